What follows belongs to an exercise in optimizing a design on an open flow for small area and a short achievable clock period; a production flow would make more cautious choices. Function was checked by simulation only, so behaviour that the tests miss may differ from the original. The runs stand in the order in which they began. Some may have run side by side, so a run need not build on the results above it, and the first need not be the original design. The series may have gaps, and a smaller design here may also do less where the tests do not look. Power figures rest on the tool's default switching activity, not on a simulated workload.

[design/flow/run.sh]
#!/bin/bash
# synth_recipe.tcl (not shown) runs the flow's synth.tcl, then flattens the netlist and writes it again
# the make line also repeats each setting of config.mk as NAME=value (left out here)
make -C /OpenROAD-flow-scripts/flow DESIGN_CONFIG=/design/flow/config.mk WORK_HOME=/design/flow/orfs CLKGATE_MAP_FILE= SYNTH_SCRIPT=/design/flow/synth_recipe.tcl finish
[design/flow/config.mk]
export PLATFORM = sky130hd
export DESIGN_NAME = MIPS_16_bit_Processor
export DESIGN_NICKNAME = MIPS_16_bit_Processor
export VERILOG_FILES = /design/flow/design.v
export SDC_FILE = /design/flow/constraint.sdc
export NUM_CORES = 4
export LEC_CHECK = 0
export CAP_MARGIN = 35
export CORE_MARGIN = 2
export CORE_UTILIZATION = 40
export SLEW_MARGIN = 35
[design/flow/constraint.sdc]
create_clock -name core_clock -period 24.0 [get_ports {clk}]
set_input_delay 4.8000 -clock core_clock [delete_from_list [all_inputs] [get_ports {clk}]]
set_output_delay 4.8000 -clock core_clock [all_outputs]
set_load 0.01 [all_outputs]
[design/flow/design.v]
`timescale 1ns / 1ps
module booth_multiplication(Product,multiplicand,multiplier
    );
parameter multiplier_width=8;
parameter multiplicand_width=8;
reg [multiplicand_width-1 : 0] AC;
reg [multiplier_width-1 : 0] QR;
input [multiplicand_width-1 : 0] multiplicand;
input [multiplier_width-1 : 0] multiplier;
reg [multiplicand_width-1 : 0] BR;   
reg qnext;   
output [15:0] Product;
assign Product = (multiplicand==8'b10000000 && multiplier == 8'b10000000) ? 16'b0100000000000000 : {AC,QR};
integer i;
always@(multiplicand,multiplier) 
begin
BR=multiplicand;
QR=multiplier;
AC=0;
qnext=1'b0;
for(i=0; i<multiplier_width; i=i+1)
    begin
    case({QR[0],qnext})
    2'b01:  AC=AC+BR;
    2'b10:  AC=AC-BR;
    default: ;
    endcase
    qnext=QR[0];
    QR={AC[0],QR[multiplier_width-1 : 1]};
    AC={AC[multiplicand_width-1],AC[multiplicand_width-1 : 1]};
    end
end
endmodule
`timescale 1ns / 1ps
module ALU_16_bit(A,B,data_in,op_dec,clk,reset,ans_ex,DM_data,data_out,flag_ex);
input [15:0] A,B,data_in;
input [5:0] op_dec;
input reset,clk;
output reg [15:0] ans_ex,DM_data;
output reg [15:0] data_out;
output wire [1:0] flag_ex;
wire [15:0] data_out_buff,ans_tmp,arith_shift,temp,BB;
reg [1:0] flag_prv;
wire zero,overflow;
wire [15:0] mul_prod;
assign BB = ((op_dec == 6'b000001 || op_dec==6'b001001) ? ~B + 1'b1 : B);     
assign temp = A[14:0]+BB[14:0];       
assign overflow = temp[15]^A[15]^BB[15];    
arithshift rsa(A,B,arith_shift);     
booth_multiplication bm(mul_prod,A[7:0],B[7:0]);
assign ans_tmp = 		  
  (op_dec == 6'b000000 ) ?  A+B             
: (op_dec == 6'b000001) ? A-B				 
: (op_dec == 6'b000010 ) ? B					 
: (op_dec == 6'b000011 ) ? mul_prod			 
: (op_dec == 6'b000100 ) ? A&B				 
: (op_dec == 6'b000101 ) ? A|B				 
: (op_dec == 6'b000110 ) ? A^B				 
: (op_dec == 6'b000111 ) ? ~B				 
: (op_dec == 6'b001000 ) ? A+B				 
: (op_dec == 6'b001001 ) ? A-B				 
: (op_dec == 6'b001010 ) ? B					 
: (op_dec == 6'b001100 ) ? A&B				 
: (op_dec == 6'b001101 ) ? A|B   			 
: (op_dec == 6'b001110 ) ? A^B				 
: (op_dec == 6'b001111 ) ? ~B				 
: (op_dec == 6'b010000 ) ? ans_ex		 
: (op_dec == 6'b010001 ) ? ans_ex			 
: (op_dec == 6'b010100 ) ? A 				 
: (op_dec == 6'b010101 ) ? A					 
: (op_dec == 6'b010110 ) ? data_in			 
: (op_dec == 6'b010111 ) ? ans_ex			 
: (op_dec == 6'b011000 ) ? ans_ex			 
: (op_dec == 6'b011001 ) ? A<<B				 
: (op_dec == 6'b011010 ) ? A>>B 			 
: (op_dec == 6'b011011 ) ? arith_shift		 
: (op_dec == 6'b011100 ) ? ans_ex			 
: (op_dec == 6'b011101 ) ? ans_ex			 
: (op_dec == 6'b011110 ) ? ans_ex : ans_ex;	 
assign zero = (ans_tmp == 16'b0000000000000000) ? 1'b1 : 1'b0;   
assign flag_ex = 
(op_dec == 6'b000000) ? {zero,overflow} : 
(op_dec == 6'b000001) ? {zero,overflow} : 
(op_dec == 6'b000010) ? {zero,1'b0} :
(op_dec == 6'b000011) ? {zero,overflow} : 
(op_dec == 6'b000100) ? {zero,1'b0} : 
(op_dec == 6'b000101) ? {zero,1'b0} : 
(op_dec == 6'b000110) ? {zero,1'b0} : 
(op_dec == 6'b000111) ? {zero,1'b0} : 
(op_dec == 6'b001000) ? {zero,overflow} : 
(op_dec == 6'b001001) ? {zero,overflow} : 
(op_dec == 6'b001010) ? {zero,1'b0} : 
(op_dec == 6'b001100) ? {zero,1'b0} : 
(op_dec == 6'b001101) ? {zero,1'b0} : 
(op_dec == 6'b001110) ? {zero,1'b0} : 
(op_dec == 6'b001111) ? {zero,1'b0} : 
(op_dec == 6'b010000) ? 2'b00:
(op_dec == 6'b010001) ? 2'b00: 
(op_dec == 6'b010100) ? 2'b00: 
(op_dec == 6'b010101) ? 2'b00: 
(op_dec == 6'b010110) ? {zero,1'b0} : 
(op_dec == 6'b010111) ? 2'b00: 
(op_dec == 6'b011000) ? 2'b00: 
(op_dec == 6'b011001) ? {zero,1'b0} : 
(op_dec == 6'b011010) ? {zero,1'b0} : 
(op_dec == 6'b011011) ? {zero,1'b0} : 
(op_dec == 6'b011100) ? flag_prv : 
(op_dec == 6'b011101) ? flag_prv : 
(op_dec == 6'b011110) ? flag_prv : flag_prv;
assign data_out_buff = ((op_dec==6'b010111) ? A : data_out);    
always @ (posedge clk)    
begin
		ans_ex <= (reset==0) ? 16'b0000000000000000 : ans_tmp ;
		data_out <= (reset==0) ? 16'b0000000000000000 : data_out_buff ;
		DM_data <= (reset==0) ? 16'b0000000000000000 : B;
		flag_prv <= (reset==0) ? 2'b00 : flag_ex;
end
endmodule
module arithshift(A,B,Ans);
input signed [15:0] A,B;   
output [15:0] Ans;
assign Ans = A >>> B;
endmodule
`timescale 1ns / 1ps
module data_dependency(ins,clk,reset,imm,op_dec,RW_dm,mux_sel_A,mux_sel_B,imm_sel,mem_en_ex,mem_rw_ex,mem_mux_sel_dm);
input [31:0] ins;
input clk,reset;
output reg [15:0] imm;
output reg [5:0] op_dec;
output [4:0] RW_dm;
output [1:0]mux_sel_A, mux_sel_B;    
output imm_sel, mem_en_ex, mem_rw_ex, mem_mux_sel_dm;
wire [14:0] and1_out;
wire jmp;
wire Cond_J;
wire LD_fd;
wire Imm;
wire LD1;
wire ST;
wire nor1_out,d1_out,and2_out,d3_out,d4_out,d5_out,or1_out,and3_out,d7_out,and7_out,and6_out,and4_out,and5_out;
wire comp1,comp2,comp3,comp4,comp5,comp6;
wire [14:0] ext;
reg [4:0] reg2,reg3,reg4,reg5,reg6,reg7;
assign jmp = (~ins[26])&(~ins[27])&ins[28]&ins[29]&ins[30]&(~ins[31]);  
assign Cond_J = ins[28]&ins[29]&ins[30]&(~ins[31]);
assign LD_fb = (~ins[26])&(~ins[27])&ins[28]&(~ins[29])&ins[30]&(~ins[31])&(~d1_out);  
assign Imm = ins[29]&(~ins[30])&(~ins[31]);
assign LD1 = (~ins[26])&(~ins[27])&ins[28]&(~ins[29])&ins[30]&(~ins[31]);
assign ST = ins[26]&(~ins[27])&ins[28]&(~ins[29])&ins[30]&(~ins[31]);
assign nor1_out = ~(jmp|Cond_J|d1_out);   
assign ext[0]= nor1_out;
assign ext[14:1] = nor1_out ==1 ? 14'b11111111111111 : 14'b00000000000000;
assign and1_out = ext&ins[25:11];
assign and2_out = LD1&(~d4_out);
assign or1_out = d4_out|d5_out;
assign and3_out = (~d3_out)&or1_out;
assign RW_dm = reg5;
DFlipFlop d1(LD_fb,clk,d1_out,reset);
DFlipFlop d3(ins[26],clk,d3_out,reset);
DFlipFlop d4(and2_out,clk,d4_out,reset);
DFlipFlop d5(ST,clk,d5_out,reset);
DFlipFlop d2(Imm,clk,imm_sel,reset);
DFlipFlop d6(d3_out,clk,mem_rw_ex,reset);
DFlipFlop d7(and3_out,clk,d7_out,reset);
DFlipFlop d8(or1_out,clk,mem_en_ex,reset);
DFlipFlop d9(d7_out,clk,mem_mux_sel_dm,reset);
assign comp1 =  (reg4 == reg2) ? 1'b1 : 1'b0;
assign comp2 =  (reg5 == reg2) ? 1'b1 : 1'b0;
assign comp3 =  (reg6 == reg2) ? 1'b1 : 1'b0;
assign comp4 =  (reg4 == reg7) ? 1'b1 : 1'b0;
assign comp5 =  (reg7 == reg5) ? 1'b1 : 1'b0;
assign comp6 =  (reg7 == reg6) ? 1'b1 : 1'b0;
assign and7_out = comp2&(~comp1);
assign and6_out = (~comp1)&(~comp2)&comp3;
assign and5_out = (~comp4)&comp5;
assign and4_out = (~comp4)&(~comp5)&comp6;
priEnc p1(comp1,and7_out,and6_out,mux_sel_A);
priEnc p2(comp4,and5_out,and4_out,mux_sel_B);
always@(posedge clk) begin
    imm <= (reset==1'b1) ? ins[15:0] : 16'b0;
    op_dec <= (reset==1'b1) ? ins[31:26] : 6'b0;
    reg2 <= (reset==1'b1) ? and1_out[9:5] : 5'b0;  
    reg3 <= (reset==1'b1) ? and1_out[14:10] : 5'b0;
    reg4 <= (reset==1'b1) ? reg3 : 5'b0;
    reg5 <= (reset==1'b1) ? reg4 : 5'b0;
    reg6 <= (reset==1'b1) ? reg5 : 5'b0;
    reg7 <= (reset==1'b1) ? and1_out[4:0] : 5'b0;
end
endmodule
module DFlipFlop(D,clk,Q,reset);
input D;  
input clk;  
input reset;
output  Q;  
reg Q_temp;
assign Q = reset==1 ? Q_temp : 1'b0;
always @(posedge clk) begin
 Q_temp <= D; 
end 
endmodule  
module priEnc(B,C,D,out);
input B,C,D;
output [1:0]out;
assign out[0] = D|(~C&B);
assign out[1] = D|C;
endmodule
`timescale 1ns / 1ps
module reg_bank(ans_ex,ans_dm,ans_wb,imm,RA,RB,RW_dm,mux_sel_A,mux_sel_B,imm_sel,clk,A,B);
input [15:0] ans_ex,ans_dm,ans_wb,imm;
input [4:0] RA,RB,RW_dm;
input [1:0] mux_sel_A,mux_sel_B;
input clk,imm_sel;
output [15:0] A,B;
reg [15:0] AR,BR;   
wire [15:0] BI;
reg [15:0] reg_bank [31:0];
assign A = mux_sel_A[1] ? (mux_sel_A[0] ? ans_wb : ans_dm ) : (mux_sel_A[0] ? ans_ex : AR);   
assign BI = mux_sel_B[1] ? (mux_sel_B[0] ? ans_wb : ans_dm ) : (mux_sel_B[0] ? ans_ex : BR);
assign B = imm_sel ? imm : BI;
always@(posedge clk) begin                     
	AR <= reg_bank[RA]; 							 
	BR <= reg_bank[RB];							 
	reg_bank[RW_dm] <= ans_dm;			 
end
endmodule
`timescale 1ns / 1ps
module stall_control(op,clk,reset,stall,stall_pm);
input [5:0] op;
input clk, reset;
output stall, stall_pm;
wire HLT, L_D, JUMP, stall_temp, stall_pm_temp, Q1, Q2, Q4;
assign HLT = op[0] & (~op[1]) & (~op[2]) & (~op[3]) & op[4] & (~op[5]);
assign L_D = (~op[0]) & (~op[1]) & op[2] & (~op[3]) & op[4] & (~op[5]) & (~Q1);
assign JUMP = op[2] & op[3] & op[4] & (~op[5]) & (~Q4);
DFlipFlop d1(L_D,clk,Q1,reset);
DFlipFlop d2(JUMP,clk,Q2,reset);
DFlipFlop d3(stall_temp,clk,stall_pm_temp,reset);
DFlipFlop d4(Q2,clk,Q4,reset);
assign stall_temp = HLT | L_D | JUMP; 
assign stall = stall_temp;
assign stall_pm = stall_pm_temp;  
endmodule  
`timescale 1ns / 1ps
module WriteBack(ans_dm, clk, reset, ans_wb);
input [15:0] ans_dm;
input clk, reset;
output reg [15:0] ans_wb;
wire [15:0] ans_wb_temp;
assign ans_wb_temp = reset==1'b1 ? ans_dm : 16'b0;
always @(posedge clk) begin  
	ans_wb <= ans_wb_temp; 
end
endmodule
`timescale 1ns / 1ps
module jump_control(jmp_address_pm,current_address,op,flag_ex,interrupt,clk,reset,jmp_loc,pc_mux_sel);
input [15:0] jmp_address_pm,current_address;
input [5:0] op;
input [1:0] flag_ex;
input interrupt,clk,reset;
output [15:0] jmp_loc;
output pc_mux_sel;	 
wire wJV,wJNV,wJZ,wJNZ,RET,wInt,flag_mux_sel;
wire [15:0] next_add,interrupt_mux_out;
wire [15:0] sel_add_mux_out;
wire [1:0] flag_mux_out;
reg [15:0] hold_add;
reg [1:0] flag_reg;
wire [1:0] sel_jmp;
assign JV = (~op[0])&(~op[1])&(op[2])&(op[3])&(op[4])&(~op[5]);
assign JNV = (op[0])&(~op[1])&(op[2])&(op[3])&(op[4])&(~op[5]);
assign JZ = (~op[0])&(op[1])&(op[2])&(op[3])&(op[4])&(~op[5]);
assign JNZ = (op[0])&(op[1])&(op[2])&(op[3])&(op[4])&(~op[5]);
assign JMP = (~op[0])&(~op[1])&(~op[2])&(op[3])&(op[4])&(~op[5]);
assign wJV = sel_jmp[0] & JV;
assign wJNV = (~sel_jmp[0]) & JNV;
assign wJZ = sel_jmp[1] & JZ;
assign wJNZ = (~sel_jmp[1]) & JNZ;
assign RET = (~op[0])&(~op[1])&(~op[2])&(~op[3])&(op[4])&(~op[5]);
DFlipFlop d1(interrupt,clk,wInt,reset);
DFlipFlop d2(wInt,clk,flag_mux_sel,reset);
assign next_add = current_address + 16'b0000000000000001;
assign sel_add_mux_out = (interrupt == 1'b1) ? next_add : hold_add;
assign flag_mux_out = (flag_mux_sel == 1'b1) ? flag_ex : flag_reg;
assign sel_jmp = (RET == 1'b1 ) ? flag_reg : flag_ex ;
assign interrupt_mux_out  = (wInt == 1'b1 ) ? 16'b1111000000000000 : jmp_address_pm;
assign jmp_loc = (RET == 1'b1) ? hold_add : interrupt_mux_out;
assign pc_mux_sel = wJV|wJNV|wJZ|wJNZ|wInt|RET|JMP;
always@(posedge clk) begin
	hold_add <= (reset == 1'b1 ) ? sel_add_mux_out : 16'b0;
	flag_reg <= (reset == 1'b1 ) ? flag_mux_out : 2'b0;
end
endmodule
`timescale 1ns / 1ps
module branch_predictor(presentState,prediction,opcode,pc_mux_sel,clk,reset); 
input pc_mux_sel, clk, reset;
input [5:0] opcode;
output prediction;				 
output [1:0] presentState;		 
reg [1:0] present_state;		 
wire prediction_incorrect;
reg update;
assign prediction = present_state[1];
assign prediction_incorrect = (opcode[5:2] == 4'b0111) ? ((pc_mux_sel == prediction) ? (1'b0) : (1'b1)) : (1'b0) ;   
assign presentState = present_state;
always@(posedge clk) begin
	present_state <= (reset) ? present_state : 2'b00;
	if(opcode[5:2] == 4'b0111) begin 
		present_state <= (prediction_incorrect == 1'b1) ? ((present_state == 2'b00 | present_state == 2'b10) ? (2'b01) : (2'b10)) :	((present_state == 2'b10 | present_state == 2'b11) ? (2'b11) : (2'b00)) ;
	end
end
endmodule
`timescale 1ns / 1ps
module Program_memory(jmp_loc , pc_mux_sel , stall , stall_pm , reset , clk , PM_out , ins , current_address);
input [15:0] jmp_loc;
input pc_mux_sel , stall , stall_pm , reset , clk;
input [31:0] PM_out;    
output [31:0] ins;
output [15:0] current_address;
wire [31:0] ins_pm;
wire [15:0] CAJ,CAR,IA;
reg [15:0] hold_address,next_address;
reg [31:0] ins_prv;
assign CAJ = (stall == 1'b0 ) ? next_address : hold_address;     
assign CAR = (pc_mux_sel == 1'b0 ) ? CAJ : jmp_loc;    
assign current_address = (reset == 1'b0 ) ? 16'b0 : CAR;    
assign IA = current_address + 16'b0000000000000001;    
assign ins_pm = (stall_pm==1'b0) ? PM_out : ins_prv;    
assign ins = (reset==1'b1) ? ins_pm : 32'b0;    
always@(posedge clk) begin
	next_address <= (reset==1'b1) ? IA : 16'b0;   
	hold_address <= (reset==1'b1) ? current_address : 16'b0;   
	ins_prv <= (reset==1'b1) ? ins : 32'b0;    
end
endmodule
`timescale 1ns / 1ps
module dataMemoryBlock(ans_ex, DM_data, mem_rw_ex, mem_en_ex,mem_mux_sel_dm,reset,clk, DM_out, ans_dm);
input [15:0] ans_ex,DM_data;
input mem_rw_ex , mem_en_ex, mem_mux_sel_dm,reset,clk;
input [15:0] DM_out;    
output [15:0] ans_dm;
reg [15:0] Ex_out;
wire[15:0] temp;
assign ans_dm = (mem_mux_sel_dm == 1'b0)  ? Ex_out : DM_out;  
assign temp = (reset == 1'b1) ? ans_ex : 16'b0;
always @(posedge clk) begin
	Ex_out <= temp;
end
endmodule
`timescale 1ns / 1ps
module MIPS_16_bit_Processor(data_in,clk,interrupt,reset,data_out,imem_addr,imem_rdata,dmem_en,dmem_we,dmem_addr,dmem_wdata,dmem_rdata,prediction,present_state);
input [15:0] data_in;
input clk;
input interrupt;
input reset;
output [15:0] data_out;
output [15:0] imem_addr;
input [31:0] imem_rdata;
output dmem_en;
output dmem_we;
output [15:0] dmem_addr;
output [15:0] dmem_wdata;
input [15:0] dmem_rdata;
output [1:0] present_state;
output prediction;
wire [31:0] ins;
wire [15:0] A;
wire [15:0] B;
wire [15:0] Current_Address;
wire [15:0] ans_ex;
wire [15:0] ans_dm;
wire [15:0] ans_wb;
wire [1:0] mux_sel_A;
wire [1:0] mux_sel_B;
wire imm_sel;
wire [15:0] jmp_loc;
wire pc_mux_sel; 
wire stall , stall_pm;
wire [15:0] DM_data;
wire mem_rw_ex , mem_en_ex, mem_mux_sel_dm;
wire [15:0] imm;
wire [4:0] RA,RB,RW_dm;
wire [5:0] op_dec;
wire [15:0] jmp_address_pm,current_address;
wire [1:0] flag_ex;
Program_memory p1(jmp_loc , pc_mux_sel , stall , stall_pm , reset , clk , imem_rdata , ins , Current_Address);
assign imem_addr = Current_Address;
assign RA = ins[20:16];
assign RB = ins[15:11];
data_dependency p8(ins,clk,reset,imm,op_dec,RW_dm,mux_sel_A,mux_sel_B,imm_sel,mem_en_ex,mem_rw_ex,mem_mux_sel_dm);
ALU_16_bit p2(A,B,data_in,op_dec,clk,reset,ans_ex,DM_data,data_out,flag_ex);
dataMemoryBlock p3(ans_ex, DM_data, mem_rw_ex, mem_en_ex,mem_mux_sel_dm,reset,clk, dmem_rdata, ans_dm);
assign dmem_en = mem_en_ex;
assign dmem_we = mem_rw_ex;
assign dmem_addr = ans_ex;
assign dmem_wdata = DM_data;
reg_bank p4(ans_ex,ans_dm,ans_wb,imm,RA,RB,RW_dm,mux_sel_A,mux_sel_B,imm_sel,clk,A,B);
stall_control p5(ins[31:26],clk,reset,stall,stall_pm);
WriteBack p6(ans_dm, clk, reset, ans_wb);
jump_control p7(ins[15:0],Current_Address,ins[31:26],flag_ex,interrupt,clk,reset,jmp_loc,pc_mux_sel);
branch_predictor bp(present_state,prediction,ins[31:26],pc_mux_sel,clk,reset);
endmodule
==> results of run 1 <==
-- through the flow --
step	hold slack (ps)	setup TNS [ps]	worst slack [ps]	power (uW)
after CTS	437	0	82.2	9540
after global placement	415	0	227	8120
after global routing	446	-96.6	-59.2	10600
after floorplan	390	0	12.9	6350
final	433	0	649	9920
after detailed placement	422	-40.8	-38.2	8190
-- kinds of logic after synthesis --
family	Yosys count	share of synthesized area, %
AND/OR/NAND/NOR	1868	18.0
AO/OA/AOI/OAI	1142	16.3
flip-flops	754	42.8
buffers and inverters	475	3.93
multiplexers	360	11.7
XOR/XNOR	182	3.53
adder cells (fa/ha/maj)	135	3.72
-- metal layers --
metal	GRT usage, %	vias to the layer above
met2	45.7	2229
li1	-	18500
met5	0	-
met4	16.4	0
met1	37.4	20400
met3	5.33	537
-- critical path: cells and delay by family --
kind                       cells  cell delay [ps]
buffers and inverters          8             1440
muxes                          6             1830
xor gates and xnor gates       6              950
adders and majority gates      7             2160
and+or+nand+nor               15             2440
AOI/OAI and AO/OA             23             4870
-- cells in the mapped netlist (all sizes together), types with 25 or more instances --
cell type and n:
a211oi 108, nand2b 35, ha 126, edfxtp 514, a21oi 283, and2 80, o211ai 43, o221ai 30
nor2 395, a31oi 93, o21ai 216, nor4 25, o22ai 31, o31ai 38, mux2i 162, nand2 820
xor2 26, a21o 27, mux2 52, buf 79, a221oi 25, a311oi 67, mux4 146, inv 126
dfxtp 240, nor2b 29, nor3 101, nand3 171, and3 117, clkbuf 267, xnor2 154
-- layout by cell type, fill, tap and decap left out, drive strengths merged, types with 93 or more instances in the layout --
master         synthesis  layout
ha                   126     126
dfxtp                240     240
xnor2                154     154
nor3                 101     101
edfxtp               514     514
o21ai                216     216
nor2                 395     395
a211oi               108     108
mux2i                162     162
nand2                820     820
a31oi                 93      93
mux4                 146     146
clkbuf               267     113
and3                 117     117
inv                  126     130
clkdlybuf4s50          0     124
a21oi                283     283
buf                   79     227
nand3                171     171
-- power by group --
part | internal (uW) | switching, uW
clock network | 756 | 562
registers | 1480 | 48.5
logic | 2970 | 4100
total | 5210 | 4710
-- how the worst max path moves through the flow --
stage,slack (ps),from,end
floorplan,10,reset,imem_addr[12]
global route,-60,reset,imem_addr[6]
CTS,80,dmem_rdata[1],imem_addr[14]
detailed placement,-40,dmem_rdata[0],imem_addr[14]
global placement,230,dmem_rdata[1],imem_addr[14]
finish,650,reset,imem_addr[6]
-- what timing repair did --
| action | CTS | global route |
|---|---|---|
| endpoints found under the setup margin | 6 | 16 |
| gates resized for setup | 3 | 60 |
| gates cloned | 0 | 1 |
| pin swaps | 0 | 20 |
| hold buffers | 0 | 0 |
| setup buffers | 0 | 26 |
-- area by class of cell --
cell class | count | area [um^2] | area share (%)
Sequential cell | 754 | 20200 | 37.3
Antenna cell | 5 | 12.5 | 0.0230
Timing Repair Buffer | 361 | 3170 | 5.84
Clock buffer | 113 | 2270 | 4.17
Multi-Input combinational cell | 3688 | 25700 | 47.3
Tap cell | 1536 | 1920 | 3.54
Clock inverter | 42 | 502 | 0.924
Inverter | 129 | 499 | 0.919
==> run_summary.xml, run 1 <==
<?xml version="1.0" encoding="UTF-8"?>
<metrics>
  <group name="worst_hold_path">
    <metric name="hold_path.class" unit="">reg -&gt; reg</metric>
    <metric name="worst_min_delay_path_startpoint" unit="">p8.reg3[2]</metric>
    <metric name="timing.hold.worst_path_depth" unit="">1</metric>
    <metric name="timing.hold.worst_endpoint" unit="">p8.reg4[2]</metric>
  </group>
  <group name="cells_and_area">
    <metric name="fillers" unit="">11100</metric>
    <metric name="synthToLayoutAreaGrowth" unit="%">15.0</metric>
    <metric name="top_register" unit="">p4.reg_bank</metric>
    <metric name="post_layout_nonfiller_instances" unit="">6628</metric>
    <metric name="nNetsFinal" unit="">5220</metric>
    <metric name="largestRegisters" unit="">p4.reg_bank (512), p1.ins_prv (32)</metric>
    <metric name="largest_register_ffs" unit="">512</metric>
    <metric name="design_area" unit="mm^2">0.0543</metric>
    <metric name="final_layout_size_suffix_gt1_share" unit="%">14.0</metric>
    <metric name="post-route-util" unit="%">46.2</metric>
  </group>
  <group name="worst_setup_path">
    <metric name="crit_path_max_fanout" unit="">10</metric>
    <metric name="end_kind" unit="">output pin</metric>
    <metric name="critPathLaunchType" unit="">primary input</metric>
    <metric name="reg2reg_to" unit="">p7.hold_add[10]</metric>
    <metric name="critPathSlowestCell" unit="">sky130_fd_sc_hd__clkdlybuf4s50_1</metric>
    <metric name="reg2reg_slack" unit="ps">8140</metric>
    <metric name="critPathMaxStageDelay" unit="ps">510</metric>
    <metric name="timing.critical_path.mode_cell" unit="">sky130_fd_sc_hd__ha_1</metric>
    <metric name="worst-setup-path-type" unit="">in -&gt; out</metric>
    <metric name="arrival_time_reported_for_the_critical_path_endpoint" unit="ps">18550</metric>
    <metric name="worst-endpoint-required" unit="ps">19200</metric>
    <metric name="reg2regPathDepth" unit="">72</metric>
    <metric name="timing.rr.start" unit="">p8.reg5[4]</metric>
  </group>
  <group name="synth">
    <metric name="mappedNetlistNets" unit="">5118</metric>
    <metric name="syn-mean-instance-area" unit="um^2">9.61</metric>
    <metric name="cell_types_occupying_the_most_area_after_synthesis" unit="">sky130_fd_sc_hd__edfxtp_1, sky130_fd_sc_hd__dfxtp_1, sky130_fd_sc_hd__mux4_2</metric>
    <metric name="ys_async_sr_fraction" unit="%">0</metric>
    <metric name="synth_edf_count" unit="">514</metric>
    <metric name="synth_register_bits" unit="">754</metric>
    <metric name="yosys.area.top_type_share" unit="%">32.7</metric>
    <metric name="postSynth.topFlopCell" unit="">sky130_fd_sc_hd__edfxtp_1</metric>
    <metric name="netlist.top_cell.by_area" unit="">sky130_fd_sc_hd__edfxtp_1</metric>
    <metric name="yosysSeqAreaShare" unit="%">42.8</metric>
    <metric name="syn-cell-area" unit="mm^2">0.0473</metric>
    <metric name="syn_inst" unit="">4916</metric>
    <metric name="count_of_different_cell_masters_after_synthesis" unit="">125</metric>
    <metric name="yosysWarningCount" unit="">16</metric>
  </group>
  <group name="floorplan">
    <metric name="die_area" unit="mm^2">0.121</metric>
    <metric name="io_pins" unit="">136</metric>
    <metric name="placementRows" unit="">126</metric>
    <metric name="chipWidth" unit="um">348</metric>
    <metric name="die_height" unit="um">348</metric>
    <metric name="total_core_area" unit="mm^2">0.118</metric>
    <metric name="initial_utilization" unit="%">40.2</metric>
  </group>
  <group name="grt">
    <metric name="overflow" unit="">0</metric>
    <metric name="grt_max_degree" unit="">160</metric>
    <metric name="grt_first_pass_wirelength" unit="um">263000</metric>
    <metric name="gr-usage-all-layers" unit="%">29.0</metric>
    <metric name="first_global_vias" unit="">39300</metric>
    <metric name="antenna_violations_before_repair" unit="">10</metric>
  </group>
  <group name="route">
    <metric name="post_drt_wl_per_cell" unit="um">27.3</metric>
    <metric name="routedLengthMet1" unit="um">71000</metric>
    <metric name="met2WireLength" unit="um">82200</metric>
    <metric name="firstDrtPassIters" unit="">6</metric>
    <metric name="vias" unit="">41600</metric>
    <metric name="ant_nets" unit="">0</metric>
    <metric name="top_layer" unit="">met4</metric>
    <metric name="route.detailed.vias_per_inst" unit="">6.28</metric>
    <metric name="dr.first_iter.drc_count" unit="">4945</metric>
    <metric name="met3RoutedLength" unit="um">16100</metric>
    <metric name="routed_wl" unit="um">181000</metric>
    <metric name="drc_violation_count_after_routing" unit="">0</metric>
  </group>
  <group name="timing">
    <metric name="drv_slew" unit="">0</metric>
    <metric name="max_clock_freq" unit="MHz">42.8</metric>
    <metric name="fin_crit" unit="ps">23350</metric>
    <metric name="max-slew-margin-rel" unit="%">29.0</metric>
    <metric name="finalHoldViolations" unit="">0</metric>
    <metric name="fin_worst_skew" unit="ps">46.1</metric>
    <metric name="report.final.setup_viol" unit="">0</metric>
    <metric name="max_slew.worst_pin.slew" unit="ps">1050</metric>
    <metric name="finalCritPeriodShare" unit="%">97.3</metric>
  </group>
  <group name="outcome">
    <metric name="outcome" unit="">timing/DRC/antenna clean</metric>
  </group>
  <group name="placed_design">
    <metric name="hpwl" unit="um">123000</metric>
    <metric name="place.port_buffers" unit="">135</metric>
    <metric name="place_area" unit="mm^2">0.0510</metric>
    <metric name="place.detailed.instances" unit="">6440</metric>
    <metric name="place.gp.congestion" unit="">1.02</metric>
  </group>
  <group name="clock_network">
    <metric name="clkSlewWorstSetupHoldPaths" unit="ps">60</metric>
    <metric name="cts_root_buffer_type" unit="">sky130_fd_sc_hd__clkbuf_16</metric>
    <metric name="cts_htree_levels" unit="">3</metric>
    <metric name="clock-sinks" unit="">754</metric>
    <metric name="worst_skew_pair.late_latency" unit="ps">690</metric>
    <metric name="cts_tree" unit="">done</metric>
    <metric name="cts_buffers" unit="">84</metric>
    <metric name="cts_buffer_depth" unit="">3</metric>
  </group>
  <group name="flow_run">
    <metric name="max_cap_viol_count" unit="">0</metric>
  </group>
  <group name="power_and_ir_drop">
    <metric name="static-leakage-power" unit="uW">0.0199</metric>
    <metric name="maximum_vdd_drop" unit="mV">0.335</metric>
    <metric name="p_per_area" unit="mW/mm^2">183</metric>
  </group>
</metrics>
==> inputs of run 2 (changes only) <==
==> design/flow/design.v (replaced) <==
`timescale 1ns / 1ps
module MIPS_16_bit_Processor(data_in,clk,interrupt,reset,data_out,imem_addr,imem_rdata,dmem_en,dmem_we,dmem_addr,dmem_wdata,dmem_rdata,prediction,present_state);
input [15:0] data_in;
input clk;
input interrupt;
input reset;
output [15:0] data_out;
output [15:0] imem_addr;
input [31:0] imem_rdata;
output dmem_en;
output dmem_we;
output [15:0] dmem_addr;
output [15:0] dmem_wdata;
input [15:0] dmem_rdata;
output [1:0] present_state;
output prediction;
reg [31:0] ins_prv;             
reg [15:0] next_address, hold_address;
reg q1_t, q2_t, q3_t, q4_t;     
reg d3_t, d5_t, d6_t, d7_t, d8_t, d9_t;
reg g_t;                        
reg [4:0] reg4, reg5;
reg [4:0] wb_idx;
reg [15:0] wb_data;
reg rst_q;
reg [15:0] ans_ex, DM_data, data_out_r, Ex_out;
reg [1:0] flag_prv;
reg wi_t, fm_t;
reg [15:0] hold_add;
reg [1:0] flag_reg;
reg [1:0] ps;
reg [15:0] rf [0:31];
wire stall_pm = reset & q3_t;
wire [31:0] ins = reset ? (stall_pm ? ins_prv : imem_rdata) : 32'b0;
wire [5:0] op = ins[31:26];
wire Q1 = reset & q1_t;
wire Q2 = reset & q2_t;
wire Q4 = reset & q4_t;
wire is_LD  = (op == 6'o24);
wire is_ST  = (op == 6'o25);
wire HLT    = (op == 6'o21);
wire Cond_J = (op[5:2] == 4'b0111);
wire L_D    = is_LD & ~Q1;
wire JUMP   = Cond_J & ~Q4;
wire stall  = HLT | L_D | JUMP;
wire nor1_out = ~(Cond_J | Q1);
wire d3_out = reset & d3_t;
wire d5_out = reset & d5_t;
wire d7_out = reset & d7_t;
wire or1_out = Q1 | d5_out;
wire and3_out = ~d3_out & or1_out;
wire mem_rw_ex = reset & d6_t;
wire mem_en_ex = reset & d8_t;
wire mem_mux_sel_dm = reset & d9_t;
always @(posedge clk) begin
    ins_prv <= ins;
    q1_t <= L_D;
    q2_t <= JUMP;
    q3_t <= stall;
    q4_t <= Q2;
    d3_t <= ins[26];
    d5_t <= is_ST;
    d6_t <= d3_out;
    d7_t <= and3_out;
    d8_t <= or1_out;
    d9_t <= d7_out;
    g_t <= nor1_out;
end
wire [5:0] op_dec = ins_prv[31:26];
wire [15:0] imm = ins_prv[15:0];
wire imm_sel = (op_dec[5:3] == 3'b001);
wire [4:0] reg2 = g_t ? ins_prv[20:16] : 5'b0;
wire [4:0] reg3 = g_t ? ins_prv[25:21] : 5'b0;
wire [4:0] reg7 = g_t ? ins_prv[15:11] : 5'b0;
wire [4:0] reg6 = rst_q ? wb_idx : 5'b0;
wire [15:0] ans_wb = rst_q ? wb_data : 16'b0;
wire [15:0] ans_dm = mem_mux_sel_dm ? dmem_rdata : Ex_out;
wire comp1 = (reg4 == reg2);
wire comp2 = (reg5 == reg2);
wire comp3 = (reg6 == reg2);
wire comp4 = (reg4 == reg7);
wire comp5 = (reg7 == reg5);
wire comp6 = (reg7 == reg6);
wire [15:0] AR = rf[ins_prv[20:16]];
wire [15:0] BR = rf[ins_prv[15:11]];
wire [15:0] A  = comp1 ? ans_ex : comp2 ? ans_dm : comp3 ? ans_wb : AR;
wire [15:0] BI = comp4 ? ans_ex : comp5 ? ans_dm : comp6 ? ans_wb : BR;
wire [15:0] B  = imm_sel ? imm : BI;
wire is_sub = (op_dec[4] == 1'b0) & (op_dec[2:0] == 3'b001);
wire [15:0] BB = is_sub ? ~B : B;
wire [15:0] sum = A + BB + {15'b0, is_sub};
wire ovf = sum[15];
wire a80 = (A[7:0] == 8'h80);
wire b80 = (B[7:0] == 8'h80);
wire signed [8:0] ma = {A[7] & ~(a80 & ~b80), A[7:0]};
wire signed [7:0] mb = B[7:0];
wire signed [16:0] mp = ma * mb;
wire [15:0] mul_prod = mp[15:0];
wire sh_big = |B[15:4];
wire [3:0] sh = B[3:0];
wire [15:0] sh_l = sh_big ? 16'b0 : (A << sh);
wire [15:0] sh_r = sh_big ? 16'b0 : (A >> sh);
wire signed [15:0] A_s = A;
wire [15:0] sh_ra0 = A_s >>> sh;
wire [15:0] sh_ra = sh_big ? {16{A[15]}} : sh_ra0;
reg [15:0] ans_tmp;
always @(*) begin
    ans_tmp = ans_ex;
    if (op_dec[4] == 1'b0) begin
        case (op_dec[2:0])
            3'd0: ans_tmp = sum;
            3'd1: ans_tmp = sum;
            3'd2: ans_tmp = B;
            3'd3: ans_tmp = mul_prod;
            3'd4: ans_tmp = A & B;
            3'd5: ans_tmp = A | B;
            3'd6: ans_tmp = A ^ B;
            default: ans_tmp = ~B;
        endcase
    end else begin
        case (op_dec[3:0])
            4'd4: ans_tmp = A;
            4'd5: ans_tmp = A;
            4'd6: ans_tmp = data_in;
            4'd9: ans_tmp = sh_l;
            4'd10: ans_tmp = sh_r;
            4'd11: ans_tmp = sh_ra;
            default: ans_tmp = ans_ex;
        endcase
    end
end
wire z_add = ~|((A ^ B) ^ {(A[14:0] | B[14:0]), 1'b0});
wire z_eq  = (A == B);
wire z_B   = ~|B;
wire z_nB  = &B;
wire z_mul = ~|A[7:0] | ~|B[7:0];
wire z_and = ~|(A & B);
wire z_or  = ~|(A | B);
wire z_in  = ~|data_in;
wire z_ls  = sh_big | ~|(A & (16'hFFFF >> sh));
wire z_rs  = sh_big | ~|(A & (16'hFFFF << sh));
wire z_rsa = ~A[15] & z_rs;
reg [1:0] flag_ex;
always @(*) begin
    flag_ex = flag_prv;
    if (op_dec[4] == 1'b0) begin
        case (op_dec[2:0])
            3'd0: flag_ex = {z_add, ovf};
            3'd1: flag_ex = {z_eq, ovf};
            3'd2: flag_ex = {z_B, 1'b0};
            3'd3: flag_ex = {z_mul, ovf};
            3'd4: flag_ex = {z_and, 1'b0};
            3'd5: flag_ex = {z_or, 1'b0};
            3'd6: flag_ex = {z_eq, 1'b0};
            default: flag_ex = {z_nB, 1'b0};
        endcase
    end else begin
        case (op_dec[3:0])
            4'd6: flag_ex = {z_in, 1'b0};
            4'd9: flag_ex = {z_ls, 1'b0};
            4'd10: flag_ex = {z_rs, 1'b0};
            4'd11: flag_ex = {z_rsa, 1'b0};
            4'd12, 4'd13, 4'd14, 4'd15: flag_ex = flag_prv;
            default: flag_ex = 2'b00;
        endcase
    end
end
wire is_OUT = (op_dec == 6'o27);
always @(posedge clk) begin
    ans_ex <= reset ? ans_tmp : 16'b0;
    data_out_r <= reset ? (is_OUT ? A : data_out_r) : 16'b0;
    DM_data <= reset ? B : 16'b0;
    flag_prv <= reset ? flag_ex : 2'b00;
    Ex_out <= reset ? ans_ex : 16'b0;
    reg4 <= reset ? reg3 : 5'b0;
    reg5 <= reset ? reg4 : 5'b0;
    wb_idx <= reg5;
    wb_data <= ans_dm;
    rst_q <= reset;
    rf[wb_idx] <= wb_data;
end
wire wInt = reset & wi_t;
wire flag_mux_sel = reset & fm_t;
wire RET = (op == 6'o20);
wire JMP = (op == 6'o30);
wire JV  = (op == 6'o34);
wire JNV = (op == 6'o35);
wire JZ  = (op == 6'o36);
wire JNZ = (op == 6'o37);
wire pc_mux_sel = (JV & flag_ex[0]) | (JNV & ~flag_ex[0]) | (JZ & flag_ex[1]) | (JNZ & ~flag_ex[1])
                | wInt | RET | JMP;
wire [15:0] jmp_loc = RET ? hold_add : (wInt ? 16'hF000 : ins[15:0]);
wire [15:0] CAJ = stall ? hold_address : next_address;
wire [15:0] CAR = pc_mux_sel ? jmp_loc : CAJ;
wire [15:0] current_address = reset ? CAR : 16'b0;
wire [15:0] IA = current_address + 16'd1;
always @(posedge clk) begin
    next_address <= reset ? IA : 16'b0;
    hold_address <= current_address;
    wi_t <= interrupt;
    fm_t <= wInt;
    hold_add <= reset ? (interrupt ? IA : hold_add) : 16'b0;
    flag_reg <= reset ? (flag_mux_sel ? flag_ex : flag_reg) : 2'b00;
end
wire pred = ps[1];
wire incorrect = (pc_mux_sel != pred);
always @(posedge clk) begin
    if (Cond_J)
        ps <= incorrect ? (ps[0] ? 2'b10 : 2'b01) : (ps[1] ? 2'b11 : 2'b00);
    else if (!reset)
        ps <= 2'b00;
end
assign imem_addr = current_address;
assign dmem_en = mem_en_ex;
assign dmem_we = mem_rw_ex;
assign dmem_addr = ans_ex;
assign dmem_wdata = DM_data;
assign data_out = data_out_r;
assign prediction = pred;
assign present_state = ps;
endmodule
==> run_summary.xml, run 2 <==
<?xml version="1.0" encoding="UTF-8"?>
<metrics>
  <group name="outcome">
    <metric name="outcome" unit="">timing/DRC/antenna clean</metric>
  </group>
  <group name="synth">
    <metric name="syn_inst" unit="">3518</metric>
    <metric name="synth_edf_count" unit="">514</metric>
    <metric name="count_of_different_cell_masters_after_synthesis" unit="">118</metric>
    <metric name="synth_register_bits" unit="">708</metric>
    <metric name="syn-mean-instance-area" unit="um^2">11.7</metric>
    <metric name="yosysSeqAreaShare" unit="%">46.9</metric>
    <metric name="ys_async_sr_fraction" unit="%">0</metric>
    <metric name="top_cells_by_instance_count_after_synthesis" unit="">sky130_fd_sc_hd__edfxtp_1, sky130_fd_sc_hd__mux2i_1, sky130_fd_sc_hd__nor2_1</metric>
    <metric name="yosysWarningCount" unit="">1</metric>
    <metric name="mappedNetlistNets" unit="">3723</metric>
    <metric name="syn-cell-area" unit="mm^2">0.0412</metric>
    <metric name="postSynth.topFlopCell" unit="">sky130_fd_sc_hd__edfxtp_1</metric>
    <metric name="yosys.area.top_type_share" unit="%">37.5</metric>
    <metric name="cell_types_occupying_the_most_area_after_synthesis" unit="">sky130_fd_sc_hd__edfxtp_1, sky130_fd_sc_hd__dfxtp_1, sky130_fd_sc_hd__mux4_2</metric>
    <metric name="synth_most_common_cell" unit="">sky130_fd_sc_hd__edfxtp_1</metric>
    <metric name="netlist.top_cell.by_area" unit="">sky130_fd_sc_hd__edfxtp_1</metric>
  </group>
  <group name="grt">
    <metric name="grt_max_degree" unit="">95</metric>
    <metric name="overflow" unit="">0</metric>
    <metric name="use_met1" unit="%">36.2</metric>
    <metric name="grt_util_met2" unit="%">46.6</metric>
    <metric name="antenna_violations_before_repair" unit="">2</metric>
    <metric name="grt_util_met3" unit="%">6.19</metric>
    <metric name="first_global_vias" unit="">31200</metric>
    <metric name="grt.busiest_layer" unit="">met2</metric>
    <metric name="gr-usage-all-layers" unit="%">28.6</metric>
    <metric name="grt_first_pass_wirelength" unit="um">221000</metric>
  </group>
  <group name="route">
    <metric name="routed_wl" unit="um">155000</metric>
    <metric name="drc_violation_count_after_routing" unit="">0</metric>
    <metric name="ant_nets" unit="">0</metric>
    <metric name="vias" unit="">31900</metric>
    <metric name="post_drt_wl_per_cell" unit="um">30.8</metric>
    <metric name="firstDrtPassIters" unit="">6</metric>
    <metric name="route.detailed.vias_per_inst" unit="">6.35</metric>
    <metric name="dr.first_iter.drc_count" unit="">4597</metric>
  </group>
  <group name="cells_and_area">
    <metric name="final_layout_size_suffix_gt1_share" unit="%">15.4</metric>
    <metric name="top_register" unit="">rf</metric>
    <metric name="post-route-util" unit="%">46.3</metric>
    <metric name="nNetsFinal" unit="">3799</metric>
    <metric name="largest_register_ffs" unit="">512</metric>
    <metric name="layout.cells.most_common_list" unit="">sky130_fd_sc_hd__edfxtp_1, sky130_fd_sc_hd__mux2i_1, sky130_fd_sc_hd__nor2_1, sky130_fd_sc_hd__nand2_1, sky130_fd_sc_hd__dfxtp_1</metric>
    <metric name="synthToLayoutAreaGrowth" unit="%">14.7</metric>
    <metric name="largestRegisters" unit="">rf (512), ins_prv (32)</metric>
    <metric name="most_frequent_standard_cell_in_the_layout_excluding_fill_and_tap_cells" unit="">sky130_fd_sc_hd__edfxtp_1</metric>
    <metric name="post_layout_nonfiller_instances" unit="">5027</metric>
  </group>
  <group name="clock_network">
    <metric name="cts_buffer_depth" unit="">3</metric>
    <metric name="cts.repair.resized" unit="">0</metric>
    <metric name="cts_buffers" unit="">81</metric>
    <metric name="clkSlewWorstSetupHoldPaths" unit="ps">60</metric>
    <metric name="buffers_inserted_by_post_cts_timing_repair" unit="">0</metric>
    <metric name="cts.hold.buffers_added" unit="">0</metric>
    <metric name="worst_skew_pair.late_latency" unit="ps">680</metric>
    <metric name="cts_root_buffer_type" unit="">sky130_fd_sc_hd__clkbuf_16</metric>
    <metric name="clock-sinks" unit="">708</metric>
    <metric name="cts_tree" unit="">done</metric>
    <metric name="cts_htree_levels" unit="">3</metric>
  </group>
  <group name="worst_setup_path">
    <metric name="worst-setup-path-type" unit="">in -&gt; out</metric>
    <metric name="critPathLaunchType" unit="">primary input</metric>
    <metric name="crit_path_max_fanout" unit="">39</metric>
    <metric name="worst-endpoint-required" unit="ps">19200</metric>
    <metric name="end_kind" unit="">output pin</metric>
    <metric name="arrival_time_reported_for_the_critical_path_endpoint" unit="ps">12010</metric>
  </group>
  <group name="floorplan">
    <metric name="die_height" unit="um">325</metric>
    <metric name="chipWidth" unit="um">325</metric>
    <metric name="placementRows" unit="">117</metric>
    <metric name="io_pins" unit="">136</metric>
    <metric name="initial_utilization" unit="%">40.4</metric>
    <metric name="die_area" unit="mm^2">0.106</metric>
    <metric name="total_core_area" unit="mm^2">0.102</metric>
  </group>
  <group name="power_and_ir_drop">
    <metric name="power.share.switching" unit="%">39.1</metric>
    <metric name="design_power_total" unit="uW">4660</metric>
    <metric name="power.share.combinational" unit="%">41.2</metric>
    <metric name="static-leakage-power" unit="uW">0.0166</metric>
    <metric name="power_switching" unit="uW">1820</metric>
    <metric name="power.share.clock" unit="%">27.3</metric>
    <metric name="p_per_area" unit="mW/mm^2">98.5</metric>
    <metric name="power.internal" unit="uW">2840</metric>
    <metric name="maximum_vdd_drop" unit="mV">0.197</metric>
    <metric name="power_frac_seq" unit="%">31.5</metric>
  </group>
  <group name="timing">
    <metric name="fin_crit" unit="ps">16810</metric>
    <metric name="fin_worst_skew" unit="ps">39.2</metric>
    <metric name="max-slew-margin-rel" unit="%">32.4</metric>
    <metric name="drv_slew" unit="">0</metric>
    <metric name="unrepaired_setup_endpoints_after_global_routing" unit="">false</metric>
    <metric name="finalCritPeriodShare" unit="%">70.0</metric>
    <metric name="report.final.setup_viol" unit="">0</metric>
    <metric name="final_worst_path_setup_slack" unit="ps">7190</metric>
    <metric name="max_clock_freq" unit="MHz">59.5</metric>
    <metric name="max_slew.worst_pin.slew" unit="ps">1010</metric>
    <metric name="finalHoldViolations" unit="">0</metric>
    <metric name="totalNegativeSetupSlack" unit="ps">0</metric>
  </group>
  <group name="placed_design">
    <metric name="place.port_buffers" unit="">135</metric>
    <metric name="worst_slack_at_placement" unit="ps">7330</metric>
    <metric name="place.gp.congestion" unit="">0.989</metric>
    <metric name="place.detailed.instances" unit="">4879</metric>
    <metric name="hpwl" unit="um">107000</metric>
  </group>
  <group name="worst_hold_path">
    <metric name="hold_path.class" unit="">reg -&gt; reg</metric>
  </group>
  <group name="flow_run">
    <metric name="max_cap_viol_count" unit="">0</metric>
  </group>
</metrics>
## run 2: cell types whose count changed after synthesis, sizes merged, moves of 60 or more
cell    delta
nand2    -595
mux2i    +166
clkbuf   -155
a21oi    -143
and3     -103
xnor2    -102
a22oi     +96
o21ai     -92
nor2      -88
nand3     -85
a31oi     -68
a311oi    -60
nor3      -60
## run 2: metrics by stage
stage	cell area, um^2	hold slack (ps)
2_1_floorplan	41200	380
3_3_place_gp	43900	408
3_5_place_dp	44600	410
4_1_cts	47300	406
5_1_grt	47300	417
6_report	47300	408
## run 2: area by class of cell
type / count / area [um^2]
clock inverters: 43 / 504
inverters: 156 / 588
flip-flops and latches: 708 / 19400
repair buffers: 243 / 2610
fillers: 9309 / 54800
well taps: 1368 / 1710
diodes: 1 / 2.50
clock buffers: 104 / 2200
multi-input cells: 2404 / 20300
## run 2: routing by layer
layer	wire length (um)	vias up
li1	-	13600
met3	15900	368
met1	58700	16100
met2	72100	1885
met4	8140	2
met5	13	-
## run 2: path summary, 6_finish.rpt
check,start,end,slack [ps],cells after the start
min,reg5[4],wb_idx[4],410,0
min reg2reg,reg5[4],wb_idx[4],410,0
max,reset,imem_addr[0],7190,27
max reg2reg,ins_prv[11],ans_ex[15],13580,30
## run 2: worst max-delay path, cell delays in order
cell and delay [ps]:
sky130_fd_sc_hd__buf_2 80, sky130_fd_sc_hd__buf_4 380, sky130_fd_sc_hd__nand2_1 510, sky130_fd_sc_hd__buf_6 320, sky130_fd_sc_hd__mux2_2 300, sky130_fd_sc_hd__or4_1 510
sky130_fd_sc_hd__a22oi_1 200, sky130_fd_sc_hd__or2_1 720, sky130_fd_sc_hd__xnor2_1 180, sky130_fd_sc_hd__ha_1 250, sky130_fd_sc_hd__a21oi_1 160, sky130_fd_sc_hd__o21ai_0 90
sky130_fd_sc_hd__a21oi_1 130, sky130_fd_sc_hd__o21ai_0 90, sky130_fd_sc_hd__a31oi_1 340, sky130_fd_sc_hd__o21ai_0 150, sky130_fd_sc_hd__mux2i_1 200, sky130_fd_sc_hd__mux2i_1 120
sky130_fd_sc_hd__o21a_1 250, sky130_fd_sc_hd__a2111oi_2 450, sky130_fd_sc_hd__o32ai_2 160, sky130_fd_sc_hd__nor3b_4 170, sky130_fd_sc_hd__buf_4 290, sky130_fd_sc_hd__a211oi_1 260
sky130_fd_sc_hd__a21oi_1 100, sky130_fd_sc_hd__and2_1 230, sky130_fd_sc_hd__clkdlybuf4s50_1 490
## run 2: power groups by stage
stage	Combinational (uW)	Clock, uW	Sequential [uW]
final	1920	1270	1470
after global routing	2070	1330	1470
after CTS	1890	1290	1460
after detailed placement	1880	0	1490
after global placement	1860	0	1490
after floorplan	1260	0	1460
## run 2: kinds of logic (layout without fill, tap and decap cells)
| logic type | after synthesis | count (layout) | synth area share, % |
|---|---|---|---|
| flip-flops | 708 | 708 | 46.9 |
| AND/OR/NAND/NOR | 941 | 941 | 11.1 |
| multiplexers | 533 | 533 | 18.2 |
| AO/OA/AOI/OAI | 699 | 699 | 11.9 |
| adder cells (fa/ha/maj) | 140 | 140 | 5.28 |
| XOR/XNOR | 91 | 91 | 1.97 |
| buffers and inverters | 406 | 546 | 4.61 |
| other | 0 | 1 | 0 |
==> inputs of run 3 (changes only) <==
--- a/design/flow/design.v
+++ b/design/flow/design.v
@@ -26,22 +26,21 @@
 reg [15:0] ans_ex, DM_data, data_out_r, Ex_out;
 reg [1:0] flag_prv;
-reg wi_t, fm_t;
+reg wi_t;
 reg [15:0] hold_add;
-reg [1:0] flag_reg;
 reg [1:0] ps;
 reg [15:0] rf [0:31];
-wire stall_pm = reset & q3_t;
-wire [31:0] ins = reset ? (stall_pm ? ins_prv : imem_rdata) : 32'b0;
+integer i, j;
+wire [31:0] insU = q3_t ? ins_prv : imem_rdata;
+wire [31:0] ins = reset ? insU : 32'b0;
 wire [5:0] op = ins[31:26];
+wire [5:0] opU = insU[31:26];
 wire Q1 = reset & q1_t;
 wire Q2 = reset & q2_t;
-wire Q4 = reset & q4_t;
 wire is_LD  = (op == 6'o24);
 wire is_ST  = (op == 6'o25);
-wire HLT    = (op == 6'o21);
 wire Cond_J = (op[5:2] == 4'b0111);
 wire L_D    = is_LD & ~Q1;
-wire JUMP   = Cond_J & ~Q4;
-wire stall  = HLT | L_D | JUMP;
+wire JUMP   = Cond_J & ~(reset & q4_t);
+wire stall  = (op == 6'o21) | L_D | JUMP;
 wire nor1_out = ~(Cond_J | Q1);
 wire d3_out = reset & d3_t;
@@ -84,24 +83,46 @@
 wire [15:0] AR = rf[ins_prv[20:16]];
 wire [15:0] BR = rf[ins_prv[15:11]];
-wire [15:0] A  = comp1 ? ans_ex : comp2 ? ans_dm : comp3 ? ans_wb : AR;
-wire [15:0] BI = comp4 ? ans_ex : comp5 ? ans_dm : comp6 ? ans_wb : BR;
-wire [15:0] B  = imm_sel ? imm : BI;
+wire selA_dm = ~comp1 & comp2 & d9_t;
+wire selB_dm = ~imm_sel & ~comp4 & comp5 & d9_t;
+wire [15:0] A_early = comp1 ? ans_ex : comp2 ? Ex_out : comp3 ? ans_wb : AR;
+wire [15:0] B_early = imm_sel ? imm : comp4 ? ans_ex : comp5 ? Ex_out : comp6 ? ans_wb : BR;
+wire [15:0] A = selA_dm ? dmem_rdata : A_early;
+wire [15:0] B = selB_dm ? dmem_rdata : B_early;
 wire is_sub = (op_dec[4] == 1'b0) & (op_dec[2:0] == 3'b001);
 wire [15:0] BB = is_sub ? ~B : B;
 wire [15:0] sum = A + BB + {15'b0, is_sub};
 wire ovf = sum[15];
-wire a80 = (A[7:0] == 8'h80);
-wire b80 = (B[7:0] == 8'h80);
-wire signed [8:0] ma = {A[7] & ~(a80 & ~b80), A[7:0]};
-wire signed [7:0] mb = B[7:0];
-wire signed [16:0] mp = ma * mb;
-wire [15:0] mul_prod = mp[15:0];
+reg [15:0] row [0:7];
+reg [15:0] cs_s, cs_c, cs_t;
+always @(*) begin
+    for (i = 0; i < 8; i = i + 1) begin
+        row[i] = 16'b0;
+        for (j = 0; j < 8; j = j + 1)
+            row[i][i+j] = ((i == 7) ^ (j == 7)) ? ~(A[j] & B[i]) : (A[j] & B[i]);
+    end
+    cs_s = row[0] ^ row[1] ^ 16'h8100;
+    cs_c = ((row[0] & row[1]) | (row[0] & 16'h8100) | (row[1] & 16'h8100)) << 1;
+    for (i = 2; i < 8; i = i + 1) begin
+        cs_t = cs_s ^ cs_c ^ row[i];
+        cs_c = ((cs_s & cs_c) | (cs_s & row[i]) | (cs_c & row[i])) << 1;
+        cs_s = cs_t;
+    end
+end
+wire mul_fix = (A[7:0] == 8'h80) & (B[7:0] != 8'h80);
+wire [15:0] mul_pp = cs_s + cs_c;
+wire [15:0] mul_prod = mul_fix ? {B[7], B[7:0], 7'b0} : mul_pp;
 wire sh_big = |B[15:4];
 wire [3:0] sh = B[3:0];
-wire [15:0] sh_l = sh_big ? 16'b0 : (A << sh);
-wire [15:0] sh_r = sh_big ? 16'b0 : (A >> sh);
-wire signed [15:0] A_s = A;
-wire [15:0] sh_ra0 = A_s >>> sh;
-wire [15:0] sh_ra = sh_big ? {16{A[15]}} : sh_ra0;
+wire sh_fill = (op_dec[1:0] == 2'b11) & A[15];    
+reg [15:0] sh_in, sh_out;
+always @(*)
+    for (i = 0; i < 16; i = i + 1)
+        sh_in[i] = (op_dec[1:0] == 2'b01) ? A[15-i] : A[i];
+wire [31:0] sh_ext = {{16{sh_fill}}, sh_in};
+wire [31:0] sh_t = sh_ext >> sh;
+wire [15:0] sh_r = sh_big ? {16{sh_fill}} : sh_t[15:0];
+always @(*)
+    for (i = 0; i < 16; i = i + 1)
+        sh_out[i] = (op_dec[1:0] == 2'b01) ? sh_r[15-i] : sh_r[i];
 reg [15:0] ans_tmp;
 always @(*) begin
@@ -123,7 +144,7 @@
             4'd5: ans_tmp = A;
             4'd6: ans_tmp = data_in;
-            4'd9: ans_tmp = sh_l;
-            4'd10: ans_tmp = sh_r;
-            4'd11: ans_tmp = sh_ra;
+            4'd9: ans_tmp = sh_out;
+            4'd10: ans_tmp = sh_out;
+            4'd11: ans_tmp = sh_out;
             default: ans_tmp = ans_ex;
         endcase
@@ -180,36 +201,31 @@
     rf[wb_idx] <= wb_data;
 end
-wire wInt = reset & wi_t;
-wire flag_mux_sel = reset & fm_t;
-wire RET = (op == 6'o20);
-wire JMP = (op == 6'o30);
-wire JV  = (op == 6'o34);
-wire JNV = (op == 6'o35);
-wire JZ  = (op == 6'o36);
-wire JNZ = (op == 6'o37);
-wire pc_mux_sel = (JV & flag_ex[0]) | (JNV & ~flag_ex[0]) | (JZ & flag_ex[1]) | (JNZ & ~flag_ex[1])
-                | wInt | RET | JMP;
-wire [15:0] jmp_loc = RET ? hold_add : (wInt ? 16'hF000 : ins[15:0]);
-wire [15:0] CAJ = stall ? hold_address : next_address;
-wire [15:0] CAR = pc_mux_sel ? jmp_loc : CAJ;
-wire [15:0] current_address = reset ? CAR : 16'b0;
-wire [15:0] IA = current_address + 16'd1;
+wire RET = (opU == 6'o20);
+wire JMP = (opU == 6'o30);
+wire CJ  = (opU[5:2] == 4'b0111);
+wire stallU = (opU == 6'o21) | ((opU == 6'o24) & ~q1_t) | (CJ & ~q4_t);
+wire X = wi_t | RET | JMP;
+wire [15:0] jmp_loc = RET ? hold_add : (wi_t ? 16'hF000 : insU[15:0]);
+wire [15:0] CAJ = stallU ? hold_address : next_address;
+wire [15:0] t0 = X ? jmp_loc : CAJ;           
+wire [15:0] t1 = (X | CJ) ? jmp_loc : CAJ;    
+wire cond = (opU[1] ? flag_ex[1] : flag_ex[0]) ^ opU[0];
+wire [15:0] CAR = cond ? t1 : t0;
+wire pc_mux_sel = X | (CJ & cond);
+wire [15:0] IA = CAR + 16'd1;
 always @(posedge clk) begin
     next_address <= reset ? IA : 16'b0;
-    hold_address <= current_address;
+    hold_address <= reset ? CAR : 16'b0;
     wi_t <= interrupt;
-    fm_t <= wInt;
     hold_add <= reset ? (interrupt ? IA : hold_add) : 16'b0;
-    flag_reg <= reset ? (flag_mux_sel ? flag_ex : flag_reg) : 2'b00;
-end
-wire pred = ps[1];
-wire incorrect = (pc_mux_sel != pred);
-always @(posedge clk) begin
-    if (Cond_J)
+end
+wire incorrect = (pc_mux_sel != ps[1]);
+always @(posedge clk) begin
+    if (!reset)
+        ps <= 2'b00;
+    else if (CJ)
         ps <= incorrect ? (ps[0] ? 2'b10 : 2'b01) : (ps[1] ? 2'b11 : 2'b00);
-    else if (!reset)
-        ps <= 2'b00;
-end
-assign imem_addr = current_address;
+end
+assign imem_addr = reset ? CAR : 16'b0;
 assign dmem_en = mem_en_ex;
 assign dmem_we = mem_rw_ex;
@@ -217,5 +233,5 @@
 assign dmem_wdata = DM_data;
 assign data_out = data_out_r;
-assign prediction = pred;
+assign prediction = ps[1];
 assign present_state = ps;
 endmodule
==> run_summary.xml, run 3 <==
<?xml version="1.0" encoding="UTF-8"?>
<metrics>
  <group name="synth">
    <metric name="yosysWarningCount" unit="">2</metric>
    <metric name="synth_register_bits" unit="">708</metric>
    <metric name="synth_most_common_cell" unit="">sky130_fd_sc_hd__edfxtp_1</metric>
    <metric name="mappedNetlistNets" unit="">3570</metric>
    <metric name="syn-cell-area" unit="mm^2">0.0404</metric>
    <metric name="count_of_different_cell_masters_after_synthesis" unit="">107</metric>
    <metric name="top_cells_by_instance_count_after_synthesis" unit="">sky130_fd_sc_hd__edfxtp_1, sky130_fd_sc_hd__mux2i_1, sky130_fd_sc_hd__nor2_1</metric>
    <metric name="yosysSeqAreaShare" unit="%">47.8</metric>
    <metric name="ys_async_sr_fraction" unit="%">0</metric>
    <metric name="synth_edf_count" unit="">512</metric>
    <metric name="netlist.top_cell.by_area" unit="">sky130_fd_sc_hd__edfxtp_1</metric>
    <metric name="postSynth.topFlopCell" unit="">sky130_fd_sc_hd__edfxtp_1</metric>
    <metric name="syn-mean-instance-area" unit="um^2">11.9</metric>
    <metric name="cell_types_occupying_the_most_area_after_synthesis" unit="">sky130_fd_sc_hd__edfxtp_1, sky130_fd_sc_hd__dfxtp_1, sky130_fd_sc_hd__mux4_2</metric>
    <metric name="syn_inst" unit="">3394</metric>
    <metric name="yosys.area.top_type_share" unit="%">38.1</metric>
  </group>
  <group name="power_and_ir_drop">
    <metric name="maximum_vdd_drop" unit="mV">0.0907</metric>
    <metric name="static-leakage-power" unit="uW">0.0157</metric>
    <metric name="p_per_area" unit="mW/mm^2">93.5</metric>
  </group>
  <group name="worst_setup_path">
    <metric name="reg2regPathDepth" unit="">33</metric>
    <metric name="crit_path_max_fanout" unit="">13</metric>
    <metric name="worst_path_dominant_cell_family" unit="">simple AND/OR/NAND/NOR gates</metric>
    <metric name="end_kind" unit="">output pin</metric>
    <metric name="reg2reg_to" unit="">ans_ex[15]</metric>
    <metric name="worst-endpoint-required" unit="ps">19200</metric>
    <metric name="worst-setup-path-type" unit="">in -&gt; out</metric>
    <metric name="worstPathCellList" unit="">clkdlybuf4s50_1 &gt; nor2_1 &gt; a21oi_1 &gt; a22oi_1 &gt; o21ai_0 &gt; nand2_1 &gt; nand2_1 &gt; inv_1 &gt; ha_1 &gt; xnor2_1 &gt; nor4_1 &gt; nand4_1 &gt; nor3_1 &gt; a211oi_1 &gt; o21ai_0 &gt; o22a_1 &gt; or2_2 &gt; o21ai_2 &gt; mux2_4 &gt; a22oi_1 &gt; and2_1 &gt; clkdlybuf4s50_1</metric>
    <metric name="critPathLaunchType" unit="">primary input</metric>
    <metric name="arrival_time_reported_for_the_critical_path_endpoint" unit="ps">10520</metric>
    <metric name="timing.critical_path.buf_inv" unit="">3</metric>
    <metric name="reg2reg_slack" unit="ps">13290</metric>
    <metric name="timing.rr.start" unit="">ins_prv[13]</metric>
    <metric name="critPathMaxStageDelay" unit="ps">660</metric>
    <metric name="worstSetupStartpoint" unit="">dmem_rdata[6]</metric>
    <metric name="critPathSlowestCell" unit="">sky130_fd_sc_hd__clkdlybuf4s50_1</metric>
  </group>
  <group name="worst_hold_path">
    <metric name="timing.hold.worst_path_depth" unit="">0</metric>
    <metric name="worst_min_delay_path_startpoint" unit="">reg5[0]</metric>
    <metric name="timing.hold.worst_endpoint" unit="">wb_idx[0]</metric>
    <metric name="hold_path.class" unit="">reg -&gt; reg</metric>
  </group>
  <group name="timing">
    <metric name="max_slew.worst_pin.slew" unit="ps">1030</metric>
    <metric name="drv_slew" unit="">0</metric>
    <metric name="max_clock_freq" unit="MHz">65.3</metric>
    <metric name="report.final.setup_viol" unit="">0</metric>
    <metric name="fin_worst_skew" unit="ps">43.7</metric>
    <metric name="totalNegativeSetupSlack" unit="ps">0</metric>
    <metric name="finalCritPeriodShare" unit="%">63.8</metric>
    <metric name="max-slew-margin-rel" unit="%">31.0</metric>
    <metric name="fin_crit" unit="ps">15320</metric>
    <metric name="unrepaired_setup_endpoints_after_global_routing" unit="">false</metric>
    <metric name="finalHoldViolations" unit="">0</metric>
  </group>
  <group name="grt">
    <metric name="antenna_violations_before_repair" unit="">9</metric>
    <metric name="grt_max_degree" unit="">132</metric>
    <metric name="gr-usage-all-layers" unit="%">28.2</metric>
    <metric name="grt_first_pass_wirelength" unit="um">212000</metric>
    <metric name="overflow" unit="">0</metric>
    <metric name="first_global_vias" unit="">29700</metric>
  </group>
  <group name="clock_network">
    <metric name="clock-sinks" unit="">708</metric>
    <metric name="worst_skew_pair.late_latency" unit="ps">680</metric>
    <metric name="cts_buffer_depth" unit="">3</metric>
    <metric name="cts_root_buffer_type" unit="">sky130_fd_sc_hd__clkbuf_16</metric>
    <metric name="clkSlewWorstSetupHoldPaths" unit="ps">70</metric>
    <metric name="buffers_inserted_by_post_cts_timing_repair" unit="">0</metric>
    <metric name="cts.hold.buffers_added" unit="">0</metric>
    <metric name="cts_tree" unit="">done</metric>
    <metric name="cts_htree_levels" unit="">3</metric>
    <metric name="cts.repair.resized" unit="">0</metric>
    <metric name="cts_buffers" unit="">80</metric>
  </group>
  <group name="route">
    <metric name="vias" unit="">30700</metric>
    <metric name="drc_violation_count_after_routing" unit="">0</metric>
    <metric name="dr.first_iter.drc_count" unit="">4138</metric>
    <metric name="routed_wl" unit="um">148000</metric>
    <metric name="ant_nets" unit="">0</metric>
    <metric name="post_drt_wl_per_cell" unit="um">30.7</metric>
    <metric name="firstDrtPassIters" unit="">6</metric>
    <metric name="route.detailed.vias_per_inst" unit="">6.36</metric>
  </group>
  <group name="floorplan">
    <metric name="die_area" unit="mm^2">0.103</metric>
    <metric name="initial_utilization" unit="%">40.4</metric>
    <metric name="total_core_area" unit="mm^2">0.100</metric>
    <metric name="io_pins" unit="">136</metric>
    <metric name="placementRows" unit="">116</metric>
    <metric name="die_height" unit="um">322</metric>
    <metric name="chipWidth" unit="um">322</metric>
  </group>
  <group name="cells_and_area">
    <metric name="synthToLayoutAreaGrowth" unit="%">13.7</metric>
    <metric name="nNetsFinal" unit="">3640</metric>
    <metric name="top_register" unit="">rf</metric>
    <metric name="layout.cells.most_common_list" unit="">sky130_fd_sc_hd__edfxtp_1, sky130_fd_sc_hd__mux2i_1, sky130_fd_sc_hd__nor2_1, sky130_fd_sc_hd__nand2_1, sky130_fd_sc_hd__dfxtp_1</metric>
    <metric name="register_area" unit="mm^2">0.0193</metric>
    <metric name="multiInputGateArea" unit="mm^2">0.0197</metric>
    <metric name="largest_register_ffs" unit="">512</metric>
    <metric name="final_layout_size_suffix_gt1_share" unit="%">16.3</metric>
    <metric name="fillers" unit="">8995</metric>
    <metric name="most_frequent_standard_cell_in_the_layout_excluding_fill_and_tap_cells" unit="">sky130_fd_sc_hd__edfxtp_1</metric>
    <metric name="largestRegisters" unit="">rf (512), ins_prv (32)</metric>
    <metric name="post_layout_nonfiller_instances" unit="">4828</metric>
  </group>
  <group name="placed_design">
    <metric name="place.port_buffers" unit="">135</metric>
    <metric name="hpwl" unit="um">100000</metric>
    <metric name="place.gp.congestion" unit="">1.02</metric>
    <metric name="place.detailed.instances" unit="">4679</metric>
  </group>
  <group name="flow_run">
    <metric name="max_cap_viol_count" unit="">0</metric>
  </group>
  <group name="outcome">
    <metric name="outcome" unit="">timing/DRC/antenna clean</metric>
  </group>
</metrics>
run 3: cell families after synthesis:
group           share of synthesized area [%]
buf+inv                                  3.79
mux                                      19.4
simple gates                             10.7
flops                                    47.8
compound gates                           12.3
fa+ha+maj                                4.20
xor+xnor                                 1.86
run 3: layer usage:
| layer | track usage [%] | routed length (um) | up-vias |
|---|---|---|---|
| met5 | 0 | 39 | - |
| met4 | 13.0 | 7500 | 6 |
| met3 | 5.87 | 14300 | 387 |
| met2 | 44.8 | 68300 | 1710 |
| met1 | 36.9 | 58100 | 15400 |
| li1 | - | - | 13200 |
run 3: how the worst max path moves through the flow:
stage,to,slack [ps],cells after the start
finish,imem_addr[8],8680,22
global placement,imem_addr[8],8860,20
global route,imem_addr[8],8540,22
detailed placement,imem_addr[8],8800,20
floorplan,imem_addr[8],10420,20
CTS,imem_addr[8],8780,20
run 3: final cells by class:
cell class	instances	area share, %
Antenna cell	3	0.0164
Clock buffer	101	4.68
Clock inverter	44	1.14
Inverter	93	0.766
Multi-Input combinational cell	2344	43.0
Sequential cell	708	42.1
Tap cell	1298	3.54
Timing Repair Buffer	237	4.72
run 3: power breakdown:
part | internal, uW | total (uW) | leakage, uW | switching (uW)
combinational | 589 | 1550 | 0.00810 | 966
sequential | 1400 | 1490 | 0.00637 | 90.2
clock | 708 | 1250 | 0.00127 | 542
run 3: stage by stage:
stage	setup WS, ps	area, um^2	power [uW]	util, %	hold slack (ps)
after floorplan	10420	40400	2460	-	329
after global placement	8860	43100	3030	43.1	415
after detailed placement	8800	43200	3040	43.2	417
after CTS	8780	45900	4280	45.9	424
after global routing	8540	45900	4470	45.9	430
final	8680	45900	4290	45.9	426
==> inputs of run 4 (changes only) <==
==> design/flow/flow/run.sh (new file) <==
#!/bin/bash
set -euo pipefail
export SETUP_SLACK_MARGIN=10
bash standard.sh > standard_flow.log 2>&1
==> design/flow/standard.sh (new file) <==
#!/bin/bash
# synth_recipe.tcl (not shown) runs the flow's synth.tcl, then flattens the netlist and writes it again
# the make line also repeats each setting of config.mk as NAME=value (left out here)
make -C /OpenROAD-flow-scripts/flow DESIGN_CONFIG=/design/flow/config.mk WORK_HOME=/design/flow/orfs CLKGATE_MAP_FILE= SYNTH_SCRIPT=/design/flow/synth_recipe.tcl "${@:-finish}"
removed: design/flow/run.sh
==> run_summary.xml, run 4 <==
<?xml version="1.0" encoding="UTF-8"?>
<metrics>
  <group name="synth">
    <metric name="synth-simple-area-share" unit="%">10.7</metric>
    <metric name="yosys.area.top_type_share" unit="%">38.1</metric>
    <metric name="synth_register_bits" unit="">708</metric>
    <metric name="ys_async_sr_fraction" unit="%">0</metric>
    <metric name="syn-mean-instance-area" unit="um^2">11.9</metric>
    <metric name="syn_inst" unit="">3394</metric>
    <metric name="postSynth.topFlopCell" unit="">sky130_fd_sc_hd__edfxtp_1</metric>
    <metric name="dominant_combinational_cell_family_by_area_after_synthesis" unit="">multiplexers</metric>
    <metric name="netlist.top_cell.by_area" unit="">sky130_fd_sc_hd__edfxtp_1</metric>
    <metric name="yosysSeqAreaShare" unit="%">47.8</metric>
    <metric name="top_cells_by_instance_count_after_synthesis" unit="">sky130_fd_sc_hd__edfxtp_1, sky130_fd_sc_hd__mux2i_1, sky130_fd_sc_hd__nor2_1</metric>
    <metric name="post_synth_fa_ha_maj_area_fraction" unit="%">4.20</metric>
    <metric name="synth_most_common_cell" unit="">sky130_fd_sc_hd__edfxtp_1</metric>
    <metric name="synth_edf_count" unit="">512</metric>
    <metric name="count_of_different_cell_masters_after_synthesis" unit="">107</metric>
    <metric name="parity_gate_share_of_the_synthesized_area_counting_xor_and_xnor_cells" unit="%">1.86</metric>
    <metric name="synth_compound_gate_area_share" unit="%">12.3</metric>
    <metric name="yosysWarningCount" unit="">2</metric>
    <metric name="cell_types_occupying_the_most_area_after_synthesis" unit="">sky130_fd_sc_hd__edfxtp_1, sky130_fd_sc_hd__dfxtp_1, sky130_fd_sc_hd__mux4_2</metric>
    <metric name="synth.mux.area_fraction" unit="%">19.4</metric>
    <metric name="mappedNetlistNets" unit="">3570</metric>
    <metric name="syn-cell-area" unit="mm^2">0.0404</metric>
  </group>
  <group name="worst_setup_path">
    <metric name="reg2reg_slack" unit="ps">13680</metric>
    <metric name="reg2reg_to" unit="">ans_ex[15]</metric>
    <metric name="arrival_time_reported_for_the_critical_path_endpoint" unit="ps">9170</metric>
    <metric name="worst-setup-path-type" unit="">in -&gt; out</metric>
    <metric name="critPathLaunchType" unit="">primary input</metric>
    <metric name="crit_path_max_fanout" unit="">9</metric>
    <metric name="worst-endpoint-required" unit="ps">19200</metric>
    <metric name="reg2regPathDepth" unit="">32</metric>
    <metric name="end_kind" unit="">output pin</metric>
  </group>
  <group name="route">
    <metric name="vias" unit="">31300</metric>
    <metric name="ant_nets" unit="">0</metric>
    <metric name="drc_violation_count_after_routing" unit="">0</metric>
    <metric name="route.detailed.vias_per_inst" unit="">6.40</metric>
    <metric name="dr.first_iter.drc_count" unit="">4421</metric>
    <metric name="firstDrtPassIters" unit="">6</metric>
    <metric name="routed_wl" unit="um">151000</metric>
    <metric name="post_drt_wl_per_cell" unit="um">30.8</metric>
  </group>
  <group name="worst_hold_path">
    <metric name="hold_path.class" unit="">reg -&gt; reg</metric>
    <metric name="timing.hold.worst_path_depth" unit="">0</metric>
    <metric name="timing.hold.worst_endpoint" unit="">wb_idx[0]</metric>
    <metric name="worst_min_delay_path_startpoint" unit="">reg5[0]</metric>
  </group>
  <group name="grt">
    <metric name="grt_first_pass_wirelength" unit="um">215000</metric>
    <metric name="gr-usage-all-layers" unit="%">28.6</metric>
    <metric name="use_met1" unit="%">37.2</metric>
    <metric name="overflow" unit="">0</metric>
    <metric name="grt_max_degree" unit="">132</metric>
    <metric name="antenna_violations_before_repair" unit="">8</metric>
    <metric name="grt_util_met3" unit="%">5.90</metric>
    <metric name="grt_util_met2" unit="%">45.3</metric>
    <metric name="first_global_vias" unit="">30100</metric>
    <metric name="grt.busiest_layer" unit="">met2</metric>
  </group>
  <group name="timing">
    <metric name="final_worst_path_setup_slack" unit="ps">10030</metric>
    <metric name="totalNegativeSetupSlack" unit="ps">0</metric>
    <metric name="drv_slew" unit="">0</metric>
    <metric name="max-slew-margin-rel" unit="%">32.1</metric>
    <metric name="fin_crit" unit="ps">13970</metric>
    <metric name="max_slew.worst_pin.slew" unit="ps">1010</metric>
    <metric name="fin_worst_skew" unit="ps">40.1</metric>
    <metric name="finalCritPeriodShare" unit="%">58.2</metric>
    <metric name="finalHoldViolations" unit="">0</metric>
    <metric name="report.final.setup_viol" unit="">0</metric>
    <metric name="max_clock_freq" unit="MHz">71.6</metric>
    <metric name="unrepaired_setup_endpoints_after_global_routing" unit="">true</metric>
  </group>
  <group name="floorplan">
    <metric name="total_core_area" unit="mm^2">0.100</metric>
    <metric name="io_pins" unit="">136</metric>
    <metric name="die_height" unit="um">322</metric>
    <metric name="die_area" unit="mm^2">0.103</metric>
    <metric name="placementRows" unit="">116</metric>
    <metric name="chipWidth" unit="um">322</metric>
    <metric name="initial_utilization" unit="%">40.4</metric>
  </group>
  <group name="placed_design">
    <metric name="place_area" unit="mm^2">0.0432</metric>
    <metric name="worst_slack_at_placement" unit="ps">8800</metric>
    <metric name="place.gp.congestion" unit="">1.02</metric>
    <metric name="hpwl" unit="um">100000</metric>
    <metric name="place.port_buffers" unit="">135</metric>
  </group>
  <group name="clock_network">
    <metric name="cts_tree" unit="">done</metric>
    <metric name="cts_buffers" unit="">80</metric>
    <metric name="clock-sinks" unit="">708</metric>
    <metric name="cts_buffer_depth" unit="">3</metric>
    <metric name="cts.hold.buffers_added" unit="">0</metric>
    <metric name="clkSlewWorstSetupHoldPaths" unit="ps">70</metric>
    <metric name="cts_root_buffer_type" unit="">sky130_fd_sc_hd__clkbuf_16</metric>
    <metric name="cts_htree_levels" unit="">3</metric>
    <metric name="worst_skew_pair.late_latency" unit="ps">680</metric>
  </group>
  <group name="cells_and_area">
    <metric name="nNetsFinal" unit="">3703</metric>
    <metric name="most_frequent_standard_cell_in_the_layout_excluding_fill_and_tap_cells" unit="">sky130_fd_sc_hd__edfxtp_1</metric>
    <metric name="final_layout_size_suffix_gt1_share" unit="%">19.6</metric>
    <metric name="largestRegisters" unit="">rf (512), ins_prv (32)</metric>
    <metric name="largest_register_ffs" unit="">512</metric>
    <metric name="synthToLayoutAreaGrowth" unit="%">16.3</metric>
    <metric name="top_register" unit="">rf</metric>
    <metric name="layout.cells.most_common_list" unit="">sky130_fd_sc_hd__edfxtp_1, sky130_fd_sc_hd__mux2i_1, sky130_fd_sc_hd__nor2_1, sky130_fd_sc_hd__nand2_1, sky130_fd_sc_hd__dfxtp_1</metric>
    <metric name="design_area" unit="mm^2">0.0469</metric>
  </group>
  <group name="power_and_ir_drop">
    <metric name="maximum_vdd_drop" unit="mV">0.0907</metric>
    <metric name="design_power_total" unit="uW">4420</metric>
    <metric name="static-leakage-power" unit="uW">0.0162</metric>
    <metric name="p_per_area" unit="mW/mm^2">94.1</metric>
  </group>
  <group name="outcome">
    <metric name="outcome" unit="">timing/DRC/antenna clean</metric>
  </group>
  <group name="flow_run">
    <metric name="max_cap_viol_count" unit="">0</metric>
  </group>
</metrics>
[run 4: worst max path at each step]
stage	startpoint	cells past startpoint	end
global route	dmem_rdata[8]	19	imem_addr[5]
global placement	dmem_rdata[3]	20	imem_addr[8]
finish	dmem_rdata[13]	21	imem_addr[5]
floorplan	dmem_rdata[1]	20	imem_addr[8]
CTS	dmem_rdata[3]	20	imem_addr[10]
detailed placement	dmem_rdata[3]	20	imem_addr[8]
[run 4: area by class of cell]
| class | instances | area, um^2 |
|---|---|---|
| sequential | 708 | 19300 |
| fill | 8921 | 53100 |
| clock buffer | 101 | 2150 |
| inverter | 93 | 390 |
| timing repair buffer | 296 | 2730 |
| antenna | 4 | 10.0 |
| tap | 1298 | 1620 |
| timing repair inverter | 2 | 13.8 |
| multi-input combinational | 2346 | 20200 |
| clock inverter | 44 | 523 |
[run 4: critical path, stage by stage]
cell and delay [ps]:
sky130_fd_sc_hd__dlygate4sd2_1 350, sky130_fd_sc_hd__a21oi_1 210, sky130_fd_sc_hd__a21oi_1 90, sky130_fd_sc_hd__a32oi_2 260, sky130_fd_sc_hd__buf_6 200, sky130_fd_sc_hd__inv_1 190, sky130_fd_sc_hd__ha_4 340, sky130_fd_sc_hd__nor4_1 40
sky130_fd_sc_hd__nand4_1 120, sky130_fd_sc_hd__o22ai_1 100, sky130_fd_sc_hd__a211oi_1 220, sky130_fd_sc_hd__o21ai_1 180, sky130_fd_sc_hd__o22a_2 330, sky130_fd_sc_hd__or2_4 270, sky130_fd_sc_hd__o21ai_4 220, sky130_fd_sc_hd__buf_4 160
sky130_fd_sc_hd__mux2i_4 220, sky130_fd_sc_hd__buf_4 150, sky130_fd_sc_hd__mux2i_2 240, sky130_fd_sc_hd__and2_4 180, sky130_fd_sc_hd__dlygate4sd2_1 270
[run 4: through the flow]
step                      cells  hold WS, ps  util (%)
final                      4892          421      46.9
after global routing       4889          428      46.9
after CTS                  4861          424      46.5
after detailed placement   4679          417      43.2
after global placement     4678          415      43.1
after floorplan            3394          329         -
[run 4: metal layers]
metal / up-vias / share of wire (%)
li1: 13400 / -
met1: 15700 / 39
met2: 1825 / 46
met3: 464 / 9.6
met4: 2 / 5.9
met5: - / 0.0080
[run 4: power breakdown]
group / internal, uW / switching, uW
Combinational: 662 / 1020
Sequential: 1400 / 90.7
Clock: 708 / 543
[run 4: timing repair]
action	in CTS	in global routing
setup endpoints to repair	16	15
cloned	5	1
pin swaps	20	16
gates resized for setup	100	49
setup buffers	32	24
[run 4: logic make-up (layout without fill, tap and decap cells)]
family,after synthesis,count (layout)
other cells,0,4
flops,708,708
mux,560,561
xor+xnor,84,84
buf+inv,342,536
compound gates,705,705
simple gates,886,887
fa+ha+maj,109,109
==> inputs of run 5 (changes only) <==
--- a/design/flow/design.v
+++ b/design/flow/design.v
@@ -16,5 +16,5 @@
 output prediction;
 reg [31:0] ins_prv;             
-reg [15:0] next_address, hold_address;
+reg [15:0] hold_address;           
 reg q1_t, q2_t, q3_t, q4_t;     
 reg d3_t, d5_t, d6_t, d7_t, d8_t, d9_t;
@@ -27,5 +27,5 @@
 reg [1:0] flag_prv;
 reg wi_t;
-reg [15:0] hold_add;
+reg [15:0] hold_ret;               
 reg [1:0] ps;
 reg [15:0] rf [0:31];
@@ -81,6 +81,15 @@
 wire comp5 = (reg7 == reg5);
 wire comp6 = (reg7 == reg6);
-wire [15:0] AR = rf[ins_prv[20:16]];
-wire [15:0] BR = rf[ins_prv[15:11]];
+wire [31:0] selA = 32'b1 << ins_prv[20:16];
+wire [31:0] selB = 32'b1 << ins_prv[15:11];
+reg [15:0] AR, BR;
+always @(*) begin
+    AR = 16'b0;
+    BR = 16'b0;
+    for (i = 0; i < 32; i = i + 1) begin
+        AR = AR | ({16{selA[i]}} & rf[i]);
+        BR = BR | ({16{selB[i]}} & rf[i]);
+    end
+end
 wire selA_dm = ~comp1 & comp2 & d9_t;
 wire selB_dm = ~imm_sel & ~comp4 & comp5 & d9_t;
@@ -91,5 +100,6 @@
 wire is_sub = (op_dec[4] == 1'b0) & (op_dec[2:0] == 3'b001);
 wire [15:0] BB = is_sub ? ~B : B;
-wire [15:0] sum = A + BB + {15'b0, is_sub};
+wire [16:0] sum17 = {A, 1'b1} + {BB, is_sub};
+wire [15:0] sum = sum17[16:1];
 wire ovf = sum[15];
 reg [15:0] row [0:7];
@@ -206,4 +216,6 @@
 wire stallU = (opU == 6'o21) | ((opU == 6'o24) & ~q1_t) | (CJ & ~q4_t);
 wire X = wi_t | RET | JMP;
+wire [15:0] next_address = rst_q ? hold_address + 16'd1 : 16'b0;
+wire [15:0] hold_add = hold_ret + 16'd1;
 wire [15:0] jmp_loc = RET ? hold_add : (wi_t ? 16'hF000 : insU[15:0]);
 wire [15:0] CAJ = stallU ? hold_address : next_address;
@@ -213,10 +225,8 @@
 wire [15:0] CAR = cond ? t1 : t0;
 wire pc_mux_sel = X | (CJ & cond);
-wire [15:0] IA = CAR + 16'd1;
-always @(posedge clk) begin
-    next_address <= reset ? IA : 16'b0;
+always @(posedge clk) begin
     hold_address <= reset ? CAR : 16'b0;
     wi_t <= interrupt;
-    hold_add <= reset ? (interrupt ? IA : hold_add) : 16'b0;
+    hold_ret <= reset ? (interrupt ? CAR : hold_ret) : 16'hFFFF;
 end
 wire incorrect = (pc_mux_sel != ps[1]);
==> design/flow/flow/run.sh (replaced) <==
#!/bin/bash
set -euo pipefail
export SETUP_SLACK_MARGIN=12
export BUFFER_PORTS_ARGS="-buffer_cell sky130_fd_sc_hd__buf_2"
bash standard.sh > standard_flow.log 2>&1
==> run_summary.xml, run 5 <==
<?xml version="1.0" encoding="UTF-8"?>
<metrics>
  <group name="cells_and_area">
    <metric name="fillers" unit="">9075</metric>
    <metric name="nNetsFinal" unit="">4096</metric>
    <metric name="register_area" unit="mm^2">0.0189</metric>
    <metric name="most_frequent_standard_cell_in_the_layout_excluding_fill_and_tap_cells" unit="">sky130_fd_sc_hd__edfxtp_1</metric>
    <metric name="final_layout_size_suffix_gt1_share" unit="%">18.5</metric>
    <metric name="top_register" unit="">rf</metric>
    <metric name="layout.cells.most_common_list" unit="">sky130_fd_sc_hd__edfxtp_1, sky130_fd_sc_hd__nand3_1, sky130_fd_sc_hd__and3_1, sky130_fd_sc_hd__nor2_1, sky130_fd_sc_hd__buf_4</metric>
    <metric name="largestRegisters" unit="">rf (512), ins_prv (32)</metric>
    <metric name="multiInputGateArea" unit="mm^2">0.0193</metric>
    <metric name="largest_register_ffs" unit="">512</metric>
    <metric name="synthToLayoutAreaGrowth" unit="%">16.4</metric>
  </group>
  <group name="route">
    <metric name="vias" unit="">38200</metric>
    <metric name="routedLengthMet1" unit="um">77400</metric>
    <metric name="drc_violation_count_after_routing" unit="">0</metric>
    <metric name="firstDrtPassIters" unit="">9</metric>
    <metric name="dr.first_iter.drc_count" unit="">8156</metric>
    <metric name="met3RoutedLength" unit="um">34700</metric>
    <metric name="ant_nets" unit="">0</metric>
    <metric name="post_drt_wl_per_cell" unit="um">39.2</metric>
    <metric name="top_layer" unit="">met5</metric>
    <metric name="met2WireLength" unit="um">80000</metric>
    <metric name="routed_wl" unit="um">207000</metric>
    <metric name="route.detailed.vias_per_inst" unit="">7.25</metric>
  </group>
  <group name="synth">
    <metric name="syn-mean-instance-area" unit="um^2">10.3</metric>
    <metric name="syn-cell-area" unit="mm^2">0.0391</metric>
    <metric name="syn_inst" unit="">3796</metric>
    <metric name="yosysSeqAreaShare" unit="%">48.3</metric>
    <metric name="synth_edf_count" unit="">512</metric>
    <metric name="post_synth_fa_ha_maj_area_fraction" unit="%">4.41</metric>
    <metric name="postSynth.topFlopCell" unit="">sky130_fd_sc_hd__edfxtp_1</metric>
    <metric name="yosys.area.top_type_share" unit="%">39.4</metric>
    <metric name="count_of_different_cell_masters_after_synthesis" unit="">98</metric>
    <metric name="synth_most_common_cell" unit="">sky130_fd_sc_hd__edfxtp_1</metric>
    <metric name="synth_register_bits" unit="">687</metric>
    <metric name="yosysWarningCount" unit="">2</metric>
    <metric name="synth.mux.area_fraction" unit="%">4.59</metric>
    <metric name="synth-simple-area-share" unit="%">21.3</metric>
    <metric name="mappedNetlistNets" unit="">3975</metric>
    <metric name="parity_gate_share_of_the_synthesized_area_counting_xor_and_xnor_cells" unit="%">2.17</metric>
    <metric name="cell_types_occupying_the_most_area_after_synthesis" unit="">sky130_fd_sc_hd__edfxtp_1, sky130_fd_sc_hd__dfxtp_1, sky130_fd_sc_hd__and3_1</metric>
    <metric name="netlist.top_cell.by_area" unit="">sky130_fd_sc_hd__edfxtp_1</metric>
    <metric name="top_cells_by_instance_count_after_synthesis" unit="">sky130_fd_sc_hd__edfxtp_1, sky130_fd_sc_hd__nand3_1, sky130_fd_sc_hd__and3_1</metric>
    <metric name="synth_compound_gate_area_share" unit="%">14.8</metric>
    <metric name="ys_async_sr_fraction" unit="%">0</metric>
    <metric name="dominant_combinational_cell_family_by_area_after_synthesis" unit="">simple AND/OR/NAND/NOR gates</metric>
  </group>
  <group name="floorplan">
    <metric name="initial_utilization" unit="%">40.4</metric>
    <metric name="placementRows" unit="">114</metric>
    <metric name="io_pins" unit="">136</metric>
    <metric name="die_height" unit="um">317</metric>
    <metric name="total_core_area" unit="mm^2">0.0967</metric>
    <metric name="chipWidth" unit="um">317</metric>
    <metric name="die_area" unit="mm^2">0.100</metric>
  </group>
  <group name="timing">
    <metric name="fin_crit" unit="ps">14340</metric>
    <metric name="drv_slew" unit="">0</metric>
    <metric name="finalHoldViolations" unit="">0</metric>
    <metric name="unrepaired_setup_endpoints_after_global_routing" unit="">true</metric>
    <metric name="totalNegativeSetupSlack" unit="ps">0</metric>
    <metric name="finalCritPeriodShare" unit="%">59.8</metric>
    <metric name="final_worst_path_setup_slack" unit="ps">9660</metric>
    <metric name="report.final.setup_viol" unit="">0</metric>
    <metric name="max_slew.worst_pin.slew" unit="ps">1100</metric>
    <metric name="max_clock_freq" unit="MHz">69.7</metric>
    <metric name="fin_worst_skew" unit="ps">58.8</metric>
    <metric name="max-slew-margin-rel" unit="%">26.4</metric>
  </group>
  <group name="worst_setup_path">
    <metric name="worst_path_dominant_cell_family" unit="">simple AND/OR/NAND/NOR gates</metric>
    <metric name="end_kind" unit="">output pin</metric>
    <metric name="reg2reg_slack" unit="ps">12900</metric>
    <metric name="arrival_time_reported_for_the_critical_path_endpoint" unit="ps">9540</metric>
    <metric name="worst-setup-path-type" unit="">in -&gt; out</metric>
    <metric name="worstPathCellList" unit="">buf_2 &gt; mux2i_1 &gt; nor2_1 &gt; a21oi_1 &gt; a21oi_1 &gt; xnor2_1 &gt; ha_1 &gt; and4_1 &gt; nand4_1 &gt; nor3_2 &gt; o2111ai_1 &gt; o211ai_1 &gt; buf_4 &gt; mux2_4 &gt; and3_4 &gt; nand4_1 &gt; o311ai_4 &gt; nor3_4 &gt; buf_6 &gt; buf_16 &gt; mux2i_1 &gt; nor2_2 &gt; buf_2</metric>
    <metric name="timing.rr.start" unit="">ins_prv[11]</metric>
    <metric name="timing.critical_path.buf_inv" unit="">5</metric>
    <metric name="reg2reg_to" unit="">ans_ex[15]</metric>
    <metric name="worst-endpoint-required" unit="ps">19200</metric>
    <metric name="critPathSlowestCell" unit="">sky130_fd_sc_hd__a21oi_1</metric>
    <metric name="crit_path_max_fanout" unit="">6</metric>
    <metric name="reg2regPathDepth" unit="">35</metric>
    <metric name="critPathMaxStageDelay" unit="ps">610</metric>
    <metric name="critPathLaunchType" unit="">primary input</metric>
  </group>
  <group name="grt">
    <metric name="gr-usage-all-layers" unit="%">40.1</metric>
    <metric name="grt_max_degree" unit="">65</metric>
    <metric name="antenna_violations_before_repair" unit="">22</metric>
    <metric name="grt_first_pass_wirelength" unit="um">282000</metric>
    <metric name="first_global_vias" unit="">35100</metric>
    <metric name="overflow" unit="">0</metric>
  </group>
  <group name="worst_hold_path">
    <metric name="hold_path.class" unit="">reg -&gt; reg</metric>
    <metric name="worst_min_delay_path_startpoint" unit="">d7_t</metric>
    <metric name="timing.hold.worst_path_depth" unit="">1</metric>
    <metric name="timing.hold.worst_endpoint" unit="">d9_t</metric>
  </group>
  <group name="placed_design">
    <metric name="place.gp.congestion" unit="">1.03</metric>
    <metric name="hpwl" unit="um">134000</metric>
    <metric name="place.port_buffers" unit="">135</metric>
    <metric name="worst_slack_at_placement" unit="ps">8790</metric>
  </group>
  <group name="clock_network">
    <metric name="cts_htree_levels" unit="">3</metric>
    <metric name="worst_skew_pair.late_latency" unit="ps">700</metric>
    <metric name="cts_buffer_depth" unit="">3</metric>
    <metric name="cts_buffers" unit="">80</metric>
    <metric name="clock-sinks" unit="">687</metric>
    <metric name="cts_root_buffer_type" unit="">sky130_fd_sc_hd__clkbuf_16</metric>
    <metric name="clkSlewWorstSetupHoldPaths" unit="ps">60</metric>
    <metric name="cts.hold.buffers_added" unit="">0</metric>
    <metric name="cts_tree" unit="">done</metric>
  </group>
  <group name="outcome">
    <metric name="outcome" unit="">timing/DRC/antenna clean</metric>
  </group>
  <group name="flow_run">
    <metric name="max_cap_viol_count" unit="">0</metric>
  </group>
  <group name="power_and_ir_drop">
    <metric name="static-leakage-power" unit="uW">0.0170</metric>
    <metric name="maximum_vdd_drop" unit="mV">0.0783</metric>
    <metric name="p_per_area" unit="mW/mm^2">101</metric>
  </group>
</metrics>
==> run 5: cell types whose count changed after synthesis, moves of 21 or more <==
cell / delta
sky130_fd_sc_hd__nand2_1: -24
sky130_fd_sc_hd__mux4_2: -170
sky130_fd_sc_hd__a2111oi_0: +79
sky130_fd_sc_hd__nand4_1: +101
sky130_fd_sc_hd__and3_1: +284
sky130_fd_sc_hd__mux2i_1: -194
sky130_fd_sc_hd__o22ai_1: -23
sky130_fd_sc_hd__nand3_1: +222
sky130_fd_sc_hd__a32oi_1: +52
sky130_fd_sc_hd__dfxtp_1: -21
sky130_fd_sc_hd__o21ai_0: -67
sky130_fd_sc_hd__clkbuf_1: +74
sky130_fd_sc_hd__nand2b_1: -22
==> run 5: logic make-up (layout without fill, tap and decap cells) <==
group,Yosys count,count (layout)
buffers and inverters,417,602
other,0,14
multiplexers,174,174
XOR/XNOR,97,97
AND/OR/NAND/NOR,1545,1545
AO/OA/AOI/OAI,764,765
flip-flops,687,687
adder cells (fa/ha/maj),112,112
==> run 5: timing repair <==
item / CTS / global route
gates cloned: 3 / 1
pin swaps: 9 / 13
setup endpoints to repair: 17 / 17
setup buffers: 36 / 13
hold endpoints to repair: 0 / 0
gates resized for setup: 56 / 21
==> run 5: how the worst max path moves through the flow <==
stage	startpoint	slack [ps]	to	cells after the start
after floorplan	dmem_rdata[2]	10500	imem_addr[6]	24
after global placement	dmem_rdata[4]	8920	imem_addr[2]	22
after detailed placement	dmem_rdata[4]	8790	imem_addr[0]	22
after CTS	dmem_rdata[4]	9800	imem_addr[6]	27
after global routing	dmem_rdata[3]	9510	imem_addr[6]	26
final	dmem_rdata[13]	9660	imem_addr[6]	23
==> run 5: layer usage <==
| layer | global-route usage [%] | vias up |
|---|---|---|
| li1 | - | 14900 |
| met1 | 54.0 | 18600 |
| met2 | 53.5 | 3834 |
| met3 | 17.1 | 878 |
| met4 | 22.4 | 22 |
| met5 | 0 | - |
==> run 5: final cells by class <==
| class | count | area share [%] |
|---|---|---|
| diodes | 14 | 0.0771 |
| flip-flops and latches | 687 | 41.6 |
| repair buffers | 353 | 5.41 |
| clock buffers | 102 | 4.90 |
| clock inverters | 45 | 1.10 |
| multi-input cells | 2693 | 42.5 |
| inverters | 102 | 0.949 |
| well taps | 1276 | 3.51 |
==> run 5: where the power goes <==
group | switching (uW) | internal (uW)
registers | 83.6 | 1360
clock network | 550 | 747
logic | 1230 | 609
==> run 5: through the flow <==
step                area, um^2  power [uW]  hold slack [ps]  utilization, %  std cells
floorplan                39300        2430              388               -       3796
global placement         41700        3140              415            43.1       5058
detailed placement       41800        3130              420            43.2       5058
CTS                      45100        4470              436            46.7       5244
global route             45400        4700              465            47.0       5262
finish                   45500        4580              435            47.0       5272
==> inputs of run 6 (changes only) <==
--- a/design/flow/design.v
+++ b/design/flow/design.v
@@ -21,6 +21,7 @@
 reg g_t;                        
 reg [4:0] reg4, reg5;
-reg [4:0] wb_idx;
-reg [15:0] wb_data;
+reg [4:0] reg6;
+reg [15:0] ans_wb;
+reg [15:0] AR, BR;                
 reg rst_q;
 reg [15:0] ans_ex, DM_data, data_out_r, Ex_out;
@@ -72,6 +73,4 @@
 wire [4:0] reg3 = g_t ? ins_prv[25:21] : 5'b0;
 wire [4:0] reg7 = g_t ? ins_prv[15:11] : 5'b0;
-wire [4:0] reg6 = rst_q ? wb_idx : 5'b0;
-wire [15:0] ans_wb = rst_q ? wb_data : 16'b0;
 wire [15:0] ans_dm = mem_mux_sel_dm ? dmem_rdata : Ex_out;
 wire comp1 = (reg4 == reg2);
@@ -81,13 +80,13 @@
 wire comp5 = (reg7 == reg5);
 wire comp6 = (reg7 == reg6);
-wire [31:0] selA = 32'b1 << ins_prv[20:16];
-wire [31:0] selB = 32'b1 << ins_prv[15:11];
-reg [15:0] AR, BR;
+wire [31:0] selA = 32'b1 << ins[20:16];
+wire [31:0] selB = 32'b1 << ins[15:11];
+reg [15:0] rdA, rdB;
 always @(*) begin
-    AR = 16'b0;
-    BR = 16'b0;
+    rdA = 16'b0;
+    rdB = 16'b0;
     for (i = 0; i < 32; i = i + 1) begin
-        AR = AR | ({16{selA[i]}} & rf[i]);
-        BR = BR | ({16{selB[i]}} & rf[i]);
+        rdA = rdA | ({16{selA[i]}} & rf[i]);
+        rdB = rdB | ({16{selB[i]}} & rf[i]);
     end
 end
@@ -161,40 +160,36 @@
     end
 end
-wire z_add = ~|((A ^ B) ^ {(A[14:0] | B[14:0]), 1'b0});
-wire z_eq  = (A == B);
-wire z_B   = ~|B;
-wire z_nB  = &B;
-wire z_mul = ~|A[7:0] | ~|B[7:0];
-wire z_and = ~|(A & B);
-wire z_or  = ~|(A | B);
-wire z_in  = ~|data_in;
-wire z_ls  = sh_big | ~|(A & (16'hFFFF >> sh));
-wire z_rs  = sh_big | ~|(A & (16'hFFFF << sh));
-wire z_rsa = ~A[15] & z_rs;
-reg [1:0] flag_ex;
-always @(*) begin
-    flag_ex = flag_prv;
-    if (op_dec[4] == 1'b0) begin
-        case (op_dec[2:0])
-            3'd0: flag_ex = {z_add, ovf};
-            3'd1: flag_ex = {z_eq, ovf};
-            3'd2: flag_ex = {z_B, 1'b0};
-            3'd3: flag_ex = {z_mul, ovf};
-            3'd4: flag_ex = {z_and, 1'b0};
-            3'd5: flag_ex = {z_or, 1'b0};
-            3'd6: flag_ex = {z_eq, 1'b0};
-            default: flag_ex = {z_nB, 1'b0};
-        endcase
-    end else begin
-        case (op_dec[3:0])
-            4'd6: flag_ex = {z_in, 1'b0};
-            4'd9: flag_ex = {z_ls, 1'b0};
-            4'd10: flag_ex = {z_rs, 1'b0};
-            4'd11: flag_ex = {z_rsa, 1'b0};
-            4'd12, 4'd13, 4'd14, 4'd15: flag_ex = flag_prv;
-            default: flag_ex = 2'b00;
-        endcase
-    end
-end
+wire c_lo   = (op_dec[4] == 1'b0);                       
+wire c_add  = c_lo & (op_dec[2:0] == 3'd0);
+wire c_eqx  = c_lo & ((op_dec[2:0] == 3'd1) | (op_dec[2:0] == 3'd6));    
+wire c_movB = c_lo & (op_dec[2:0] == 3'd2);
+wire c_mul  = c_lo & (op_dec[2:0] == 3'd3);
+wire c_and  = c_lo & (op_dec[2:0] == 3'd4);
+wire c_or   = c_lo & (op_dec[2:0] == 3'd5);
+wire c_not  = c_lo & (op_dec[2:0] == 3'd7);
+wire c_hi   = op_dec[4];                                 
+wire c_in   = c_hi & (op_dec[3:0] == 4'd6);
+wire c_ls   = c_hi & (op_dec[3:0] == 4'd9);
+wire c_rs   = c_hi & (op_dec[3:1] == 3'd5);              
+wire c_rsa  = c_hi & (op_dec[3:0] == 4'd11);
+wire c_j    = c_hi & (op_dec[3:2] == 2'd3);              
+wire c_zf   = c_lo | c_in | c_ls | c_rs;                 
+wire c_ovf  = c_lo & ~op_dec[2] & ~(op_dec[1] & ~op_dec[0]);   
+wire [15:0] mask_l = 16'hFFFF >> B[3:0];
+wire [15:0] mask_r = 16'hFFFF << B[3:0];
+wire [15:0] t_add = (A ^ B) ^ {(A[14:0] | B[14:0]), 1'b0};
+wire [15:0] nz = ({16{c_add}} & t_add)
+               | ({16{c_eqx}} & (A ^ B))
+               | ({16{c_movB}} & B)
+               | ({16{c_not}} & ~B)
+               | ({16{c_and}} & (A & B))
+               | ({16{c_or}} & (A | B))
+               | ({16{c_in}} & data_in)
+               | ({16{c_ls & ~sh_big}} & A & mask_l)
+               | ({16{c_rs & ~sh_big}} & A & mask_r)
+               | {c_rsa & A[15], 14'b0, c_mul & (|A[7:0]) & (|B[7:0])};
+wire zf = (c_zf & ~|nz) | (c_j & flag_prv[1]);
+wire of = (c_ovf & ovf) | (c_j & flag_prv[0]);
+wire [1:0] flag_ex = {zf, of};
 wire is_OUT = (op_dec == 6'o27);
 always @(posedge clk) begin
@@ -206,8 +201,10 @@
     reg4 <= reset ? reg3 : 5'b0;
     reg5 <= reset ? reg4 : 5'b0;
-    wb_idx <= reg5;
-    wb_data <= ans_dm;
+    reg6 <= reset ? reg5 : 5'b0;
+    ans_wb <= reset ? ans_dm : 16'b0;
     rst_q <= reset;
-    rf[wb_idx] <= wb_data;
+    AR <= rdA;
+    BR <= rdB;
+    rf[reg5] <= ans_dm;
 end
 wire RET = (opU == 6'o20);
==> run_summary.xml, run 6 <==
<?xml version="1.0" encoding="UTF-8"?>
<metrics>
  <group name="worst_hold_path">
    <metric name="hold_path.class" unit="">reg -&gt; reg</metric>
  </group>
  <group name="grt">
    <metric name="grt_max_degree" unit="">62</metric>
    <metric name="first_global_vias" unit="">31900</metric>
    <metric name="grt_first_pass_wirelength" unit="um">246000</metric>
    <metric name="gr-usage-all-layers" unit="%">36.5</metric>
    <metric name="overflow" unit="">0</metric>
    <metric name="antenna_violations_before_repair" unit="">7</metric>
  </group>
  <group name="synth">
    <metric name="synth_register_bits" unit="">719</metric>
    <metric name="top_cells_by_instance_count_after_synthesis" unit="">sky130_fd_sc_hd__edfxtp_1, sky130_fd_sc_hd__a22oi_1, sky130_fd_sc_hd__nor2_1</metric>
    <metric name="count_of_different_cell_masters_after_synthesis" unit="">107</metric>
    <metric name="syn_inst" unit="">3379</metric>
    <metric name="yosys.area.top_type_share" unit="%">41.1</metric>
    <metric name="ys_async_sr_fraction" unit="%">0</metric>
    <metric name="syn-mean-instance-area" unit="um^2">11.1</metric>
    <metric name="yosysWarningCount" unit="">2</metric>
    <metric name="synth_edf_count" unit="">512</metric>
    <metric name="cell_types_occupying_the_most_area_after_synthesis" unit="">sky130_fd_sc_hd__edfxtp_1, sky130_fd_sc_hd__dfxtp_1, sky130_fd_sc_hd__a22oi_1</metric>
    <metric name="syn-cell-area" unit="mm^2">0.0374</metric>
    <metric name="yosysSeqAreaShare" unit="%">52.2</metric>
    <metric name="synth_most_common_cell" unit="">sky130_fd_sc_hd__edfxtp_1</metric>
    <metric name="mappedNetlistNets" unit="">3552</metric>
    <metric name="netlist.top_cell.by_area" unit="">sky130_fd_sc_hd__edfxtp_1</metric>
    <metric name="postSynth.topFlopCell" unit="">sky130_fd_sc_hd__edfxtp_1</metric>
  </group>
  <group name="placed_design">
    <metric name="worst_slack_at_placement" unit="ps">9390</metric>
    <metric name="hpwl" unit="um">110000</metric>
    <metric name="place.port_buffers" unit="">135</metric>
    <metric name="place.gp.congestion" unit="">0.991</metric>
  </group>
  <group name="clock_network">
    <metric name="clock-sinks" unit="">719</metric>
    <metric name="worst_skew_pair.late_latency" unit="ps">670</metric>
    <metric name="cts_buffer_depth" unit="">3</metric>
    <metric name="cts_tree" unit="">done</metric>
    <metric name="cts_htree_levels" unit="">3</metric>
    <metric name="clkSlewWorstSetupHoldPaths" unit="ps">50</metric>
    <metric name="cts_root_buffer_type" unit="">sky130_fd_sc_hd__clkbuf_16</metric>
    <metric name="cts_buffers" unit="">78</metric>
  </group>
  <group name="cells_and_area">
    <metric name="largestRegisters" unit="">rf (512), ins_prv (32)</metric>
    <metric name="layout.cells.most_common_list" unit="">sky130_fd_sc_hd__edfxtp_1, sky130_fd_sc_hd__a22oi_1, sky130_fd_sc_hd__dfxtp_1, sky130_fd_sc_hd__nor2_1, sky130_fd_sc_hd__nand2_1</metric>
    <metric name="top_register" unit="">rf</metric>
    <metric name="synthToLayoutAreaGrowth" unit="%">18.7</metric>
    <metric name="largest_register_ffs" unit="">512</metric>
    <metric name="final_layout_size_suffix_gt1_share" unit="%">20.0</metric>
    <metric name="most_frequent_standard_cell_in_the_layout_excluding_fill_and_tap_cells" unit="">sky130_fd_sc_hd__edfxtp_1</metric>
    <metric name="post-route-util" unit="%">47.7</metric>
    <metric name="nNetsFinal" unit="">3740</metric>
  </group>
  <group name="floorplan">
    <metric name="chipWidth" unit="um">310</metric>
    <metric name="placementRows" unit="">112</metric>
    <metric name="die_height" unit="um">310</metric>
    <metric name="initial_utilization" unit="%">40.2</metric>
    <metric name="io_pins" unit="">136</metric>
    <metric name="total_core_area" unit="mm^2">0.0930</metric>
    <metric name="die_area" unit="mm^2">0.0960</metric>
  </group>
  <group name="timing">
    <metric name="timing.hold.ws" unit="ps">440</metric>
    <metric name="fin_crit" unit="ps">14040</metric>
    <metric name="unrepaired_setup_endpoints_after_global_routing" unit="">true</metric>
    <metric name="final_worst_path_setup_slack" unit="ps">9960</metric>
    <metric name="finalHoldViolations" unit="">0</metric>
    <metric name="max_clock_freq" unit="MHz">71.2</metric>
    <metric name="max_slew.worst_pin.slew" unit="ps">1100</metric>
    <metric name="fin_worst_skew" unit="ps">43.3</metric>
    <metric name="drv_slew" unit="">0</metric>
    <metric name="totalNegativeSetupSlack" unit="ps">0</metric>
    <metric name="max-slew-margin-rel" unit="%">26.5</metric>
    <metric name="finalCritPeriodShare" unit="%">58.5</metric>
    <metric name="report.final.setup_viol" unit="">0</metric>
  </group>
  <group name="worst_setup_path">
    <metric name="end_kind" unit="">output pin</metric>
    <metric name="crit_path_max_fanout" unit="">5</metric>
    <metric name="critPathLaunchType" unit="">primary input</metric>
    <metric name="worst-setup-path-type" unit="">in -&gt; out</metric>
    <metric name="worst_path_dominant_cell_family" unit="">simple AND/OR/NAND/NOR gates</metric>
    <metric name="critPathMaxStageDelay" unit="ps">360</metric>
    <metric name="timing.critical_path.buf_inv" unit="">6</metric>
    <metric name="arrival_time_reported_for_the_critical_path_endpoint" unit="ps">9240</metric>
    <metric name="reg2reg_slack" unit="ps">14540</metric>
    <metric name="worstPathCellList" unit="">buf_12 &gt; a2111oi_4 &gt; a311oi_2 &gt; or2_4 &gt; clkinvlp_4 &gt; ha_4 &gt; nor4_4 &gt; nand4_1 &gt; buf_4 &gt; nor2_1 &gt; or4_1 &gt; nor4bb_2 &gt; o32ai_2 &gt; o21a_1 &gt; or3_4 &gt; o21a_1 &gt; a221oi_4 &gt; buf_12 &gt; buf_8 &gt; nand3_4 &gt; a32oi_2 &gt; nor2_1 &gt; buf_2</metric>
    <metric name="critPathSlowestCell" unit="">sky130_fd_sc_hd__a2111oi_4</metric>
    <metric name="worst-endpoint-required" unit="ps">19200</metric>
  </group>
  <group name="power_and_ir_drop">
    <metric name="maximum_vdd_drop" unit="mV">0.116</metric>
    <metric name="design_power_total" unit="uW">4590</metric>
    <metric name="static-leakage-power" unit="uW">0.0156</metric>
    <metric name="p_per_area" unit="mW/mm^2">103</metric>
  </group>
  <group name="route">
    <metric name="drc_violation_count_after_routing" unit="">0</metric>
    <metric name="dr.first_iter.drc_count" unit="">6838</metric>
    <metric name="routed_wl" unit="um">180000</metric>
    <metric name="firstDrtPassIters" unit="">8</metric>
    <metric name="met3RoutedLength" unit="um">27400</metric>
    <metric name="met2WireLength" unit="um">74600</metric>
    <metric name="ant_nets" unit="">0</metric>
    <metric name="vias" unit="">34300</metric>
    <metric name="route.detailed.vias_per_inst" unit="">7.02</metric>
    <metric name="post_drt_wl_per_cell" unit="um">36.8</metric>
    <metric name="routedLengthMet1" unit="um">63900</metric>
    <metric name="top_layer" unit="">met5</metric>
  </group>
  <group name="flow_run">
    <metric name="max_cap_viol_count" unit="">0</metric>
  </group>
  <group name="outcome">
    <metric name="outcome" unit="">timing/DRC/antenna clean</metric>
  </group>
</metrics>
run 6: cell count changes after synthesis, sizes merged, moves of 41 or more:
cell	before	now
and3	307	25
a22oi	96	312
nand3	309	121
a221oi	30	128
a22o	21	108
a2111oi	86	7
clkbuf	217	157
nand4	128	76
a32oi	61	12
buf	98	53
mux2i	133	92
run 6: stage by stage:
stage               cell area (um^2)  cells
detailed placement             40200   4669
floorplan                      37500   3379
global placement               40200   4667
CTS                            43800   4854
global route                   44400   4882
finish                         44400   4886
run 6: timing repair:
item | CTS | global route
setup buffers | 39 | 17
hold endpoints to repair | 0 | 0
cloned | 5 | 1
resized for setup | 102 | 23
pin swaps | 31 | 20
hold buffers | 0 | 0
endpoints found under the setup margin | 16 | 16
run 6: worst register-to-register path: cells and delay by family, from the launching register on:
| family | cells | cell delay [ps] |
|---|---|---|
| compound gates | 13 | 3620 |
| xor+xnor | 1 | 80 |
| fa+ha+maj | 8 | 3410 |
| buf+inv | 8 | 1070 |
| flops | 1 | 300 |
| simple gates | 4 | 920 |
run 6: cells by family (layout without fill, tap and decap cells):
| kind of cell | after synthesis | count (layout) | synth area share (%) |
|---|---|---|---|
| simple gates | 970 | 974 | 12.8 |
| buf+inv | 300 | 545 | 3.21 |
| xor+xnor | 98 | 98 | 2.33 |
| compound gates | 1044 | 1044 | 21.0 |
| other cells | 0 | 4 | 0 |
| fa+ha+maj | 109 | 109 | 4.49 |
| flops | 719 | 719 | 52.2 |
| mux | 139 | 139 | 3.90 |
run 6: cell type report:
type | instances | area (um^2)
Fill cell | 8528 | 48700
Sequential cell | 719 | 19500
Multi-Input combinational cell | 2364 | 17700
Timing Repair Buffer | 314 | 2400
Clock buffer | 96 | 2100
Tap cell | 1254 | 1570
Clock inverter | 45 | 629
Inverter | 90 | 413
Antenna cell | 4 | 10.0
run 6: where the power goes:
group	switching [uW]	leakage, uW	internal (uW)
clock network	534	0.00133	758
registers	57.7	0.00647	1420
logic	1140	0.00775	681
run 6: path summary, 6_finish.rpt:
path                                      end  cells past startpoint     startpoint
worst max-delay path            imem_addr[15]                     23  dmem_rdata[4]
worst min-delay path                     d9_t                      1           d7_t
worst max register to register     ans_ex[15]                     34            g_t
worst min register to register           d9_t                      1           d7_t
run 6: metal layers:
layer / up-vias / GRT usage, %
li1: 13700 / -
met1: 16500 / 45.7
met2: 3207 / 53.2
met3: 871 / 14.4
met4: 8 / 21.8
met5: - / 0.455
==> inputs of run 7 (changes only) <==
--- a/design/flow/design.v
+++ b/design/flow/design.v
@@ -95,11 +95,7 @@
 wire [15:0] A_early = comp1 ? ans_ex : comp2 ? Ex_out : comp3 ? ans_wb : AR;
 wire [15:0] B_early = imm_sel ? imm : comp4 ? ans_ex : comp5 ? Ex_out : comp6 ? ans_wb : BR;
-wire [15:0] A = selA_dm ? dmem_rdata : A_early;
-wire [15:0] B = selB_dm ? dmem_rdata : B_early;
-wire is_sub = (op_dec[4] == 1'b0) & (op_dec[2:0] == 3'b001);
-wire [15:0] BB = is_sub ? ~B : B;
-wire [16:0] sum17 = {A, 1'b1} + {BB, is_sub};
-wire [15:0] sum = sum17[16:1];
-wire ovf = sum[15];
+wire [15:0] A, B, sum;
+wire [1:0] flag_ex;
+wire cond;
 reg [15:0] row [0:7];
 reg [15:0] cs_s, cs_c, cs_t;
@@ -160,4 +156,81 @@
     end
 end
+wire is_OUT = (op_dec == 6'o27);
+always @(posedge clk) begin
+    ans_ex <= reset ? ans_tmp : 16'b0;
+    data_out_r <= reset ? (is_OUT ? A : data_out_r) : 16'b0;
+    DM_data <= reset ? B : 16'b0;
+    flag_prv <= reset ? flag_ex : 2'b00;
+    Ex_out <= reset ? ans_ex : 16'b0;
+    reg4 <= reset ? reg3 : 5'b0;
+    reg5 <= reset ? reg4 : 5'b0;
+    reg6 <= reset ? reg5 : 5'b0;
+    ans_wb <= reset ? ans_dm : 16'b0;
+    rst_q <= reset;
+    AR <= rdA;
+    BR <= rdB;
+    rf[reg5] <= ans_dm;
+end
+wire RET = (opU == 6'o20);
+wire JMP = (opU == 6'o30);
+wire CJ  = (opU[5:2] == 4'b0111);
+wire stallU = (opU == 6'o21) | ((opU == 6'o24) & ~q1_t) | (CJ & ~q4_t);
+wire X = wi_t | RET | JMP;
+wire [15:0] next_address = rst_q ? hold_address + 16'd1 : 16'b0;
+wire [15:0] hold_add = hold_ret + 16'd1;
+wire [15:0] jmp_loc = RET ? hold_add : (wi_t ? 16'hF000 : insU[15:0]);
+wire [15:0] CAJ = stallU ? hold_address : next_address;
+wire [15:0] t0 = X ? jmp_loc : CAJ;           
+wire [15:0] t1 = (X | CJ) ? jmp_loc : CAJ;    
+wire [15:0] CAR = cond ? t1 : t0;
+jump_unit ju(
+    .A_early(A_early), .B_early(B_early), .dm(dmem_rdata),
+    .selA_dm(selA_dm), .selB_dm(selB_dm),
+    .op_dec(op_dec), .data_in(data_in), .flag_prv(flag_prv),
+    .jop(opU[1:0]), .reset(reset), .t0(t0), .t1(t1),
+    .A(A), .B(B), .sum(sum), .flag_ex(flag_ex), .cond(cond), .imem_addr(imem_addr));
+wire pc_mux_sel = X | (CJ & cond);
+always @(posedge clk) begin
+    hold_address <= reset ? CAR : 16'b0;
+    wi_t <= interrupt;
+    hold_ret <= reset ? (interrupt ? CAR : hold_ret) : 16'hFFFF;
+end
+wire incorrect = (pc_mux_sel != ps[1]);
+always @(posedge clk) begin
+    if (!reset)
+        ps <= 2'b00;
+    else if (CJ)
+        ps <= incorrect ? (ps[0] ? 2'b10 : 2'b01) : (ps[1] ? 2'b11 : 2'b00);
+end
+assign dmem_en = mem_en_ex;
+assign dmem_we = mem_rw_ex;
+assign dmem_addr = ans_ex;
+assign dmem_wdata = DM_data;
+assign data_out = data_out_r;
+assign prediction = ps[1];
+assign present_state = ps;
+endmodule
+module jump_unit(A_early, B_early, dm, selA_dm, selB_dm, op_dec, data_in, flag_prv,
+                 jop, reset, t0, t1, A, B, sum, flag_ex, cond, imem_addr);
+input [15:0] A_early, B_early, dm;
+input selA_dm, selB_dm;
+input [5:0] op_dec;
+input [15:0] data_in;
+input [1:0] flag_prv;
+input [1:0] jop;             
+input reset;
+input [15:0] t0, t1;         
+output [15:0] A, B, sum;
+output [1:0] flag_ex;
+output cond;
+output [15:0] imem_addr;
+assign A = selA_dm ? dm : A_early;
+assign B = selB_dm ? dm : B_early;
+wire is_sub = (op_dec[4] == 1'b0) & (op_dec[2:0] == 3'b001);
+wire [15:0] BB = is_sub ? ~B : B;
+wire [16:0] sum17 = {A, 1'b1} + {BB, is_sub};
+assign sum = sum17[16:1];
+wire ovf = sum[15];
+wire sh_big = |B[15:4];
 wire c_lo   = (op_dec[4] == 1'b0);                       
 wire c_add  = c_lo & (op_dec[2:0] == 3'd0);
@@ -191,54 +264,6 @@
 wire zf = (c_zf & ~|nz) | (c_j & flag_prv[1]);
 wire of = (c_ovf & ovf) | (c_j & flag_prv[0]);
-wire [1:0] flag_ex = {zf, of};
-wire is_OUT = (op_dec == 6'o27);
-always @(posedge clk) begin
-    ans_ex <= reset ? ans_tmp : 16'b0;
-    data_out_r <= reset ? (is_OUT ? A : data_out_r) : 16'b0;
-    DM_data <= reset ? B : 16'b0;
-    flag_prv <= reset ? flag_ex : 2'b00;
-    Ex_out <= reset ? ans_ex : 16'b0;
-    reg4 <= reset ? reg3 : 5'b0;
-    reg5 <= reset ? reg4 : 5'b0;
-    reg6 <= reset ? reg5 : 5'b0;
-    ans_wb <= reset ? ans_dm : 16'b0;
-    rst_q <= reset;
-    AR <= rdA;
-    BR <= rdB;
-    rf[reg5] <= ans_dm;
-end
-wire RET = (opU == 6'o20);
-wire JMP = (opU == 6'o30);
-wire CJ  = (opU[5:2] == 4'b0111);
-wire stallU = (opU == 6'o21) | ((opU == 6'o24) & ~q1_t) | (CJ & ~q4_t);
-wire X = wi_t | RET | JMP;
-wire [15:0] next_address = rst_q ? hold_address + 16'd1 : 16'b0;
-wire [15:0] hold_add = hold_ret + 16'd1;
-wire [15:0] jmp_loc = RET ? hold_add : (wi_t ? 16'hF000 : insU[15:0]);
-wire [15:0] CAJ = stallU ? hold_address : next_address;
-wire [15:0] t0 = X ? jmp_loc : CAJ;           
-wire [15:0] t1 = (X | CJ) ? jmp_loc : CAJ;    
-wire cond = (opU[1] ? flag_ex[1] : flag_ex[0]) ^ opU[0];
-wire [15:0] CAR = cond ? t1 : t0;
-wire pc_mux_sel = X | (CJ & cond);
-always @(posedge clk) begin
-    hold_address <= reset ? CAR : 16'b0;
-    wi_t <= interrupt;
-    hold_ret <= reset ? (interrupt ? CAR : hold_ret) : 16'hFFFF;
-end
-wire incorrect = (pc_mux_sel != ps[1]);
-always @(posedge clk) begin
-    if (!reset)
-        ps <= 2'b00;
-    else if (CJ)
-        ps <= incorrect ? (ps[0] ? 2'b10 : 2'b01) : (ps[1] ? 2'b11 : 2'b00);
-end
-assign imem_addr = reset ? CAR : 16'b0;
-assign dmem_en = mem_en_ex;
-assign dmem_we = mem_rw_ex;
-assign dmem_addr = ans_ex;
-assign dmem_wdata = DM_data;
-assign data_out = data_out_r;
-assign prediction = ps[1];
-assign present_state = ps;
+assign flag_ex = {zf, of};
+assign cond = (jop[1] ? flag_ex[1] : flag_ex[0]) ^ jop[0];
+assign imem_addr = cond ? (reset ? t1 : 16'b0) : (reset ? t0 : 16'b0);
 endmodule
--- a/design/flow/config.mk
+++ b/design/flow/config.mk
@@ -9,3 +9,4 @@
 export CORE_MARGIN = 2
 export CORE_UTILIZATION = 40
+export CTS_BUF_LIST = sky130_fd_sc_hd__clkbuf_4
 export SLEW_MARGIN = 35
==> run_summary.xml, run 7 <==
<?xml version="1.0" encoding="UTF-8"?>
<metrics>
  <group name="floorplan">
    <metric name="die_height" unit="um">311</metric>
    <metric name="initial_utilization" unit="%">40.4</metric>
    <metric name="die_area" unit="mm^2">0.0969</metric>
    <metric name="placementRows" unit="">112</metric>
    <metric name="io_pins" unit="">136</metric>
    <metric name="chipWidth" unit="um">311</metric>
    <metric name="total_core_area" unit="mm^2">0.0935</metric>
  </group>
  <group name="clock_network">
    <metric name="worst_skew_pair.late_latency" unit="ps">1180</metric>
    <metric name="clock-sinks" unit="">719</metric>
    <metric name="clkSlewWorstSetupHoldPaths" unit="ps">70</metric>
    <metric name="cts_tree" unit="">done</metric>
    <metric name="cts_buffer_depth" unit="">3</metric>
    <metric name="cts_htree_levels" unit="">4</metric>
    <metric name="cts_root_buffer_type" unit="">sky130_fd_sc_hd__clkbuf_4</metric>
    <metric name="cts_buffers" unit="">187</metric>
  </group>
  <group name="synth">
    <metric name="netlist.top_cell.by_area" unit="">sky130_fd_sc_hd__edfxtp_1</metric>
    <metric name="yosys.area.top_type_share" unit="%">40.7</metric>
    <metric name="synth_register_bits" unit="">719</metric>
    <metric name="parity_gate_share_of_the_synthesized_area_counting_xor_and_xnor_cells" unit="%">2.30</metric>
    <metric name="yosysSeqAreaShare" unit="%">51.7</metric>
    <metric name="dominant_combinational_cell_family_by_area_after_synthesis" unit="">compound AO/OA/AOI/OAI gates</metric>
    <metric name="synth_compound_gate_area_share" unit="%">21.6</metric>
    <metric name="yosysWarningCount" unit="">2</metric>
    <metric name="synth_most_common_cell" unit="">sky130_fd_sc_hd__edfxtp_1</metric>
    <metric name="ys_async_sr_fraction" unit="%">0</metric>
    <metric name="syn_inst" unit="">3447</metric>
    <metric name="post_synth_fa_ha_maj_area_fraction" unit="%">4.49</metric>
    <metric name="synth-simple-area-share" unit="%">13.0</metric>
    <metric name="syn-mean-instance-area" unit="um^2">11.0</metric>
    <metric name="synth_edf_count" unit="">512</metric>
    <metric name="mappedNetlistNets" unit="">3623</metric>
    <metric name="top_cells_by_instance_count_after_synthesis" unit="">sky130_fd_sc_hd__edfxtp_1, sky130_fd_sc_hd__a22oi_1, sky130_fd_sc_hd__nor2_1</metric>
    <metric name="count_of_different_cell_masters_after_synthesis" unit="">104</metric>
    <metric name="syn-cell-area" unit="mm^2">0.0378</metric>
    <metric name="cell_types_occupying_the_most_area_after_synthesis" unit="">sky130_fd_sc_hd__edfxtp_1, sky130_fd_sc_hd__dfxtp_1, sky130_fd_sc_hd__a22oi_1</metric>
    <metric name="synth.mux.area_fraction" unit="%">3.41</metric>
    <metric name="postSynth.topFlopCell" unit="">sky130_fd_sc_hd__edfxtp_1</metric>
  </group>
  <group name="route">
    <metric name="drc_violation_count_after_routing" unit="">0</metric>
    <metric name="vias" unit="">36000</metric>
    <metric name="route.detailed.vias_per_inst" unit="">6.98</metric>
    <metric name="dr.first_iter.drc_count" unit="">7193</metric>
    <metric name="ant_nets" unit="">0</metric>
    <metric name="routed_wl" unit="um">183000</metric>
    <metric name="firstDrtPassIters" unit="">8</metric>
    <metric name="post_drt_wl_per_cell" unit="um">35.5</metric>
  </group>
  <group name="grt">
    <metric name="grt_first_pass_wirelength" unit="um">253000</metric>
    <metric name="gr-usage-all-layers" unit="%">36.6</metric>
    <metric name="grt_max_degree" unit="">67</metric>
    <metric name="first_global_vias" unit="">33500</metric>
    <metric name="antenna_violations_before_repair" unit="">15</metric>
    <metric name="overflow" unit="">0</metric>
  </group>
  <group name="worst_setup_path">
    <metric name="reg2regPathDepth" unit="">30</metric>
    <metric name="critPathLaunchType" unit="">primary input</metric>
    <metric name="end_kind" unit="">output pin</metric>
    <metric name="timing.rr.start" unit="">ins_prv[13]</metric>
    <metric name="timing.critical_path.to" unit="">imem_addr[5]</metric>
    <metric name="reg2reg_to" unit="">ans_ex[12]</metric>
    <metric name="arrival_time_reported_for_the_critical_path_endpoint" unit="ps">9120</metric>
    <metric name="worstSetupStartpoint" unit="">dmem_rdata[14]</metric>
    <metric name="worst-setup-path-type" unit="">in -&gt; out</metric>
    <metric name="worst-endpoint-required" unit="ps">19200</metric>
    <metric name="crit_path_max_fanout" unit="">7</metric>
    <metric name="reg2reg_slack" unit="ps">14540</metric>
  </group>
  <group name="cells_and_area">
    <metric name="top_register" unit="">rf</metric>
    <metric name="nNetsFinal" unit="">3920</metric>
    <metric name="largest_register_ffs" unit="">512</metric>
    <metric name="layout.cells.most_common_list" unit="">sky130_fd_sc_hd__edfxtp_1, sky130_fd_sc_hd__a22oi_1, sky130_fd_sc_hd__clkbuf_4, sky130_fd_sc_hd__dfxtp_1, sky130_fd_sc_hd__nor2_1</metric>
    <metric name="most_frequent_standard_cell_in_the_layout_excluding_fill_and_tap_cells" unit="">sky130_fd_sc_hd__edfxtp_1</metric>
    <metric name="post_layout_nonfiller_instances" unit="">5151</metric>
    <metric name="fillers" unit="">8632</metric>
    <metric name="final_layout_size_suffix_gt1_share" unit="%">23.3</metric>
    <metric name="largestRegisters" unit="">rf (512), ins_prv (32)</metric>
    <metric name="synthToLayoutAreaGrowth" unit="%">17.8</metric>
  </group>
  <group name="timing">
    <metric name="max-slew-margin-rel" unit="%">23.8</metric>
    <metric name="totalNegativeSetupSlack" unit="ps">0</metric>
    <metric name="finalCritPeriodShare" unit="%">58.0</metric>
    <metric name="drv_slew" unit="">0</metric>
    <metric name="finalHoldViolations" unit="">0</metric>
    <metric name="report.final.setup_viol" unit="">0</metric>
    <metric name="fin_worst_skew" unit="ps">119</metric>
    <metric name="unrepaired_setup_endpoints_after_global_routing" unit="">true</metric>
    <metric name="max_slew.worst_pin.slew" unit="ps">1140</metric>
    <metric name="max_clock_freq" unit="MHz">71.8</metric>
    <metric name="fin_crit" unit="ps">13920</metric>
  </group>
  <group name="power_and_ir_drop">
    <metric name="static-leakage-power" unit="uW">0.0159</metric>
    <metric name="power_frac_seq" unit="%">34.8</metric>
    <metric name="p_per_area" unit="mW/mm^2">96.0</metric>
    <metric name="maximum_vdd_drop" unit="mV">0.0927</metric>
    <metric name="power.internal" unit="uW">2590</metric>
    <metric name="power_switching" unit="uW">1680</metric>
    <metric name="power.share.combinational" unit="%">39.2</metric>
    <metric name="power.share.clock" unit="%">26.0</metric>
    <metric name="power.share.switching" unit="%">39.4</metric>
    <metric name="design_power_total" unit="uW">4270</metric>
  </group>
  <group name="placed_design">
    <metric name="place.detailed.instances" unit="">4723</metric>
    <metric name="place.port_buffers" unit="">135</metric>
    <metric name="hpwl" unit="um">114000</metric>
    <metric name="place.gp.congestion" unit="">1.00</metric>
  </group>
  <group name="outcome">
    <metric name="outcome" unit="">timing/DRC/antenna clean</metric>
  </group>
  <group name="flow_run">
    <metric name="max_cap_viol_count" unit="">0</metric>
  </group>
  <group name="worst_hold_path">
    <metric name="hold_path.class" unit="">reg -&gt; reg</metric>
  </group>
</metrics>
-- run 7: worst min path at each step --
stage               startpoint   end  slack (ps)  depth (start not counted)
finish                    q2_t  q4_t         450                          1
detailed placement        d7_t  d9_t         420                          1
CTS                       q2_t  q4_t         440                          1
floorplan                 d7_t  d9_t         410                          1
global route              q2_t  q4_t         470                          1
global placement          q2_t  q4_t         420                          1
-- run 7: logic make-up after synthesis --
kind of cell               Yosys count
muxes                              123
xor gates and xnor gates            97
adders and majority gates          110
buffers and inverters              326
and+or+nand+nor                    985
DFF                                719
AOI/OAI and AO/OA                 1087
-- run 7: power groups by stage --
| stage | combinational (uW) | clock, uW | sequential [uW] |
|---|---|---|---|
| 6_report | 1670 | 1110 | 1490 |
| 5_1_grt | 1790 | 1180 | 1490 |
| 4_1_cts | 1620 | 1120 | 1480 |
| 3_5_place_dp | 1540 | 0 | 1510 |
| 3_3_place_gp | 1530 | 0 | 1510 |
| 2_1_floorplan | 998 | 0 | 1480 |
-- run 7: per-layer routing --
layer	track usage, %	vias to the layer above	share of wire [%]
met5	0.692	-	0.19
met2	52.2	3524	41
met4	21.2	18	7.2
met1	46.3	17200	36
met3	15.1	897	16
li1	-	14300	-
-- run 7: cell type report --
cell class / count / area (um^2) / share of cell area, %
clock inverters: 71 / 494 / 1.11
repair buffers: 334 / 2520 / 5.66
inverters: 100 / 425 / 0.956
clock buffers: 258 / 1940 / 4.35
diodes: 13 / 32.5 / 0.0731
multi-input cells: 2402 / 18000 / 40.4
well taps: 1254 / 1570 / 3.53
flip-flops and latches: 719 / 19500 / 43.9
-- run 7: timing repair --
item | CTS | global route
pin swaps | 27 | 18
resized for setup | 83 | 10
hold buffers | 0 | 0
setup endpoints to repair | 16 | 16
setup buffers | 59 | 16
-- run 7: per-stage QoR --
step                utilization, %  setup slack (ps)  instance area [um^2]  hold slack [ps]
finish                        47.6             10080                 44500              449
global route                  47.6             10010                 44500              468
floorplan                        -             10810                 38000              412
detailed placement            43.5              9150                 40700              423
CTS                           47.1             10210                 44000              444
global placement              43.4              9220                 40500              417
-- run 7: worst max-delay path, cell delays in order --
cell and delay (ps):
sky130_fd_sc_hd__buf_6 100, sky130_fd_sc_hd__and2_4 130, sky130_fd_sc_hd__a2111oi_4 210, sky130_fd_sc_hd__a311oi_2 90, sky130_fd_sc_hd__a21oi_1 190, sky130_fd_sc_hd__buf_4 170
sky130_fd_sc_hd__buf_4 180, sky130_fd_sc_hd__ha_1 290, sky130_fd_sc_hd__nor4_2 280, sky130_fd_sc_hd__nand4_1 130, sky130_fd_sc_hd__nand3_1 140, sky130_fd_sc_hd__o221ai_1 120
sky130_fd_sc_hd__or3_1 440, sky130_fd_sc_hd__a21oi_2 120, sky130_fd_sc_hd__nand4bb_1 210, sky130_fd_sc_hd__a221oi_4 290, sky130_fd_sc_hd__buf_12 160, sky130_fd_sc_hd__a21boi_4 60
sky130_fd_sc_hd__a211o_4 400, sky130_fd_sc_hd__buf_6 160, sky130_fd_sc_hd__o21ai_4 170, sky130_fd_sc_hd__a21oi_2 70, sky130_fd_sc_hd__buf_2 180
==> inputs of run 8 (changes only) <==
--- a/design/flow/config.mk
+++ b/design/flow/config.mk
@@ -11,2 +11,3 @@
 export CTS_BUF_LIST = sky130_fd_sc_hd__clkbuf_4
 export SLEW_MARGIN = 35
+export SYNTH_HIERARCHICAL = 1
==> run_summary.xml, run 8 <==
<?xml version="1.0" encoding="UTF-8"?>
<metrics>
  <group name="worst_hold_path">
    <metric name="worst_min_delay_path_startpoint" unit="">q2_t</metric>
    <metric name="hold_path.class" unit="">reg -&gt; reg</metric>
    <metric name="timing.hold.worst_endpoint" unit="">q4_t</metric>
    <metric name="timing.hold.worst_path_depth" unit="">1</metric>
  </group>
  <group name="worst_setup_path">
    <metric name="critPathSlowestCell" unit="">sky130_fd_sc_hd__a311oi_1</metric>
    <metric name="timing.rr.start" unit="">reg5[4]</metric>
    <metric name="end_kind" unit="">output pin</metric>
    <metric name="critPathLaunchType" unit="">primary input</metric>
    <metric name="worst-setup-path-type" unit="">in -&gt; out</metric>
    <metric name="worst-endpoint-required" unit="ps">19200</metric>
    <metric name="reg2regPathDepth" unit="">32</metric>
    <metric name="worstPathCellList" unit="">clkbuf_4 &gt; mux2i_4 &gt; buf_4 &gt; inv_8 &gt; ha_1 &gt; nor3_1 &gt; nand3_1 &gt; a311oi_1 &gt; nand4_1 &gt; nor4b_4 &gt; a21boi_2 &gt; a2bb2oi_4 &gt; buf_12 &gt; clkbuf_16 &gt; a21oi_2 &gt; a311o_1 &gt; buf_2</metric>
    <metric name="reg2reg_to" unit="">ans_ex[14]</metric>
    <metric name="crit_path_max_fanout" unit="">18</metric>
    <metric name="reg2reg_slack" unit="ps">13850</metric>
    <metric name="critPathMaxStageDelay" unit="ps">350</metric>
    <metric name="arrival_time_reported_for_the_critical_path_endpoint" unit="ps">8030</metric>
  </group>
  <group name="grt">
    <metric name="first_global_vias" unit="">34900</metric>
    <metric name="gr-usage-all-layers" unit="%">35.6</metric>
    <metric name="grt_max_degree" unit="">80</metric>
    <metric name="antenna_violations_before_repair" unit="">16</metric>
    <metric name="overflow" unit="">0</metric>
    <metric name="grt_first_pass_wirelength" unit="um">261000</metric>
  </group>
  <group name="cells_and_area">
    <metric name="synthToLayoutAreaGrowth" unit="%">15.9</metric>
    <metric name="multiInputGateArea" unit="mm^2">0.0200</metric>
    <metric name="top_register" unit="">rf</metric>
    <metric name="final_layout_size_suffix_gt1_share" unit="%">22.1</metric>
    <metric name="post-route-util" unit="%">46.6</metric>
    <metric name="most_frequent_standard_cell_in_the_layout_excluding_fill_and_tap_cells" unit="">sky130_fd_sc_hd__edfxtp_1</metric>
    <metric name="register_area" unit="mm^2">0.0195</metric>
    <metric name="layout.cells.most_common_list" unit="">sky130_fd_sc_hd__edfxtp_1, sky130_fd_sc_hd__a22oi_1, sky130_fd_sc_hd__nand2_1, sky130_fd_sc_hd__nor2_1, sky130_fd_sc_hd__clkbuf_4</metric>
    <metric name="fillers" unit="">9346</metric>
    <metric name="largestRegisters" unit="">rf (512), ins_prv (32)</metric>
    <metric name="nNetsFinal" unit="">4295</metric>
    <metric name="design_area" unit="mm^2">0.0465</metric>
    <metric name="largest_register_ffs" unit="">512</metric>
  </group>
  <group name="timing">
    <metric name="fin_crit" unit="ps">12830</metric>
    <metric name="fin_worst_skew" unit="ps">117</metric>
    <metric name="max_clock_freq" unit="MHz">78.0</metric>
    <metric name="totalNegativeSetupSlack" unit="ps">0</metric>
    <metric name="finalCritPeriodShare" unit="%">53.4</metric>
    <metric name="unrepaired_setup_endpoints_after_global_routing" unit="">true</metric>
    <metric name="drv_slew" unit="">0</metric>
    <metric name="timing.hold.ws" unit="ps">434</metric>
    <metric name="finalHoldViolations" unit="">0</metric>
    <metric name="max_slew.worst_pin.slew" unit="ps">1120</metric>
    <metric name="max-slew-margin-rel" unit="%">25.4</metric>
    <metric name="report.final.setup_viol" unit="">0</metric>
  </group>
  <group name="synth">
    <metric name="netlist.top_cell.by_area" unit="">sky130_fd_sc_hd__edfxtp_1</metric>
    <metric name="synth_most_common_cell" unit="">sky130_fd_sc_hd__edfxtp_1</metric>
    <metric name="yosysWarningCount" unit="">8</metric>
    <metric name="top_cells_by_instance_count_after_synthesis" unit="">sky130_fd_sc_hd__edfxtp_1, sky130_fd_sc_hd__a22oi_1, sky130_fd_sc_hd__nor2_1</metric>
    <metric name="count_of_different_cell_masters_after_synthesis" unit="">102</metric>
    <metric name="cell_types_occupying_the_most_area_after_synthesis" unit="">sky130_fd_sc_hd__edfxtp_1, sky130_fd_sc_hd__dfxtp_1, sky130_fd_sc_hd__a22oi_1</metric>
    <metric name="postSynth.topFlopCell" unit="">sky130_fd_sc_hd__edfxtp_1</metric>
    <metric name="syn_inst" unit="">3816</metric>
    <metric name="ys_async_sr_fraction" unit="%">0</metric>
    <metric name="syn-cell-area" unit="mm^2">0.0402</metric>
    <metric name="yosys.area.top_type_share" unit="%">38.3</metric>
    <metric name="yosysSeqAreaShare" unit="%">48.6</metric>
    <metric name="syn-mean-instance-area" unit="um^2">10.5</metric>
    <metric name="mappedNetlistNets" unit="">4027</metric>
    <metric name="synth_register_bits" unit="">719</metric>
    <metric name="synth_edf_count" unit="">512</metric>
  </group>
  <group name="floorplan">
    <metric name="initial_utilization" unit="%">40.2</metric>
    <metric name="die_area" unit="mm^2">0.103</metric>
    <metric name="chipWidth" unit="um">321</metric>
    <metric name="placementRows" unit="">116</metric>
    <metric name="io_pins" unit="">136</metric>
    <metric name="total_core_area" unit="mm^2">0.0999</metric>
    <metric name="die_height" unit="um">321</metric>
  </group>
  <group name="clock_network">
    <metric name="cts_buffer_depth" unit="">3</metric>
    <metric name="cts_buffers" unit="">185</metric>
    <metric name="cts_root_buffer_type" unit="">sky130_fd_sc_hd__clkbuf_4</metric>
    <metric name="clkSlewWorstSetupHoldPaths" unit="ps">70</metric>
    <metric name="cts_htree_levels" unit="">4</metric>
    <metric name="clock-sinks" unit="">719</metric>
    <metric name="cts_tree" unit="">done</metric>
    <metric name="worst_skew_pair.late_latency" unit="ps">1160</metric>
  </group>
  <group name="route">
    <metric name="firstDrtPassIters" unit="">10</metric>
    <metric name="post_drt_wl_per_cell" unit="um">34.1</metric>
    <metric name="vias" unit="">37600</metric>
    <metric name="route.detailed.vias_per_inst" unit="">6.80</metric>
    <metric name="dr.first_iter.drc_count" unit="">6767</metric>
    <metric name="routed_wl" unit="um">189000</metric>
    <metric name="ant_nets" unit="">0</metric>
    <metric name="drc_violation_count_after_routing" unit="">0</metric>
  </group>
  <group name="power_and_ir_drop">
    <metric name="power.share.combinational" unit="%">37.0</metric>
    <metric name="design_power_total" unit="uW">4070</metric>
    <metric name="power.share.clock" unit="%">27.0</metric>
    <metric name="maximum_vdd_drop" unit="mV">0.106</metric>
    <metric name="p_per_area" unit="mW/mm^2">87.5</metric>
    <metric name="power.share.switching" unit="%">38.1</metric>
    <metric name="static-leakage-power" unit="uW">0.0170</metric>
    <metric name="power_frac_seq" unit="%">35.9</metric>
    <metric name="power_switching" unit="uW">1550</metric>
    <metric name="power.internal" unit="uW">2520</metric>
  </group>
  <group name="placed_design">
    <metric name="place_area" unit="mm^2">0.0428</metric>
    <metric name="place.port_buffers" unit="">135</metric>
    <metric name="hpwl" unit="um">121000</metric>
    <metric name="place.gp.congestion" unit="">1.06</metric>
  </group>
  <group name="flow_run">
    <metric name="max_cap_viol_count" unit="">0</metric>
  </group>
  <group name="outcome">
    <metric name="outcome" unit="">timing/DRC/antenna clean</metric>
  </group>
</metrics>
## run 8: cell count changes after synthesis, moves of 37 or more
cell                       before  now
sky130_fd_sc_hd__nor2_1       276  333
sky130_fd_sc_hd__a221oi_1     127   46
sky130_fd_sc_hd__nand2_1      190  328
sky130_fd_sc_hd__buf_2         24   61
sky130_fd_sc_hd__a22oi_1      312  461
sky130_fd_sc_hd__mux2_2        30   69
sky130_fd_sc_hd__a22o_1       114   32
sky130_fd_sc_hd__nand3_1      120   60
## run 8: repair_timing
action | in CTS | in global routing
endpoints found under the setup margin | 16 | 16
cloned | 3 | 1
resized for setup | 96 | 19
hold buffers | 0 | 0
buffers inserted | 52 | 12
pin swaps | 30 | 11
## run 8: area by class of cell
class | instances | share of cell area (%)
antenna | 10 | 0.0538
clock buffer | 263 | 4.24
clock inverter | 66 | 0.920
inverter | 132 | 1.13
multi-input combinational | 2718 | 43.0
sequential | 719 | 42.0
tap | 1298 | 3.49
timing repair buffer | 327 | 5.19
timing repair inverter | 1 | 0.0134
## run 8: cell families (layout without fill, tap and decap cells)
kind of cell	Yosys count	in the layout	share of synthesized area (%)
DFF	719	719	48.6
buffers and inverters	379	789	4.00
adders and majority gates	145	145	5.32
and+or+nand+nor	1216	1216	14.9
xor gates and xnor gates	82	82	1.79
muxes	207	207	6.01
AOI/OAI and AO/OA	1068	1068	19.3
other	0	10	0
## run 8: critical path, delay by kind of cell
kind / cells / cell delay (ps)
mux: 1 / 220
fa+ha+maj: 1 / 190
buf+inv: 6 / 920
simple gates: 4 / 870
compound gates: 5 / 980
## run 8: worst max-delay path by stage
stage	from	endpoint	slack, ps	depth (start not counted)
3_5_place_dp	dmem_rdata[1]	imem_addr[11]	10720	16
5_1_grt	dmem_rdata[4]	imem_addr[2]	11100	16
3_3_place_gp	dmem_rdata[3]	imem_addr[7]	10280	15
4_1_cts	dmem_rdata[6]	imem_addr[7]	11230	16
2_1_floorplan	dmem_rdata[3]	imem_addr[10]	11890	14
6_report	dmem_rdata[1]	imem_addr[15]	11170	17
## run 8: per-module statistics from Yosys (local to each module, per instance)
module,cells inside,flip-flops and latches,times used
MIPS_16_bit_Processor,3320,719,1
jump_unit,496,0,1
## run 8: power by group through the flow
stage               logic [uW]  clock network [uW]  registers [uW]
finish                    1510                1100            1460
global route              1600                1170            1460
floorplan                  870                   0            1460
global placement          1330                   0            1490
CTS                       1430                1110            1460
detailed placement        1340                   0            1490
## run 8: per-layer routing
metal | wire (um) | global-route usage (%) | vias up
met4 | 16100 | 24.2 | 14
met2 | 80400 | 53.7 | 3318
li1 | - | - | 15400
met3 | 25700 | 11.8 | 897
met5 | 219 | 0.662 | -
met1 | 66100 | 43.1 | 18000
## run 8: metrics by stage
stage	cells	setup slack (ps)
global placement	5119	10280
CTS	5506	11230
finish	5534	11170
floorplan	3816	11890
global route	5528	11100
detailed placement	5122	10720
==> inputs of run 9 (changes only) <==
--- a/design/flow/design.v
+++ b/design/flow/design.v
@@ -183,5 +183,4 @@
 wire [15:0] t0 = X ? jmp_loc : CAJ;           
 wire [15:0] t1 = (X | CJ) ? jmp_loc : CAJ;    
-wire [15:0] CAR = cond ? t1 : t0;
 jump_unit ju(
     .A_early(A_early), .B_early(B_early), .dm(dmem_rdata),
@@ -192,7 +191,7 @@
 wire pc_mux_sel = X | (CJ & cond);
 always @(posedge clk) begin
-    hold_address <= reset ? CAR : 16'b0;
+    hold_address <= imem_addr;           
     wi_t <= interrupt;
-    hold_ret <= reset ? (interrupt ? CAR : hold_ret) : 16'hFFFF;
+    hold_ret <= reset ? (interrupt ? imem_addr : hold_ret) : 16'hFFFF;
 end
 wire incorrect = (pc_mux_sel != ps[1]);
--- a/design/flow/config.mk
+++ b/design/flow/config.mk
@@ -6,8 +6,8 @@
 export NUM_CORES = 4
 export LEC_CHECK = 0
-export CAP_MARGIN = 35
+export CAP_MARGIN = 15
 export CORE_MARGIN = 2
 export CORE_UTILIZATION = 40
-export CTS_BUF_LIST = sky130_fd_sc_hd__clkbuf_4
-export SLEW_MARGIN = 35
+export GPL_TIMING_DRIVEN = 1
+export SLEW_MARGIN = 15
 export SYNTH_HIERARCHICAL = 1
==> run_summary.xml, run 9 <==
<?xml version="1.0" encoding="UTF-8"?>
<metrics>
  <group name="outcome">
    <metric name="outcome" unit="">timing/DRC/antenna clean</metric>
  </group>
  <group name="timing">
    <metric name="finalHoldViolations" unit="">0</metric>
    <metric name="report.final.setup_viol" unit="">0</metric>
    <metric name="fin_worst_skew" unit="ps">56.3</metric>
    <metric name="timing.hold.ws" unit="ps">437</metric>
    <metric name="unrepaired_setup_endpoints_after_global_routing" unit="">true</metric>
    <metric name="max-slew-margin-rel" unit="%">15.2</metric>
    <metric name="max_slew.worst_pin.slew" unit="ps">1270</metric>
    <metric name="drv_slew" unit="">0</metric>
    <metric name="finalCritPeriodShare" unit="%">53.6</metric>
    <metric name="fin_crit" unit="ps">12870</metric>
    <metric name="final_worst_path_setup_slack" unit="ps">11130</metric>
    <metric name="totalNegativeSetupSlack" unit="ps">0</metric>
    <metric name="max_clock_freq" unit="MHz">77.7</metric>
  </group>
  <group name="synth">
    <metric name="yosysSeqAreaShare" unit="%">50.2</metric>
    <metric name="cell_types_occupying_the_most_area_after_synthesis" unit="">sky130_fd_sc_hd__edfxtp_1, sky130_fd_sc_hd__dfxtp_1, sky130_fd_sc_hd__a22oi_1</metric>
    <metric name="synth_register_bits" unit="">719</metric>
    <metric name="ys_async_sr_fraction" unit="%">0</metric>
    <metric name="count_of_different_cell_masters_after_synthesis" unit="">88</metric>
    <metric name="syn_inst" unit="">3593</metric>
    <metric name="top_cells_by_instance_count_after_synthesis" unit="">sky130_fd_sc_hd__edfxtp_1, sky130_fd_sc_hd__a22oi_1, sky130_fd_sc_hd__nor2_1</metric>
    <metric name="postSynth.topFlopCell" unit="">sky130_fd_sc_hd__edfxtp_1</metric>
    <metric name="syn-cell-area" unit="mm^2">0.0389</metric>
    <metric name="yosysWarningCount" unit="">8</metric>
    <metric name="synth_most_common_cell" unit="">sky130_fd_sc_hd__edfxtp_1</metric>
    <metric name="netlist.top_cell.by_area" unit="">sky130_fd_sc_hd__edfxtp_1</metric>
    <metric name="yosys.area.top_type_share" unit="%">39.6</metric>
    <metric name="mappedNetlistNets" unit="">3804</metric>
    <metric name="syn-mean-instance-area" unit="um^2">10.8</metric>
    <metric name="synth_edf_count" unit="">512</metric>
  </group>
  <group name="worst_setup_path">
    <metric name="worstPathCellList" unit="">buf_6 &gt; mux2i_4 &gt; xnor2_1 &gt; ha_1 &gt; a21oi_1 &gt; o21a_1 &gt; o21ai_2 &gt; o211ai_1 &gt; o21a_1 &gt; o21ai_4 &gt; mux2i_4 &gt; buf_12 &gt; buf_12 &gt; a2bb2oi_4 &gt; buf_12 &gt; and3_1 &gt; a311o_1 &gt; buf_2</metric>
    <metric name="critPathLaunchType" unit="">primary input</metric>
    <metric name="worst-setup-path-type" unit="">in -&gt; out</metric>
    <metric name="crit_path_max_fanout" unit="">12</metric>
    <metric name="worst-endpoint-required" unit="ps">19200</metric>
    <metric name="end_kind" unit="">output pin</metric>
    <metric name="critPathMaxStageDelay" unit="ps">360</metric>
    <metric name="arrival_time_reported_for_the_critical_path_endpoint" unit="ps">8070</metric>
    <metric name="timing.critical_path.mode_cell" unit="">sky130_fd_sc_hd__buf_12</metric>
    <metric name="critPathSlowestCell" unit="">sky130_fd_sc_hd__ha_1</metric>
  </group>
  <group name="power_and_ir_drop">
    <metric name="p_per_area" unit="mW/mm^2">96.0</metric>
    <metric name="maximum_vdd_drop" unit="mV">0.0872</metric>
    <metric name="static-leakage-power" unit="uW">0.0162</metric>
  </group>
  <group name="route">
    <metric name="firstDrtPassIters" unit="">9</metric>
    <metric name="vias" unit="">36000</metric>
    <metric name="drc_violation_count_after_routing" unit="">0</metric>
    <metric name="route.detailed.vias_per_inst" unit="">7.03</metric>
    <metric name="ant_nets" unit="">0</metric>
    <metric name="routed_wl" unit="um">175000</metric>
    <metric name="dr.first_iter.drc_count" unit="">7791</metric>
    <metric name="post_drt_wl_per_cell" unit="um">34.2</metric>
  </group>
  <group name="floorplan">
    <metric name="chipWidth" unit="um">316</metric>
    <metric name="placementRows" unit="">114</metric>
    <metric name="die_height" unit="um">316</metric>
    <metric name="total_core_area" unit="mm^2">0.0964</metric>
    <metric name="die_area" unit="mm^2">0.0997</metric>
    <metric name="io_pins" unit="">136</metric>
    <metric name="initial_utilization" unit="%">40.3</metric>
  </group>
  <group name="grt">
    <metric name="overflow" unit="">0</metric>
    <metric name="grt_max_degree" unit="">73</metric>
    <metric name="antenna_violations_before_repair" unit="">15</metric>
    <metric name="use_met1" unit="%">42.1</metric>
    <metric name="grt.busiest_layer" unit="">met2</metric>
    <metric name="grt_util_met2" unit="%">49.3</metric>
    <metric name="gr-usage-all-layers" unit="%">34.0</metric>
    <metric name="first_global_vias" unit="">33400</metric>
    <metric name="grt_util_met3" unit="%">14.5</metric>
    <metric name="grt_first_pass_wirelength" unit="um">242000</metric>
  </group>
  <group name="cells_and_area">
    <metric name="most_frequent_standard_cell_in_the_layout_excluding_fill_and_tap_cells" unit="">sky130_fd_sc_hd__edfxtp_1</metric>
    <metric name="largest_register_ffs" unit="">512</metric>
    <metric name="nNetsFinal" unit="">3973</metric>
    <metric name="layout.cells.most_common_list" unit="">sky130_fd_sc_hd__edfxtp_1, sky130_fd_sc_hd__a22oi_1, sky130_fd_sc_hd__nand2_1, sky130_fd_sc_hd__dfxtp_1, sky130_fd_sc_hd__nor2_1</metric>
    <metric name="largestRegisters" unit="">rf (512), ins_prv (32)</metric>
    <metric name="top_register" unit="">rf</metric>
    <metric name="synthToLayoutAreaGrowth" unit="%">17.3</metric>
    <metric name="fillers" unit="">8821</metric>
    <metric name="final_layout_size_suffix_gt1_share" unit="%">18.4</metric>
  </group>
  <group name="clock_network">
    <metric name="cts_htree_levels" unit="">3</metric>
    <metric name="cts_buffers" unit="">78</metric>
    <metric name="cts.hold.buffers_added" unit="">0</metric>
    <metric name="worst_skew_pair.late_latency" unit="ps">670</metric>
    <metric name="cts_root_buffer_type" unit="">sky130_fd_sc_hd__clkbuf_16</metric>
    <metric name="clock-sinks" unit="">719</metric>
    <metric name="cts_tree" unit="">done</metric>
    <metric name="cts_buffer_depth" unit="">3</metric>
    <metric name="clkSlewWorstSetupHoldPaths" unit="ps">60</metric>
  </group>
  <group name="placed_design">
    <metric name="place.port_buffers" unit="">135</metric>
    <metric name="hpwl" unit="um">105000</metric>
    <metric name="worst_slack_at_placement" unit="ps">10010</metric>
    <metric name="place.gp.congestion" unit="">1.01</metric>
  </group>
  <group name="worst_hold_path">
    <metric name="hold_path.class" unit="">reg -&gt; reg</metric>
  </group>
  <group name="flow_run">
    <metric name="max_cap_viol_count" unit="">0</metric>
  </group>
</metrics>
[run 9: cell count changes after synthesis, sizes merged, moves of 24 or more]
cell / change
a22oi: -140
a221oi: +83
a22o: +81
nand2: -71
nor3: -47
nor2: -45
nand3: +39
mux2: -30
a211oi: +26
a211o: -24
buf: -24
[run 9: timing repair]
item / CTS / global route
pin swaps: 29 / 20
setup endpoints to repair: 16 / 16
gates cloned: 7 / 0
resized for setup: 82 / 27
setup buffers: 72 / 8
[run 9: metal layers]
metal  vias to the layer above  wire length (um)
met2                      3433             72200
met1                     17300             62200
met5                         -               160
met4                        11             13000
met3                       887             27400
li1                      14300                 -
[run 9: path summary, 6_finish.rpt]
kind / from / endpoint / slack (ps) / cells past startpoint
worst min-delay path: q2_t / q4_t / 440 / 1
worst max-delay path: dmem_rdata[4] / imem_addr[10] / 11130 / 18
worst max register to register: g_t / ans_ex[15] / 14210 / 32
worst min register to register: q2_t / q4_t / 440 / 1
[run 9: where the power goes]
group	leakage, uW	internal (uW)	switching (uW)	total (uW)
combinational	0.00847	637	991	1630
sequential	0.00644	1420	65.6	1480
clock	0.00127	723	538	1260
[run 9: modules after synthesis (local to each module, per instance)]
module                 area [um^2]  cells inside
MIPS_16_bit_Processor        35300          3097
jump_unit                     3510           496
[run 9: per-stage QoR]
| step | cells | util [%] | area, um^2 | power [uW] |
|---|---|---|---|---|
| 6_report | 5113 | 47.3 | 45600 | 4370 |
| 5_1_grt | 5101 | 47.2 | 45500 | 4530 |
| 4_1_cts | 5092 | 47.0 | 45300 | 4300 |
| 3_5_place_dp | 4871 | 43.0 | 41500 | 2920 |
| 3_3_place_gp | 4871 | 43.0 | 41500 | 2910 |
| 2_1_floorplan | 3593 | - | 39000 | 2430 |
[run 9: layout make-up]
cell class / count / area [um^2] / area share (%)
Antenna cell: 13 / 32.5 / 0.0714
Sequential cell: 719 / 19500 / 42.8
Clock buffer: 94 / 2080 / 4.57
Inverter: 127 / 494 / 1.08
Timing Repair Buffer: 315 / 2290 / 5.02
Clock inverter: 48 / 561 / 1.23
Tap cell: 1276 / 1600 / 3.50
Multi-Input combinational cell: 2521 / 19000 / 41.7
[run 9: logic make-up after synthesis]
group                    synth area share, %
AND/OR/NAND/NOR                         13.3
AO/OA/AOI/OAI                           19.9
adder cells (fa/ha/maj)                 5.49
buffers and inverters                   3.76
flip-flops                              50.2
XOR/XNOR                                2.01
multiplexers                            5.28
[run 9: critical path, delay by kind of cell]
family | cells | cell delay (ps)
compound gates | 8 | 1440
buf+inv | 5 | 710
mux | 2 | 450
fa+ha+maj | 1 | 360
simple gates | 1 | 160
xor+xnor | 1 | 130
==> inputs of run 10 (changes only) <==
--- a/design/flow/design.v
+++ b/design/flow/design.v
@@ -16,5 +16,5 @@
 output prediction;
 reg [31:0] ins_prv;             
-reg [15:0] hold_address;           
+reg [15:0] hold_address;        
 reg q1_t, q2_t, q3_t, q4_t;     
 reg d3_t, d5_t, d6_t, d7_t, d8_t, d9_t;
@@ -23,17 +23,16 @@
 reg [4:0] reg6;
 reg [15:0] ans_wb;
-reg [15:0] AR, BR;                
+reg [15:0] AR, BR;              
 reg rst_q;
 reg [15:0] ans_ex, DM_data, data_out_r, Ex_out;
 reg [1:0] flag_prv;
 reg wi_t;
-reg [15:0] hold_ret;               
+reg [15:0] hold_ret;            
 reg [1:0] ps;
 reg [15:0] rf [0:31];
 integer i, j;
-wire [31:0] insU = q3_t ? ins_prv : imem_rdata;
+wire [31:0] insU;               
 wire [31:0] ins = reset ? insU : 32'b0;
 wire [5:0] op = ins[31:26];
-wire [5:0] opU = insU[31:26];
 wire Q1 = reset & q1_t;
 wire Q2 = reset & q2_t;
@@ -97,5 +96,4 @@
 wire [15:0] A, B, sum;
 wire [1:0] flag_ex;
-wire cond;
 reg [15:0] row [0:7];
 reg [15:0] cs_s, cs_c, cs_t;
@@ -172,22 +170,15 @@
     rf[reg5] <= ans_dm;
 end
-wire RET = (opU == 6'o20);
-wire JMP = (opU == 6'o30);
-wire CJ  = (opU[5:2] == 4'b0111);
-wire stallU = (opU == 6'o21) | ((opU == 6'o24) & ~q1_t) | (CJ & ~q4_t);
-wire X = wi_t | RET | JMP;
 wire [15:0] next_address = rst_q ? hold_address + 16'd1 : 16'b0;
 wire [15:0] hold_add = hold_ret + 16'd1;
-wire [15:0] jmp_loc = RET ? hold_add : (wi_t ? 16'hF000 : insU[15:0]);
-wire [15:0] CAJ = stallU ? hold_address : next_address;
-wire [15:0] t0 = X ? jmp_loc : CAJ;           
-wire [15:0] t1 = (X | CJ) ? jmp_loc : CAJ;    
+wire CJ, pc_mux_sel;
 jump_unit ju(
+    .imem_rdata(imem_rdata), .ins_prv(ins_prv), .q3_t(q3_t), .q1_t(q1_t), .q4_t(q4_t),
+    .wi_t(wi_t), .hold_address(hold_address), .next_address(next_address), .hold_add(hold_add),
     .A_early(A_early), .B_early(B_early), .dm(dmem_rdata),
     .selA_dm(selA_dm), .selB_dm(selB_dm),
-    .op_dec(op_dec), .data_in(data_in), .flag_prv(flag_prv),
-    .jop(opU[1:0]), .reset(reset), .t0(t0), .t1(t1),
-    .A(A), .B(B), .sum(sum), .flag_ex(flag_ex), .cond(cond), .imem_addr(imem_addr));
-wire pc_mux_sel = X | (CJ & cond);
+    .op_dec(op_dec), .data_in(data_in), .flag_prv(flag_prv), .reset(reset),
+    .insU(insU), .A(A), .B(B), .sum(sum), .flag_ex(flag_ex),
+    .CJ(CJ), .pc_mux_sel(pc_mux_sel), .imem_addr(imem_addr));
 always @(posedge clk) begin
     hold_address <= imem_addr;           
@@ -210,6 +201,10 @@
 assign present_state = ps;
 endmodule
-module jump_unit(A_early, B_early, dm, selA_dm, selB_dm, op_dec, data_in, flag_prv,
-                 jop, reset, t0, t1, A, B, sum, flag_ex, cond, imem_addr);
+module jump_unit(imem_rdata, ins_prv, q3_t, q1_t, q4_t, wi_t, hold_address, next_address, hold_add,
+                 A_early, B_early, dm, selA_dm, selB_dm, op_dec, data_in, flag_prv, reset,
+                 insU, A, B, sum, flag_ex, CJ, pc_mux_sel, imem_addr);
+input [31:0] imem_rdata, ins_prv;
+input q3_t, q1_t, q4_t, wi_t;
+input [15:0] hold_address, next_address, hold_add;
 input [15:0] A_early, B_early, dm;
 input selA_dm, selB_dm;
@@ -217,11 +212,23 @@
 input [15:0] data_in;
 input [1:0] flag_prv;
-input [1:0] jop;             
 input reset;
-input [15:0] t0, t1;         
+output [31:0] insU;
 output [15:0] A, B, sum;
 output [1:0] flag_ex;
-output cond;
+output CJ, pc_mux_sel;
 output [15:0] imem_addr;
+assign insU = q3_t ? ins_prv : imem_rdata;
+wire [5:0] opU = insU[31:26];
+wire RET = (opU == 6'o20);
+wire JMP = (opU == 6'o30);
+assign CJ = (opU[5:2] == 4'b0111);
+wire stallU = (opU == 6'o21) | ((opU == 6'o24) & ~q1_t) | (CJ & ~q4_t);
+wire X = wi_t | RET | JMP;
+wire [15:0] jmp_loc = RET ? hold_add : (wi_t ? 16'hF000 : insU[15:0]);
+wire [15:0] CAJ = stallU ? hold_address : next_address;
+wire [15:0] t0 = X ? jmp_loc : CAJ;           
+wire [15:0] t1 = (X | CJ) ? jmp_loc : CAJ;    
+wire [1:0] jop = opU[1:0];                    
+wire cond;
 assign A = selA_dm ? dm : A_early;
 assign B = selB_dm ? dm : B_early;
@@ -266,3 +273,4 @@
 assign cond = (jop[1] ? flag_ex[1] : flag_ex[0]) ^ jop[0];
 assign imem_addr = cond ? (reset ? t1 : 16'b0) : (reset ? t0 : 16'b0);
+assign pc_mux_sel = X | (CJ & cond);
 endmodule
--- a/design/flow/config.mk
+++ b/design/flow/config.mk
@@ -6,8 +6,9 @@
 export NUM_CORES = 4
 export LEC_CHECK = 0
-export CAP_MARGIN = 15
+export CAP_MARGIN = 35
 export CORE_MARGIN = 2
 export CORE_UTILIZATION = 40
-export GPL_TIMING_DRIVEN = 1
-export SLEW_MARGIN = 15
+export CTS_CLUSTER_DIAMETER = 60
+export CTS_CLUSTER_SIZE = 24
+export SLEW_MARGIN = 35
 export SYNTH_HIERARCHICAL = 1
==> run_summary.xml, run 10 <==
<?xml version="1.0" encoding="UTF-8"?>
<metrics>
  <group name="outcome">
    <metric name="outcome" unit="">timing/DRC/antenna clean</metric>
  </group>
  <group name="synth">
    <metric name="synth_register_bits" unit="">719</metric>
    <metric name="synth_edf_count" unit="">512</metric>
    <metric name="syn-mean-instance-area" unit="um^2">10.7</metric>
    <metric name="syn-cell-area" unit="mm^2">0.0389</metric>
    <metric name="mappedNetlistNets" unit="">3851</metric>
    <metric name="yosys.area.top_type_share" unit="%">39.5</metric>
    <metric name="postSynth.topFlopCell" unit="">sky130_fd_sc_hd__edfxtp_1</metric>
    <metric name="yosysWarningCount" unit="">8</metric>
    <metric name="yosysSeqAreaShare" unit="%">50.2</metric>
    <metric name="syn_inst" unit="">3640</metric>
    <metric name="netlist.top_cell.by_area" unit="">sky130_fd_sc_hd__edfxtp_1</metric>
    <metric name="cell_types_occupying_the_most_area_after_synthesis" unit="">sky130_fd_sc_hd__edfxtp_1, sky130_fd_sc_hd__dfxtp_1, sky130_fd_sc_hd__a22oi_1</metric>
    <metric name="count_of_different_cell_masters_after_synthesis" unit="">93</metric>
    <metric name="top_cells_by_instance_count_after_synthesis" unit="">sky130_fd_sc_hd__edfxtp_1, sky130_fd_sc_hd__nand2_1, sky130_fd_sc_hd__nor2_1</metric>
    <metric name="synth_most_common_cell" unit="">sky130_fd_sc_hd__edfxtp_1</metric>
    <metric name="ys_async_sr_fraction" unit="%">0</metric>
  </group>
  <group name="clock_network">
    <metric name="cts_buffers" unit="">69</metric>
    <metric name="cts_tree" unit="">done</metric>
    <metric name="cts_root_buffer_type" unit="">sky130_fd_sc_hd__clkbuf_16</metric>
    <metric name="cts.hold.buffers_added" unit="">0</metric>
    <metric name="clock-sinks" unit="">719</metric>
    <metric name="cts_buffer_depth" unit="">3</metric>
    <metric name="worst_skew_pair.late_latency" unit="ps">680</metric>
    <metric name="clkSlewWorstSetupHoldPaths" unit="ps">60</metric>
    <metric name="cts_htree_levels" unit="">3</metric>
  </group>
  <group name="floorplan">
    <metric name="placementRows" unit="">114</metric>
    <metric name="chipWidth" unit="um">316</metric>
    <metric name="initial_utilization" unit="%">40.3</metric>
    <metric name="io_pins" unit="">136</metric>
    <metric name="die_area" unit="mm^2">0.0998</metric>
    <metric name="total_core_area" unit="mm^2">0.0966</metric>
    <metric name="die_height" unit="um">316</metric>
  </group>
  <group name="flow_run">
    <metric name="max_cap_viol_count" unit="">0</metric>
  </group>
  <group name="timing">
    <metric name="fin_crit" unit="ps">13070</metric>
    <metric name="finalCritPeriodShare" unit="%">54.5</metric>
    <metric name="drv_slew" unit="">0</metric>
    <metric name="timing.hold.ws" unit="ps">437</metric>
    <metric name="finalHoldViolations" unit="">0</metric>
    <metric name="max-slew-margin-rel" unit="%">24.7</metric>
    <metric name="max_slew.worst_pin.slew" unit="ps">1130</metric>
    <metric name="fin_worst_skew" unit="ps">45.5</metric>
    <metric name="unrepaired_setup_endpoints_after_global_routing" unit="">true</metric>
    <metric name="report.final.setup_viol" unit="">0</metric>
    <metric name="max_clock_freq" unit="MHz">76.5</metric>
    <metric name="totalNegativeSetupSlack" unit="ps">0</metric>
  </group>
  <group name="route">
    <metric name="route.detailed.vias_per_inst" unit="">6.86</metric>
    <metric name="firstDrtPassIters" unit="">10</metric>
    <metric name="post_drt_wl_per_cell" unit="um">35.2</metric>
    <metric name="dr.first_iter.drc_count" unit="">7123</metric>
    <metric name="ant_nets" unit="">0</metric>
    <metric name="routed_wl" unit="um">181000</metric>
    <metric name="vias" unit="">35300</metric>
    <metric name="drc_violation_count_after_routing" unit="">0</metric>
  </group>
  <group name="cells_and_area">
    <metric name="largest_register_ffs" unit="">512</metric>
    <metric name="synthToLayoutAreaGrowth" unit="%">17.7</metric>
    <metric name="post_layout_nonfiller_instances" unit="">5139</metric>
    <metric name="largestRegisters" unit="">rf (512), ins_prv (32)</metric>
    <metric name="final_layout_size_suffix_gt1_share" unit="%">19.8</metric>
    <metric name="nNetsFinal" unit="">4014</metric>
    <metric name="layout.cells.most_common_list" unit="">sky130_fd_sc_hd__edfxtp_1, sky130_fd_sc_hd__nand2_1, sky130_fd_sc_hd__a22oi_1, sky130_fd_sc_hd__nor2_1, sky130_fd_sc_hd__dfxtp_1</metric>
    <metric name="top_register" unit="">rf</metric>
    <metric name="most_frequent_standard_cell_in_the_layout_excluding_fill_and_tap_cells" unit="">sky130_fd_sc_hd__edfxtp_1</metric>
  </group>
  <group name="power_and_ir_drop">
    <metric name="power_switching" unit="uW">1550</metric>
    <metric name="p_per_area" unit="mW/mm^2">88.8</metric>
    <metric name="power.share.clock" unit="%">28.7</metric>
    <metric name="power.share.switching" unit="%">38.1</metric>
    <metric name="power.share.combinational" unit="%">35.3</metric>
    <metric name="power.internal" unit="uW">2520</metric>
    <metric name="maximum_vdd_drop" unit="mV">0.0587</metric>
    <metric name="power_frac_seq" unit="%">36.0</metric>
    <metric name="static-leakage-power" unit="uW">0.0162</metric>
  </group>
  <group name="grt">
    <metric name="gr-usage-all-layers" unit="%">35.1</metric>
    <metric name="antenna_violations_before_repair" unit="">17</metric>
    <metric name="grt_max_degree" unit="">61</metric>
    <metric name="overflow" unit="">0</metric>
    <metric name="grt_first_pass_wirelength" unit="um">248000</metric>
    <metric name="first_global_vias" unit="">32700</metric>
  </group>
  <group name="placed_design">
    <metric name="place.port_buffers" unit="">135</metric>
    <metric name="place.gp.congestion" unit="">1.00</metric>
    <metric name="hpwl" unit="um">115000</metric>
    <metric name="place.detailed.instances" unit="">4929</metric>
  </group>
  <group name="worst_setup_path">
    <metric name="crit_path_max_fanout" unit="">5</metric>
    <metric name="worst-endpoint-required" unit="ps">19200</metric>
    <metric name="end_kind" unit="">output pin</metric>
    <metric name="critPathLaunchType" unit="">primary input</metric>
    <metric name="worst-setup-path-type" unit="">in -&gt; out</metric>
    <metric name="arrival_time_reported_for_the_critical_path_endpoint" unit="ps">8270</metric>
  </group>
  <group name="worst_hold_path">
    <metric name="hold_path.class" unit="">reg -&gt; reg</metric>
  </group>
</metrics>
run 10: cell count changes after synthesis, moves of 29 or more:
cell | previous run | this run
sky130_fd_sc_hd__a221oi_1 | 129 | 70
sky130_fd_sc_hd__a222oi_1 | 0 | 51
sky130_fd_sc_hd__a22o_1 | 113 | 42
sky130_fd_sc_hd__a22oi_1 | 321 | 278
sky130_fd_sc_hd__inv_1 | 121 | 150
sky130_fd_sc_hd__mux2_2 | 40 | 81
sky130_fd_sc_hd__nand2_1 | 259 | 371
sky130_fd_sc_hd__o21ai_0 | 89 | 129
sky130_fd_sc_hd__o221ai_1 | 5 | 39
run 10: metrics by stage:
| step | util (%) | setup slack [ps] | total power (uW) | area [um^2] |
|---|---|---|---|---|
| detailed placement | 43.1 | 9770 | 2730 | 41600 |
| global placement | 43.0 | 9880 | 2730 | 41500 |
| CTS | 47.0 | 10940 | 4000 | 45400 |
| floorplan | - | 11350 | 2250 | 39100 |
| global route | 47.4 | 10860 | 4190 | 45800 |
| finish | 47.4 | 10930 | 4070 | 45800 |
run 10: path summary, 6_finish.rpt:
path | slack [ps] | from | depth (start not counted) | end
worst min register to register | 440 | d7_t | 1 | d9_t
worst min-delay path | 440 | d7_t | 1 | d9_t
worst max-delay path | 10930 | dmem_rdata[9] | 19 | imem_addr[10]
worst max register to register | 14300 | ins_prv[15] | 31 | ans_ex[14]
run 10: critical path: stages:
cell and delay, ps:
sky130_fd_sc_hd__buf_6 120, sky130_fd_sc_hd__mux2i_4 270, sky130_fd_sc_hd__clkinvlp_4 180, sky130_fd_sc_hd__buf_6 150, sky130_fd_sc_hd__ha_4 150, sky130_fd_sc_hd__nor4_4 390
sky130_fd_sc_hd__nor3b_2 90, sky130_fd_sc_hd__o21ai_1 130, sky130_fd_sc_hd__a31oi_1 100, sky130_fd_sc_hd__nor4_2 270, sky130_fd_sc_hd__buf_4 170, sky130_fd_sc_hd__a21oi_2 50
sky130_fd_sc_hd__a211o_1 260, sky130_fd_sc_hd__xnor2_1 130, sky130_fd_sc_hd__a211o_2 340, sky130_fd_sc_hd__buf_4 150, sky130_fd_sc_hd__buf_12 140, sky130_fd_sc_hd__mux2i_4 190
sky130_fd_sc_hd__buf_6 150
run 10: layer usage:
layer	global-route usage [%]	wire length [um]	share of wire [%]
met5	0.237	198	0.11
met4	20.5	13300	7.3
met3	13.2	26700	15
met2	51.9	76200	42
met1	43.6	64600	36
run 10: cell families (layout without fill, tap and decap cells):
family / Yosys count / in the layout / synth area share [%]
AOI/OAI and AO/OA: 929 / 929 / 17.3
xor gates and xnor gates: 91 / 91 / 2.05
adders and majority gates: 144 / 144 / 5.46
buffers and inverters: 380 / 596 / 4.03
DFF: 719 / 719 / 50.2
muxes: 229 / 229 / 6.74
other: 0 / 7 / 0
and+or+nand+nor: 1148 / 1148 / 14.3
run 10: area by class of cell:
| cell class | instances | area [um^2] |
|---|---|---|
| timing repair buffer | 318 | 2490 |
| tap | 1276 | 1600 |
| sequential | 719 | 19500 |
| clock buffer | 70 | 1730 |
| inverter | 154 | 637 |
| antenna | 7 | 17.5 |
| fill | 8847 | 50800 |
| clock inverter | 54 | 659 |
| multi-input combinational | 2541 | 19100 |
run 10: per-module statistics from Yosys, one instance, submodules excluded:
module                 area [um^2]  times used  flip-flops and latches
MIPS_16_bit_Processor        34700           1                     719
jump_unit                     4230           1                       0
run 10: power by group through the flow:
stage | sequential [uW] | clock (uW) | combinational (uW)
detailed placement | 1490 | 0 | 1240
global route | 1470 | 1220 | 1510
finish | 1460 | 1170 | 1430
CTS | 1460 | 1170 | 1370
floorplan | 1460 | 0 | 792
global placement | 1490 | 0 | 1240
run 10: timing repair:
action                     CTS  global route
gates resized for setup    191            26
setup endpoints to repair   16            16
cloned                       2             0
hold endpoints to repair     0             0
buffers inserted            62            10
pin swaps                   15            15
==> inputs of run 11 (changes only) <==
--- a/design/flow/config.mk
+++ b/design/flow/config.mk
@@ -6,9 +6,8 @@
 export NUM_CORES = 4
 export LEC_CHECK = 0
-export CAP_MARGIN = 35
+export CAP_MARGIN = 15
 export CORE_MARGIN = 2
 export CORE_UTILIZATION = 40
-export CTS_CLUSTER_DIAMETER = 60
-export CTS_CLUSTER_SIZE = 24
-export SLEW_MARGIN = 35
+export GPL_TIMING_DRIVEN = 1
+export SLEW_MARGIN = 15
 export SYNTH_HIERARCHICAL = 1
==> run_summary.xml, run 11 <==
<?xml version="1.0" encoding="UTF-8"?>
<metrics>
  <group name="timing">
    <metric name="drv_slew" unit="">0</metric>
    <metric name="report.final.setup_viol" unit="">0</metric>
    <metric name="max_clock_freq" unit="MHz">76.8</metric>
    <metric name="fin_crit" unit="ps">13030</metric>
    <metric name="max_slew.worst_pin.slew" unit="ps">1270</metric>
    <metric name="finalCritPeriodShare" unit="%">54.3</metric>
    <metric name="unrepaired_setup_endpoints_after_global_routing" unit="">true</metric>
    <metric name="totalNegativeSetupSlack" unit="ps">0</metric>
    <metric name="max-slew-margin-rel" unit="%">15.0</metric>
    <metric name="fin_worst_skew" unit="ps">47.4</metric>
    <metric name="timing.hold.ws" unit="ps">430</metric>
    <metric name="finalHoldViolations" unit="">0</metric>
  </group>
  <group name="clock_network">
    <metric name="cts_tree" unit="">done</metric>
    <metric name="cts_root_buffer_type" unit="">sky130_fd_sc_hd__clkbuf_16</metric>
    <metric name="cts_buffers" unit="">80</metric>
    <metric name="worst_skew_pair.late_latency" unit="ps">690</metric>
    <metric name="clkSlewWorstSetupHoldPaths" unit="ps">60</metric>
    <metric name="cts_htree_levels" unit="">3</metric>
    <metric name="cts.hold.buffers_added" unit="">0</metric>
    <metric name="clock-sinks" unit="">719</metric>
    <metric name="cts_buffer_depth" unit="">3</metric>
  </group>
  <group name="worst_setup_path">
    <metric name="arrival_time_reported_for_the_critical_path_endpoint" unit="ps">8230</metric>
    <metric name="reg2regPathDepth" unit="">29</metric>
    <metric name="critPathLaunchType" unit="">primary input</metric>
    <metric name="worst-setup-path-type" unit="">in -&gt; out</metric>
    <metric name="worst-endpoint-required" unit="ps">19200</metric>
    <metric name="reg2reg_to" unit="">ans_ex[14]</metric>
    <metric name="end_kind" unit="">output pin</metric>
    <metric name="crit_path_max_fanout" unit="">5</metric>
    <metric name="reg2reg_slack" unit="ps">14120</metric>
    <metric name="timing.rr.start" unit="">g_t</metric>
  </group>
  <group name="synth">
    <metric name="synth_compound_gate_area_share" unit="%">17.3</metric>
    <metric name="post_synth_fa_ha_maj_area_fraction" unit="%">5.46</metric>
    <metric name="synth.mux.area_fraction" unit="%">6.74</metric>
    <metric name="syn-mean-instance-area" unit="um^2">10.7</metric>
    <metric name="yosysWarningCount" unit="">8</metric>
    <metric name="netlist.top_cell.by_area" unit="">sky130_fd_sc_hd__edfxtp_1</metric>
    <metric name="syn-cell-area" unit="mm^2">0.0389</metric>
    <metric name="syn_inst" unit="">3640</metric>
    <metric name="ys_async_sr_fraction" unit="%">0</metric>
    <metric name="synth_most_common_cell" unit="">sky130_fd_sc_hd__edfxtp_1</metric>
    <metric name="top_cells_by_instance_count_after_synthesis" unit="">sky130_fd_sc_hd__edfxtp_1, sky130_fd_sc_hd__nand2_1, sky130_fd_sc_hd__nor2_1</metric>
    <metric name="synth-simple-area-share" unit="%">14.3</metric>
    <metric name="parity_gate_share_of_the_synthesized_area_counting_xor_and_xnor_cells" unit="%">2.05</metric>
    <metric name="mappedNetlistNets" unit="">3851</metric>
    <metric name="yosys.area.top_type_share" unit="%">39.5</metric>
    <metric name="synth_register_bits" unit="">719</metric>
    <metric name="dominant_combinational_cell_family_by_area_after_synthesis" unit="">compound AO/OA/AOI/OAI gates</metric>
    <metric name="count_of_different_cell_masters_after_synthesis" unit="">93</metric>
    <metric name="yosysSeqAreaShare" unit="%">50.2</metric>
    <metric name="postSynth.topFlopCell" unit="">sky130_fd_sc_hd__edfxtp_1</metric>
    <metric name="synth_edf_count" unit="">512</metric>
    <metric name="cell_types_occupying_the_most_area_after_synthesis" unit="">sky130_fd_sc_hd__edfxtp_1, sky130_fd_sc_hd__dfxtp_1, sky130_fd_sc_hd__a22oi_1</metric>
  </group>
  <group name="floorplan">
    <metric name="die_area" unit="mm^2">0.0998</metric>
    <metric name="chipWidth" unit="um">316</metric>
    <metric name="total_core_area" unit="mm^2">0.0966</metric>
    <metric name="io_pins" unit="">136</metric>
    <metric name="placementRows" unit="">114</metric>
    <metric name="die_height" unit="um">316</metric>
    <metric name="initial_utilization" unit="%">40.3</metric>
  </group>
  <group name="placed_design">
    <metric name="place.gp.congestion" unit="">1.00</metric>
    <metric name="hpwl" unit="um">114000</metric>
    <metric name="place.port_buffers" unit="">135</metric>
  </group>
  <group name="grt">
    <metric name="grt_max_degree" unit="">61</metric>
    <metric name="first_global_vias" unit="">32900</metric>
    <metric name="antenna_violations_before_repair" unit="">16</metric>
    <metric name="grt_first_pass_wirelength" unit="um">249000</metric>
    <metric name="overflow" unit="">0</metric>
    <metric name="gr-usage-all-layers" unit="%">35.3</metric>
  </group>
  <group name="cells_and_area">
    <metric name="post-route-util" unit="%">47.7</metric>
    <metric name="largest_register_ffs" unit="">512</metric>
    <metric name="most_frequent_standard_cell_in_the_layout_excluding_fill_and_tap_cells" unit="">sky130_fd_sc_hd__edfxtp_1</metric>
    <metric name="fillers" unit="">8816</metric>
    <metric name="layout.cells.most_common_list" unit="">sky130_fd_sc_hd__edfxtp_1, sky130_fd_sc_hd__nand2_1, sky130_fd_sc_hd__a22oi_1, sky130_fd_sc_hd__nor2_1, sky130_fd_sc_hd__dfxtp_1</metric>
    <metric name="largestRegisters" unit="">rf (512), ins_prv (32)</metric>
    <metric name="top_register" unit="">rf</metric>
    <metric name="final_layout_size_suffix_gt1_share" unit="%">20.0</metric>
    <metric name="synthToLayoutAreaGrowth" unit="%">18.3</metric>
    <metric name="nNetsFinal" unit="">4039</metric>
  </group>
  <group name="route">
    <metric name="drc_violation_count_after_routing" unit="">0</metric>
    <metric name="dr.first_iter.drc_count" unit="">7242</metric>
    <metric name="route.detailed.vias_per_inst" unit="">6.85</metric>
    <metric name="post_drt_wl_per_cell" unit="um">35.2</metric>
    <metric name="ant_nets" unit="">0</metric>
    <metric name="vias" unit="">35400</metric>
    <metric name="routed_wl" unit="um">182000</metric>
    <metric name="firstDrtPassIters" unit="">11</metric>
  </group>
  <group name="power_and_ir_drop">
    <metric name="maximum_vdd_drop" unit="mV">0.0585</metric>
    <metric name="static-leakage-power" unit="uW">0.0164</metric>
    <metric name="p_per_area" unit="mW/mm^2">90.3</metric>
  </group>
  <group name="worst_hold_path">
    <metric name="worst_min_delay_path_startpoint" unit="">q2_t</metric>
    <metric name="timing.hold.worst_path_depth" unit="">1</metric>
    <metric name="timing.hold.worst_endpoint" unit="">q4_t</metric>
    <metric name="hold_path.class" unit="">reg -&gt; reg</metric>
  </group>
  <group name="outcome">
    <metric name="outcome" unit="">timing/DRC/antenna clean</metric>
  </group>
  <group name="flow_run">
    <metric name="max_cap_viol_count" unit="">0</metric>
  </group>
</metrics>
[run 11: cell counts after synthesis]
Identical to the previous run, type by type.
[run 11: layout make-up]
| type | count | area [um^2] | area share (%) |
|---|---|---|---|
| sequential | 719 | 19500 | 42.4 |
| tap | 1276 | 1600 | 3.47 |
| timing repair inverter | 1 | 5.00 | 0.0109 |
| clock inverter | 46 | 427 | 0.927 |
| antenna | 5 | 12.5 | 0.0272 |
| timing repair buffer | 331 | 2460 | 5.34 |
| inverter | 154 | 639 | 1.39 |
| clock buffer | 97 | 2130 | 4.62 |
| multi-input combinational | 2541 | 19200 | 41.8 |
[run 11: power breakdown]
group          switching [uW]  internal [uW]  leakage [uW]
Combinational             924            548       0.00866
Sequential               56.2           1410       0.00646
Clock                     540            680       0.00125
Total                    1520           2640        0.0164
[run 11: kinds of logic (layout without fill, tap and decap cells)]
logic type / count (synthesis) / count (layout)
other: 0 / 5
AO/OA/AOI/OAI: 929 / 929
multiplexers: 229 / 229
adder cells (fa/ha/maj): 144 / 144
buffers and inverters: 380 / 629
XOR/XNOR: 91 / 91
AND/OR/NAND/NOR: 1148 / 1148
flip-flops: 719 / 719
[run 11: worst max-delay path: stages]
cell	delay, ps
sky130_fd_sc_hd__buf_12	120
sky130_fd_sc_hd__mux2i_4	230
sky130_fd_sc_hd__buf_6	150
sky130_fd_sc_hd__clkinvlp_4	110
sky130_fd_sc_hd__ha_4	190
sky130_fd_sc_hd__nor4_4	360
sky130_fd_sc_hd__nand3_2	140
sky130_fd_sc_hd__nand3_2	100
sky130_fd_sc_hd__o211ai_1	160
sky130_fd_sc_hd__nor4_4	290
sky130_fd_sc_hd__buf_4	170
sky130_fd_sc_hd__a21oi_2	50
sky130_fd_sc_hd__a211o_1	250
sky130_fd_sc_hd__xnor2_1	140
sky130_fd_sc_hd__a211o_2	390
sky130_fd_sc_hd__clkbuf_16	210
sky130_fd_sc_hd__mux2i_4	200
sky130_fd_sc_hd__buf_6	150
[run 11: modules after synthesis (local to each module, per instance)]
module                 flops+latches  cell area, um^2  times used
MIPS_16_bit_Processor            719            34700           1
jump_unit                          0             4230           1
[run 11: how the worst max path moves through the flow]
| stage | startpoint | end | slack (ps) | cells after the start |
|---|---|---|---|---|
| after global placement | dmem_rdata[9] | imem_addr[1] | 9880 | 16 |
| final | dmem_rdata[12] | imem_addr[15] | 10970 | 18 |
| after detailed placement | dmem_rdata[9] | imem_addr[15] | 9800 | 16 |
| after CTS | dmem_rdata[7] | imem_addr[12] | 11030 | 18 |
| after floorplan | dmem_rdata[2] | imem_addr[6] | 11350 | 15 |
| after global routing | dmem_rdata[12] | imem_addr[15] | 10910 | 18 |
[run 11: timing repair]
action,in CTS,in global routing
buffers inserted,81,12
hold endpoints to repair,0,0
pin swaps,42,19
resized for setup,186,52
gates cloned,3,0
setup endpoints to repair,16,16
[run 11: routing by layer]
layer  wire length, um  up-vias  track usage (%)
li1                  -    14300                -
met1             65400    17200             44.2
met2             76900     3091             52.4
met3             26200      838             13.3
met4             13200       10             19.6
met5               216        -            0.947
[run 11: through the flow]
stage          instance area [um^2]  total power (uW)  instances  setup slack [ps]
6_report                      46000              4160       5170             10970
3_5_place_dp                  41500              2730       4926              9800
5_1_grt                       46000              4280       5167             10910
2_1_floorplan                 39100              2250       3640             11350
4_1_cts                       45600              4060       5153             11030
3_3_place_gp                  41500              2730       4926              9880
==> inputs of run 12 (changes only) <==
==> design/flow/design.v: back to that of run 9 <==
--- a/design/flow/config.mk
+++ b/design/flow/config.mk
@@ -9,4 +9,6 @@
 export CORE_MARGIN = 2
 export CORE_UTILIZATION = 40
+export CTS_CLUSTER_DIAMETER = 80
+export CTS_CLUSTER_SIZE = 24
 export GPL_TIMING_DRIVEN = 1
 export SLEW_MARGIN = 15
==> run_summary.xml, run 12 <==
<?xml version="1.0" encoding="UTF-8"?>
<metrics>
  <group name="route">
    <metric name="vias" unit="">35500</metric>
    <metric name="post_drt_wl_per_cell" unit="um">34.5</metric>
    <metric name="route.detailed.vias_per_inst" unit="">7.02</metric>
    <metric name="routed_wl" unit="um">174000</metric>
    <metric name="firstDrtPassIters" unit="">8</metric>
    <metric name="dr.first_iter.drc_count" unit="">7631</metric>
    <metric name="drc_violation_count_after_routing" unit="">0</metric>
    <metric name="ant_nets" unit="">0</metric>
  </group>
  <group name="cells_and_area">
    <metric name="top_register" unit="">rf</metric>
    <metric name="layout.cells.most_common_list" unit="">sky130_fd_sc_hd__edfxtp_1, sky130_fd_sc_hd__a22oi_1, sky130_fd_sc_hd__nand2_1, sky130_fd_sc_hd__dfxtp_1, sky130_fd_sc_hd__nor2_1</metric>
    <metric name="synthToLayoutAreaGrowth" unit="%">14.7</metric>
    <metric name="nNetsFinal" unit="">3957</metric>
    <metric name="largestRegisters" unit="">rf (512), ins_prv (32)</metric>
    <metric name="largest_register_ffs" unit="">512</metric>
    <metric name="final_layout_size_suffix_gt1_share" unit="%">17.9</metric>
    <metric name="design_area" unit="mm^2">0.0446</metric>
    <metric name="most_frequent_standard_cell_in_the_layout_excluding_fill_and_tap_cells" unit="">sky130_fd_sc_hd__edfxtp_1</metric>
  </group>
  <group name="synth">
    <metric name="top_cells_by_instance_count_after_synthesis" unit="">sky130_fd_sc_hd__edfxtp_1, sky130_fd_sc_hd__a22oi_1, sky130_fd_sc_hd__nor2_1</metric>
    <metric name="syn_inst" unit="">3593</metric>
    <metric name="synth_register_bits" unit="">719</metric>
    <metric name="syn-mean-instance-area" unit="um^2">10.8</metric>
    <metric name="yosysWarningCount" unit="">8</metric>
    <metric name="syn-cell-area" unit="mm^2">0.0389</metric>
    <metric name="synth_most_common_cell" unit="">sky130_fd_sc_hd__edfxtp_1</metric>
    <metric name="yosysSeqAreaShare" unit="%">50.2</metric>
    <metric name="synth_edf_count" unit="">512</metric>
    <metric name="mappedNetlistNets" unit="">3804</metric>
    <metric name="ys_async_sr_fraction" unit="%">0</metric>
    <metric name="cell_types_occupying_the_most_area_after_synthesis" unit="">sky130_fd_sc_hd__edfxtp_1, sky130_fd_sc_hd__dfxtp_1, sky130_fd_sc_hd__a22oi_1</metric>
    <metric name="yosys.area.top_type_share" unit="%">39.6</metric>
    <metric name="count_of_different_cell_masters_after_synthesis" unit="">88</metric>
    <metric name="postSynth.topFlopCell" unit="">sky130_fd_sc_hd__edfxtp_1</metric>
    <metric name="netlist.top_cell.by_area" unit="">sky130_fd_sc_hd__edfxtp_1</metric>
  </group>
  <group name="floorplan">
    <metric name="total_core_area" unit="mm^2">0.0964</metric>
    <metric name="io_pins" unit="">136</metric>
    <metric name="initial_utilization" unit="%">40.3</metric>
    <metric name="chipWidth" unit="um">316</metric>
    <metric name="die_area" unit="mm^2">0.0997</metric>
    <metric name="die_height" unit="um">316</metric>
    <metric name="placementRows" unit="">114</metric>
  </group>
  <group name="placed_design">
    <metric name="place.port_buffers" unit="">135</metric>
    <metric name="place.gp.congestion" unit="">1.01</metric>
    <metric name="place_area" unit="mm^2">0.0415</metric>
    <metric name="hpwl" unit="um">105000</metric>
  </group>
  <group name="worst_setup_path">
    <metric name="worst-setup-path-type" unit="">in -&gt; out</metric>
    <metric name="crit_path_max_fanout" unit="">6</metric>
    <metric name="arrival_time_reported_for_the_critical_path_endpoint" unit="ps">8110</metric>
    <metric name="end_kind" unit="">output pin</metric>
    <metric name="critPathSlowestCell" unit="">sky130_fd_sc_hd__ha_1</metric>
    <metric name="worst-endpoint-required" unit="ps">19200</metric>
    <metric name="critPathLaunchType" unit="">primary input</metric>
    <metric name="critPathMaxStageDelay" unit="ps">350</metric>
    <metric name="timing.critical_path.mode_cell" unit="">sky130_fd_sc_hd__buf_12</metric>
    <metric name="worstPathCellList" unit="">buf_12 &gt; mux2i_4 &gt; buf_6 &gt; xnor2_2 &gt; ha_1 &gt; nand2_1 &gt; nor3_2 &gt; o211ai_1 &gt; o21a_1 &gt; o21ai_4 &gt; mux2i_4 &gt; buf_12 &gt; a2bb2oi_4 &gt; buf_12 &gt; buf_16 &gt; and3_4 &gt; a311o_1 &gt; buf_2</metric>
  </group>
  <group name="clock_network">
    <metric name="cts_buffers" unit="">41</metric>
    <metric name="cts_tree" unit="">done</metric>
    <metric name="clock-sinks" unit="">719</metric>
    <metric name="worst_skew_pair.late_latency" unit="ps">690</metric>
    <metric name="cts.hold.buffers_added" unit="">0</metric>
    <metric name="cts_buffer_depth" unit="">3</metric>
    <metric name="cts_htree_levels" unit="">2</metric>
    <metric name="cts_root_buffer_type" unit="">sky130_fd_sc_hd__clkbuf_16</metric>
    <metric name="clkSlewWorstSetupHoldPaths" unit="ps">110</metric>
  </group>
  <group name="flow_run">
    <metric name="max_cap_viol_count" unit="">0</metric>
  </group>
  <group name="timing">
    <metric name="fin_worst_skew" unit="ps">70.6</metric>
    <metric name="report.final.setup_viol" unit="">0</metric>
    <metric name="finalCritPeriodShare" unit="%">53.8</metric>
    <metric name="max_clock_freq" unit="MHz">77.5</metric>
    <metric name="finalHoldViolations" unit="">0</metric>
    <metric name="max-slew-margin-rel" unit="%">16.3</metric>
    <metric name="unrepaired_setup_endpoints_after_global_routing" unit="">true</metric>
    <metric name="drv_slew" unit="">0</metric>
    <metric name="totalNegativeSetupSlack" unit="ps">0</metric>
    <metric name="fin_crit" unit="ps">12910</metric>
    <metric name="max_slew.worst_pin.slew" unit="ps">1250</metric>
  </group>
  <group name="grt">
    <metric name="gr-usage-all-layers" unit="%">33.6</metric>
    <metric name="first_global_vias" unit="">32700</metric>
    <metric name="antenna_violations_before_repair" unit="">13</metric>
    <metric name="overflow" unit="">0</metric>
    <metric name="grt_max_degree" unit="">73</metric>
    <metric name="grt_first_pass_wirelength" unit="um">240000</metric>
  </group>
  <group name="power_and_ir_drop">
    <metric name="maximum_vdd_drop" unit="mV">0.0865</metric>
    <metric name="static-leakage-power" unit="uW">0.0157</metric>
    <metric name="p_per_area" unit="mW/mm^2">88.4</metric>
  </group>
  <group name="worst_hold_path">
    <metric name="hold_path.class" unit="">reg -&gt; reg</metric>
  </group>
  <group name="outcome">
    <metric name="outcome" unit="">timing/DRC/antenna clean</metric>
  </group>
</metrics>
run 12: changes by cell type in the layout (fill, tap and decap cells not counted), moves of 27 or more:
cell and change:
sky130_fd_sc_hd__nand2_1 -112, sky130_fd_sc_hd__a22o_1 +71, sky130_fd_sc_hd__a221oi_1 +60, sky130_fd_sc_hd__a222oi_1 -51, sky130_fd_sc_hd__mux2_2 -49, sky130_fd_sc_hd__a22oi_1 +43, sky130_fd_sc_hd__o21ai_0 -41, sky130_fd_sc_hd__clkbuf_16 -40
sky130_fd_sc_hd__o221ai_1 -34, sky130_fd_sc_hd__a211oi_1 +27, sky130_fd_sc_hd__mux2i_4 -27
run 12: logic make-up after synthesis:
group,synth area share (%)
AO/OA/AOI/OAI,19.9
XOR/XNOR,2.01
adder cells (fa/ha/maj),5.49
buffers and inverters,3.76
flip-flops,50.2
multiplexers,5.28
AND/OR/NAND/NOR,13.3
run 12: routing by layer:
| metal | routed length (um) | up-vias | part of all wire, % | global-route usage (%) |
|---|---|---|---|---|
| met4 | 13200 | 15 | 7.6 | 18.4 |
| met5 | 227 | - | 0.13 | 0.758 |
| met3 | 27200 | 863 | 16 | 14.4 |
| li1 | - | 14300 | - | - |
| met2 | 71700 | 3251 | 41 | 49.1 |
| met1 | 61900 | 17100 | 36 | 41.9 |
run 12: area by class of cell:
type	count	area (um^2)
clock inverter	20	264
antenna	12	30.0
clock buffer	46	1040
fill	8912	51800
multi-input combinational	2521	19100
tap	1276	1600
inverter	127	512
sequential	719	19500
timing repair buffer	336	2510
run 12: worst max-delay path, delay by kind of cell:
family / cells / cell delay [ps]
adder cells (fa/ha/maj): 1 / 350
buffers and inverters: 6 / 840
AND/OR/NAND/NOR: 3 / 480
multiplexers: 2 / 570
XOR/XNOR: 1 / 60
AO/OA/AOI/OAI: 5 / 980
run 12: final timing paths:
check                                    from      endpoint  slack [ps]  depth (start not counted)
worst max-delay path            dmem_rdata[1]  imem_addr[2]       11090                         18
worst min-delay path                     q2_t          q4_t         450                          1
worst max register to register            g_t    ans_ex[15]       14300                         31
worst min register to register           q2_t          q4_t         450                          1
run 12: metrics by stage:
step / cells / utilization, % / worst slack, ps / hold slack [ps] / power, uW
3_5_place_dp: 4871 / 43.0 / 10010 / 421 / 2920
3_3_place_gp: 4871 / 43.0 / 10140 / 415 / 2910
2_1_floorplan: 3593 / - / 11870 / 412 / 2430
5_1_grt: 5046 / 46.2 / 10970 / 469 / 4090
6_report: 5057 / 46.2 / 11090 / 449 / 3940
4_1_cts: 5007 / 45.5 / 11090 / 445 / 3810
run 12: repair_timing:
action	in CTS	in global routing
pin swaps	28	44
gates cloned	7	2
endpoints found under the setup margin	16	16
resized for setup	72	81
buffers inserted	63	36
run 12: per-module statistics from Yosys, one instance, submodules excluded:
module	area (um^2)	cells inside	copies in the design	flops+latches
MIPS_16_bit_Processor	35300	3097	1	719
jump_unit	3510	496	1	0
run 12: power breakdown:
part	leakage [uW]	switching, uW	internal, uW
logic	0.00864	1000	659
clock network	0.000625	461	333
registers	0.00644	65.6	1420
total	0.0157	1530	2410
==> inputs of run 13 (changes only) <==
--- a/design/flow/config.mk
+++ b/design/flow/config.mk
@@ -8,5 +8,5 @@
 export CAP_MARGIN = 15
 export CORE_MARGIN = 2
-export CORE_UTILIZATION = 40
+export CORE_UTILIZATION = 50
 export CTS_CLUSTER_DIAMETER = 80
 export CTS_CLUSTER_SIZE = 24
==> run_summary.xml, run 13 <==
<?xml version="1.0" encoding="UTF-8"?>
<metrics>
  <group name="synth">
    <metric name="syn-cell-area" unit="mm^2">0.0389</metric>
    <metric name="mappedNetlistNets" unit="">3804</metric>
    <metric name="syn_inst" unit="">3593</metric>
    <metric name="dominant_combinational_cell_family_by_area_after_synthesis" unit="">compound AO/OA/AOI/OAI gates</metric>
    <metric name="count_of_different_cell_masters_after_synthesis" unit="">88</metric>
    <metric name="yosysSeqAreaShare" unit="%">50.2</metric>
    <metric name="synth_edf_count" unit="">512</metric>
    <metric name="ys_async_sr_fraction" unit="%">0</metric>
    <metric name="synth.mux.area_fraction" unit="%">5.28</metric>
    <metric name="cell_types_occupying_the_most_area_after_synthesis" unit="">sky130_fd_sc_hd__edfxtp_1, sky130_fd_sc_hd__dfxtp_1, sky130_fd_sc_hd__a22oi_1</metric>
    <metric name="synth_most_common_cell" unit="">sky130_fd_sc_hd__edfxtp_1</metric>
    <metric name="synth_register_bits" unit="">719</metric>
    <metric name="synth-simple-area-share" unit="%">13.3</metric>
    <metric name="synth_compound_gate_area_share" unit="%">19.9</metric>
    <metric name="yosys.area.top_type_share" unit="%">39.6</metric>
    <metric name="postSynth.topFlopCell" unit="">sky130_fd_sc_hd__edfxtp_1</metric>
    <metric name="post_synth_fa_ha_maj_area_fraction" unit="%">5.49</metric>
    <metric name="syn-mean-instance-area" unit="um^2">10.8</metric>
    <metric name="netlist.top_cell.by_area" unit="">sky130_fd_sc_hd__edfxtp_1</metric>
    <metric name="parity_gate_share_of_the_synthesized_area_counting_xor_and_xnor_cells" unit="%">2.01</metric>
    <metric name="yosysWarningCount" unit="">8</metric>
    <metric name="top_cells_by_instance_count_after_synthesis" unit="">sky130_fd_sc_hd__edfxtp_1, sky130_fd_sc_hd__a22oi_1, sky130_fd_sc_hd__nor2_1</metric>
  </group>
  <group name="cells_and_area">
    <metric name="layout.cells.most_common_list" unit="">sky130_fd_sc_hd__edfxtp_1, sky130_fd_sc_hd__a22oi_1, sky130_fd_sc_hd__nand2_1, sky130_fd_sc_hd__nor2_1, sky130_fd_sc_hd__dfxtp_1</metric>
    <metric name="most_frequent_standard_cell_in_the_layout_excluding_fill_and_tap_cells" unit="">sky130_fd_sc_hd__edfxtp_1</metric>
    <metric name="largestRegisters" unit="">rf (512), ins_prv (32)</metric>
    <metric name="largest_register_ffs" unit="">512</metric>
    <metric name="final_layout_size_suffix_gt1_share" unit="%">17.6</metric>
    <metric name="fillers" unit="">6503</metric>
    <metric name="top_register" unit="">rf</metric>
    <metric name="nNetsFinal" unit="">3948</metric>
    <metric name="post_layout_nonfiller_instances" unit="">4819</metric>
    <metric name="synthToLayoutAreaGrowth" unit="%">14.0</metric>
  </group>
  <group name="clock_network">
    <metric name="cts_buffer_depth" unit="">3</metric>
    <metric name="cts_root_buffer_type" unit="">sky130_fd_sc_hd__clkbuf_16</metric>
    <metric name="cts.hold.buffers_added" unit="">0</metric>
    <metric name="clkSlewWorstSetupHoldPaths" unit="ps">80</metric>
    <metric name="cts_buffers" unit="">44</metric>
    <metric name="cts_tree" unit="">done</metric>
    <metric name="worst_skew_pair.late_latency" unit="ps">670</metric>
    <metric name="clock-sinks" unit="">719</metric>
    <metric name="cts_htree_levels" unit="">2</metric>
  </group>
  <group name="grt">
    <metric name="grt_max_degree" unit="">69</metric>
    <metric name="gr-usage-all-layers" unit="%">44.0</metric>
    <metric name="first_global_vias" unit="">33300</metric>
    <metric name="grt_first_pass_wirelength" unit="um">248000</metric>
    <metric name="antenna_violations_before_repair" unit="">11</metric>
    <metric name="overflow" unit="">0</metric>
  </group>
  <group name="worst_setup_path">
    <metric name="critPathSlowestCell" unit="">sky130_fd_sc_hd__ha_1</metric>
    <metric name="end_kind" unit="">output pin</metric>
    <metric name="critPathLaunchType" unit="">primary input</metric>
    <metric name="reg2regPathDepth" unit="">29</metric>
    <metric name="arrival_time_reported_for_the_critical_path_endpoint" unit="ps">8030</metric>
    <metric name="timing.rr.start" unit="">g_t</metric>
    <metric name="crit_path_max_fanout" unit="">5</metric>
    <metric name="timing.critical_path.to" unit="">imem_addr[13]</metric>
    <metric name="reg2reg_slack" unit="ps">13790</metric>
    <metric name="worstPathCellList" unit="">buf_12 &gt; mux2i_4 &gt; xnor2_1 &gt; ha_1 &gt; nand4_1 &gt; nor3_2 &gt; o211ai_1 &gt; o21a_1 &gt; o21ai_4 &gt; mux2i_4 &gt; buf_12 &gt; a2bb2oi_4 &gt; buf_6 &gt; a21oi_1 &gt; a311o_1 &gt; buf_2</metric>
    <metric name="worst-endpoint-required" unit="ps">19200</metric>
    <metric name="reg2reg_to" unit="">ans_ex[12]</metric>
    <metric name="worstSetupStartpoint" unit="">dmem_rdata[4]</metric>
    <metric name="worst-setup-path-type" unit="">in -&gt; out</metric>
    <metric name="critPathMaxStageDelay" unit="ps">370</metric>
  </group>
  <group name="timing">
    <metric name="finalHoldViolations" unit="">0</metric>
    <metric name="finalCritPeriodShare" unit="%">53.4</metric>
    <metric name="max-slew-margin-rel" unit="%">13.8</metric>
    <metric name="fin_crit" unit="ps">12830</metric>
    <metric name="max_clock_freq" unit="MHz">78.0</metric>
    <metric name="fin_worst_skew" unit="ps">59.8</metric>
    <metric name="drv_slew" unit="">0</metric>
    <metric name="unrepaired_setup_endpoints_after_global_routing" unit="">true</metric>
    <metric name="report.final.setup_viol" unit="">0</metric>
    <metric name="totalNegativeSetupSlack" unit="ps">0</metric>
    <metric name="max_slew.worst_pin.slew" unit="ps">1290</metric>
  </group>
  <group name="floorplan">
    <metric name="die_height" unit="um">283</metric>
    <metric name="io_pins" unit="">136</metric>
    <metric name="die_area" unit="mm^2">0.0800</metric>
    <metric name="total_core_area" unit="mm^2">0.0772</metric>
    <metric name="initial_utilization" unit="%">50.3</metric>
    <metric name="placementRows" unit="">102</metric>
    <metric name="chipWidth" unit="um">283</metric>
  </group>
  <group name="worst_hold_path">
    <metric name="hold_path.class" unit="">reg -&gt; reg</metric>
  </group>
  <group name="placed_design">
    <metric name="place.port_buffers" unit="">135</metric>
    <metric name="place.detailed.instances" unit="">4622</metric>
    <metric name="place.gp.congestion" unit="">0.991</metric>
    <metric name="hpwl" unit="um">109000</metric>
  </group>
  <group name="flow_run">
    <metric name="max_cap_viol_count" unit="">0</metric>
  </group>
  <group name="route">
    <metric name="ant_nets" unit="">0</metric>
    <metric name="firstDrtPassIters" unit="">10</metric>
    <metric name="vias" unit="">35700</metric>
    <metric name="dr.first_iter.drc_count" unit="">6060</metric>
    <metric name="routed_wl" unit="um">179000</metric>
    <metric name="drc_violation_count_after_routing" unit="">0</metric>
    <metric name="route.detailed.vias_per_inst" unit="">7.41</metric>
    <metric name="post_drt_wl_per_cell" unit="um">37.2</metric>
  </group>
  <group name="power_and_ir_drop">
    <metric name="static-leakage-power" unit="uW">0.0156</metric>
    <metric name="maximum_vdd_drop" unit="mV">0.109</metric>
    <metric name="p_per_area" unit="mW/mm^2">90.8</metric>
  </group>
  <group name="outcome">
    <metric name="outcome" unit="">timing/DRC/antenna clean</metric>
  </group>
</metrics>
## run 13: report_power, final
group          switching (uW)  total [uW]  internal (uW)
Clock                     483         873            390
Sequential               66.5        1480           1420
Combinational            1020        1670            647
Total                    1570        4020           2450
## run 13: layout make-up
cell class,instances,area (um^2),area share [%]
Antenna cell,13,32.5,0.0734
Clock buffer,56,1200,2.70
Clock inverter,19,303,0.683
Inverter,127,512,1.15
Multi-Input combinational cell,2522,19200,43.3
Sequential cell,719,19500,44.1
Tap cell,1040,1300,2.94
Timing Repair Buffer,322,2250,5.09
Timing Repair inverter,1,5.00,0.0113
## run 13: worst max-delay path: cells and delay by family
| kind | cells | cell delay [ps] |
|---|---|---|
| compound gates | 6 | 1220 |
| xor+xnor | 1 | 120 |
| mux | 2 | 550 |
| simple gates | 2 | 370 |
| buf+inv | 4 | 570 |
| fa+ha+maj | 1 | 370 |
## run 13: stage by stage
stage / total power, uW / util, % / area [um^2] / hold WS, ps / setup slack (ps)
after floorplan: 2430 / - / 39000 / 412 / 11870
after global routing: 4180 / 57.4 / 44300 / 462 / 11040
after global placement: 2920 / 53.3 / 41100 / 418 / 10210
after detailed placement: 2930 / 53.3 / 41100 / 428 / 10070
final: 4020 / 57.4 / 44300 / 446 / 11170
after CTS: 3920 / 56.8 / 43900 / 447 / 11190
## run 13: cell families (layout without fill, tap and decap cells)
family,after synthesis,after routing
simple gates,1053,1053
compound gates,1049,1052
flops,719,719
buf+inv,358,525
mux,180,183
fa+ha+maj,145,145
xor+xnor,89,89
other cells,0,13
## run 13: metal layers
layer  GRT usage (%)  part of all wire (%)
met5           0.611                 0.042
met3            15.6                    14
met4            28.2                   8.4
met2            65.5                    43
met1            54.3                    35
## run 13: how the worst min path moves through the flow
stage          from   end  depth (start not counted)  slack (ps)
2_1_floorplan  d7_t  d9_t                          1         410
3_3_place_gp   q2_t  q4_t                          1         420
3_5_place_dp   q2_t  q4_t                          1         430
4_1_cts        q2_t  q4_t                          1         450
5_1_grt        q2_t  q4_t                          1         460
6_report       q2_t  q4_t                          1         450
## run 13: per-module statistics from Yosys (local to each module, per instance)
module,cell area [um^2],flip-flops and latches
MIPS_16_bit_Processor,35300,719
jump_unit,3510,0
## run 13: what timing repair did
| action | 4_1_cts | 5_1_grt |
|---|---|---|
| setup buffers | 79 | 22 |
| gates cloned | 7 | 0 |
| endpoints found under the setup margin | 16 | 16 |
| pin swaps | 26 | 28 |
| hold endpoints to repair | 0 | 0 |
| resized for setup | 90 | 47 |
==> inputs of run 14 (changes only) <==
==> design/flow/flow/run.sh (replaced) <==
#!/bin/bash
set -euo pipefail
export SETUP_SLACK_MARGIN=12
export BUFFER_PORTS_ARGS="-buffer_cell sky130_fd_sc_hd__buf_2"
export CTS_ARGS="-sink_clustering_enable -repair_clock_nets -sink_clustering_size 24 -sink_clustering_max_diameter 80 -dont_use_dummy_load"
bash standard.sh > standard_flow.log 2>&1
--- a/design/flow/config.mk
+++ b/design/flow/config.mk
@@ -8,5 +8,5 @@
 export CAP_MARGIN = 15
 export CORE_MARGIN = 2
-export CORE_UTILIZATION = 50
+export CORE_UTILIZATION = 40
 export CTS_CLUSTER_DIAMETER = 80
 export CTS_CLUSTER_SIZE = 24
==> run_summary.xml, run 14 <==
<?xml version="1.0" encoding="UTF-8"?>
<metrics>
  <group name="grt">
    <metric name="use_met1" unit="%">42.1</metric>
    <metric name="grt_first_pass_wirelength" unit="um">240000</metric>
    <metric name="grt_max_degree" unit="">73</metric>
    <metric name="grt.busiest_layer" unit="">met2</metric>
    <metric name="antenna_violations_before_repair" unit="">18</metric>
    <metric name="grt_util_met3" unit="%">13.8</metric>
    <metric name="overflow" unit="">0</metric>
    <metric name="first_global_vias" unit="">32600</metric>
    <metric name="grt_util_met2" unit="%">49.2</metric>
    <metric name="gr-usage-all-layers" unit="%">33.6</metric>
  </group>
  <group name="power_and_ir_drop">
    <metric name="static-leakage-power" unit="uW">0.0155</metric>
    <metric name="p_per_area" unit="mW/mm^2">87.0</metric>
    <metric name="maximum_vdd_drop" unit="mV">0.0876</metric>
  </group>
  <group name="cells_and_area">
    <metric name="largestRegisters" unit="">rf (512), ins_prv (32)</metric>
    <metric name="final_layout_size_suffix_gt1_share" unit="%">17.1</metric>
    <metric name="layout.cells.most_common_list" unit="">sky130_fd_sc_hd__edfxtp_1, sky130_fd_sc_hd__a22oi_1, sky130_fd_sc_hd__nand2_1, sky130_fd_sc_hd__dfxtp_1, sky130_fd_sc_hd__nor2_1</metric>
    <metric name="synthToLayoutAreaGrowth" unit="%">13.5</metric>
    <metric name="post_layout_nonfiller_instances" unit="">5018</metric>
    <metric name="most_frequent_standard_cell_in_the_layout_excluding_fill_and_tap_cells" unit="">sky130_fd_sc_hd__edfxtp_1</metric>
    <metric name="design_area" unit="mm^2">0.0441</metric>
    <metric name="post-route-util" unit="%">45.7</metric>
    <metric name="top_register" unit="">rf</metric>
    <metric name="largest_register_ffs" unit="">512</metric>
    <metric name="nNetsFinal" unit="">3942</metric>
  </group>
  <group name="timing">
    <metric name="report.final.setup_viol" unit="">0</metric>
    <metric name="timing.hold.ws" unit="ps">446</metric>
    <metric name="finalCritPeriodShare" unit="%">53.8</metric>
    <metric name="totalNegativeSetupSlack" unit="ps">0</metric>
    <metric name="finalHoldViolations" unit="">0</metric>
    <metric name="fin_crit" unit="ps">12910</metric>
    <metric name="max_clock_freq" unit="MHz">77.4</metric>
    <metric name="drv_slew" unit="">0</metric>
    <metric name="fin_worst_skew" unit="ps">110</metric>
    <metric name="unrepaired_setup_endpoints_after_global_routing" unit="">true</metric>
    <metric name="max-slew-margin-rel" unit="%">16.1</metric>
    <metric name="max_slew.worst_pin.slew" unit="ps">1260</metric>
  </group>
  <group name="clock_network">
    <metric name="cts_buffers" unit="">41</metric>
    <metric name="cts_root_buffer_type" unit="">sky130_fd_sc_hd__clkbuf_16</metric>
    <metric name="worst_skew_pair.late_latency" unit="ps">690</metric>
    <metric name="cts_htree_levels" unit="">2</metric>
    <metric name="clock-sinks" unit="">719</metric>
    <metric name="cts.hold.buffers_added" unit="">0</metric>
    <metric name="cts_tree" unit="">done</metric>
    <metric name="cts_buffer_depth" unit="">3</metric>
    <metric name="clkSlewWorstSetupHoldPaths" unit="ps">100</metric>
  </group>
  <group name="flow_run">
    <metric name="max_cap_viol_count" unit="">0</metric>
  </group>
  <group name="outcome">
    <metric name="outcome" unit="">timing/DRC/antenna clean</metric>
  </group>
  <group name="synth">
    <metric name="yosys.area.top_type_share" unit="%">39.6</metric>
    <metric name="mappedNetlistNets" unit="">3804</metric>
    <metric name="yosysWarningCount" unit="">8</metric>
    <metric name="top_cells_by_instance_count_after_synthesis" unit="">sky130_fd_sc_hd__edfxtp_1, sky130_fd_sc_hd__a22oi_1, sky130_fd_sc_hd__nor2_1</metric>
    <metric name="synth_register_bits" unit="">719</metric>
    <metric name="cell_types_occupying_the_most_area_after_synthesis" unit="">sky130_fd_sc_hd__edfxtp_1, sky130_fd_sc_hd__dfxtp_1, sky130_fd_sc_hd__a22oi_1</metric>
    <metric name="syn_inst" unit="">3593</metric>
    <metric name="synth_edf_count" unit="">512</metric>
    <metric name="syn-cell-area" unit="mm^2">0.0389</metric>
    <metric name="yosysSeqAreaShare" unit="%">50.2</metric>
    <metric name="ys_async_sr_fraction" unit="%">0</metric>
    <metric name="netlist.top_cell.by_area" unit="">sky130_fd_sc_hd__edfxtp_1</metric>
    <metric name="synth_most_common_cell" unit="">sky130_fd_sc_hd__edfxtp_1</metric>
    <metric name="postSynth.topFlopCell" unit="">sky130_fd_sc_hd__edfxtp_1</metric>
    <metric name="count_of_different_cell_masters_after_synthesis" unit="">88</metric>
    <metric name="syn-mean-instance-area" unit="um^2">10.8</metric>
  </group>
  <group name="placed_design">
    <metric name="place_area" unit="mm^2">0.0415</metric>
    <metric name="place.detailed.instances" unit="">4871</metric>
    <metric name="place.gp.congestion" unit="">1.01</metric>
    <metric name="place.port_buffers" unit="">135</metric>
    <metric name="hpwl" unit="um">105000</metric>
  </group>
  <group name="floorplan">
    <metric name="initial_utilization" unit="%">40.3</metric>
    <metric name="io_pins" unit="">136</metric>
    <metric name="placementRows" unit="">114</metric>
    <metric name="die_area" unit="mm^2">0.0997</metric>
    <metric name="chipWidth" unit="um">316</metric>
    <metric name="total_core_area" unit="mm^2">0.0964</metric>
    <metric name="die_height" unit="um">316</metric>
  </group>
  <group name="worst_setup_path">
    <metric name="arrival_time_reported_for_the_critical_path_endpoint" unit="ps">8110</metric>
    <metric name="worst-setup-path-type" unit="">in -&gt; out</metric>
    <metric name="worstSetupStartpoint" unit="">dmem_rdata[3]</metric>
    <metric name="critPathLaunchType" unit="">primary input</metric>
    <metric name="worst-endpoint-required" unit="ps">19200</metric>
    <metric name="reg2reg_slack" unit="ps">14280</metric>
    <metric name="crit_path_max_fanout" unit="">6</metric>
    <metric name="end_kind" unit="">output pin</metric>
    <metric name="timing.rr.start" unit="">g_t</metric>
  </group>
  <group name="route">
    <metric name="drc_violation_count_after_routing" unit="">0</metric>
    <metric name="route.detailed.vias_per_inst" unit="">7.06</metric>
    <metric name="ant_nets" unit="">0</metric>
    <metric name="vias" unit="">35400</metric>
    <metric name="routed_wl" unit="um">173000</metric>
    <metric name="firstDrtPassIters" unit="">11</metric>
    <metric name="dr.first_iter.drc_count" unit="">7742</metric>
    <metric name="post_drt_wl_per_cell" unit="um">34.6</metric>
  </group>
  <group name="worst_hold_path">
    <metric name="worst_min_delay_path_startpoint" unit="">q2_t</metric>
    <metric name="hold_path.class" unit="">reg -&gt; reg</metric>
  </group>
</metrics>
[run 14: cell counts after synthesis]
No cell type changed its count.
[run 14: cell families (layout without fill, tap and decap cells)]
group	count (synthesis)	in the layout	synth area share, %
muxes	180	182	5.28
buffers and inverters	358	489	3.76
AOI/OAI and AO/OA	1049	1052	19.9
DFF	719	719	50.2
other	0	13	0
adders and majority gates	145	145	5.49
and+or+nand+nor	1053	1053	13.3
xor gates and xnor gates	89	89	2.01
[run 14: path summary, 6_finish.rpt]
kind,end,depth (start not counted)
max reg2reg,ans_ex[15],29
min reg2reg,q4_t,1
min,q4_t,1
max,imem_addr[2],18
[run 14: critical path: stages]
cell and delay [ps]:
sky130_fd_sc_hd__buf_12 110, sky130_fd_sc_hd__mux2i_4 260, sky130_fd_sc_hd__buf_12 160, sky130_fd_sc_hd__xnor2_4 70, sky130_fd_sc_hd__ha_4 290, sky130_fd_sc_hd__nand4_1 180, sky130_fd_sc_hd__nor3_2 210, sky130_fd_sc_hd__o211ai_1 170
sky130_fd_sc_hd__o21a_1 250, sky130_fd_sc_hd__o21ai_4 230, sky130_fd_sc_hd__mux2i_4 310, sky130_fd_sc_hd__buf_12 160, sky130_fd_sc_hd__a2bb2oi_4 210, sky130_fd_sc_hd__buf_12 140, sky130_fd_sc_hd__buf_16 110, sky130_fd_sc_hd__and3_4 170
sky130_fd_sc_hd__a311o_1 150, sky130_fd_sc_hd__buf_2 150
[run 14: metal layers]
layer	vias to the layer above	share of wire (%)
li1	14200	-
met1	17000	36
met2	3313	41
met3	878	15
met4	16	7.5
met5	-	0.15
[run 14: repair_timing]
action / 4_1_cts / 5_1_grt
resized for setup: 72 / 59
hold endpoints to repair: 0 / 0
setup buffers: 63 / 23
endpoints found under the setup margin: 16 / 16
cloned: 7 / 0
pin swaps: 28 / 23
[run 14: power breakdown]
group	internal, uW	leakage [uW]	switching [uW]
clock network	304	0.000505	408
logic	645	0.00852	999
registers	1420	0.00644	65.1
[run 14: through the flow]
step	power, uW	setup slack [ps]
final	3840	11090
after global routing	3980	10980
after CTS	3730	11090
after detailed placement	2920	10010
after global placement	2910	10140
after floorplan	2430	11870
[run 14: Yosys stat by module, one instance, submodules excluded]
| module | flip-flops and latches | cell area, um^2 |
|---|---|---|
| jump_unit | 0 | 3510 |
| MIPS_16_bit_Processor | 719 | 35300 |
[run 14: final cells by class]
cell class	instances	area (um^2)
inverters	127	502
diodes	13	32.5
fillers	8939	52300
multi-input cells	2521	19100
flip-flops and latches	719	19500
clock buffers	41	1030
repair buffers	321	2330
well taps	1276	1600
==> inputs of run 15 (changes only) <==
--- a/design/flow/config.mk
+++ b/design/flow/config.mk
@@ -8,5 +8,5 @@
 export CAP_MARGIN = 15
 export CORE_MARGIN = 2
-export CORE_UTILIZATION = 40
+export CORE_UTILIZATION = 50
 export CTS_CLUSTER_DIAMETER = 80
 export CTS_CLUSTER_SIZE = 24
==> run_summary.xml, run 15 <==
<?xml version="1.0" encoding="UTF-8"?>
<metrics>
  <group name="outcome">
    <metric name="outcome" unit="">timing/DRC/antenna clean</metric>
  </group>
  <group name="synth">
    <metric name="postSynth.topFlopCell" unit="">sky130_fd_sc_hd__edfxtp_1</metric>
    <metric name="yosys.area.top_type_share" unit="%">39.6</metric>
    <metric name="synth_most_common_cell" unit="">sky130_fd_sc_hd__edfxtp_1</metric>
    <metric name="top_cells_by_instance_count_after_synthesis" unit="">sky130_fd_sc_hd__edfxtp_1, sky130_fd_sc_hd__a22oi_1, sky130_fd_sc_hd__nor2_1</metric>
    <metric name="syn-mean-instance-area" unit="um^2">10.8</metric>
    <metric name="yosysWarningCount" unit="">8</metric>
    <metric name="synth_edf_count" unit="">512</metric>
    <metric name="ys_async_sr_fraction" unit="%">0</metric>
    <metric name="count_of_different_cell_masters_after_synthesis" unit="">88</metric>
    <metric name="yosysSeqAreaShare" unit="%">50.2</metric>
    <metric name="netlist.top_cell.by_area" unit="">sky130_fd_sc_hd__edfxtp_1</metric>
    <metric name="cell_types_occupying_the_most_area_after_synthesis" unit="">sky130_fd_sc_hd__edfxtp_1, sky130_fd_sc_hd__dfxtp_1, sky130_fd_sc_hd__a22oi_1</metric>
    <metric name="mappedNetlistNets" unit="">3804</metric>
    <metric name="syn-cell-area" unit="mm^2">0.0389</metric>
    <metric name="synth_register_bits" unit="">719</metric>
    <metric name="syn_inst" unit="">3593</metric>
  </group>
  <group name="worst_setup_path">
    <metric name="critPathLaunchType" unit="">primary input</metric>
    <metric name="crit_path_max_fanout" unit="">4</metric>
    <metric name="end_kind" unit="">output pin</metric>
    <metric name="worst-endpoint-required" unit="ps">19200</metric>
    <metric name="worst-setup-path-type" unit="">in -&gt; out</metric>
    <metric name="arrival_time_reported_for_the_critical_path_endpoint" unit="ps">8060</metric>
  </group>
  <group name="cells_and_area">
    <metric name="largest_register_ffs" unit="">512</metric>
    <metric name="register_area" unit="mm^2">0.0195</metric>
    <metric name="most_frequent_standard_cell_in_the_layout_excluding_fill_and_tap_cells" unit="">sky130_fd_sc_hd__edfxtp_1</metric>
    <metric name="largestRegisters" unit="">rf (512), ins_prv (32)</metric>
    <metric name="top_register" unit="">rf</metric>
    <metric name="final_layout_size_suffix_gt1_share" unit="%">16.6</metric>
    <metric name="fillers" unit="">6555</metric>
    <metric name="multiInputGateArea" unit="mm^2">0.0191</metric>
    <metric name="synthToLayoutAreaGrowth" unit="%">12.3</metric>
    <metric name="nNetsFinal" unit="">3937</metric>
    <metric name="layout.cells.most_common_list" unit="">sky130_fd_sc_hd__edfxtp_1, sky130_fd_sc_hd__a22oi_1, sky130_fd_sc_hd__nand2_1, sky130_fd_sc_hd__nor2_1, sky130_fd_sc_hd__dfxtp_1</metric>
  </group>
  <group name="power_and_ir_drop">
    <metric name="p_per_area" unit="mW/mm^2">88.5</metric>
    <metric name="maximum_vdd_drop" unit="mV">0.108</metric>
    <metric name="static-leakage-power" unit="uW">0.0154</metric>
  </group>
  <group name="route">
    <metric name="firstDrtPassIters" unit="">9</metric>
    <metric name="route.detailed.vias_per_inst" unit="">7.43</metric>
    <metric name="dr.first_iter.drc_count" unit="">5998</metric>
    <metric name="drc_violation_count_after_routing" unit="">0</metric>
    <metric name="routed_wl" unit="um">179000</metric>
    <metric name="post_drt_wl_per_cell" unit="um">37.5</metric>
    <metric name="ant_nets" unit="">0</metric>
    <metric name="vias" unit="">35500</metric>
  </group>
  <group name="grt">
    <metric name="overflow" unit="">0</metric>
    <metric name="grt_max_degree" unit="">69</metric>
    <metric name="first_global_vias" unit="">33400</metric>
    <metric name="grt_first_pass_wirelength" unit="um">247000</metric>
    <metric name="gr-usage-all-layers" unit="%">43.9</metric>
    <metric name="antenna_violations_before_repair" unit="">9</metric>
  </group>
  <group name="placed_design">
    <metric name="place.gp.congestion" unit="">0.991</metric>
    <metric name="worst_slack_at_placement" unit="ps">10070</metric>
    <metric name="hpwl" unit="um">109000</metric>
    <metric name="place.port_buffers" unit="">135</metric>
  </group>
  <group name="floorplan">
    <metric name="chipWidth" unit="um">283</metric>
    <metric name="total_core_area" unit="mm^2">0.0772</metric>
    <metric name="die_area" unit="mm^2">0.0800</metric>
    <metric name="die_height" unit="um">283</metric>
    <metric name="initial_utilization" unit="%">50.3</metric>
    <metric name="io_pins" unit="">136</metric>
    <metric name="placementRows" unit="">102</metric>
  </group>
  <group name="clock_network">
    <metric name="worst_skew_pair.late_latency" unit="ps">680</metric>
    <metric name="cts_htree_levels" unit="">2</metric>
    <metric name="clock-sinks" unit="">719</metric>
    <metric name="cts_root_buffer_type" unit="">sky130_fd_sc_hd__clkbuf_16</metric>
    <metric name="cts_buffers" unit="">44</metric>
    <metric name="cts_buffer_depth" unit="">3</metric>
    <metric name="cts_tree" unit="">done</metric>
    <metric name="cts.hold.buffers_added" unit="">0</metric>
    <metric name="clkSlewWorstSetupHoldPaths" unit="ps">60</metric>
  </group>
  <group name="flow_run">
    <metric name="max_cap_viol_count" unit="">0</metric>
  </group>
  <group name="timing">
    <metric name="report.final.setup_viol" unit="">0</metric>
    <metric name="drv_slew" unit="">0</metric>
    <metric name="max_slew.worst_pin.slew" unit="ps">1300</metric>
    <metric name="unrepaired_setup_endpoints_after_global_routing" unit="">true</metric>
    <metric name="final_worst_path_setup_slack" unit="ps">11140</metric>
    <metric name="fin_worst_skew" unit="ps">143</metric>
    <metric name="max-slew-margin-rel" unit="%">13.2</metric>
    <metric name="fin_crit" unit="ps">12860</metric>
    <metric name="finalCritPeriodShare" unit="%">53.6</metric>
    <metric name="finalHoldViolations" unit="">0</metric>
    <metric name="max_clock_freq" unit="MHz">77.7</metric>
    <metric name="totalNegativeSetupSlack" unit="ps">0</metric>
  </group>
  <group name="worst_hold_path">
    <metric name="hold_path.class" unit="">reg -&gt; reg</metric>
  </group>
</metrics>
==> run 15: cell counts after synthesis <==
No cell type changed its count.
==> run 15: where the power goes <==
part | switching, uW | internal [uW] | leakage (uW)
registers | 65.8 | 1420 | 0.00644
clock network | 418 | 325 | 0.000542
logic | 1010 | 626 | 0.00839
total | 1490 | 2370 | 0.0154
==> run 15: layout make-up <==
cell class | instances | area share [%]
antenna | 5 | 0.0287
timing repair buffer | 311 | 4.89
tap | 1040 | 2.98
sequential | 719 | 44.7
inverter | 127 | 1.16
timing repair inverter | 1 | 0.0115
multi-input combinational | 2522 | 43.7
clock buffer | 44 | 2.52
==> run 15: timing repair <==
item | 4_1_cts | 5_1_grt
cloned | 7 | 0
setup endpoints to repair | 16 | 16
pin swaps | 26 | 4
resized for setup | 90 | 23
setup buffers | 79 | 12
==> run 15: critical path, cell delays in order <==
cell                        delay [ps]
sky130_fd_sc_hd__buf_12            110
sky130_fd_sc_hd__mux2i_4           220
sky130_fd_sc_hd__xnor2_1           120
sky130_fd_sc_hd__ha_1              370
sky130_fd_sc_hd__nand4_1           190
sky130_fd_sc_hd__o21ai_1           210
sky130_fd_sc_hd__o211ai_1          190
sky130_fd_sc_hd__o21a_1            270
sky130_fd_sc_hd__o21ai_4           210
sky130_fd_sc_hd__mux2i_4           320
sky130_fd_sc_hd__buf_12            160
sky130_fd_sc_hd__a2bb2oi_4         190
sky130_fd_sc_hd__buf_6             140
sky130_fd_sc_hd__a21oi_2            30
sky130_fd_sc_hd__a311o_1           350
sky130_fd_sc_hd__buf_6             140
==> run 15: cells by family (layout without fill, tap and decap cells) <==
| logic type | after synthesis | after routing | share of synthesized area [%] |
|---|---|---|---|
| other cells | 0 | 5 | 0 |
| fa+ha+maj | 145 | 145 | 5.49 |
| buf+inv | 358 | 483 | 3.76 |
| xor+xnor | 89 | 89 | 2.01 |
| compound gates | 1049 | 1052 | 19.9 |
| mux | 180 | 183 | 5.28 |
| flops | 719 | 719 | 50.2 |
| simple gates | 1053 | 1053 | 13.3 |
==> run 15: metrics by stage <==
stage | power, uW | cell area, um^2 | instances | hold slack (ps) | utilization [%]
finish | 3860 | 43600 | 4769 | 423 | 56.5
global placement | 2920 | 41100 | 4622 | 418 | 53.3
floorplan | 2430 | 39000 | 3593 | 412 | -
CTS | 3780 | 43500 | 4752 | 427 | 56.3
global route | 4010 | 43600 | 4766 | 441 | 56.5
detailed placement | 2930 | 41100 | 4622 | 428 | 53.3
==> run 15: layer usage <==
layer | wire length [um] | vias up | global-route usage [%]
li1 | - | 14200 | -
met1 | 61500 | 17000 | 53.8
met2 | 75700 | 3288 | 65.4
met3 | 26300 | 977 | 16.3
met4 | 15000 | 10 | 28.0
met5 | 85 | - | 0
==> run 15: path summary, 6_finish.rpt <==
path | startpoint | end | slack [ps] | cells past startpoint
max | dmem_rdata[4] | imem_addr[0] | 11140 | 16
min | q2_t | q4_t | 420 | 1
max reg2reg | g_t | ans_ex[12] | 13750 | 29
min reg2reg | q2_t | q4_t | 420 | 1
==> run 15: Yosys stat by module (local to each module, per instance) <==
module / cell area [um^2] / copies in the design
MIPS_16_bit_Processor: 35300 / 1
jump_unit: 3510 / 1
==> inputs of run 16 (changes only) <==
--- a/design/flow/config.mk
+++ b/design/flow/config.mk
@@ -8,5 +8,5 @@
 export CAP_MARGIN = 15
 export CORE_MARGIN = 2
-export CORE_UTILIZATION = 50
+export CORE_UTILIZATION = 55
 export CTS_CLUSTER_DIAMETER = 80
 export CTS_CLUSTER_SIZE = 24
==> run_summary.xml, run 16 <==
<?xml version="1.0" encoding="UTF-8"?>
<metrics>
  <group name="outcome">
    <metric name="outcome" unit="">timing/DRC/antenna clean</metric>
  </group>
  <group name="grt">
    <metric name="grt_util_met3" unit="%">17.8</metric>
    <metric name="overflow" unit="">0</metric>
    <metric name="grt.busiest_layer" unit="">met2</metric>
    <metric name="grt_max_degree" unit="">74</metric>
    <metric name="first_global_vias" unit="">33800</metric>
    <metric name="antenna_violations_before_repair" unit="">15</metric>
    <metric name="grt_first_pass_wirelength" unit="um">242000</metric>
    <metric name="use_met1" unit="%">56.5</metric>
    <metric name="grt_util_met2" unit="%">67.3</metric>
    <metric name="gr-usage-all-layers" unit="%">45.8</metric>
  </group>
  <group name="synth">
    <metric name="syn_inst" unit="">3593</metric>
    <metric name="netlist.top_cell.by_area" unit="">sky130_fd_sc_hd__edfxtp_1</metric>
    <metric name="synth_register_bits" unit="">719</metric>
    <metric name="cell_types_occupying_the_most_area_after_synthesis" unit="">sky130_fd_sc_hd__edfxtp_1, sky130_fd_sc_hd__dfxtp_1, sky130_fd_sc_hd__a22oi_1</metric>
    <metric name="syn-cell-area" unit="mm^2">0.0389</metric>
    <metric name="yosys.area.top_type_share" unit="%">39.6</metric>
    <metric name="mappedNetlistNets" unit="">3804</metric>
    <metric name="postSynth.topFlopCell" unit="">sky130_fd_sc_hd__edfxtp_1</metric>
    <metric name="yosysSeqAreaShare" unit="%">50.2</metric>
    <metric name="synth_edf_count" unit="">512</metric>
    <metric name="syn-mean-instance-area" unit="um^2">10.8</metric>
    <metric name="synth_most_common_cell" unit="">sky130_fd_sc_hd__edfxtp_1</metric>
    <metric name="count_of_different_cell_masters_after_synthesis" unit="">88</metric>
    <metric name="ys_async_sr_fraction" unit="%">0</metric>
    <metric name="top_cells_by_instance_count_after_synthesis" unit="">sky130_fd_sc_hd__edfxtp_1, sky130_fd_sc_hd__a22oi_1, sky130_fd_sc_hd__nor2_1</metric>
    <metric name="yosysWarningCount" unit="">8</metric>
  </group>
  <group name="worst_hold_path">
    <metric name="hold_path.class" unit="">reg -&gt; reg</metric>
    <metric name="worst_min_delay_path_startpoint" unit="">q2_t</metric>
  </group>
  <group name="cells_and_area">
    <metric name="layout.cells.most_common_list" unit="">sky130_fd_sc_hd__edfxtp_1, sky130_fd_sc_hd__a22oi_1, sky130_fd_sc_hd__nand2_1, sky130_fd_sc_hd__nor2_1, sky130_fd_sc_hd__dfxtp_1</metric>
    <metric name="synthToLayoutAreaGrowth" unit="%">12.6</metric>
    <metric name="multiInputGateArea" unit="mm^2">0.0192</metric>
    <metric name="final_layout_size_suffix_gt1_share" unit="%">16.9</metric>
    <metric name="top_register" unit="">rf</metric>
    <metric name="nNetsFinal" unit="">3929</metric>
    <metric name="most_frequent_standard_cell_in_the_layout_excluding_fill_and_tap_cells" unit="">sky130_fd_sc_hd__edfxtp_1</metric>
    <metric name="register_area" unit="mm^2">0.0195</metric>
    <metric name="largest_register_ffs" unit="">512</metric>
    <metric name="post_layout_nonfiller_instances" unit="">4668</metric>
    <metric name="largestRegisters" unit="">rf (512), ins_prv (32)</metric>
    <metric name="fillers" unit="">5692</metric>
  </group>
  <group name="power_and_ir_drop">
    <metric name="p_per_area" unit="mW/mm^2">89.2</metric>
    <metric name="maximum_vdd_drop" unit="mV">0.149</metric>
    <metric name="static-leakage-power" unit="uW">0.0154</metric>
  </group>
  <group name="worst_setup_path">
    <metric name="worstSetupStartpoint" unit="">dmem_rdata[5]</metric>
    <metric name="worst-setup-path-type" unit="">in -&gt; out</metric>
    <metric name="critPathLaunchType" unit="">primary input</metric>
    <metric name="timing.rr.start" unit="">g_t</metric>
    <metric name="crit_path_max_fanout" unit="">14</metric>
    <metric name="end_kind" unit="">output pin</metric>
    <metric name="arrival_time_reported_for_the_critical_path_endpoint" unit="ps">8090</metric>
    <metric name="worst-endpoint-required" unit="ps">19200</metric>
  </group>
  <group name="clock_network">
    <metric name="cts_root_buffer_type" unit="">sky130_fd_sc_hd__clkbuf_16</metric>
    <metric name="cts_htree_levels" unit="">2</metric>
    <metric name="clkSlewWorstSetupHoldPaths" unit="ps">60</metric>
    <metric name="cts.hold.buffers_added" unit="">0</metric>
    <metric name="cts_buffers" unit="">43</metric>
    <metric name="cts_tree" unit="">done</metric>
    <metric name="worst_skew_pair.late_latency" unit="ps">670</metric>
    <metric name="clock-sinks" unit="">719</metric>
    <metric name="cts_buffer_depth" unit="">3</metric>
  </group>
  <group name="floorplan">
    <metric name="chipWidth" unit="um">270</metric>
    <metric name="initial_utilization" unit="%">55.5</metric>
    <metric name="total_core_area" unit="mm^2">0.0700</metric>
    <metric name="die_height" unit="um">270</metric>
    <metric name="placementRows" unit="">97</metric>
    <metric name="die_area" unit="mm^2">0.0728</metric>
    <metric name="io_pins" unit="">136</metric>
  </group>
  <group name="timing">
    <metric name="max_clock_freq" unit="MHz">77.6</metric>
    <metric name="drv_slew" unit="">0</metric>
    <metric name="fin_crit" unit="ps">12890</metric>
    <metric name="max_slew.worst_pin.slew" unit="ps">1270</metric>
    <metric name="finalHoldViolations" unit="">0</metric>
    <metric name="totalNegativeSetupSlack" unit="ps">0</metric>
    <metric name="max-slew-margin-rel" unit="%">15.3</metric>
    <metric name="finalCritPeriodShare" unit="%">53.7</metric>
    <metric name="fin_worst_skew" unit="ps">131</metric>
    <metric name="unrepaired_setup_endpoints_after_global_routing" unit="">true</metric>
    <metric name="report.final.setup_viol" unit="">0</metric>
  </group>
  <group name="placed_design">
    <metric name="place.gp.congestion" unit="">0.998</metric>
    <metric name="hpwl" unit="um">105000</metric>
    <metric name="place.detailed.instances" unit="">4511</metric>
    <metric name="place.port_buffers" unit="">135</metric>
  </group>
  <group name="flow_run">
    <metric name="max_cap_viol_count" unit="">0</metric>
  </group>
  <group name="route">
    <metric name="routed_wl" unit="um">172000</metric>
    <metric name="drc_violation_count_after_routing" unit="">0</metric>
    <metric name="route.detailed.vias_per_inst" unit="">7.72</metric>
    <metric name="firstDrtPassIters" unit="">11</metric>
    <metric name="post_drt_wl_per_cell" unit="um">37.0</metric>
    <metric name="ant_nets" unit="">0</metric>
    <metric name="vias" unit="">36000</metric>
    <metric name="dr.first_iter.drc_count" unit="">6695</metric>
  </group>
</metrics>
==> run 16: cell count changes in the layout (fill, tap and decap cells not counted), sizes merged <==
cell and change:
inv +2, diode +7, clkbuf -1, clkinvlp -1, buf -8
==> run 16: timing repair <==
| action | in CTS | in global routing |
|---|---|---|
| resized for setup | 118 | 27 |
| pin swaps | 30 | 13 |
| buffers inserted | 82 | 11 |
| setup endpoints to repair | 16 | 16 |
| cloned | 9 | 0 |
==> run 16: logic make-up (layout without fill, tap and decap cells) <==
logic type                 after synthesis  count (layout)  synth area share (%)
DFF                                    719             719                  50.2
adders and majority gates              145             145                  5.49
and+or+nand+nor                       1053            1053                  13.3
AOI/OAI and AO/OA                     1049            1052                  19.9
other                                    0              12                     0
xor gates and xnor gates                89              89                  2.01
buffers and inverters                  358             475                  3.76
muxes                                  180             183                  5.28
==> run 16: power by group <==
part / switching (uW) / leakage, uW / internal (uW)
clock network: 411 / 0.000530 / 318
logic: 1040 / 0.00842 / 652
registers: 65.2 / 0.00644 / 1420
total: 1520 / 0.0154 / 2390
==> run 16: per-module statistics from Yosys (local to each module, per instance) <==
module                 cell area (um^2)  cells
MIPS_16_bit_Processor             35300   3097
jump_unit                          3510    496
==> run 16: cell type report <==
type	count	area share (%)
Inverter	127	1.16
Tap cell	940	2.69
Timing Repair inverter	2	0.0257
Antenna cell	12	0.0686
Multi-Input combinational cell	2522	44.0
Clock buffer	43	2.46
Sequential cell	719	44.6
Timing Repair Buffer	303	5.00
==> run 16: worst paths after layout <==
check             cells after the start  slack (ps)             to
setup / recovery                     16       11110  imem_addr[14]
hold / removal                        1         450           q4_t
setup reg to reg                     27       14170     ans_ex[12]
hold reg to reg                       1         450           q4_t
==> run 16: routing by layer <==
metal / routed length [um] / vias to the layer above
met5: 178 / -
met4: 14900 / 12
met3: 27400 / 1048
met2: 71900 / 3587
met1: 58200 / 17200
li1: - / 14200
==> run 16: through the flow <==
| stage | cell area, um^2 | hold slack, ps | setup slack, ps | power, uW | utilization (%) |
|---|---|---|---|---|---|
| after floorplan | 39000 | 412 | 11870 | 2430 | - |
| after global placement | 40900 | 416 | 10030 | 2910 | 58.5 |
| after detailed placement | 40900 | 430 | 9800 | 2940 | 58.5 |
| after CTS | 43500 | 452 | 11230 | 3800 | 62.1 |
| after global routing | 43700 | 479 | 11020 | 4040 | 62.4 |
| final | 43700 | 448 | 11110 | 3900 | 62.5 |
==> run 16: critical path: stages <==
cell and delay [ps]:
sky130_fd_sc_hd__buf_12 110, sky130_fd_sc_hd__mux2i_4 280, sky130_fd_sc_hd__inv_4 160, sky130_fd_sc_hd__ha_1 220, sky130_fd_sc_hd__nor4_2 280, sky130_fd_sc_hd__nand3_1 150
sky130_fd_sc_hd__a311oi_2 390, sky130_fd_sc_hd__nand4_1 210, sky130_fd_sc_hd__nor4b_4 350, sky130_fd_sc_hd__a21boi_4 130, sky130_fd_sc_hd__buf_12 160, sky130_fd_sc_hd__a2bb2oi_4 170
sky130_fd_sc_hd__buf_6 150, sky130_fd_sc_hd__a21oi_1 40, sky130_fd_sc_hd__a311o_1 310, sky130_fd_sc_hd__buf_2 160

-- separate check: timing with driven ports --
No port has a modelled driver above. Below, the same layouts with a new extraction and two added sets of constraints. Step 1 assumes that a clkbuf_16 drives the clock port and a buf_2 every other input. Step 2 adds t to the input delays and takes it off the output delays; t is the mean of the earliest and latest rising clock arrival at the registers after step 1. Input paths then give back, and output paths get back, about the clock's delay inside the block. Three values: no drivers, after step 1, after step 2; two values: the first two.
run	t, ns	setup WS [ns]	clock arrival spread, ns	slew at the worst register clock pin (ns)
run 1	0.734	0.649 / 0.589 / 0.589	0.053 / 0.053	0.09 / 0.09
run 2	0.731	7.193 / 7.170 / 7.170	0.042 / 0.042	0.06 / 0.06
run 3	0.727	8.683 / 8.647 / 8.647	0.044 / 0.044	0.07 / 0.07
run 4	0.730	10.030 / 9.956 / 9.956	0.040 / 0.041	0.07 / 0.07
run 5	0.750	9.656 / 9.544 / 9.544	0.058 / 0.059	0.07 / 0.07
run 6	0.715	9.956 / 9.905 / 9.905	0.050 / 0.050	0.07 / 0.07
run 7	1.177	10.080 / 9.989 / 9.989	0.130 / 0.129	0.09 / 0.09
run 8	1.169	11.174 / 11.086 / 11.086	0.120 / 0.120	0.09 / 0.09
run 9	0.710	11.126 / 11.064 / 11.064	0.059 / 0.059	0.07 / 0.07
run 10	0.715	10.925 / 10.878 / 10.878	0.057 / 0.057	0.09 / 0.09
run 11	0.737	10.972 / 10.918 / 10.918	0.048 / 0.048	0.08 / 0.08
run 12	0.719	11.093 / 11.041 / 11.041	0.084 / 0.084	0.11 / 0.11
run 13	0.707	11.174 / 11.096 / 11.096	0.060 / 0.060	0.11 / 0.11
run 14	0.684	11.086 / 11.002 / 11.002	0.154 / 0.155	0.11 / 0.11
run 15	0.675	11.135 / 11.086 / 11.086	0.143 / 0.144	0.10 / 0.10
run 16	0.673	11.108 / 11.059 / 11.059	0.132 / 0.133	0.11 / 0.11
After both steps every run listed still meets setup and hold. For run 5, which loses most, drivers alone change the setup slack by -0.112 ns; drivers and shift together by -0.112 ns.
